This design comes from an exercise in tuning for small area on the open sky130 flow, not from production work. Where RTL was checked, it was by simulation tests only, not by an equivalence proof against the original. Order is by start time. A run may have started before the one above it ended, and the first run may already hold edits. Not every run is shown, and edits may drop behaviour that the tests do not exercise. For runs 7 to 9, 11 and 12, only the layout was checked, not whether the RTL still works. No activity file was given, so power comes from the tool's default toggle rates.

### run.sh
#!/bin/bash
# synth_recipe.tcl (not shown) runs the flow's synth.tcl, then flattens the netlist and writes it again
# the make line also repeats each setting of config.mk as NAME=value (left out here)
make -C /OpenROAD-flow-scripts/flow DESIGN_CONFIG=/design/flow/config.mk WORK_HOME=/design/flow/orfs CLKGATE_MAP_FILE= SYNTH_SCRIPT=/design/flow/synth_recipe.tcl finish
### config.mk
export PLATFORM = sky130hd
export DESIGN_NAME = Edge_Detection_Top
export DESIGN_NICKNAME = Edge_Detection_Top
export VERILOG_FILES = /design/flow/design.v
export SDC_FILE = /design/flow/constraint.sdc
export NUM_CORES = 4
export LEC_CHECK = 0
export CAP_MARGIN = 40
export CORE_MARGIN = 2
export CORE_UTILIZATION = 35
export PLACE_DENSITY = 0.5
export SLEW_MARGIN = 40
### constraint.sdc
create_clock -name core_clock -period 10.0 [get_ports {clk}]
set_input_delay 2.0000 -clock core_clock [delete_from_list [all_inputs] [get_ports {clk}]]
set_output_delay 2.0000 -clock core_clock [all_outputs]
set_load 0.01 [all_outputs]
### design.v
`timescale 1ns / 1ps
module Edge_Detection_Top #(
    parameter WIDTH   = 8,
    parameter H_RES   = 80,
    parameter V_RES   = 120,
    parameter TH_HIGH = 40,
    parameter TH_LOW  = 20
) (
    input  logic             clk,
    input  logic             rstn,
    input  logic             i_vsync,
    input  logic             i_hsync,
    input  logic             i_de,
    input  logic [WIDTH-1:0] i_r_data,
    input  logic [WIDTH-1:0] i_g_data,
    input  logic [WIDTH-1:0] i_b_data,
    output logic             o_vsync,
    output logic             o_hsync,
    output logic             o_de,
    output logic [WIDTH-1:0] o_data
);
    localparam int SD = 173;             
    localparam int L2 = 2 * H_RES + 2;   
    logic [SD-1:0] vd, hd, sd;
    always_ff @(posedge clk) begin
        vd <= {vd[SD-2:0], i_vsync};
        hd <= {hd[SD-2:0], i_hsync};
        sd <= {sd[SD-2:0], i_de};
    end
    assign o_vsync = vd[SD-1];
    assign o_hsync = hd[SD-1];
    assign o_de    = sd[SD-1];
    wire en_g = sd[0];   
    wire en_s = sd[3];   
    wire en_n = sd[4];   
    logic [7:0] gray;
    logic [15:0] gsum;
    assign gsum = 16'(i_r_data * 7'd77) + 16'(i_g_data * 8'd150) + 16'(i_b_data * 5'd29);
    always_ff @(posedge clk) gray <= gsum[15:8];
    logic [8*L2-1:0] gc;   
    logic [7:0] g1, g2, g3;   
    logic [11:0] gconv;
    always_comb begin
        gconv = 12'(gc[8*((L2)-1)+:8]) + 12'({gc[8*((L2-1)-1)+:8], 1'b0}) + 12'(gc[8*((L2-2)-1)+:8])
              + 12'({gc[8*((H_RES+2)-1)+:8], 1'b0}) + 12'({gc[8*((H_RES+1)-1)+:8], 2'b0}) + 12'({gc[8*((H_RES)-1)+:8], 1'b0})
              + 12'(gc[8*((2)-1)+:8]) + 12'({gc[8*((1)-1)+:8], 1'b0}) + 12'(gray);
    end
    always_ff @(posedge clk) begin
        if (en_g) begin
            gc <= {gc[8*L2-9:0], gray};
            g1 <= gconv[11:4];
            g2 <= g1;
            g3 <= g2;
        end
    end
    logic [8*L2-1:0] sc;
    always_ff @(posedge clk) if (en_s) sc <= {sc[8*L2-9:0], g3};
    logic signed [10:0] gx, gy;
    always_ff @(posedge clk) begin
        gx <= $signed({3'b0, sc[8*((L2-2)-1)+:8]}) + $signed({2'b0, sc[8*((H_RES)-1)+:8], 1'b0}) + $signed({3'b0, g3})
            - $signed({3'b0, sc[8*((L2)-1)+:8]}) - $signed({2'b0, sc[8*((H_RES+2)-1)+:8], 1'b0}) - $signed({3'b0, sc[8*((2)-1)+:8]});
        gy <= $signed({3'b0, sc[8*((2)-1)+:8]}) + $signed({2'b0, sc[8*((1)-1)+:8], 1'b0}) + $signed({3'b0, g3})
            - $signed({3'b0, sc[8*((L2)-1)+:8]}) - $signed({2'b0, sc[8*((L2-1)-1)+:8], 1'b0}) - $signed({3'b0, sc[8*((L2-2)-1)+:8]});
    end
    logic [10:0] ax, ay;
    logic [11:0] msum;
    logic [7:0] mag;
    logic [1:0] dir;
    always_comb begin
        ax   = gx[10] ? 11'(-gx) : 11'(gx);
        ay   = gy[10] ? 11'(-gy) : 11'(gy);
        msum = ax + ay;
        mag  = (msum[11:9] != 3'b0) ? 8'hFF : msum[8:1];
        if (ax > {ay[9:0], 1'b0}) dir = 2'd0;
        else if (ay > {ax[9:0], 1'b0}) dir = 2'd2;
        else if (gx[10] == gy[10]) dir = 2'd3;
        else dir = 2'd1;
    end
    localparam int LM = H_RES + 1;
    logic [8*LM-1:0] mc;        
    logic [3:0] older_ok;       
    logic [H_RES-1:0] fl;       
    logic [2*H_RES-1:0] dl;     
    logic res;
    logic [7:0] ctr, nb;
    logic f_new, res_new;
    logic [1:0] dold;
    always_comb begin
        f_new = older_ok[dir] & ((dir != 2'd0) | (mc[8*((1)-1)+:8] >= mag));
        dold = dl[2*H_RES-1 -: 2];
        ctr  = mc[8*((LM)-1)+:8];
        case (dold)
            2'd1:    nb = mc[8*((2)-1)+:8];
            2'd2:    nb = mc[8*((1)-1)+:8];
            2'd3:    nb = mag;
            default: nb = 8'd0;
        endcase
        res_new = fl[H_RES-1] & (ctr >= nb);
    end
    always_ff @(posedge clk) begin
        if (en_n) begin
            mc <= {mc[8*LM-9:0], mag};
            older_ok[0] <= (mag >= TH_HIGH) & (mag >= mc[8*((1)-1)+:8]);
            older_ok[1] <= (mag >= TH_HIGH) & (mag >= mc[8*((H_RES-1)-1)+:8]);
            older_ok[2] <= (mag >= TH_HIGH) & (mag >= mc[8*((H_RES)-1)+:8]);
            older_ok[3] <= (mag >= TH_HIGH) & (mag >= mc[8*((H_RES+1)-1)+:8]);
            fl <= {fl[H_RES-2:0], f_new};
            dl <= {dl[2*H_RES-3:0], dir};
            res <= res_new;
        end
    end
    logic [5:0] od;
    always_ff @(posedge clk) od <= {od[4:0], en_n & res};
    assign o_data = {WIDTH{od[5]}};
endmodule
==> impl_metrics.env, run 1 <==
export IMPL_outcome="no timing/DRC/antenna violations"
export IMPL_path_class="in2reg"
export IMPL_synth_avg_cell_area_um2=24.96
export IMPL_die_h_um=603.2
export IMPL_synth_area_leader_cell="edfxtp_1"
export IMPL_comb_power_share=0.140
export IMPL_firstDrtPassIters=4
export IMPL_grt_pass1_vias=44980
export IMPL_post_route_util=0.4074
export IMPL_ys_ff_latch=4064
export IMPL_grt_max_degree=182
export IMPL_startpoint_type="input port"
export IMPL_critical_path_startpoint="i_g_data[6]"
export IMPL_clk_pin_slew_ns=0.06
export IMPL_wl_mm=156.1
export IMPL_numPortBuffers=38
export IMPL_max_vdd_ir_drop_uv=174.4
export IMPL_cts_resized=0
export IMPL_r2r_start="gy[0]$_DFF_P_"
export IMPL_layout_common_cells="edfxtp_1, dfxtp_1, clkbuf_16"
export IMPL_synth_main_ff_cell="edfxtp_1"
export IMPL_htree_levels=5
export IMPL_antenna_found_initial=7
export IMPL_cp_endpoint="gray[7]$_DFF_P_"
export IMPL_layout_drive_gt1_share=0.1147
export IMPL_synth_distinct_cells=65
export IMPL_power_density_mw_per_mm2=278.2
export IMPL_cp_slowest_stage_delay_ns=0.58
export IMPL_clock_fmax_mhz=127.8
export IMPL_async_reset_ff_frac=0
export IMPL_swShare=0.2415
export IMPL_dp_cells=9869
export IMPL_ys_warnings_count=1
export IMPL_cts_sinks=4064
export IMPL_vias=43900
export IMPL_drv_cap=0
export IMPL_finalHoldViolCount=0
export IMPL_whs_ns=0.3157
export IMPL_crit_top_cell="fa_1"
export IMPL_crit_fanout=4
export IMPL_syn_inst=5034
export IMPL_fin_skew_ns=0.05622
export IMPL_pwr_share_clk=0.363
export IMPL_syn_num_nets=5412
export IMPL_clock_path_buffers=4
export IMPL_synth_edf_count=3509
export IMPL_setup_tns_ns=0
export IMPL_yosysSeqAreaShare=0.9271
export IMPL_track_usage=0.08416
export IMPL_area_growth_pct=16.12
export IMPL_grt_first_pass_wirelength_mm=252.7
export IMPL_setup_viol=0
export IMPL_path_cells="clkdlybuf4s50_1 -> ha_1 -> ha_1 -> inv_1 -> fa_1 -> fa_1 -> inv_1 -> ha_1 -> xnor2_1 -> fa_1 -> inv_1 -> fa_1 -> fa_1 -> inv_1 -> fa_1 -> ha_1 -> a31oi_1 -> o21ai_0 -> or4_1 -> a31oi_1 -> xnor2_1"
export IMPL_r2r_slack_ns=4.24
export IMPL_io_pins=40
export IMPL_die_x_um=603.2
export IMPL_p_int_w=0.03079
export IMPL_dp_hpwl_mm=71.74
export IMPL_drt_wirelength_per_cell_um=14.69
export IMPL_r2r_cells=23
export IMPL_slew_headroom=0.4462
export IMPL_row_count=220
export IMPL_seqPwrFrac=0.496
export IMPL_synth_top_area_share=0.8386
export IMPL_critPathRequiredTime_ns=10.85
export IMPL_dieArea_mm2=0.3638
export IMPL_coreArea_mm2=0.3581
export IMPL_cts_tree="built"
export IMPL_synth_cell_area_mm2=0.1256
export IMPL_cts_made_buffers=403
export IMPL_route_detailed_drc=0
export IMPL_place_gp_congestion=0.7094
export IMPL_final_instance_count_excl_fill=10630
export IMPL_post_cts_buffers=0
export IMPL_p_switching_w=0.009803
export IMPL_leakage_nw=50.58
export IMPL_post_route_min_period_ns=7.823
export IMPL_initial_core_util=0.3508
export IMPL_ctsHoldBuffers=0
export IMPL_cts_root_buf="clkbuf_16"
export IMPL_period_share=0.7823
export IMPL_report_final_slew_viol_count=0
export IMPL_tightest_slew_ns=0.8307
export IMPL_ys_top_cells_by_area="edfxtp_1, dfxtp_1, fa_1"
export IMPL_clk_latency_ns=0.93
export IMPL_end_kind="flip-flop"
export IMPL_r2r_end="res$_DFFE_PP_"
export IMPL_drtIter0Drc=3614
export IMPL_grt_remaining_overflow=0
export IMPL_rsz0062_at_grt="false"
export IMPL_fin_nets=5883
export IMPL_ant_nets=0
export IMPL_viasPerCell=4.131
export IMPL_min_path_type="reg2reg"
export IMPL_crit_slowest_cell="clkdlybuf4s50_1"
export IMPL_layout_commonest_cell="edfxtp_1"
export IMPL_arrival_ns=8.67
[how the worst min path moves through the flow]
stage                                from               to  slack [ns]  cells after the start
final                     hd[148]$_DFF_P_  hd[149]$_DFF_P_        0.32                      0
after global routing      hd[148]$_DFF_P_  hd[149]$_DFF_P_        0.32                      0
after CTS                 hd[148]$_DFF_P_  hd[149]$_DFF_P_        0.31                      0
after detailed placement  hd[117]$_DFF_P_  hd[118]$_DFF_P_        0.31                      0
after global placement     hd[67]$_DFF_P_   hd[68]$_DFF_P_        0.31                      0
after floorplan             sd[2]$_DFF_P_    sd[3]$_DFF_P_        0.31                      0
[power groups by stage]
stage	sequential, W	clock [W]	combinational (W)
2_1_floorplan	0.0207	0	0.00421
3_3_place_gp	0.0205	0	0.00582
3_5_place_dp	0.0205	0	0.00585
4_1_cts	0.0202	0.0154	0.00588
5_1_grt	0.0203	0.0161	0.00665
6_report	0.0201	0.0147	0.00570
[synthesized netlist by cell type (3+ instances only)]
| master | number |
|---|---|
| and2_1 | 4 |
| dfxtp_1 | 555 |
| nand2_1 | 24 |
| o31ai_1 | 11 |
| or3_1 | 4 |
| a31oi_1 | 3 |
| a21oi_1 | 46 |
| nand4_1 | 6 |
| or2_2 | 3 |
| buf_4 | 8 |
| nor2b_1 | 14 |
| maj3_1 | 6 |
| inv_1 | 212 |
| fa_1 | 170 |
| nand2b_1 | 16 |
| a21o_1 | 37 |
| mux2_2 | 3 |
| clkbuf_1 | 7 |
| xor2_1 | 16 |
| nor2_1 | 41 |
| ha_1 | 179 |
| o21a_1 | 5 |
| o21bai_1 | 6 |
| mux2i_1 | 3 |
| nor3_1 | 6 |
| nand3_1 | 13 |
| xnor2_1 | 52 |
| edfxtp_1 | 3509 |
| o22ai_1 | 4 |
| o21ai_0 | 24 |
| or4_1 | 3 |
[critical path, delay by kind of cell]
family	cells	cell delay, ns
AO/OA/AOI/OAI	3	0.84
AND/OR/NAND/NOR	1	0.50
XOR/XNOR	2	0.42
buffers and inverters	5	0.82
adder cells (fa/ha/maj)	10	4.08
[cell type report]
type	count	area, um2
antenna	2	5.005
clock buffer	549	11240
clock inverter	202	1927
fill	30960	212200
inverter	212	795.8
multi-input combinational	743	8295
sequential	4064	116500
tap	4773	5972
timing repair buffer	81	1172
[per-stage QoR]
step / setup slack (ns) / total power (W) / area (um2)
2_1_floorplan: -1.971 / 0.02495 / 125700
3_3_place_gp: 0.9931 / 0.02633 / 132300
3_5_place_dp: 1.070 / 0.02634 / 132600
4_1_cts: 2.096 / 0.04145 / 145800
5_1_grt: 1.744 / 0.04296 / 145900
6_report: 2.177 / 0.04059 / 145900
[layer usage]
metal	share of wire	vias up	global-route usage
met3	0.042	424	0.01858
met5	0.00019	-	0
met2	0.40	590	0.1120
met4	0.036	6	0.03574
li1	-	20320	-
met1	0.52	22560	0.1311
[sequential cells by signal (all words and copies together) (netlist names), 11 cells and up]
| signal | flops |
|---|---|
| dl | 160 |
| fl | 80 |
| gy | 11 |
| vd | 173 |
| sd | 173 |
| sc | 1296 |
| gc | 1296 |
| gx | 11 |
| mc | 648 |
| hd | 173 |
[logic make-up (layout without fill, tap and decap cells)]
| family | after synthesis | count (layout) | share of synthesized area |
|---|---|---|---|
| flops | 4064 | 4064 | 0.9271 |
| fa+ha+maj | 356 | 356 | 0.04548 |
| buf+inv | 227 | 1044 | 0.007021 |
| compound gates | 168 | 168 | 0.009132 |
| simple gates | 143 | 143 | 0.005786 |
| xor+xnor | 70 | 70 | 0.004999 |
| mux | 6 | 6 | 0.0005079 |
| other cells | 0 | 2 | 0 |
==> run 2: changes to the inputs <==
==> config.mk (replaced) <==
export PLATFORM = sky130hd
export DESIGN_NAME = Edge_Detection_Top
export DESIGN_NICKNAME = Edge_Detection_Top
export VERILOG_FILES = /design/flow/design.v
export SDC_FILE = /design/flow/constraint.sdc
export NUM_CORES = 4
export LEC_CHECK = 0
export CAP_MARGIN = 10
export CORE_MARGIN = 2
export CORE_UTILIZATION = 60
export PLACE_DENSITY = 0.7
export SLEW_MARGIN = 10
==> run 2 against run 1 <==
Net effect: still clean on timing, DRC and antenna; flip-flop and latch count did not move; hold slack worse by 0.016 ns; maximum frequency decreased by 0.88%; non-clock buffer count decreased by 11; via count shrank 0.56%; critical endpoint unchanged.
==> impl_metrics.env, run 2 <==
export IMPL_path_buf_inv=5
export IMPL_crit_slowest_cell="clkdlybuf4s50_1"
export IMPL_slew_headroom=0.2303
export IMPL_wl_mm=162.4
export IMPL_setup_viol=0
export IMPL_synth_avg_cell_area_um2=24.96
export IMPL_grt_remaining_overflow=0
export IMPL_dieArea_mm2=0.2131
export IMPL_r2r_end="res$_DFFE_PP_"
export IMPL_viasPerCell=5.099
export IMPL_report_final_slew_viol_count=0
export IMPL_grt_first_pass_wirelength_mm=251.9
export IMPL_coreArea_mm2=0.2077
export IMPL_post_route_util=0.6845
export IMPL_clk_latency_ns=0.93
export IMPL_htree_levels=5
export IMPL_numPortBuffers=38
export IMPL_min_from="hd[64]$_DFF_P_"
export IMPL_dp_hpwl_mm=70.07
export IMPL_ys_warnings_count=1
export IMPL_end_kind="flip-flop"
export IMPL_synth_distinct_cells=65
export IMPL_startpoint_type="input port"
export IMPL_async_reset_ff_frac=0
export IMPL_finalHoldViolCount=0
export IMPL_synth_top_area_share=0.8386
export IMPL_crit_top_cell="fa_1"
export IMPL_post_cts_buffers=0
export IMPL_drtIter0Drc=4045
export IMPL_power_density_mw_per_mm2=281.5
export IMPL_outcome="no timing/DRC/antenna violations"
export IMPL_synth_main_ff_cell="edfxtp_1"
export IMPL_crit_family="adder cells"
export IMPL_ant_nets=0
export IMPL_arrival_ns=8.70
export IMPL_row_count=167
export IMPL_cts_sinks=4064
export IMPL_fin_nets=5851
export IMPL_drt_wirelength_per_cell_um=18.96
export IMPL_clk_pin_slew_ns=0.06
export IMPL_leakage_nw=50.02
export IMPL_syn_inst=5034
export IMPL_min_path_type="reg2reg"
export IMPL_route_detailed_drc=0
export IMPL_vias=43650
export IMPL_layout_commonest_cell="edfxtp_1"
export IMPL_grt_max_degree=228
export IMPL_drv_cap=0
export IMPL_io_pins=40
export IMPL_max_vdd_ir_drop_uv=220.8
export IMPL_clock_fmax_mhz=126.7
export IMPL_holdPathEnd="hd[65]$_DFF_P_"
export IMPL_clock_path_buffers=4
export IMPL_ctsHoldBuffers=0
export IMPL_setup_tns_ns=0
export IMPL_power_total_w=0.04002
export IMPL_yosysSeqAreaShare=0.9271
export IMPL_critPathRequiredTime_ns=10.81
export IMPL_cp_slowest_stage_delay_ns=0.51
export IMPL_fin_skew_ns=0.06722
export IMPL_synth_edf_count=3509
export IMPL_layout_drive_gt1_share=0.1054
export IMPL_layout_common_cells="edfxtp_1, dfxtp_1, clkbuf_16"
export IMPL_top_regs="gc: 1296 flops, sc: 1296 flops, mc: 648 flops"
export IMPL_r2r_slack_ns=4.41
export IMPL_initial_core_util=0.6049
export IMPL_cts_made_buffers=382
export IMPL_cts_root_buf="clkbuf_16"
export IMPL_grt_pass1_vias=44350
export IMPL_crit_fanout=4
export IMPL_syn_num_nets=5412
export IMPL_r2r_start="gy[0]$_DFF_P_"
export IMPL_rsz0062_at_grt="false"
export IMPL_ys_ff_latch=4064
export IMPL_ys_top_cells_by_area="edfxtp_1, dfxtp_1, fa_1"
export IMPL_track_usage=0.1526
export IMPL_place_gp_congestion=0.7554
export IMPL_period_share=0.7892
export IMPL_synth_top_cells_by_count="edfxtp_1, dfxtp_1, inv_1"
export IMPL_area_growth_pct=13.15
export IMPL_path_cells="clkdlybuf4s50_1 -> ha_1 -> ha_1 -> inv_1 -> fa_1 -> fa_1 -> inv_1 -> ha_1 -> xnor2_1 -> fa_1 -> inv_1 -> fa_1 -> fa_1 -> inv_1 -> fa_1 -> ha_1 -> a31oi_1 -> o21ai_0 -> or4_1 -> a31oi_1 -> xnor2_1"
export IMPL_r2r_cells=23
export IMPL_path_class="in2reg"
export IMPL_yosys_cell_count_top_type="edfxtp_1"
export IMPL_die_h_um=461.6
export IMPL_post_route_min_period_ns=7.892
export IMPL_antenna_found_initial=3
export IMPL_firstDrtPassIters=5
export IMPL_cts_tree="built"
export IMPL_die_x_um=461.6
export IMPL_cts_resized=0
export IMPL_tightest_slew_ns=1.155
export IMPL_worstHoldPathCells=0
export IMPL_synth_area_leader_cell="edfxtp_1"
export IMPL_synth_cell_area_mm2=0.1256
run 2: cell counts after synthesis:
Identical to the previous run, type by type.
run 2: area by class of cell:
type	instances	area (um2)
inverter	212	795.8
timing repair buffer	70	745.7
fill	12280	65530
antenna	2	5.005
multi-input combinational	743	8280
clock inverter	200	1981
tap	2788	3488
clock buffer	482	10380
sequential	4064	116500
run 2: how the worst max path moves through the flow:
| stage | endpoint | depth (start not counted) | start |
|---|---|---|---|
| after floorplan | sd[5]$_DFF_P_ | 0 | sd[4]$_DFF_P_ |
| after global placement | gray[7]$_DFF_P_ | 21 | i_g_data[4] |
| after CTS | gray[7]$_DFF_P_ | 21 | i_g_data[6] |
| after detailed placement | gray[7]$_DFF_P_ | 21 | i_g_data[6] |
| after global routing | gray[7]$_DFF_P_ | 21 | i_g_data[4] |
| final | gray[7]$_DFF_P_ | 21 | i_g_data[4] |
run 2: kinds of logic after synthesis:
group,after synthesis,synth area share
DFF,4064,0.9271
AOI/OAI and AO/OA,168,0.009132
muxes,6,0.0005079
and+or+nand+nor,143,0.005786
xor gates and xnor gates,70,0.004999
adders and majority gates,356,0.04548
buffers and inverters,227,0.007021
run 2: layer usage:
layer,part of all wire,vias up,global-route usage
met3,0.037,348,0.02905
met5,0,-,0
met1,0.49,22340,0.2351
met4,0.027,0,0.05239
met2,0.45,773,0.2237
li1,-,20190,-
run 2: power by group:
part | total [W] | switching (W) | internal [W]
Combinational | 0.00564 | 0.00321 | 0.00243
Sequential | 0.0202 | 0.000445 | 0.0198
Clock | 0.0142 | 0.00589 | 0.00829
run 2: stage by stage:
step           hold WS (ns)  worst slack (ns)  cell area, um2  std cells
6_report             0.2996             2.108          142200       8561
5_1_grt              0.3146             1.709          142200       8560
3_5_place_dp         0.3121             1.061          129800       7877
3_3_place_gp         0.3106             1.031          129800       7877
2_1_floorplan        0.3089            -1.971          125700       5034
4_1_cts              0.3038             2.019          142200       8559
==> run 3: changes to the inputs <==
==> flow/run.sh (new file) <==
#!/bin/bash
# Standard ORFS layout, except that clock tree synthesis uses small clock
# buffers and inserts no dummy balancing loads.  Each tool's output goes to a
# log file of its own in this folder.
set -euo pipefail
cd "$(dirname "$0")/.."
source flow/opts.sh
bash standard.sh "CTS_ARGS=$CTS_ARGS" $EXTRA synth > synth.log 2>&1
bash standard.sh "CTS_ARGS=$CTS_ARGS" $EXTRA floorplan > floorplan.log 2>&1
bash standard.sh "CTS_ARGS=$CTS_ARGS" $EXTRA place > place.log 2>&1
bash standard.sh "CTS_ARGS=$CTS_ARGS" $EXTRA cts > cts.log 2>&1
bash standard.sh "CTS_ARGS=$CTS_ARGS" $EXTRA finish > finish.log 2>&1
==> flow/opts.sh (new file) <==
CTS_ARGS="-sink_clustering_enable -repair_clock_nets -dont_use_dummy_load -buf_list sky130_fd_sc_hd__clkbuf_4"
EXTRA=""
==> standard.sh (new file) <==
#!/bin/bash
# synth_recipe.tcl (not shown) runs the flow's synth.tcl, then flattens the netlist and writes it again
# the make line also repeats each setting of config.mk as NAME=value (left out here)
make -C /OpenROAD-flow-scripts/flow DESIGN_CONFIG=/design/flow/config.mk WORK_HOME=/design/flow/orfs CLKGATE_MAP_FILE= SYNTH_SCRIPT=/design/flow/synth_recipe.tcl "${@:-finish}"
removed: run.sh
==> run 3 against run 2 <==
Net effect: critical path depth unchanged; die area unchanged; hold slack worse by 0.048 ns; first-iteration DRC count down 5.3%; cell area down 3.8%; sequential share of layout area up 3.3 points; final cell count up 2.8%; synthesized area unchanged; routed wire length down 7.5%; setup slack better by 0.35 ns; largest cell class unchanged.
==> impl_metrics.env, run 3 <==
export IMPL_outcome="no timing/DRC/antenna violations"
export IMPL_vias=45120
export IMPL_synth_top_area_share=0.8386
export IMPL_drtIter0Drc=3830
export IMPL_cts_sinks=4064
export IMPL_grt_first_pass_wirelength_mm=239.6
export IMPL_power_density_mw_per_mm2=256.6
export IMPL_syn_inst=5034
export IMPL_synth_avg_cell_area_um2=24.96
export IMPL_layout_common_cells="edfxtp_1, clkbuf_4, dfxtp_1"
export IMPL_slew_headroom=0.2144
export IMPL_arrival_ns=8.73
export IMPL_cts_tree="built"
export IMPL_firstDrtPassIters=5
export IMPL_clock_path_buffers=4
export IMPL_cts_root_buf="clkbuf_4"
export IMPL_synth_edf_count=3509
export IMPL_setup_viol=0
export IMPL_cts_resized=0
export IMPL_numPortBuffers=38
export IMPL_grt_pass1_vias=46310
export IMPL_clock_fmax_mhz=132.6
export IMPL_wl_mm=150.1
export IMPL_layout_commonest_cell="edfxtp_1"
export IMPL_critPathRequiredTime_ns=11.19
export IMPL_grt_max_degree=228
export IMPL_wl_met2_mm=61.98
export IMPL_finalHoldViolCount=0
export IMPL_leakage_nw=48.16
export IMPL_clk_pin_slew_ns=0.07
export IMPL_synth_top_cells_by_count="edfxtp_1, dfxtp_1, inv_1"
export IMPL_initial_core_util=0.6049
export IMPL_worst_slack_ns=2.458
export IMPL_coreArea_mm2=0.2077
export IMPL_end_kind="flip-flop"
export IMPL_synth_main_ff_cell="edfxtp_1"
export IMPL_synth_cell_area_mm2=0.1256
export IMPL_dr_max_layer_used="met4"
export IMPL_yosysSeqAreaShare=0.9271
export IMPL_power_total_w=0.03508
export IMPL_syn_num_nets=5412
export IMPL_grt_remaining_overflow=0
export IMPL_wl_met1_mm=77.73
export IMPL_die_x_um=461.6
export IMPL_ctsHoldBuffers=0
export IMPL_wl_met3_mm=7.008
export IMPL_dp_hpwl_mm=70.07
export IMPL_max_vdd_ir_drop_uv=202.0
export IMPL_route_detailed_drc=0
export IMPL_place_gp_congestion=0.7554
export IMPL_async_reset_ff_frac=0
export IMPL_area_growth_pct=8.813
export IMPL_cts_made_buffers=918
export IMPL_post_cts_buffers=0
export IMPL_fin_skew_ns=0.1628
export IMPL_ant_nets=0
export IMPL_viasPerCell=5.124
export IMPL_synth_area_leader_cell="edfxtp_1"
export IMPL_drt_wirelength_per_cell_um=17.05
export IMPL_place_ws_ns=1.061
export IMPL_synth_distinct_cells=65
export IMPL_path_class="in2reg"
export IMPL_period_share=0.7542
export IMPL_clk_latency_ns=1.42
export IMPL_startpoint_type="input port"
export IMPL_drv_cap=0
export IMPL_antenna_found_initial=6
export IMPL_dp_cells=7877
export IMPL_dieArea_mm2=0.2131
export IMPL_htree_levels=6
export IMPL_report_final_slew_viol_count=0
export IMPL_io_pins=40
export IMPL_post_route_min_period_ns=7.542
export IMPL_ys_ff_latch=4064
export IMPL_track_usage=0.1420
export IMPL_tightest_slew_ns=1.178
export IMPL_top_regs="gc: 1296 flops, sc: 1296 flops, mc: 648 flops"
export IMPL_layout_drive_gt1_share=0.1615
export IMPL_row_count=167
export IMPL_yosys_cell_count_top_type="edfxtp_1"
export IMPL_min_path_type="reg2reg"
export IMPL_ys_top_cells_by_area="edfxtp_1, dfxtp_1, fa_1"
export IMPL_fin_nets=6387
export IMPL_rsz0062_at_grt="false"
export IMPL_die_h_um=461.6
export IMPL_post_route_util=0.6583
export IMPL_crit_fanout=4
export IMPL_ys_warnings_count=1
export IMPL_final_instance_count_excl_fill=8804
[run 3: cell types whose count changed in the layout (fill, tap and decap cells not counted), moves of 10 or more]
cell and delta:
clkbuf_16 -392, clkinv_2 -71, clkbuf_8 -21, clkbuf_4 +913
inv_6 -10, clkbuf_1 -63, clkinvlp_4 -10, clkinv_1 -60
bufinv_16 -37
[run 3: logic make-up after synthesis]
logic type | after synthesis | share of synthesized area
adders and majority gates | 356 | 0.04548
DFF | 4064 | 0.9271
muxes | 6 | 0.0005079
xor gates and xnor gates | 70 | 0.004999
and+or+nand+nor | 143 | 0.005786
AOI/OAI and AO/OA | 168 | 0.009132
buffers and inverters | 227 | 0.007021
[run 3: critical path, stage by stage]
cell	delay, ns
clkdlybuf4s50_1	0.51
ha_1	0.34
ha_1	0.27
inv_1	0.05
fa_1	0.49
fa_1	0.51
inv_1	0.04
ha_1	0.34
xnor2_1	0.27
fa_1	0.46
inv_1	0.09
fa_1	0.43
fa_1	0.49
inv_1	0.05
fa_1	0.50
ha_1	0.34
a31oi_1	0.36
o21ai_0	0.33
or4_1	0.50
a31oi_1	0.22
xnor2_1	0.13
[run 3: final cells by class]
| type | count | area [um2] |
|---|---|---|
| Multi-Input combinational cell | 743 | 8280 |
| Tap cell | 2788 | 3488 |
| Inverter | 212 | 795.8 |
| Fill cell | 13120 | 70980 |
| Antenna cell | 9 | 22.52 |
| Timing Repair Buffer | 70 | 745.7 |
| Clock buffer | 918 | 6892 |
| Sequential cell | 4064 | 116500 |
[run 3: worst paths after layout]
path                                startpoint         endpoint  slack (ns)  cells past startpoint
worst min register to register  hd[83]$_DFF_P_   hd[84]$_DFF_P_        0.25                      0
worst max-delay path               i_g_data[4]  gray[7]$_DFF_P_        2.46                     21
worst min-delay path            hd[83]$_DFF_P_   hd[84]$_DFF_P_        0.25                      0
worst max register to register   gy[0]$_DFF_P_    res$_DFFE_PP_        4.47                     23
[run 3: through the flow]
stage | cell area (um2) | hold WS (ns) | setup TNS (ns)
2_1_floorplan | 125700 | 0.3089 | -1393.91
3_3_place_gp | 129800 | 0.3106 | 0
3_5_place_dp | 129800 | 0.3121 | 0
4_1_cts | 136700 | 0.2329 | 0
5_1_grt | 136700 | 0.2402 | 0
6_report | 136700 | 0.2518 | 0
[run 3: report_power, final]
| group | total, W | switching [W] | leakage, nW | internal, W |
|---|---|---|---|---|
| registers | 0.0202 | 0.000411 | 38.9 | 0.0198 |
| clock network | 0.00930 | 0.00514 | 4.22 | 0.00416 |
| logic | 0.00561 | 0.00318 | 5.07 | 0.00243 |
| total | 0.0351 | 0.00874 | 48.2 | 0.0263 |
[run 3: routing by layer]
metal | GRT usage | up-vias
li1 | - | 21200
met1 | 0.2294 | 22650
met2 | 0.1783 | 981
met3 | 0.04172 | 285
met4 | 0.06616 | 0
met5 | 0 | -
==> run 4: changes to the inputs <==
==> flow/opts.sh (replaced) <==
CTS_ARGS="-sink_clustering_enable -repair_clock_nets -dont_use_dummy_load -buf_list sky130_fd_sc_hd__clkbuf_8"
EXTRA=""
==> run 4 against run 3 <==
Net effect: first-iteration DRC count decreased by 2.8%; clock skew shrank 0.060 ns; flip-flop and latch count is the same; sequential power about the same; maximum frequency fell by 4.2%; synthesized area is the same; routed wire length decreased by 0.85%; critical path depth unchanged; clock-buffer cell count is 312 lower; final cell count is 3.6% lower; hold slack better by 0.028 ns; largest power group unchanged.
==> impl_metrics.env, run 4 <==
export IMPL_clock_path_buffers=4
export IMPL_die_h_um=461.6
export IMPL_clk_latency_ns=1.05
export IMPL_track_usage=0.1398
export IMPL_ant_nets=0
export IMPL_synth_edf_count=3509
export IMPL_grt_remaining_overflow=0
export IMPL_vias=43630
export IMPL_grt_first_pass_wirelength_mm=234.9
export IMPL_ys_ff_latch=4064
export IMPL_comb_power_share=0.154
export IMPL_end_kind="flip-flop"
export IMPL_grt_max_degree=228
export IMPL_pwr_share_clk=0.290
export IMPL_multi_input_area_mm2=0.008280
export IMPL_synth_top_cells_by_count="edfxtp_1, dfxtp_1, inv_1"
export IMPL_synth_main_ff_cell="edfxtp_1"
export IMPL_htree_levels=6
export IMPL_cts_tree="built"
export IMPL_coreArea_mm2=0.2077
export IMPL_layout_commonest_cell="edfxtp_1"
export IMPL_use_met3=0.03726
export IMPL_swShare=0.2415
export IMPL_worst_slack_ns=2.129
export IMPL_finalHoldViolCount=0
export IMPL_ys_warnings_count=1
export IMPL_route_detailed_drc=0
export IMPL_rsz0062_at_grt="false"
export IMPL_fin_skew_ns=0.1030
export IMPL_cts_sinks=4064
export IMPL_power_total_w=0.03632
export IMPL_yosys_cell_count_top_type="edfxtp_1"
export IMPL_syn_num_nets=5412
export IMPL_yosysSeqAreaShare=0.9271
export IMPL_seqPwrFrac=0.556
export IMPL_cts_resized=0
export IMPL_setup_viol=0
export IMPL_grt_pass1_vias=44060
export IMPL_place_ws_ns=1.061
export IMPL_n_fill_cell=12500
export IMPL_cts_root_buf="clkbuf_8"
export IMPL_p_switching_w=0.008771
export IMPL_row_count=167
export IMPL_dieArea_mm2=0.2131
export IMPL_die_x_um=461.6
export IMPL_outcome="no timing/DRC/antenna violations"
export IMPL_top_regs="gc: 1296 flops, sc: 1296 flops, mc: 648 flops"
export IMPL_path_class="in2reg"
export IMPL_drtIter0Drc=3724
export IMPL_arrival_ns=8.75
export IMPL_wl_mm=148.8
export IMPL_max_vdd_ir_drop_uv=205.9
export IMPL_tightest_slew_ns=1.209
export IMPL_post_cts_buffers=0
export IMPL_area_growth_pct=9.962
export IMPL_dp_hpwl_mm=70.07
export IMPL_leakage_nw=48.29
export IMPL_layout_drive_gt1_share=0.1155
export IMPL_crit_fanout=4
export IMPL_synth_distinct_cells=65
export IMPL_min_path_type="reg2reg"
export IMPL_ctsHoldBuffers=0
export IMPL_syn_inst=5034
export IMPL_cts_made_buffers=606
export IMPL_viasPerCell=5.139
export IMPL_met1_usage=0.2277
export IMPL_critPathRequiredTime_ns=10.88
export IMPL_drv_cap=0
export IMPL_antenna_found_initial=4
export IMPL_numPortBuffers=38
export IMPL_clock_fmax_mhz=127.0
export IMPL_ys_top_cells_by_area="edfxtp_1, dfxtp_1, fa_1"
export IMPL_p_int_w=0.02755
export IMPL_top_usage_layer="met1"
export IMPL_slew_headroom=0.1937
export IMPL_synth_cell_area_mm2=0.1256
export IMPL_post_route_min_period_ns=7.871
export IMPL_grtUsageMet2=0.1791
export IMPL_place_gp_congestion=0.7554
export IMPL_synth_area_leader_cell="edfxtp_1"
export IMPL_period_share=0.7871
export IMPL_initial_core_util=0.6049
export IMPL_power_density_mw_per_mm2=262.9
export IMPL_register_area_mm2=0.1165
export IMPL_layout_common_cells="edfxtp_1, clkbuf_8, dfxtp_1"
export IMPL_io_pins=40
export IMPL_drt_wirelength_per_cell_um=17.53
export IMPL_clk_pin_slew_ns=0.06
export IMPL_synth_top_area_share=0.8386
export IMPL_report_final_slew_viol_count=0
export IMPL_synth_avg_cell_area_um2=24.96
export IMPL_fin_nets=6075
export IMPL_startpoint_type="input port"
export IMPL_async_reset_ff_frac=0
export IMPL_firstDrtPassIters=7
==> run 4: cell counts after synthesis <==
No cell type changed its count.
==> run 4: layout make-up <==
class                      instances  area share
tap                             2788     0.02525
inverter                         212    0.005760
sequential                      4064      0.8432
antenna                            7   0.0001268
timing repair buffer              70    0.005397
multi-input combinational        743     0.05993
clock buffer                     606     0.06037
==> run 4: metal layers <==
metal  vias up  share of wire
met1     22130           0.51
met2       864           0.41
li1      20270              -
met5         -              0
met4         0          0.029
met3       374          0.049
==> run 4: power by group through the flow <==
stage	logic, W	registers, W	clock network, W
floorplan	0.00421	0.0207	0
global placement	0.00559	0.0205	0
detailed placement	0.00569	0.0205	0
CTS	0.00573	0.0202	0.0110
global route	0.00647	0.0203	0.0117
finish	0.00561	0.0202	0.0105
==> run 4: logic make-up (layout without fill, tap and decap cells) <==
family | Yosys count | after routing | synth area share
DFF | 4064 | 4064 | 0.9271
adders and majority gates | 356 | 356 | 0.04548
buffers and inverters | 227 | 888 | 0.007021
AOI/OAI and AO/OA | 168 | 168 | 0.009132
and+or+nand+nor | 143 | 143 | 0.005786
xor gates and xnor gates | 70 | 70 | 0.004999
muxes | 6 | 6 | 0.0005079
other | 0 | 7 | 0
==> run 4: per-stage QoR <==
step	hold slack (ns)	cell area [um2]	instances	utilization	setup TNS, ns
finish	0.2799	138200	8490	0.6652	0
global route	0.2801	138200	8489	0.6652	0
CTS	0.2762	138100	8483	0.6651	0
detailed placement	0.3121	129800	7877	0.6250	0
global placement	0.3106	129800	7877	0.6250	0
floorplan	0.3089	125700	5034	-	-1393.91
==> run 4: critical path, stage by stage <==
cell,delay (ns)
clkdlybuf4s50_1,0.51
ha_1,0.34
ha_1,0.27
inv_1,0.05
fa_1,0.49
fa_1,0.51
inv_1,0.04
ha_1,0.34
xnor2_1,0.27
fa_1,0.46
inv_1,0.09
fa_1,0.43
fa_1,0.49
inv_1,0.05
fa_1,0.50
ha_1,0.34
a31oi_1,0.36
o21ai_0,0.33
or4_1,0.51
a31oi_1,0.22
xnor2_1,0.13
==> run 4: final timing paths <==
check | from | end | slack [ns] | cells past startpoint
worst max-delay path | i_g_data[4] | gray[7]$_DFF_P_ | 2.13 | 21
worst min register to register | sd[107]$_DFF_P_ | sd[108]$_DFF_P_ | 0.28 | 0
worst min-delay path | sd[107]$_DFF_P_ | sd[108]$_DFF_P_ | 0.28 | 0
worst max register to register | gy[0]$_DFF_P_ | res$_DFFE_PP_ | 4.44 | 23
==> run 5: changes to the inputs <==
--- a/design.v
+++ b/design.v
@@ -34,8 +34,13 @@
     wire en_s = sd[3];   
     wire en_n = sd[4];   
     logic [7:0] gray;
-    logic [15:0] gsum;
-    assign gsum = 16'(i_r_data * 7'd77) + 16'(i_g_data * 8'd150) + 16'(i_b_data * 5'd29);
+    logic [15:0] gsum, rr, gg, bb, rb;
+    assign rr = 16'(i_r_data);
+    assign gg = 16'(i_g_data);
+    assign bb = 16'(i_b_data);
+    assign rb = rr + bb;
+    assign gsum = (rr << 6) + (bb << 4) + (rb << 3) + (rb << 2) + rb
+                + (gg << 7) + (gg << 4) + (gg << 2) + (gg << 1);
     always_ff @(posedge clk) gray <= gsum[15:8];
     logic [8*L2-1:0] gc;   
     logic [7:0] g1, g2, g3;   
@@ -55,26 +60,30 @@
     end
     logic [8*L2-1:0] sc;
     always_ff @(posedge clk) if (en_s) sc <= {sc[8*L2-9:0], g3};
-    logic signed [10:0] gx, gy;
+    logic signed [10:0] ss, tt;
     always_ff @(posedge clk) begin
-        gx <= $signed({3'b0, sc[8*((L2-2)-1)+:8]}) + $signed({2'b0, sc[8*((H_RES)-1)+:8], 1'b0}) + $signed({3'b0, g3})
-            - $signed({3'b0, sc[8*((L2)-1)+:8]}) - $signed({2'b0, sc[8*((H_RES+2)-1)+:8], 1'b0}) - $signed({3'b0, sc[8*((2)-1)+:8]});
-        gy <= $signed({3'b0, sc[8*((2)-1)+:8]}) + $signed({2'b0, sc[8*((1)-1)+:8], 1'b0}) + $signed({3'b0, g3})
-            - $signed({3'b0, sc[8*((L2)-1)+:8]}) - $signed({2'b0, sc[8*((L2-1)-1)+:8], 1'b0}) - $signed({3'b0, sc[8*((L2-2)-1)+:8]});
+        ss <= $signed({3'b0, g3}) - $signed({3'b0, sc[8*((L2)-1)+:8]})
+            + $signed({3'b0, sc[8*((H_RES)-1)+:8]}) - $signed({3'b0, sc[8*((H_RES+2)-1)+:8]})
+            + $signed({3'b0, sc[8*((1)-1)+:8]}) - $signed({3'b0, sc[8*((L2-1)-1)+:8]});
+        tt <= $signed({3'b0, sc[8*((L2-2)-1)+:8]}) - $signed({3'b0, sc[8*((2)-1)+:8]})
+            + $signed({3'b0, sc[8*((H_RES)-1)+:8]}) - $signed({3'b0, sc[8*((H_RES+2)-1)+:8]})
+            - $signed({3'b0, sc[8*((1)-1)+:8]}) + $signed({3'b0, sc[8*((L2-1)-1)+:8]});
     end
-    logic [10:0] ax, ay;
-    logic [11:0] msum;
+    logic [9:0] as, at, ma, mb;
+    logic s_ge_t;
+    logic [11:0] mb3;
     logic [7:0] mag;
     logic [1:0] dir;
     always_comb begin
-        ax   = gx[10] ? 11'(-gx) : 11'(gx);
-        ay   = gy[10] ? 11'(-gy) : 11'(gy);
-        msum = ax + ay;
-        mag  = (msum[11:9] != 3'b0) ? 8'hFF : msum[8:1];
-        if (ax > {ay[9:0], 1'b0}) dir = 2'd0;
-        else if (ay > {ax[9:0], 1'b0}) dir = 2'd2;
-        else if (gx[10] == gy[10]) dir = 2'd3;
-        else dir = 2'd1;
+        as   = ss[10] ? 10'(-ss) : 10'(ss);
+        at   = tt[10] ? 10'(-tt) : 10'(tt);
+        s_ge_t = as >= at;
+        ma   = s_ge_t ? as : at;
+        mb   = s_ge_t ? at : as;
+        mb3  = 12'(mb) + 12'({mb, 1'b0});
+        mag  = (ma[9:8] != 2'b0) ? 8'hFF : ma[7:0];
+        if (mb3 > 12'(ma)) dir = (ss[10] == tt[10]) ? 2'd0 : 2'd2;
+        else dir = s_ge_t ? 2'd3 : 2'd1;
     end
     localparam int LM = H_RES + 1;
     logic [8*LM-1:0] mc;        
==> flow/opts.sh (replaced) <==
CTS_ARGS="-sink_clustering_enable -repair_clock_nets -dont_use_dummy_load -buf_list sky130_fd_sc_hd__clkbuf_8 -sink_clustering_size 20 -sink_clustering_max_diameter 50"
EXTRA=""
==> run 5 against run 4 <==
Net effect: clock skew fell by 0.0071 ns; combinational power up 33%; first-iteration DRC count shrank 2.0%; setup slack better by 0.64 ns; final cell count fell by 3.5%; flip-flop and latch count stayed put; critical path type is now reg2reg; largest power group unchanged; highest routed layer unchanged.
==> impl_metrics.env, run 5 <==
export IMPL_wl_mm=140.0
export IMPL_yosys_cell_count_top_type="edfxtp_1"
export IMPL_grt_remaining_overflow=0
export IMPL_power_total_w=0.03464
export IMPL_grt_max_degree=234
export IMPL_r2r_start="tt[2]$_DFF_P_"
export IMPL_grtUsageMet2=0.1721
export IMPL_track_usage=0.1309
export IMPL_r2r_slack_ns=2.77
export IMPL_cts_resized=0
export IMPL_period_share=0.7234
export IMPL_cts_sinks=4064
export IMPL_dp_hpwl_mm=68.25
export IMPL_ys_top_cells_by_area="edfxtp_1, dfxtp_1, fa_1"
export IMPL_coreArea_mm2=0.2073
export IMPL_r2r_end="fl[0]$_DFFE_PP_"
export IMPL_drt_wirelength_per_cell_um=17.09
export IMPL_path_class="reg2reg"
export IMPL_die_h_um=461.0
export IMPL_cts_tree="built"
export IMPL_initial_core_util=0.6045
export IMPL_final_cell_area_mm2=0.1334
export IMPL_leakage_nw=45.88
export IMPL_path_buf_inv=0
export IMPL_area_growth_pct=6.436
export IMPL_layout_commonest_cell="edfxtp_1"
export IMPL_max_vdd_ir_drop_uv=462.5
export IMPL_layout_drive_gt1_share=0.06209
export IMPL_fin_nets=5733
export IMPL_syn_inst=5062
export IMPL_top_regs="gc: 1296 flops, sc: 1296 flops, mc: 648 flops"
export IMPL_cts_root_buf="clkbuf_8"
export IMPL_slew_headroom=0.1872
export IMPL_die_x_um=461.0
export IMPL_setup_viol=0
export IMPL_ys_ff_latch=4064
export IMPL_n_fill_cell=13110
export IMPL_route_detailed_drc=0
export IMPL_place_ws_ns=1.764
export IMPL_critPathRequiredTime_ns=10.83
export IMPL_htree_levels=5
export IMPL_vias=42030
export IMPL_numPortBuffers=38
export IMPL_post_route_min_period_ns=7.234
export IMPL_startpoint_type="flip-flop"
export IMPL_use_met3=0.02600
export IMPL_post_cts_buffers=0
export IMPL_synth_top_cells_by_count="edfxtp_1, dfxtp_1, inv_1"
export IMPL_grt_first_pass_wirelength_mm=221.1
export IMPL_synth_top_area_share=0.8409
export IMPL_clk_pin_slew_ns=0.11
export IMPL_min_path_type="reg2reg"
export IMPL_outcome="no timing/DRC/antenna violations"
export IMPL_clk_latency_ns=1.03
export IMPL_ant_nets=0
export IMPL_holdPathEnd="sd[116]$_DFF_P_"
export IMPL_viasPerCell=5.132
export IMPL_synth_area_leader_cell="edfxtp_1"
export IMPL_worstHoldPathCells=0
export IMPL_top_usage_layer="met1"
export IMPL_worst_slack_ns=2.766
export IMPL_met1_usage=0.2198
export IMPL_report_final_slew_viol_count=0
export IMPL_r2r_cells=28
export IMPL_async_reset_ff_frac=0
export IMPL_place_gp_congestion=0.7648
export IMPL_syn_num_nets=5398
export IMPL_setup_tns_ns=0
export IMPL_ctsHoldBuffers=0
export IMPL_worstSetupPathDepth=28
export IMPL_cp_slowest_stage_delay_ns=0.57
export IMPL_layout_common_cells="edfxtp_1, dfxtp_1, clkbuf_8"
export IMPL_power_density_mw_per_mm2=259.8
export IMPL_min_from="sd[115]$_DFF_P_"
export IMPL_synth_edf_count=3509
export IMPL_ys_warnings_count=1
export IMPL_io_pins=40
export IMPL_synth_main_ff_cell="edfxtp_1"
export IMPL_rsz0062_at_grt="false"
export IMPL_dieArea_mm2=0.2125
export IMPL_grt_pass1_vias=40820
export IMPL_yosysSeqAreaShare=0.9296
export IMPL_synth_distinct_cells=62
export IMPL_synth_cell_area_mm2=0.1253
export IMPL_arrival_ns=8.06
export IMPL_fin_skew_ns=0.09587
export IMPL_firstDrtPassIters=5
export IMPL_antenna_found_initial=2
export IMPL_cts_made_buffers=287
export IMPL_drv_cap=0
export IMPL_tightest_slew_ns=1.219
export IMPL_clock_fmax_mhz=138.2
export IMPL_drtIter0Drc=3650
export IMPL_crit_family="compound AO/OA/AOI/OAI gates"
export IMPL_crit_fanout=25
export IMPL_place_area_mm2=0.1294
export IMPL_row_count=167
export IMPL_crit_slowest_cell="nand2_1"
export IMPL_end_kind="flip-flop"
export IMPL_clock_path_buffers=4
export IMPL_synth_avg_cell_area_um2=24.75
export IMPL_finalHoldViolCount=0
export IMPL_whs_ns=0.2551
run 5: routing by layer:
layer / up-vias / wire length [um]
met1: 21450 / 73630
met5: - / 0
met2: 614 / 57080
met3: 308 / 5361
li1: 19660 / -
met4: 0 / 3876
run 5: how the worst max path moves through the flow:
stage	from	end	slack, ns
2_1_floorplan	sd[4]$_DFF_P_	sd[5]$_DFF_P_	-1.97
3_3_place_gp	i_b_data[0]	gray[7]$_DFF_P_	1.72
3_5_place_dp	i_r_data[0]	gray[7]$_DFF_P_	1.76
4_1_cts	tt[2]$_DFF_P_	fl[0]$_DFFE_PP_	2.69
5_1_grt	tt[2]$_DFF_P_	fl[0]$_DFFE_PP_	2.00
6_report	tt[2]$_DFF_P_	fl[0]$_DFFE_PP_	2.77
run 5: where the power goes:
| group | switching [W] | internal, W | leakage, nW |
|---|---|---|---|
| Clock | 0.00445 | 0.00259 | 2.06 |
| Sequential | 0.000410 | 0.0197 | 38.9 |
| Combinational | 0.00425 | 0.00320 | 4.95 |
run 5: layout make-up:
class / instances / area [um2] / share of cell area
Tap cell: 2788 / 3488 / 0.02616
Clock buffer: 287 / 3950 / 0.02962
Timing Repair Buffer: 65 / 708.2 / 0.005310
Antenna cell: 6 / 15.01 / 0.0001126
Sequential cell: 4064 / 116500 / 0.8735
Inverter: 223 / 837.1 / 0.006276
Multi-Input combinational cell: 756 / 7873 / 0.05903
run 5: metrics by stage:
stage / util / cells
after floorplan: - / 5062
after global placement: 0.6243 / 7896
after detailed placement: 0.6243 / 7896
after CTS: 0.6433 / 8183
after global routing: 0.6434 / 8187
final: 0.6434 / 8189
run 5: logic make-up (layout without fill, tap and decap cells):
kind of cell               count (synthesis)  in the layout  synth area share
adders and majority gates                307            307           0.03964
buffers and inverters                    242            575          0.007549
DFF                                     4064           4064            0.9296
AOI/OAI and AO/OA                        210            210           0.01101
muxes                                      9              9         0.0007589
other                                      0              6                 0
and+or+nand+nor                          157            157          0.006311
xor gates and xnor gates                  73             73          0.005103
run 5: worst reg2reg max path: cells and delay by family, from the launching register on:
kind,cells,cell delay [ns]
flops,1,0.35
xor+xnor,2,0.41
fa+ha+maj,3,0.86
simple gates,9,2.31
compound gates,12,2.76
mux,2,0.40
==> run 6: changes to the inputs <==
==> flow/opts.sh (replaced) <==
CTS_ARGS="-sink_clustering_enable -repair_clock_nets -dont_use_dummy_load -buf_list sky130_fd_sc_hd__clkbuf_4 -sink_clustering_size 10 -sink_clustering_max_diameter 40"
EXTRA=""
==> run 6 against run 5 <==
Net effect: largest power group unchanged; still clean; combinational power is essentially flat; routed wire length is 2.3% higher; critical path depth did not move; hold slack better by 0.0056 ns; setup slack got worse by 0.056 ns; synthesized area stayed put.
==> impl_metrics.env, run 6 <==
export IMPL_route_detailed_drc=0
export IMPL_setup_tns_ns=0
export IMPL_comb_power_share=0.217
export IMPL_synth_main_ff_cell="edfxtp_1"
export IMPL_r2r_cells=28
export IMPL_cp_slowest_stage_delay_ns=0.57
export IMPL_worst_slack_ns=2.711
export IMPL_syn_num_nets=5398
export IMPL_die_h_um=461.0
export IMPL_crit_slowest_cell="nand2_1"
export IMPL_critical_path_startpoint="tt[2]$_DFF_P_"
export IMPL_n_fill_cell=13390
export IMPL_cts_tree="built"
export IMPL_die_x_um=461.0
export IMPL_report_final_slew_viol_count=0
export IMPL_r2r_end="fl[0]$_DFFE_PP_"
export IMPL_layout_drive_gt1_share=0.09514
export IMPL_finalHoldViolCount=0
export IMPL_clk_latency_ns=1.40
export IMPL_synth_top_area_share=0.8409
export IMPL_grt_remaining_overflow=0
export IMPL_viasPerCell=5.156
export IMPL_yosysSeqAreaShare=0.9296
export IMPL_ys_ff_latch=4064
export IMPL_synth_edf_count=3509
export IMPL_period_share=0.7289
export IMPL_muxShareOfSynthArea=0.0007589
export IMPL_seqPwrFrac=0.586
export IMPL_yosys_area_share_adder=0.03964
export IMPL_swShare=0.2688
export IMPL_area_growth_pct=6.187
export IMPL_firstDrtPassIters=5
export IMPL_r2r_start="tt[2]$_DFF_P_"
export IMPL_synth_top_family_by_area="adder cells"
export IMPL_place_ws_ns=1.764
export IMPL_track_usage=0.1349
export IMPL_cts_made_buffers=484
export IMPL_final_instance_count_excl_fill=8388
export IMPL_synth_distinct_cells=62
export IMPL_post_route_min_period_ns=7.289
export IMPL_ctsHoldBuffers=0
export IMPL_cts_sinks=4064
export IMPL_ant_nets=0
export IMPL_crit_fanout=25
export IMPL_antenna_found_initial=3
export IMPL_path_class="reg2reg"
export IMPL_synthXorXnorAreaFrac=0.005103
export IMPL_p_int_w=0.02516
export IMPL_yosys_cell_count_top_type="edfxtp_1"
export IMPL_slew_headroom=0.2004
export IMPL_drtIter0Drc=3973
export IMPL_synth_avg_cell_area_um2=24.75
export IMPL_synth_compound_area_frac=0.01101
export IMPL_cp_endpoint="fl[0]$_DFFE_PP_"
export IMPL_min_path_type="reg2reg"
export IMPL_cts_resized=0
export IMPL_top_regs="gc: 1296 flops, sc: 1296 flops, mc: 648 flops"
export IMPL_synth_top_cells_by_count="edfxtp_1, dfxtp_1, inv_1"
export IMPL_setup_viol=0
export IMPL_layout_common_cells="edfxtp_1, dfxtp_1, clkbuf_4"
export IMPL_initial_core_util=0.6045
export IMPL_pwr_share_clk=0.197
export IMPL_numPortBuffers=38
export IMPL_layout_commonest_cell="edfxtp_1"
export IMPL_place_gp_congestion=0.7648
export IMPL_p_switching_w=0.009247
export IMPL_ys_top_cells_by_area="edfxtp_1, dfxtp_1, fa_1"
export IMPL_rsz0062_at_grt="false"
export IMPL_coreArea_mm2=0.2073
export IMPL_arrival_ns=8.45
export IMPL_dp_hpwl_mm=68.25
export IMPL_grt_first_pass_wirelength_mm=228.0
export IMPL_io_pins=40
export IMPL_power_total_w=0.03440
export IMPL_drt_wirelength_per_cell_um=17.07
export IMPL_r2r_slack_ns=2.71
export IMPL_critPathRequiredTime_ns=11.16
export IMPL_fin_nets=5930
export IMPL_clk_pin_slew_ns=0.10
export IMPL_synth_simple_area_share=0.006311
export IMPL_fin_skew_ns=0.1150
export IMPL_dp_cells=7896
export IMPL_htree_levels=5
export IMPL_outcome="no timing/DRC/antenna violations"
export IMPL_wl_mm=143.2
export IMPL_ys_warnings_count=1
export IMPL_clock_path_buffers=4
export IMPL_post_cts_buffers=0
export IMPL_max_vdd_ir_drop_uv=465.8
export IMPL_power_density_mw_per_mm2=258.6
export IMPL_end_kind="flip-flop"
export IMPL_leakage_nw=46.04
export IMPL_drv_cap=0
export IMPL_grt_pass1_vias=42770
export IMPL_dieArea_mm2=0.2125
export IMPL_synth_cell_area_mm2=0.1253
export IMPL_row_count=167
export IMPL_synth_area_leader_cell="edfxtp_1"
export IMPL_startpoint_type="flip-flop"
export IMPL_clock_fmax_mhz=137.2
export IMPL_async_reset_ff_frac=0
export IMPL_tightest_slew_ns=1.199
export IMPL_whs_ns=0.2607
export IMPL_syn_inst=5062
export IMPL_vias=43250
export IMPL_grt_max_degree=234
export IMPL_cts_root_buf="clkbuf_4"
run 6: cell families after synthesis:
logic type / count (synthesis)
fa+ha+maj: 307
xor+xnor: 73
mux: 9
flops: 4064
compound gates: 210
simple gates: 157
buf+inv: 242
run 6: per-layer routing:
metal  part of all wire  GRT usage  vias up
li1                   -          -    20250
met1               0.53     0.2254    21870
met2               0.40     0.1725      780
met3              0.042    0.02998      342
met4              0.027    0.05448        0
met5                  0          0        -
run 6: final cells by class:
cell class,instances,area [um2],share of cell area
multi-input cells,756,7873,0.05917
well taps,2788,3488,0.02622
diodes,8,20.02,0.0001505
repair buffers,65,708.2,0.005323
clock buffers,484,3633,0.02731
inverters,223,837.1,0.006291
flip-flops and latches,4064,116500,0.8755
run 6: stage by stage:
step	instance area, um2	utilization
5_1_grt	133100	0.6419
2_1_floorplan	125300	-
3_3_place_gp	129400	0.6243
6_report	133100	0.6419
3_5_place_dp	129400	0.6243
4_1_cts	133000	0.6418
run 6: power by group through the flow:
stage               clock network (W)  registers (W)  logic (W)
global route                  0.00785         0.0203    0.00854
finish                        0.00679         0.0201    0.00746
detailed placement                  0         0.0205    0.00755
floorplan                           0         0.0207    0.00577
global placement                    0         0.0205    0.00739
CTS                           0.00724         0.0202    0.00760
run 6: worst min-delay path by stage:
stage	from	end	slack [ns]	cells after the start
6_report	hd[27]$_DFF_P_	hd[28]$_DFF_P_	0.26	0
5_1_grt	hd[27]$_DFF_P_	hd[28]$_DFF_P_	0.26	0
4_1_cts	sd[20]$_DFF_P_	sd[21]$_DFF_P_	0.26	0
3_5_place_dp	sd[106]$_DFF_P_	sd[107]$_DFF_P_	0.31	0
3_3_place_gp	sd[2]$_DFF_P_	sd[3]$_DFF_P_	0.31	0
2_1_floorplan	sd[2]$_DFF_P_	sd[3]$_DFF_P_	0.31	0
run 6: critical path: cells and delay by family, from the launching register on:
family,cells,cell delay (ns)
AND/OR/NAND/NOR,9,2.30
flip-flops,1,0.36
XOR/XNOR,2,0.41
multiplexers,2,0.40
adder cells (fa/ha/maj),3,0.86
AO/OA/AOI/OAI,12,2.76
==> run 7: changes to the inputs <==
--- a/design.v
+++ b/design.v
@@ -61,19 +61,19 @@
     logic [8*L2-1:0] sc;
     always_ff @(posedge clk) if (en_s) sc <= {sc[8*L2-9:0], g3};
     logic signed [10:0] ss, tt;
-    always_ff @(posedge clk) begin
-        ss <= $signed({3'b0, g3}) - $signed({3'b0, sc[8*((L2)-1)+:8]})
+    always_comb begin
+        ss = $signed({3'b0, g3}) - $signed({3'b0, sc[8*((L2)-1)+:8]})
             + $signed({3'b0, sc[8*((H_RES)-1)+:8]}) - $signed({3'b0, sc[8*((H_RES+2)-1)+:8]})
             + $signed({3'b0, sc[8*((1)-1)+:8]}) - $signed({3'b0, sc[8*((L2-1)-1)+:8]});
-        tt <= $signed({3'b0, sc[8*((L2-2)-1)+:8]}) - $signed({3'b0, sc[8*((2)-1)+:8]})
+        tt = $signed({3'b0, sc[8*((L2-2)-1)+:8]}) - $signed({3'b0, sc[8*((2)-1)+:8]})
             + $signed({3'b0, sc[8*((H_RES)-1)+:8]}) - $signed({3'b0, sc[8*((H_RES+2)-1)+:8]})
             - $signed({3'b0, sc[8*((1)-1)+:8]}) + $signed({3'b0, sc[8*((L2-1)-1)+:8]});
     end
     logic [9:0] as, at, ma, mb;
     logic s_ge_t;
     logic [11:0] mb3;
-    logic [7:0] mag;
-    logic [1:0] dir;
+    logic [7:0] mag_c, mag;
+    logic [1:0] dir_c, dir;
     always_comb begin
         as   = ss[10] ? 10'(-ss) : 10'(ss);
         at   = tt[10] ? 10'(-tt) : 10'(tt);
@@ -81,9 +81,13 @@
         ma   = s_ge_t ? as : at;
         mb   = s_ge_t ? at : as;
         mb3  = 12'(mb) + 12'({mb, 1'b0});
-        mag  = (ma[9:8] != 2'b0) ? 8'hFF : ma[7:0];
-        if (mb3 > 12'(ma)) dir = (ss[10] == tt[10]) ? 2'd0 : 2'd2;
-        else dir = s_ge_t ? 2'd3 : 2'd1;
+        mag_c = (ma[9:8] != 2'b0) ? 8'hFF : ma[7:0];
+        if (mb3 > 12'(ma)) dir_c = (ss[10] == tt[10]) ? 2'd0 : 2'd2;
+        else dir_c = s_ge_t ? 2'd3 : 2'd1;
+    end
+    always_ff @(posedge clk) begin
+        mag <= mag_c;
+        dir <= dir_c;
     end
     localparam int LM = H_RES + 1;
     logic [8*LM-1:0] mc;        
==> flow/run.sh (replaced) <==
#!/bin/bash
# Standard ORFS layout (standard.sh, standard synthesis), except for
# the make variables in flow/opts.sh: clock tree synthesis with small clock
# buffers and no dummy balancing loads, and small port buffers.
# Each step's output goes to a log file of its own in this folder.
set -euo pipefail
cd "$(dirname "$0")/.."
source flow/opts.sh
for step in synth floorplan place cts finish; do
  bash standard.sh "${ARGS[@]}" $step > $step.log 2>&1
done
==> flow/opts.sh (replaced) <==
ARGS=(
  "CTS_ARGS=-sink_clustering_enable -repair_clock_nets -dont_use_dummy_load -buf_list sky130_fd_sc_hd__clkbuf_4 -sink_clustering_size 11 -sink_clustering_max_diameter 40"
  "BUFFER_PORTS_ARGS=-buffer_cell sky130_fd_sc_hd__buf_1"
)
==> run 7 against run 6 <==
Net effect: first-iteration DRC count fell by 1.6%; routed wire length is 2.3% higher; cell area hardly changed; setup slack worse by 2.0 ns; global-route usage rose by 0.32 points; critical path depth rose by 18; core utilization barely moved; clock skew grew 0.040 ns; highest routed layer unchanged.
==> impl_metrics.env, run 7 <==
export IMPL_io_pins=40
export IMPL_slew_headroom=0.2557
export IMPL_viasPerCell=5.159
export IMPL_route_detailed_drc=0
export IMPL_grt_first_pass_wirelength_mm=231.1
export IMPL_ant_nets=0
export IMPL_cp_slowest_stage_delay_ns=0.48
export IMPL_synth_area_leader_cell="edfxtp_1"
export IMPL_syn_num_nets=5442
export IMPL_clock_path_buffers=4
export IMPL_worstSetupPathDepth=46
export IMPL_drtIter0Drc=3911
export IMPL_drt_wirelength_per_cell_um=17.35
export IMPL_report_final_slew_viol_count=0
export IMPL_critPathRequiredTime_ns=11.22
export IMPL_layout_common_cells="edfxtp_1, dfxtp_1, clkbuf_4"
export IMPL_fin_skew_ns=0.1550
export IMPL_tightest_slew_ns=1.116
export IMPL_initial_core_util=0.6047
export IMPL_finalHoldViolCount=0
export IMPL_yosys_cell_count_top_type="edfxtp_1"
export IMPL_area_growth_pct=6.176
export IMPL_dieArea_mm2=0.2126
export IMPL_fin_nets=5984
export IMPL_min_path_type="reg2reg"
export IMPL_dp_hpwl_mm=72.87
export IMPL_muxShareOfSynthArea=0.001298
export IMPL_setup_viol=0
export IMPL_place_gp_congestion=0.7770
export IMPL_track_usage=0.1381
export IMPL_setup_tns_ns=0
export IMPL_clk_pin_slew_ns=0.11
export IMPL_ys_top_cells_by_area="edfxtp_1, dfxtp_1, fa_1"
export IMPL_crit_family="compound AO/OA/AOI/OAI gates"
export IMPL_synth_avg_cell_area_um2=24.55
export IMPL_worstHoldPathCells=0
export IMPL_layout_drive_gt1_share=0.1012
export IMPL_yosysSeqAreaShare=0.9275
export IMPL_drv_cap=0
export IMPL_whs_ns=0.2618
export IMPL_layout_commonest_cell="edfxtp_1"
export IMPL_cts_sinks=4052
export IMPL_vias=43540
export IMPL_arrival_ns=10.52
export IMPL_synth_edf_count=3509
export IMPL_synth_main_ff_cell="edfxtp_1"
export IMPL_post_route_min_period_ns=9.293
export IMPL_worst_slack_ns=0.7070
export IMPL_startpoint_type="flip-flop"
export IMPL_cts_made_buffers=456
export IMPL_grt_max_degree=216
export IMPL_ys_warnings_count=1
export IMPL_r2r_cells=46
export IMPL_die_x_um=461.0
export IMPL_place_ws_ns=0.2285
export IMPL_cts_tree="built"
export IMPL_clk_latency_ns=1.37
export IMPL_synth_simple_area_share=0.007996
export IMPL_synth_compound_area_frac=0.01033
export IMPL_synth_top_cells_by_count="edfxtp_1, dfxtp_1, inv_1"
export IMPL_end_kind="flip-flop"
export IMPL_synthXorXnorAreaFrac=0.005241
export IMPL_antenna_found_initial=3
export IMPL_cts_root_buf="clkbuf_4"
export IMPL_period_share=0.9293
export IMPL_coreArea_mm2=0.2073
export IMPL_synth_top_area_share=0.8407
export IMPL_syn_inst=5105
export IMPL_crit_slowest_cell="fa_1"
export IMPL_synth_top_family_by_area="adder cells"
export IMPL_grt_pass1_vias=43200
export IMPL_wl_mm=146.4
export IMPL_synth_distinct_cells=66
export IMPL_r2r_slack_ns=0.71
export IMPL_crit_fanout=8
export IMPL_yosys_area_share_adder=0.03973
export IMPL_path_class="reg2reg"
export IMPL_outcome="no timing/DRC/antenna violations"
export IMPL_top_regs="gc: 1296 flops, sc: 1296 flops, mc: 648 flops"
export IMPL_firstDrtPassIters=5
export IMPL_numPortBuffers=38
export IMPL_path_buf_inv=4
export IMPL_synth_cell_area_mm2=0.1253
export IMPL_htree_levels=5
export IMPL_async_reset_ff_frac=0
export IMPL_grt_remaining_overflow=0
export IMPL_die_h_um=461.0
export IMPL_ys_ff_latch=4052
export IMPL_row_count=167
export IMPL_crit_top_cell="ha_1"
export IMPL_clock_fmax_mhz=107.6
[run 7: cell types whose count changed in the layout (fill, tap and decap cells not counted), sizes merged, moves of 10 or more]
| cell | previous run | this run |
|---|---|---|
| buf | 27 | 103 |
| clkdlybuf4s50 | 38 | 0 |
| clkbuf | 484 | 456 |
| a21o | 32 | 18 |
| inv | 223 | 237 |
| dfxtp | 555 | 543 |
| nand2 | 38 | 49 |
| o21bai | 21 | 10 |
| nor2 | 43 | 53 |
| xnor2 | 45 | 55 |
[run 7: cell type report]
class	instances	area [um2]
timing repair buffer	103	788.3
clock buffer	456	3423
antenna	7	17.52
inverter	237	889.6
fill	13470	74200
multi-input combinational	797	8214
sequential	4052	116300
tap	2788	3488
[run 7: metrics by stage]
| stage | util | cell area, um2 | std cells |
|---|---|---|---|
| detailed placement | 0.6246 | 129500 | 7970 |
| global route | 0.6420 | 133100 | 8440 |
| finish | 0.6420 | 133100 | 8440 |
| CTS | 0.6411 | 132900 | 8426 |
| global placement | 0.6246 | 129500 | 7970 |
| floorplan | - | 125300 | 5105 |
[run 7: metal layers]
metal	GRT usage	vias to the layer above	wire length [um]
li1	-	20410	-
met1	0.2301	21960	76140
met2	0.1791	826	59880
met3	0.02986	341	6439
met4	0.05296	0	3933
met5	0	-	0
[run 7: worst reg2reg max path: cells and delay by family, from the launching register on]
kind / cells / cell delay [ns]
xor gates and xnor gates: 3 / 0.43
AOI/OAI and AO/OA: 21 / 3.70
and+or+nand+nor: 11 / 2.00
muxes: 1 / 0.21
DFF: 1 / 0.41
adders and majority gates: 6 / 1.91
buffers and inverters: 4 / 0.48
[run 7: path summary, 6_finish.rpt]
| check | start | to |
|---|---|---|
| hold reg to reg | mc[583]$_DFFE_PP_ | mc[591]$_DFFE_PP_ |
| setup reg to reg | sc[9]$_DFFE_PP_ | dir[1]$_DFF_P_ |
| setup / recovery | sc[9]$_DFFE_PP_ | dir[1]$_DFF_P_ |
| hold / removal | mc[583]$_DFFE_PP_ | mc[591]$_DFFE_PP_ |
[run 7: timing repair]
action	in CTS	in global routing
buffers inserted	0	6
endpoints found under the setup margin	0	2
gates resized for setup	0	31
hold buffers	0	0
[run 7: cell families after synthesis]
logic type	after synthesis
AOI/OAI and AO/OA	200
DFF	4052
and+or+nand+nor	199
adders and majority gates	308
buffers and inverters	257
muxes	14
xor gates and xnor gates	75
Power of run 7 is left out: the tool's default activity adds up to more than one toggle a clock period on the data nets, which glitch-free logic cannot reach.
==> run 8: changes to the inputs <==
==> flow/opts.sh (replaced) <==
ARGS=(
  "CTS_ARGS=-sink_clustering_enable -repair_clock_nets -dont_use_dummy_load -buf_list sky130_fd_sc_hd__clkbuf_4 -sink_clustering_size 12 -sink_clustering_max_diameter 35"
  "BUFFER_PORTS_ARGS=-buffer_cell sky130_fd_sc_hd__buf_1"
)
--- a/config.mk
+++ b/config.mk
@@ -7,6 +7,6 @@
 export LEC_CHECK = 0
 export CAP_MARGIN = 10
 export CORE_MARGIN = 2
-export CORE_UTILIZATION = 60
-export PLACE_DENSITY = 0.7
+export CORE_UTILIZATION = 70
+export PLACE_DENSITY = 0.8
 export SLEW_MARGIN = 10
==> run 8 against run 7 <==
Net effect: still clean on timing, DRC and antenna; global-route usage grew 3.7 points; clock-buffer cell count grew 13; synthesized cell count is the same; clock skew grew 0.0056 ns; synthesized area is the same; first-iteration DRC count grew 2.1%; sequential share of layout area grew 0.30 points; cell area shrank 0.34%; setup slack lost 0.0094 ns; via count grew 0.89%; flip-flop and latch count is the same; critical path depth shrank 4; critical path type unchanged; largest cell class unchanged; highest routed layer is now met5.
==> impl_metrics.env, run 8 <==
export IMPL_outcome="no timing/DRC/antenna violations"
export IMPL_cp_slowest_stage_delay_ns=0.56
export IMPL_final_instance_count_excl_fill=8017
export IMPL_synth_area_leader_cell="edfxtp_1"
export IMPL_dp_hpwl_mm=84.97
export IMPL_post_route_min_period_ns=9.302
export IMPL_fin_nets=5993
export IMPL_track_usage=0.1753
export IMPL_synth_top_area_share=0.8407
export IMPL_ant_nets=0
export IMPL_top_regs="gc: 1296 flops, sc: 1296 flops, mc: 648 flops"
export IMPL_arrival_ns=10.60
export IMPL_ctsHoldBuffers=0
export IMPL_ys_warnings_count=1
export IMPL_whs_ns=0.2701
export IMPL_critPathRequiredTime_ns=11.30
export IMPL_startpoint_type="flip-flop"
export IMPL_row_count=155
export IMPL_synth_distinct_cells=66
export IMPL_synth_cell_area_mm2=0.1253
export IMPL_place_area_mm2=0.1289
export IMPL_slew_headroom=0.1980
export IMPL_synth_main_ff_cell="edfxtp_1"
export IMPL_area_growth_pct=5.814
export IMPL_clk_pin_slew_ns=0.11
export IMPL_cts_sinks=4052
export IMPL_final_cell_area_mm2=0.1326
export IMPL_place_gp_congestion=0.8104
export IMPL_drtIter0Drc=3993
export IMPL_syn_inst=5105
export IMPL_grt_max_degree=227
export IMPL_post_route_util=0.7441
export IMPL_crit_slowest_cell="fa_1"
export IMPL_clock_fmax_mhz=107.5
export IMPL_synth_edf_count=3509
export IMPL_die_x_um=427.1
export IMPL_layout_commonest_cell="edfxtp_1"
export IMPL_path_class="reg2reg"
export IMPL_tightest_slew_ns=1.203
export IMPL_firstDrtPassIters=7
export IMPL_cts_made_buffers=469
export IMPL_vias=43930
export IMPL_async_reset_ff_frac=0
export IMPL_grt_remaining_overflow=0
export IMPL_grt_pass1_vias=44680
export IMPL_yosysSeqAreaShare=0.9275
export IMPL_end_kind="flip-flop"
export IMPL_coreArea_mm2=0.1782
export IMPL_cts_tree="built"
export IMPL_synth_top_cells_by_count="edfxtp_1, dfxtp_1, inv_1"
export IMPL_antenna_found_initial=9
export IMPL_drt_wirelength_per_cell_um=19.56
export IMPL_synth_avg_cell_area_um2=24.55
export IMPL_setup_viol=0
export IMPL_initial_core_util=0.7032
export IMPL_crit_fanout=13
export IMPL_layout_common_cells="edfxtp_1, dfxtp_1, clkbuf_4"
export IMPL_wl_mm=156.8
export IMPL_drv_cap=0
export IMPL_clock_path_buffers=4
export IMPL_die_h_um=427.1
export IMPL_layout_drive_gt1_share=0.1029
export IMPL_syn_num_nets=5442
export IMPL_period_share=0.9302
export IMPL_ys_ff_latch=4052
export IMPL_route_detailed_drc=0
export IMPL_dieArea_mm2=0.1824
export IMPL_finalHoldViolCount=0
export IMPL_numPortBuffers=38
export IMPL_yosys_cell_count_top_type="edfxtp_1"
export IMPL_dp_cells=7535
export IMPL_ys_top_cells_by_area="edfxtp_1, dfxtp_1, fa_1"
export IMPL_htree_levels=5
export IMPL_viasPerCell=5.479
export IMPL_min_path_type="reg2reg"
export IMPL_fin_skew_ns=0.1606
export IMPL_report_final_slew_viol_count=0
export IMPL_grt_first_pass_wirelength_mm=243.6
export IMPL_io_pins=40
export IMPL_cts_root_buf="clkbuf_4"
export IMPL_clk_latency_ns=1.43
-- run 8: logic make-up (layout without fill, tap and decap cells) --
group	after synthesis	after routing	synth area share
flops	4052	4052	0.9275
xor+xnor	75	75	0.005241
fa+ha+maj	308	308	0.03973
other cells	0	8	0
buf+inv	257	806	0.007946
compound gates	200	200	0.01033
mux	14	14	0.001298
simple gates	199	199	0.007996
-- run 8: final timing paths --
path,startpoint,end,slack [ns],cells after the start
setup / recovery,sc[634]$_DFFE_PP_,dir[1]$_DFF_P_,0.70,42
hold / removal,hd[47]$_DFF_P_,hd[48]$_DFF_P_,0.27,0
setup reg to reg,sc[634]$_DFFE_PP_,dir[1]$_DFF_P_,0.70,42
hold reg to reg,hd[47]$_DFF_P_,hd[48]$_DFF_P_,0.27,0
-- run 8: per-stage QoR --
step	setup WS, ns	TNS (ns)
3_3_place_gp	0.3742	0
5_1_grt	-0.06481	-0.06481
6_report	0.6976	0
3_5_place_dp	0.2111	0
4_1_cts	0.1999	0
2_1_floorplan	-1.971	-1393.91
-- run 8: cell type report --
type                            instances  area (um2)
Inverter                              237       889.6
Antenna cell                            8       20.02
Fill cell                            9221       45610
Sequential cell                      4052      116300
Clock buffer                          469        3521
Tap cell                             2355        2947
Timing Repair Buffer                  100       758.2
Multi-Input combinational cell        796        8233
-- run 8: critical path: cells and delay by family, from the launching register on --
kind	cells	cell delay, ns
flops	1	0.43
mux	1	0.21
xor+xnor	2	0.23
compound gates	14	2.51
fa+ha+maj	7	2.84
buf+inv	6	0.67
simple gates	12	2.39
-- run 8: timing repair --
action,4_1_cts,5_1_grt
endpoints found under the setup margin,0,2
buffers inserted,0,5
hold endpoints to repair,0,0
gates resized for setup,0,30
-- run 8: per-layer routing --
layer	track usage	vias up	routed length, um
met2	0.2522	940	71510
met5	0	-	9
met4	0.06385	2	3816
li1	-	20420	-
met3	0.03557	325	7366
met1	0.2749	22240	74110
Power of run 8 is not shown: the default activity estimate is doubtful for this run.
==> run 9: changes to the inputs <==
--- a/design.v
+++ b/design.v
@@ -60,20 +60,23 @@
     end
     logic [8*L2-1:0] sc;
     always_ff @(posedge clk) if (en_s) sc <= {sc[8*L2-9:0], g3};
+    logic signed [9:0] dfd, dhb, dia, dcg;
     logic signed [10:0] ss, tt;
     always_comb begin
-        ss = $signed({3'b0, g3}) - $signed({3'b0, sc[8*((L2)-1)+:8]})
-            + $signed({3'b0, sc[8*((H_RES)-1)+:8]}) - $signed({3'b0, sc[8*((H_RES+2)-1)+:8]})
-            + $signed({3'b0, sc[8*((1)-1)+:8]}) - $signed({3'b0, sc[8*((L2-1)-1)+:8]});
-        tt = $signed({3'b0, sc[8*((L2-2)-1)+:8]}) - $signed({3'b0, sc[8*((2)-1)+:8]})
-            + $signed({3'b0, sc[8*((H_RES)-1)+:8]}) - $signed({3'b0, sc[8*((H_RES+2)-1)+:8]})
-            - $signed({3'b0, sc[8*((1)-1)+:8]}) + $signed({3'b0, sc[8*((L2-1)-1)+:8]});
+        dfd = $signed({2'b0, sc[8*((H_RES)-1)+:8]}) - $signed({2'b0, sc[8*((H_RES+2)-1)+:8]});   
+        dhb = $signed({2'b0, sc[8*((1)-1)+:8]}) - $signed({2'b0, sc[8*((L2-1)-1)+:8]});          
+        dia = $signed({2'b0, g3}) - $signed({2'b0, sc[8*((L2)-1)+:8]});                          
+        dcg = $signed({2'b0, sc[8*((L2-2)-1)+:8]}) - $signed({2'b0, sc[8*((2)-1)+:8]});          
+    end
+    always_ff @(posedge clk) begin
+        ss <= 11'(dia) + 11'(dfd) + 11'(dhb);
+        tt <= 11'(dcg) + 11'(dfd) - 11'(dhb);
     end
     logic [9:0] as, at, ma, mb;
     logic s_ge_t;
     logic [11:0] mb3;
-    logic [7:0] mag_c, mag;
-    logic [1:0] dir_c, dir;
+    logic [7:0] mag;
+    logic [1:0] dir;
     always_comb begin
         as   = ss[10] ? 10'(-ss) : 10'(ss);
         at   = tt[10] ? 10'(-tt) : 10'(tt);
@@ -81,13 +84,9 @@
         ma   = s_ge_t ? as : at;
         mb   = s_ge_t ? at : as;
         mb3  = 12'(mb) + 12'({mb, 1'b0});
-        mag_c = (ma[9:8] != 2'b0) ? 8'hFF : ma[7:0];
-        if (mb3 > 12'(ma)) dir_c = (ss[10] == tt[10]) ? 2'd0 : 2'd2;
-        else dir_c = s_ge_t ? 2'd3 : 2'd1;
-    end
-    always_ff @(posedge clk) begin
-        mag <= mag_c;
-        dir <= dir_c;
+        mag  = (ma[9:8] != 2'b0) ? 8'hFF : ma[7:0];
+        if (mb3 > 12'(ma)) dir = (ss[10] == tt[10]) ? 2'd0 : 2'd2;
+        else dir = s_ge_t ? 2'd3 : 2'd1;
     end
     localparam int LM = H_RES + 1;
     logic [8*LM-1:0] mc;        
==> flow/opts.sh (replaced) <==
ARGS=(
  "CTS_ARGS=-sink_clustering_enable -repair_clock_nets -dont_use_dummy_load -buf_list sky130_fd_sc_hd__clkbuf_4 -sink_clustering_size 10 -sink_clustering_max_diameter 40"
  "BUFFER_PORTS_ARGS=-buffer_cell sky130_fd_sc_hd__buf_1"
)
--- a/config.mk
+++ b/config.mk
@@ -7,6 +7,6 @@
 export LEC_CHECK = 0
 export CAP_MARGIN = 10
 export CORE_MARGIN = 2
-export CORE_UTILIZATION = 70
-export PLACE_DENSITY = 0.8
+export CORE_UTILIZATION = 60
+export PLACE_DENSITY = 0.7
 export SLEW_MARGIN = 10
==> run 9 against run 8 <==
Net effect: still clean; non-clock buffer count fell by 30; critical path depth fell by 14; clock skew fell by 0.024 ns; sequential share of layout area rose by 0.083 points.
==> impl_metrics.env, run 9 <==
export IMPL_async_reset_ff_frac=0
export IMPL_setup_viol=0
export IMPL_grt_remaining_overflow=0
export IMPL_startpoint_type="flip-flop"
export IMPL_synth_distinct_cells=74
export IMPL_yosys_cell_count_top_type="edfxtp_1"
export IMPL_layout_commonest_cell="edfxtp_1"
export IMPL_dp_cells=7926
export IMPL_ys_top_cells_by_area="edfxtp_1, dfxtp_1, fa_1"
export IMPL_fin_skew_ns=0.1366
export IMPL_worst_slack_ns=2.856
export IMPL_initial_core_util=0.6045
export IMPL_die_x_um=461.0
export IMPL_post_route_min_period_ns=7.144
export IMPL_layout_common_cells="edfxtp_1, dfxtp_1, clkbuf_4"
export IMPL_min_path_type="reg2reg"
export IMPL_r2r_cells=28
export IMPL_coreArea_mm2=0.2073
export IMPL_synth_main_ff_cell="edfxtp_1"
export IMPL_post_cts_buffers=0
export IMPL_final_cell_area_mm2=0.1328
export IMPL_place_ws_ns=2.107
export IMPL_path_class="reg2reg"
export IMPL_multi_input_area_mm2=0.007841
export IMPL_critPathRequiredTime_ns=11.11
export IMPL_synth_top_cells_by_count="edfxtp_1, dfxtp_1, inv_1"
export IMPL_crit_fanout=28
export IMPL_area_growth_pct=5.966
export IMPL_cts_tree="built"
export IMPL_track_usage=0.1383
export IMPL_cts_root_buf="clkbuf_4"
export IMPL_numPortBuffers=38
export IMPL_top_regs="gc: 1296 flops, sc: 1296 flops, mc: 648 flops"
export IMPL_syn_inst=5089
export IMPL_synth_edf_count=3509
export IMPL_ys_ff_latch=4064
export IMPL_power_density_mw_per_mm2=259.8
export IMPL_drv_cap=0
export IMPL_clk_latency_ns=1.42
export IMPL_tightest_slew_ns=1.162
export IMPL_io_pins=40
export IMPL_grt_max_degree=216
export IMPL_vias=43340
export IMPL_place_gp_congestion=0.7588
export IMPL_drtIter0Drc=3438
export IMPL_period_share=0.7144
export IMPL_place_area_mm2=0.1291
export IMPL_cts_resized=0
export IMPL_viasPerCell=5.149
export IMPL_route_detailed_drc=0
export IMPL_ys_warnings_count=1
export IMPL_synth_avg_cell_area_um2=24.62
export IMPL_register_area_mm2=0.1165
export IMPL_firstDrtPassIters=5
export IMPL_cts_made_buffers=480
export IMPL_drt_wirelength_per_cell_um=17.34
export IMPL_wl_mm=145.9
export IMPL_htree_levels=5
export IMPL_die_h_um=461.0
export IMPL_finalHoldViolCount=0
export IMPL_report_final_slew_viol_count=0
export IMPL_synth_cell_area_mm2=0.1253
export IMPL_fin_nets=5940
export IMPL_cp_slowest_stage_delay_ns=0.64
export IMPL_outcome="no timing/DRC/antenna violations"
export IMPL_leakage_nw=45.91
export IMPL_clock_fmax_mhz=140.0
export IMPL_dieArea_mm2=0.2125
export IMPL_dp_hpwl_mm=71.20
export IMPL_syn_num_nets=5409
export IMPL_clk_pin_slew_ns=0.10
export IMPL_cts_sinks=4064
export IMPL_max_vdd_ir_drop_uv=381.1
export IMPL_end_kind="flip-flop"
export IMPL_synth_top_area_share=0.8410
export IMPL_arrival_ns=8.25
export IMPL_final_instance_count_excl_fill=8417
export IMPL_grt_pass1_vias=43230
export IMPL_grt_first_pass_wirelength_mm=232.0
export IMPL_n_fill_cell=13520
export IMPL_crit_slowest_cell="nand2_1"
export IMPL_layout_drive_gt1_share=0.09719
export IMPL_yosysSeqAreaShare=0.9297
export IMPL_synth_area_leader_cell="edfxtp_1"
export IMPL_slew_headroom=0.2256
export IMPL_worstHoldPathCells=0
export IMPL_power_total_w=0.03450
export IMPL_ctsHoldBuffers=0
export IMPL_ant_nets=0
export IMPL_clock_path_buffers=4
export IMPL_antenna_found_initial=3
export IMPL_row_count=167
export IMPL_rsz0062_at_grt="false"
## run 9: cell types whose count changed after synthesis, sizes merged, moves of 6 or more
cell    delta
a21o      +22
a21oi      +9
a31oi      +6
dfxtp     +12
fa        -27
ha        +10
inv       -22
nand2      -6
nand3      -7
nor2      -11
o21bai    +16
xor2       +8
## run 9: critical path: cells and delay by family, from the launching register on
family / cells / cell delay (ns)
compound gates: 16 / 3.26
simple gates: 4 / 1.57
fa+ha+maj: 4 / 1.16
xor+xnor: 2 / 0.38
flops: 1 / 0.36
mux: 1 / 0.10
buf+inv: 1 / 0.08
## run 9: kinds of logic (layout without fill, tap and decap cells)
| kind of cell | Yosys count | in the layout | synth area share |
|---|---|---|---|
| AOI/OAI and AO/OA | 241 | 241 | 0.01267 |
| adders and majority gates | 291 | 291 | 0.03643 |
| and+or+nand+nor | 167 | 167 | 0.007070 |
| other | 0 | 11 | 0 |
| DFF | 4064 | 4064 | 0.9297 |
| xor gates and xnor gates | 81 | 81 | 0.005662 |
| muxes | 9 | 9 | 0.0007490 |
| buffers and inverters | 236 | 765 | 0.007749 |
## run 9: layout make-up
| class | instances | area share |
|---|---|---|
| repair buffers | 70 | 0.003826 |
| inverters | 215 | 0.006078 |
| clock buffers | 480 | 0.02714 |
| diodes | 11 | 0.0002073 |
| well taps | 2788 | 0.02627 |
| multi-input cells | 789 | 0.05906 |
| flip-flops and latches | 4064 | 0.8774 |
## run 9: metal layers
metal / part of all wire / wire length, um / track usage
met5: 0 / 0 / 0
met4: 0.029 / 4294 / 0.05725
met3: 0.042 / 6170 / 0.03053
met2: 0.41 / 60110 / 0.1804
met1: 0.52 / 75380 / 0.2269
## run 9: final timing paths
kind	startpoint	end	slack (ns)
setup / recovery	ss[3]$_DFF_P_	dl[1]$_DFFE_PP_	2.86
hold / removal	sd[15]$_DFF_P_	sd[16]$_DFF_P_	0.27
setup reg to reg	ss[3]$_DFF_P_	dl[1]$_DFFE_PP_	2.86
hold reg to reg	sd[15]$_DFF_P_	sd[16]$_DFF_P_	0.27
## run 9: power by group
part / internal [W] / leakage [nW] / switching [W]
sequential: 0.0197 / 38.9 / 0.000411
combinational: 0.00318 / 4.84 / 0.00440
clock: 0.00220 / 2.21 / 0.00456
## run 9: through the flow
step | TNS [ns] | hold slack [ns] | utilization
2_1_floorplan | -1393.91 | 0.3089 | -
3_3_place_gp | 0 | 0.3094 | 0.6230
3_5_place_dp | 0 | 0.3121 | 0.6230
4_1_cts | 0 | 0.2563 | 0.6404
5_1_grt | 0 | 0.2589 | 0.6405
6_report | 0 | 0.2652 | 0.6405
==> run 10: changes to the inputs <==
--- a/design.v
+++ b/design.v
@@ -42,17 +42,20 @@
     assign gsum = (rr << 6) + (bb << 4) + (rb << 3) + (rb << 2) + rb
                 + (gg << 7) + (gg << 4) + (gg << 2) + (gg << 1);
     always_ff @(posedge clk) gray <= gsum[15:8];
-    logic [8*L2-1:0] gc;   
+    localparam int GL = 2 * H_RES;
+    logic [8*GL-1:0] gc;      
+    logic [9:0] vnew, va, vb;
+    logic [11:0] gconv;
     logic [7:0] g1, g2, g3;   
-    logic [11:0] gconv;
     always_comb begin
-        gconv = 12'(gc[8*((L2)-1)+:8]) + 12'({gc[8*((L2-1)-1)+:8], 1'b0}) + 12'(gc[8*((L2-2)-1)+:8])
-              + 12'({gc[8*((H_RES+2)-1)+:8], 1'b0}) + 12'({gc[8*((H_RES+1)-1)+:8], 2'b0}) + 12'({gc[8*((H_RES)-1)+:8], 1'b0})
-              + 12'(gc[8*((2)-1)+:8]) + 12'({gc[8*((1)-1)+:8], 1'b0}) + 12'(gray);
+        vnew  = 10'(gc[8*((GL)-1)+:8]) + 10'({gc[8*((H_RES)-1)+:8], 1'b0}) + 10'(gray);
+        gconv = 12'(vb) + 12'({va, 1'b0}) + 12'(vnew);
     end
     always_ff @(posedge clk) begin
         if (en_g) begin
-            gc <= {gc[8*L2-9:0], gray};
+            gc <= {gc[8*GL-9:0], gray};
+            va <= vnew;
+            vb <= va;
             g1 <= gconv[11:4];
             g2 <= g1;
             g3 <= g2;
==> run 10 against run 9 <==
Net effect: core utilization shrank 0.10 points; sequential power is essentially flat; register-to-register slack lost 0.06 ns; critical path depth grew 2; first-iteration DRC count grew 14%; final cell count grew 0.19%; clock power grew 0.6%; via count grew 0.33%; routed wire length shrank 0.55%; largest cell class unchanged; highest routed layer unchanged.
==> impl_metrics.env, run 10 <==
export IMPL_ys_ff_latch=4068
export IMPL_crit_slowest_cell="a2111o_1"
export IMPL_power_density_mw_per_mm2=258.7
export IMPL_viasPerCell=5.156
export IMPL_fin_skew_ns=0.1492
export IMPL_critPathRequiredTime_ns=11.19
export IMPL_yosys_cell_count_top_type="edfxtp_1"
export IMPL_worstHoldPathCells=0
export IMPL_synth_top_area_share=0.8447
export IMPL_place_gp_congestion=0.7765
export IMPL_post_cts_buffers=0
export IMPL_cts_root_buf="clkbuf_4"
export IMPL_area_growth_pct=6.042
export IMPL_clock_fmax_mhz=138.8
export IMPL_synth_main_ff_cell="edfxtp_1"
export IMPL_ant_nets=0
export IMPL_layout_common_cells="edfxtp_1, dfxtp_1, clkbuf_4"
export IMPL_period_share=0.7202
export IMPL_cts_tree="built"
export IMPL_post_route_min_period_ns=7.202
export IMPL_power_total_w=0.03426
export IMPL_largest_register_ffs=1296
export IMPL_drtIter0Drc=3907
export IMPL_max_vdd_ir_drop_uv=596.5
export IMPL_dieArea_mm2=0.2118
export IMPL_grt_remaining_overflow=0
export IMPL_initial_core_util=0.6031
export IMPL_n_fill_cell=13420
export IMPL_tightest_slew_ns=1.146
export IMPL_setup_tns_ns=0
export IMPL_leakage_nw=45.94
export IMPL_async_reset_ff_frac=0
export IMPL_finalHoldViolCount=0
export IMPL_drv_cap=0
export IMPL_cts_made_buffers=484
export IMPL_clock_path_buffers=4
export IMPL_layout_commonest_cell="edfxtp_1"
export IMPL_syn_num_nets=5391
export IMPL_layout_drive_gt1_share=0.09586
export IMPL_firstDrtPassIters=5
export IMPL_setup_viol=0
export IMPL_end_kind="flip-flop"
export IMPL_min_path_type="reg2reg"
export IMPL_synth_edf_count=3513
export IMPL_wl_mm=145.2
export IMPL_clk_latency_ns=1.39
export IMPL_coreArea_mm2=0.2071
export IMPL_r2r_cells=30
export IMPL_numPortBuffers=38
export IMPL_synth_area_leader_cell="edfxtp_1"
export IMPL_synth_cell_area_mm2=0.1249
export IMPL_synth_top_cells_by_count="edfxtp_1, dfxtp_1, inv_1"
export IMPL_row_count=167
export IMPL_top_regs="sc: 1296 flops, gc: 1280 flops, mc: 648 flops"
export IMPL_track_usage=0.1360
export IMPL_dp_hpwl_mm=70.60
export IMPL_register_area_mm2=0.1166
export IMPL_die_x_um=460.2
export IMPL_top_register="sc"
export IMPL_synth_avg_cell_area_um2=24.48
export IMPL_grt_first_pass_wirelength_mm=226.9
export IMPL_final_instance_count_excl_fill=8433
export IMPL_ys_top_cells_by_area="edfxtp_1, dfxtp_1, ha_1"
export IMPL_cts_sinks=4068
export IMPL_clk_pin_slew_ns=0.10
export IMPL_final_cell_area_mm2=0.1324
export IMPL_vias=43480
export IMPL_route_detailed_drc=0
export IMPL_ys_warnings_count=1
export IMPL_synth_distinct_cells=68
export IMPL_yosysSeqAreaShare=0.9337
export IMPL_startpoint_type="flip-flop"
export IMPL_place_area_mm2=0.1288
export IMPL_slew_headroom=0.2359
export IMPL_drt_wirelength_per_cell_um=17.21
export IMPL_report_final_slew_viol_count=0
export IMPL_grt_pass1_vias=42390
export IMPL_rsz0062_at_grt="false"
export IMPL_dp_cells=7937
export IMPL_htree_levels=5
export IMPL_syn_inst=5102
export IMPL_crit_fanout=41
export IMPL_ctsHoldBuffers=0
export IMPL_fin_nets=5924
export IMPL_cp_slowest_stage_delay_ns=0.50
export IMPL_multi_input_area_mm2=0.007229
export IMPL_arrival_ns=8.39
export IMPL_path_class="reg2reg"
export IMPL_die_h_um=460.2
export IMPL_io_pins=40
export IMPL_grt_max_degree=222
export IMPL_outcome="no timing/DRC/antenna violations"
export IMPL_antenna_found_initial=5
export IMPL_cts_resized=0
[run 10: area by class of cell]
type / count / area share
Multi-Input combinational cell: 767 / 0.05459
Antenna cell: 12 / 0.0002268
Timing Repair Buffer: 66 / 0.003798
Clock buffer: 484 / 0.02744
Sequential cell: 4068 / 0.8806
Inverter: 248 / 0.007029
Tap cell: 2788 / 0.02634
[run 10: kinds of logic (layout without fill, tap and decap cells)]
logic type / Yosys count / after routing / share of synthesized area
AO/OA/AOI/OAI: 229 / 229 / 0.01225
XOR/XNOR: 86 / 86 / 0.006092
adder cells (fa/ha/maj): 260 / 260 / 0.03134
buffers and inverters: 267 / 798 / 0.008416
flip-flops: 4068 / 4068 / 0.9337
multiplexers: 12 / 12 / 0.001032
other: 0 / 12 / 0
AND/OR/NAND/NOR: 180 / 180 / 0.007174
[run 10: critical path: cells and delay by family (launching register included)]
kind | cells | cell delay [ns]
compound gates | 10 | 2.28
simple gates | 11 | 2.13
fa+ha+maj | 4 | 1.07
mux | 3 | 0.61
xor+xnor | 2 | 0.54
flops | 1 | 0.38
[run 10: per-layer routing]
| metal | wire, um | global-route usage | vias up |
|---|---|---|---|
| met2 | 58520 | 0.1739 | 771 |
| met5 | 0 | 0 | - |
| met1 | 76230 | 0.2266 | 21920 |
| met4 | 4217 | 0.05622 | 0 |
| met3 | 6183 | 0.03053 | 357 |
| li1 | - | - | 20430 |
[run 10: worst paths after layout]
| kind | to | startpoint | slack [ns] |
|---|---|---|---|
| worst max-delay path | fl[0]$_DFFE_PP_ | tt[2]$_DFF_P_ | 2.80 |
| worst min-delay path | hd[104]$_DFF_P_ | hd[103]$_DFF_P_ | 0.24 |
| worst max register to register | fl[0]$_DFFE_PP_ | tt[2]$_DFF_P_ | 2.80 |
| worst min register to register | hd[104]$_DFF_P_ | hd[103]$_DFF_P_ | 0.24 |
[run 10: per-stage QoR]
stage	util	hold WS [ns]	setup slack [ns]
2_1_floorplan	-	0.3089	-1.971
3_3_place_gp	0.6218	0.3104	2.194
3_5_place_dp	0.6218	0.3121	2.260
4_1_cts	0.6394	0.2170	2.716
5_1_grt	0.6395	0.2192	2.199
6_report	0.6395	0.2389	2.798
[run 10: power by group]
part	internal [W]	total, W	switching (W)
Combinational	0.00304	0.00728	0.00424
Sequential	0.0198	0.0202	0.000409
Clock	0.00222	0.00680	0.00459
Total	0.0250	0.0343	0.00924
==> run 11: changes to the inputs <==
--- a/design.v
+++ b/design.v
@@ -19,7 +19,7 @@
     output logic             o_de,
     output logic [WIDTH-1:0] o_data
 );
-    localparam int SD = 173;             
+    localparam int SD = 2 * H_RES + 13;  
     localparam int L2 = 2 * H_RES + 2;   
     logic [SD-1:0] vd, hd, sd;
     always_ff @(posedge clk) begin
--- a/config.mk
+++ b/config.mk
@@ -8,5 +8,6 @@
 export CAP_MARGIN = 10
 export CORE_MARGIN = 2
 export CORE_UTILIZATION = 60
+export GPL_TIMING_DRIVEN = 0
 export PLACE_DENSITY = 0.7
 export SLEW_MARGIN = 10
==> run 11 against run 10 <==
Net effect: still clean on timing, DRC and antenna; sequential power about the same; flip-flop and latch count unchanged; total power increased by 0.63%; sequential share of layout area decreased by 0.84 points; combinational power increased by 4.0%; clock power about the same; maximum frequency decreased by 6.5%; final cell count increased by 0.50%; global-route usage about the same; core utilization increased by 0.62 points; synthesized area unchanged; critical path type unchanged.
==> impl_metrics.env, run 11 <==
export IMPL_cts_made_buffers=482
export IMPL_track_usage=0.1361
export IMPL_ys_top_cells_by_area="edfxtp_1, dfxtp_1, ha_1"
export IMPL_worst_slack_ns=2.300
export IMPL_dieArea_mm2=0.2118
export IMPL_cts_sinks=4068
export IMPL_path_class="reg2reg"
export IMPL_post_cts_buffers=0
export IMPL_p_int_w=0.02512
export IMPL_cts_tree="built"
export IMPL_synth_edf_count=3513
export IMPL_crit_slowest_cell="a2111o_1"
export IMPL_drt_wirelength_per_cell_um=16.95
export IMPL_ant_nets=0
export IMPL_layout_drive_gt1_share=0.1023
export IMPL_clk_latency_ns=1.34
export IMPL_setup_viol=0
export IMPL_min_from="sd[149]$_DFF_P_"
export IMPL_clock_fmax_mhz=129.9
export IMPL_coreArea_mm2=0.2071
export IMPL_io_pins=40
export IMPL_top_regs="sc: 1296 flops, gc: 1280 flops, mc: 648 flops"
export IMPL_min_path_type="reg2reg"
export IMPL_seqPwrFrac=0.584
export IMPL_post_route_util=0.6457
export IMPL_cts_resized=0
export IMPL_synth_top_cells_by_count="edfxtp_1, dfxtp_1, inv_1"
export IMPL_syn_num_nets=5391
export IMPL_dp_cells=7985
export IMPL_r2r_end="fl[0]$_DFFE_PP_"
export IMPL_finalHoldViolCount=0
export IMPL_cts_root_buf="clkbuf_4"
export IMPL_largest_register_ffs=1296
export IMPL_crit_fanout=10
export IMPL_antenna_found_initial=7
export IMPL_r2r_slack_ns=2.30
export IMPL_final_cell_area_mm2=0.1337
export IMPL_path_buf_inv=3
export IMPL_area_growth_pct=7.062
export IMPL_clock_path_buffers=4
export IMPL_synth_main_ff_cell="edfxtp_1"
export IMPL_leakage_nw=46.53
export IMPL_layout_common_cells="edfxtp_1, dfxtp_1, clkbuf_4"
export IMPL_holdPathEnd="sd[150]$_DFF_P_"
export IMPL_place_ws_ns=2.213
export IMPL_r2r_cells=33
export IMPL_grt_max_degree=74
export IMPL_post_route_min_period_ns=7.700
export IMPL_critPathRequiredTime_ns=11.09
export IMPL_wl_mm=143.6
export IMPL_final_instance_count_excl_fill=8475
export IMPL_swShare=0.2715
export IMPL_pwr_share_clk=0.196
export IMPL_dp_hpwl_mm=74.34
export IMPL_drv_cap=0
export IMPL_firstDrtPassIters=5
export IMPL_tightest_slew_ns=0.8403
export IMPL_fin_skew_ns=0.1158
export IMPL_slew_headroom=0.4339
export IMPL_die_h_um=460.2
export IMPL_grt_remaining_overflow=0
export IMPL_grt_first_pass_wirelength_mm=227.7
export IMPL_report_final_slew_viol_count=0
export IMPL_vias=43540
export IMPL_ys_warnings_count=1
export IMPL_numPortBuffers=38
export IMPL_die_x_um=460.2
export IMPL_initial_core_util=0.6031
export IMPL_place_gp_congestion=0.7597
export IMPL_clk_pin_slew_ns=0.10
export IMPL_r2r_start="tt[2]$_DFF_P_"
export IMPL_ctsHoldBuffers=0
export IMPL_period_share=0.7700
export IMPL_yosysSeqAreaShare=0.9337
export IMPL_top_register="sc"
export IMPL_place_area_mm2=0.1301
export IMPL_synth_cell_area_mm2=0.1249
export IMPL_arrival_ns=8.79
export IMPL_async_reset_ff_frac=0
export IMPL_synth_top_area_share=0.8447
export IMPL_drtIter0Drc=3300
export IMPL_end_kind="flip-flop"
export IMPL_crit_family="compound AO/OA/AOI/OAI gates"
export IMPL_p_switching_w=0.009360
export IMPL_rsz0062_at_grt="false"
export IMPL_htree_levels=5
export IMPL_synth_distinct_cells=68
export IMPL_fin_nets=5970
export IMPL_viasPerCell=5.137
export IMPL_outcome="no timing/DRC/antenna violations"
export IMPL_comb_power_share=0.219
export IMPL_synth_avg_cell_area_um2=24.48
export IMPL_layout_commonest_cell="edfxtp_1"
export IMPL_route_detailed_drc=0
export IMPL_ys_ff_latch=4068
export IMPL_syn_inst=5102
export IMPL_grt_pass1_vias=43250
export IMPL_yosys_cell_count_top_type="edfxtp_1"
export IMPL_synth_area_leader_cell="edfxtp_1"
export IMPL_worstHoldPathCells=0
export IMPL_power_density_mw_per_mm2=257.9
export IMPL_max_vdd_ir_drop_uv=458.4
export IMPL_row_count=167
export IMPL_cp_slowest_stage_delay_ns=0.49
export IMPL_startpoint_type="flip-flop"
==> run 11: cell counts after synthesis <==
No cell type changed its count.
==> run 11: how the worst max path moves through the flow <==
| stage | startpoint | depth (start not counted) | endpoint |
|---|---|---|---|
| after floorplan | sd[4]$_DFF_P_ | 0 | sd[5]$_DFF_P_ |
| after CTS | tt[2]$_DFF_P_ | 33 | fl[0]$_DFFE_PP_ |
| final | tt[2]$_DFF_P_ | 33 | fl[0]$_DFFE_PP_ |
| after global placement | sd[4]$_DFF_P_ | 0 | sd[5]$_DFF_P_ |
| after global routing | tt[4]$_DFF_P_ | 33 | fl[0]$_DFFE_PP_ |
| after detailed placement | tt[2]$_DFF_P_ | 33 | fl[0]$_DFFE_PP_ |
==> run 11: area by class of cell <==
cell class / count / area [um2]
diodes: 8 / 20.02
plain buffers: 19 / 120.1
clock buffers: 482 / 3618
fillers: 13220 / 73370
inverters: 248 / 930.9
multi-input cells: 767 / 7229
flip-flops and latches: 4068 / 116600
well taps: 2788 / 3488
repair buffers: 95 / 1682
==> run 11: layer usage <==
metal,wire length (um),up-vias,part of all wire,GRT usage
li1,-,20520,-,-
met1,75050,21850,0.52,0.2253
met2,58470,794,0.41,0.1765
met3,6274,370,0.044,0.03068
met4,3846,0,0.027,0.05344
met5,0,-,0,0
==> run 11: power groups by stage <==
stage | logic (W) | clock network [W] | registers [W]
CTS | 0.00777 | 0.00722 | 0.0202
floorplan | 0.00559 | 0 | 0.0208
finish | 0.00757 | 0.00677 | 0.0201
global route | 0.00875 | 0.00781 | 0.0203
detailed placement | 0.00772 | 0 | 0.0205
global placement | 0.00734 | 0 | 0.0211
==> run 11: cell families (layout without fill, tap and decap cells) <==
logic type      after synthesis  in the layout  share of synthesized area
mux                          12             12                   0.001032
flops                      4068           4068                     0.9337
compound gates              229            229                    0.01225
buf+inv                     267            844                   0.008416
other cells                   0              8                          0
simple gates                180            180                   0.007174
xor+xnor                     86             86                   0.006092
fa+ha+maj                   260            260                    0.03134
==> run 11: worst register-to-register path: cells and delay by family (launching register included) <==
family | cells | cell delay, ns
AOI/OAI and AO/OA | 10 | 2.35
xor gates and xnor gates | 2 | 0.51
adders and majority gates | 4 | 1.13
buffers and inverters | 3 | 0.59
DFF | 1 | 0.37
muxes | 3 | 0.68
and+or+nand+nor | 11 | 1.93
==> run 11: through the flow <==
stage / hold WS [ns] / TNS, ns / total power, W
after global routing: 0.2056 / 0 / 0.03682
after floorplan: 0.3089 / -1393.94 / 0.02636
after global placement: 0.3090 / - / 0.02845
after detailed placement: 0.3118 / 0 / 0.02824
final: 0.2494 / 0 / 0.03448
after CTS: 0.2148 / 0 / 0.03516
==> run 12: changes to the inputs <==
==> flow/opts.sh (replaced) <==
ARGS=(
  "CTS_ARGS=-sink_clustering_enable -repair_clock_nets -dont_use_dummy_load -buf_list sky130_fd_sc_hd__clkbuf_4 -sink_clustering_size 10 -sink_clustering_max_diameter 50"
  "BUFFER_PORTS_ARGS=-buffer_cell sky130_fd_sc_hd__buf_1"
)
--- a/config.mk
+++ b/config.mk
@@ -8,6 +8,5 @@
 export CAP_MARGIN = 10
 export CORE_MARGIN = 2
 export CORE_UTILIZATION = 60
-export GPL_TIMING_DRIVEN = 0
 export PLACE_DENSITY = 0.7
 export SLEW_MARGIN = 10
==> run 12 against run 11 <==
Net effect: clock-buffer cell count is 20 lower; synthesized cell count did not move; clock power down 1%; core utilization is 0.70 points lower; die area stayed put; hold slack worse by 0.011 ns; critical path depth shrank 3; register-to-register slack improved by 0.46 ns; routed wire length grew 0.83%; final cell count down 0.80%; combinational power fell by 3.8%.
==> impl_metrics.env, run 12 <==
export IMPL_period_share=0.7239
export IMPL_end_kind="flip-flop"
export IMPL_cts_tree="built"
export IMPL_grt_max_degree=222
export IMPL_min_path_type="reg2reg"
export IMPL_tightest_slew_ns=1.180
export IMPL_antenna_found_initial=6
export IMPL_setup_viol=0
export IMPL_report_final_slew_viol_count=0
export IMPL_synth_main_ff_cell="edfxtp_1"
export IMPL_synth_top_area_share=0.8447
export IMPL_path_class="reg2reg"
export IMPL_fin_nets=5902
export IMPL_viasPerCell=5.166
export IMPL_numPortBuffers=38
export IMPL_max_vdd_ir_drop_uv=595.3
export IMPL_synth_area_leader_cell="edfxtp_1"
export IMPL_drt_wirelength_per_cell_um=17.23
export IMPL_cts_made_buffers=462
export IMPL_ctsHoldBuffers=0
export IMPL_coreArea_mm2=0.2071
export IMPL_path_buf_inv=0
export IMPL_power_total_w=0.03413
export IMPL_synth_distinct_cells=68
export IMPL_slew_headroom=0.2133
export IMPL_route_detailed_drc=0
export IMPL_power_density_mw_per_mm2=258.1
export IMPL_crit_fanout=41
export IMPL_clock_fmax_mhz=138.1
export IMPL_row_count=167
export IMPL_yosysSeqAreaShare=0.9337
export IMPL_rsz0062_at_grt="false"
export IMPL_post_route_min_period_ns=7.239
export IMPL_initial_core_util=0.6031
export IMPL_grt_first_pass_wirelength_mm=227.1
export IMPL_crit_slowest_cell="a2111o_1"
export IMPL_ys_ff_latch=4068
export IMPL_ys_warnings_count=1
export IMPL_async_reset_ff_frac=0
export IMPL_crit_family="compound AO/OA/AOI/OAI gates"
export IMPL_clk_latency_ns=1.31
export IMPL_drv_cap=0
export IMPL_htree_levels=5
export IMPL_synth_edf_count=3513
export IMPL_place_gp_congestion=0.7765
export IMPL_startpoint_type="flip-flop"
export IMPL_vias=43430
export IMPL_clk_pin_slew_ns=0.11
export IMPL_ant_nets=0
export IMPL_synth_cell_area_mm2=0.1249
export IMPL_cp_slowest_stage_delay_ns=0.50
export IMPL_synth_top_cells_by_count="edfxtp_1, dfxtp_1, inv_1"
export IMPL_dp_hpwl_mm=70.60
export IMPL_wl_mm=144.8
export IMPL_clock_path_buffers=4
export IMPL_layout_drive_gt1_share=0.09232
export IMPL_arrival_ns=8.36
export IMPL_drtIter0Drc=3915
export IMPL_leakage_nw=45.84
export IMPL_io_pins=40
export IMPL_cts_sinks=4068
export IMPL_ys_top_cells_by_area="edfxtp_1, dfxtp_1, ha_1"
export IMPL_synth_avg_cell_area_um2=24.48
export IMPL_grt_pass1_vias=42400
export IMPL_die_h_um=460.2
export IMPL_largest_register_ffs=1296
export IMPL_grt_remaining_overflow=0
export IMPL_dieArea_mm2=0.2118
export IMPL_track_usage=0.1361
export IMPL_cts_resized=0
export IMPL_top_register="sc"
export IMPL_post_route_util=0.6387
export IMPL_die_x_um=460.2
export IMPL_yosys_cell_count_top_type="edfxtp_1"
export IMPL_layout_common_cells="edfxtp_1, dfxtp_1, clkbuf_4"
export IMPL_top_regs="sc: 1296 flops, gc: 1280 flops, mc: 648 flops"
export IMPL_syn_num_nets=5391
export IMPL_fin_skew_ns=0.1030
export IMPL_finalHoldViolCount=0
export IMPL_critPathRequiredTime_ns=11.12
export IMPL_firstDrtPassIters=5
export IMPL_whs_ns=0.2385
export IMPL_area_growth_pct=5.902
export IMPL_post_cts_buffers=0
export IMPL_layout_commonest_cell="edfxtp_1"
export IMPL_outcome="no timing/DRC/antenna violations"
export IMPL_cts_root_buf="clkbuf_4"
export IMPL_syn_inst=5102
==> run 12: cell count changes in the layout (fill, tap and decap cells not counted), sizes merged <==
cell and change:
clkbuf -22, buf -46
==> run 12: metrics by stage <==
stage	TNS (ns)	setup WS, ns	std cells	cell area [um2]
final	0	2.761	8407	132300
after global routing	0	2.094	8406	132300
after CTS	0	2.634	8399	132200
after detailed placement	0	2.260	7937	128800
after global placement	0	2.194	7937	128800
after floorplan	-1393.94	-1.971	5102	124900
==> run 12: final timing paths <==
path / startpoint / to / slack, ns / cells after the start
worst max-delay path: tt[2]$_DFF_P_ / fl[0]$_DFFE_PP_ / 2.76 / 30
worst max register to register: tt[2]$_DFF_P_ / fl[0]$_DFFE_PP_ / 2.76 / 30
worst min-delay path: vd[43]$_DFF_P_ / vd[44]$_DFF_P_ / 0.24 / 0
worst min register to register: vd[43]$_DFF_P_ / vd[44]$_DFF_P_ / 0.24 / 0
==> run 12: final cells by class <==
cell class | instances | area [um2]
sequential | 4068 | 116600
fill | 13450 | 74820
multi-input combinational | 767 | 7229
tap | 2788 | 3488
clock buffer | 462 | 3468
inverter | 248 | 930.9
timing repair buffer | 66 | 503.0
antenna | 8 | 20.02
==> run 12: report_power, final <==
group / switching, W / internal [W] / total (W)
Clock: 0.00456 / 0.00212 / 0.00668
Sequential: 0.000410 / 0.0198 / 0.0202
Combinational: 0.00424 / 0.00304 / 0.00728
Total: 0.00921 / 0.0249 / 0.0341
==> run 12: logic make-up after synthesis <==
family                     Yosys count  share of synthesized area
AOI/OAI and AO/OA                  229                    0.01225
xor gates and xnor gates            86                   0.006092
adders and majority gates          260                    0.03134
buffers and inverters              267                   0.008416
DFF                               4068                     0.9337
muxes                               12                   0.001032
and+or+nand+nor                    180                   0.007174
==> run 12: routing by layer <==
layer	GRT usage	vias up	routed length, um
li1	-	20350	-
met1	0.2267	21970	75440
met2	0.1745	776	59210
met3	0.03053	334	6380
met4	0.05481	0	3810
met5	0	-	0
==> run 13: changes to the inputs <==
--- a/design.v
+++ b/design.v
@@ -63,17 +63,17 @@
     end
     logic [8*L2-1:0] sc;
     always_ff @(posedge clk) if (en_s) sc <= {sc[8*L2-9:0], g3};
-    logic signed [9:0] dfd, dhb, dia, dcg;
+    logic [9:0] sp, sn, tp, tn;
     logic signed [10:0] ss, tt;
     always_comb begin
-        dfd = $signed({2'b0, sc[8*((H_RES)-1)+:8]}) - $signed({2'b0, sc[8*((H_RES+2)-1)+:8]});   
-        dhb = $signed({2'b0, sc[8*((1)-1)+:8]}) - $signed({2'b0, sc[8*((L2-1)-1)+:8]});          
-        dia = $signed({2'b0, g3}) - $signed({2'b0, sc[8*((L2)-1)+:8]});                          
-        dcg = $signed({2'b0, sc[8*((L2-2)-1)+:8]}) - $signed({2'b0, sc[8*((2)-1)+:8]});          
+        sp = 10'(g3) + 10'(sc[8*((H_RES)-1)+:8]) + 10'(sc[8*((1)-1)+:8]);                   
+        sn = 10'(sc[8*((L2)-1)+:8]) + 10'(sc[8*((H_RES+2)-1)+:8]) + 10'(sc[8*((L2-1)-1)+:8]);  
+        tp = 10'(sc[8*((L2-2)-1)+:8]) + 10'(sc[8*((H_RES)-1)+:8]) + 10'(sc[8*((L2-1)-1)+:8]);  
+        tn = 10'(sc[8*((2)-1)+:8]) + 10'(sc[8*((H_RES+2)-1)+:8]) + 10'(sc[8*((1)-1)+:8]);     
     end
     always_ff @(posedge clk) begin
-        ss <= 11'(dia) + 11'(dfd) + 11'(dhb);
-        tt <= 11'(dcg) + 11'(dfd) - 11'(dhb);
+        ss <= $signed({1'b0, sp}) - $signed({1'b0, sn});
+        tt <= $signed({1'b0, tp}) - $signed({1'b0, tn});
     end
     logic [9:0] as, at, ma, mb;
     logic s_ge_t;
==> flow/opts.sh (replaced) <==
ARGS=(
  "CTS_ARGS=-sink_clustering_enable -repair_clock_nets -dont_use_dummy_load -buf_list sky130_fd_sc_hd__clkbuf_4 -sink_clustering_size 10 -sink_clustering_max_diameter 40"
  "BUFFER_PORTS_ARGS=-buffer_cell sky130_fd_sc_hd__buf_1"
)
==> run 13 against run 12 <==
Net effect: maximum frequency fell by 0.96%; highest routed layer unchanged; largest cell class unchanged; still clean on timing, DRC and antenna; register-to-register slack got worse by 0.07 ns; combinational power up 3.3%.
==> impl_metrics.env, run 13 <==
export IMPL_outcome="no timing/DRC/antenna violations"
export IMPL_fin_skew_ns=0.1161
export IMPL_critical_path_startpoint="ss[0]$_DFF_P_"
export IMPL_die_x_um=459.8
export IMPL_layout_common_cells="edfxtp_1, dfxtp_1, clkbuf_4"
export IMPL_die_h_um=459.8
export IMPL_ant_nets=0
export IMPL_leakage_nw=45.66
export IMPL_layout_drive_gt1_share=0.09484
export IMPL_post_route_min_period_ns=7.309
export IMPL_grt_max_degree=241
export IMPL_critPathRequiredTime_ns=11.05
export IMPL_r2r_cells=24
export IMPL_synth_cell_area_mm2=0.1247
export IMPL_clk_pin_slew_ns=0.10
export IMPL_cp_endpoint="dl[1]$_DFFE_PP_"
export IMPL_max_vdd_ir_drop_uv=735.4
export IMPL_finalHoldViolCount=0
export IMPL_grt_first_pass_wirelength_mm=224.4
export IMPL_syn_num_nets=5319
export IMPL_async_reset_ff_frac=0
export IMPL_syn_inst=5019
export IMPL_synth_top_cells_by_count="edfxtp_1, dfxtp_1, inv_1"
export IMPL_cts_root_buf="clkbuf_4"
export IMPL_p_int_w=0.02514
export IMPL_dp_cells=7769
export IMPL_cts_sinks=4068
export IMPL_slew_headroom=0.1739
export IMPL_ys_top_cells_by_area="edfxtp_1, dfxtp_1, fa_1"
export IMPL_crit_fanout=25
export IMPL_cts_made_buffers=481
export IMPL_coreArea_mm2=0.2069
export IMPL_wl_mm=140.7
export IMPL_power_density_mw_per_mm2=261.0
export IMPL_largest_register_ffs=1296
export IMPL_route_detailed_drc=0
export IMPL_yosysSeqAreaShare=0.9352
export IMPL_top_regs="sc: 1296 flops, gc: 1280 flops, mc: 648 flops"
export IMPL_n_fill_cell=13420
export IMPL_grt_remaining_overflow=0
export IMPL_rsz0062_at_grt="false"
export IMPL_clock_fmax_mhz=136.8
export IMPL_firstDrtPassIters=5
export IMPL_ctsHoldBuffers=0
export IMPL_top_register="sc"
export IMPL_path_class="reg2reg"
export IMPL_clock_path_buffers=4
export IMPL_clk_latency_ns=1.41
export IMPL_drv_cap=0
export IMPL_setup_viol=0
export IMPL_row_count=167
export IMPL_synth_top_area_share=0.8461
export IMPL_whs_ns=0.2608
export IMPL_startpoint_type="flip-flop"
export IMPL_place_gp_congestion=0.7421
export IMPL_end_kind="flip-flop"
export IMPL_drt_wirelength_per_cell_um=17.04
export IMPL_use_met3=0.03099
export IMPL_comb_power_share=0.218
export IMPL_antenna_found_initial=6
export IMPL_area_growth_pct=5.944
export IMPL_tightest_slew_ns=1.239
export IMPL_pwr_share_clk=0.196
export IMPL_drtIter0Drc=3688
export IMPL_report_final_slew_viol_count=0
export IMPL_htree_levels=5
export IMPL_numPortBuffers=38
export IMPL_initial_core_util=0.6027
export IMPL_dp_hpwl_mm=67.38
export IMPL_grtUsageMet2=0.1678
export IMPL_layout_commonest_cell="edfxtp_1"
export IMPL_synth_avg_cell_area_um2=24.84
export IMPL_vias=42710
export IMPL_register_area_mm2=0.1166
export IMPL_synth_area_leader_cell="edfxtp_1"
export IMPL_cts_resized=0
export IMPL_min_path_type="reg2reg"
export IMPL_met1_usage=0.2247
export IMPL_period_share=0.7309
export IMPL_seqPwrFrac=0.585
export IMPL_track_usage=0.1335
export IMPL_p_switching_w=0.009328
export IMPL_arrival_ns=8.36
export IMPL_ys_ff_latch=4068
export IMPL_r2r_end="dl[1]$_DFFE_PP_"
export IMPL_ys_warnings_count=1
export IMPL_final_instance_count_excl_fill=8258
export IMPL_synth_main_ff_cell="edfxtp_1"
export IMPL_multi_input_area_mm2=0.007078
export IMPL_r2r_slack_ns=2.69
export IMPL_top_usage_layer="met1"
export IMPL_io_pins=40
export IMPL_cts_tree="built"
export IMPL_viasPerCell=5.172
export IMPL_dieArea_mm2=0.2115
export IMPL_r2r_start="ss[0]$_DFF_P_"
export IMPL_swShare=0.2706
export IMPL_synth_distinct_cells=61
export IMPL_grt_pass1_vias=42150
export IMPL_yosys_cell_count_top_type="edfxtp_1"
export IMPL_post_cts_buffers=0
export IMPL_synth_edf_count=3513
export IMPL_fin_nets=5848
==> run 13: cell count changes in the layout (fill, tap and decap cells not counted), moves of 7 or more <==
cell,previous run,this run
xnor2_1,52,45
o21ai_0,30,38
a21oi_1,75,57
nand2b_1,23,16
nand2_1,35,42
inv_1,246,234
a21o_1,39,27
ha_1,172,142
fa_1,88,129
xor2_1,33,16
clkbuf_4,462,481
nor2_1,57,45
==> run 13: power by group through the flow <==
stage	clock [W]	sequential [W]	combinational [W]
global route	0.00786	0.0203	0.00867
global placement	0	0.0205	0.00737
finish	0.00677	0.0202	0.00752
detailed placement	0	0.0206	0.00757
floorplan	0	0.0208	0.00575
CTS	0.00723	0.0202	0.00764
==> run 13: worst min-delay path by stage <==
stage | from | endpoint | slack, ns | depth (start not counted)
global placement | sd[2]$_DFF_P_ | sd[3]$_DFF_P_ | 0.31 | 0
global route | hd[88]$_DFF_P_ | hd[89]$_DFF_P_ | 0.27 | 0
CTS | hd[69]$_DFF_P_ | hd[70]$_DFF_P_ | 0.27 | 0
floorplan | sd[2]$_DFF_P_ | sd[3]$_DFF_P_ | 0.31 | 0
detailed placement | hd[108]$_DFF_P_ | hd[109]$_DFF_P_ | 0.31 | 0
finish | hd[69]$_DFF_P_ | hd[70]$_DFF_P_ | 0.26 | 0
==> run 13: critical path, cell delays in order, from the launching register on <==
cell and delay [ns]:
dfxtp_1 0.44, inv_1 0.13, ha_1 0.23, nand2b_1 0.16, xor2_1 0.35, inv_1 0.22
ha_1 0.27, a211oi_1 0.32, o21ai_0 0.25, a31oi_4 0.33, or2_1 0.73, a21oi_1 0.25
ha_1 0.31, a311o_1 0.33, o32a_1 0.30, a221oi_2 0.36, o21ai_1 0.19, a21o_1 0.20
a21oi_1 0.17, xnor2_1 0.14, ha_1 0.28, a2111oi_0 0.40, a21oi_1 0.19, nor4_4 0.37
mux2i_1 0.13
==> run 13: cell type report <==
class / instances / share of cell area
Sequential cell: 4068 / 0.8828
Multi-Input combinational cell: 697 / 0.05359
Clock buffer: 481 / 0.02734
Tap cell: 2704 / 0.02561
Inverter: 234 / 0.006650
Timing Repair Buffer: 66 / 0.003808
Antenna cell: 8 / 0.0001516
==> run 13: metal layers <==
metal | vias to the layer above | routed length, um
met4 | 0 | 4017
li1 | 20090 | -
met1 | 21440 | 73850
met5 | - | 0
met3 | 371 | 6616
met2 | 818 | 56230
==> run 13: kinds of logic (layout without fill, tap and decap cells) <==
family	count (synthesis)	in the layout	synth area share
simple gates	162	162	0.006453
compound gates	194	194	0.01035
mux	9	9	0.0007226
other cells	0	8	0
flops	4068	4068	0.9352
fa+ha+maj	271	271	0.03496
xor+xnor	61	61	0.004285
buf+inv	254	781	0.007988
==> run 13: metrics by stage <==
stage | total power (W) | instance area (um2) | setup slack, ns | utilization | setup TNS (ns)
floorplan | 0.02652 | 124700 | -1.971 | - | -1393.94
global placement | 0.02791 | 128500 | 1.783 | 0.6210 | 0
detailed placement | 0.02813 | 128500 | 1.903 | 0.6210 | 0
CTS | 0.03507 | 132100 | 2.704 | 0.6384 | 0
global route | 0.03683 | 132100 | 2.072 | 0.6385 | 0
finish | 0.03447 | 132100 | 2.691 | 0.6385 | 0
==> run 14: changes to the inputs <==
==> flow/opts.sh (replaced) <==
ARGS=(
  "CTS_ARGS=-sink_clustering_enable -repair_clock_nets -dont_use_dummy_load -buf_list sky130_fd_sc_hd__clkbuf_4 -sink_clustering_size 10 -sink_clustering_max_diameter 50"
  "BUFFER_PORTS_ARGS=-buffer_cell sky130_fd_sc_hd__buf_1"
)
==> run 14 against run 13 <==
Net effect: routed wire length is 0.18% lower; synthesized area is the same; global-route usage about the same; non-clock buffer count unchanged; clock-buffer cell count fell by 20; sequential share of layout area up 0.094 points; setup slack got worse by 0.020 ns; largest power group unchanged.
==> impl_metrics.env, run 14 <==
export IMPL_synth_area_leader_cell="edfxtp_1"
export IMPL_arrival_ns=8.40
export IMPL_setup_viol=0
export IMPL_p_switching_w=0.009321
export IMPL_numPortBuffers=38
export IMPL_dp_hpwl_mm=67.38
export IMPL_tightest_slew_ns=1.321
export IMPL_end_kind="flip-flop"
export IMPL_clk_latency_ns=1.38
export IMPL_ant_nets=0
export IMPL_leakage_nw=45.57
export IMPL_cts_tree="built"
export IMPL_synth_cell_area_mm2=0.1247
export IMPL_pwr_share_clk=0.194
export IMPL_grt_max_degree=241
export IMPL_grt_first_pass_wirelength_mm=224.1
export IMPL_startpoint_type="flip-flop"
export IMPL_yosysSeqAreaShare=0.9352
export IMPL_ys_top_cells_by_area="edfxtp_1, dfxtp_1, fa_1"
export IMPL_top_regs="sc: 1296 flops, gc: 1280 flops, mc: 648 flops"
export IMPL_dr_max_layer_used="met5"
export IMPL_synth_top_area_share=0.8461
export IMPL_fin_nets=5828
export IMPL_post_route_util=0.6379
export IMPL_place_gp_congestion=0.7421
export IMPL_fin_skew_ns=0.1313
export IMPL_whs_ns=0.2657
export IMPL_layout_common_cells="edfxtp_1, dfxtp_1, clkbuf_4"
export IMPL_clock_path_buffers=4
export IMPL_n_fill_cell=13410
export IMPL_cts_resized=0
export IMPL_async_reset_ff_frac=0
export IMPL_firstDrtPassIters=5
export IMPL_drv_cap=0
export IMPL_period_share=0.7329
export IMPL_post_route_min_period_ns=7.329
export IMPL_die_x_um=459.8
export IMPL_grt_pass1_vias=42120
export IMPL_path_class="reg2reg"
export IMPL_syn_num_nets=5319
export IMPL_layout_commonest_cell="edfxtp_1"
export IMPL_post_cts_buffers=0
export IMPL_syn_inst=5019
export IMPL_cts_made_buffers=461
export IMPL_swShare=0.2711
export IMPL_synth_top_cells_by_count="edfxtp_1, dfxtp_1, inv_1"
export IMPL_finalHoldViolCount=0
export IMPL_coreArea_mm2=0.2069
export IMPL_area_growth_pct=5.832
export IMPL_route_detailed_drc=0
export IMPL_clk_pin_slew_ns=0.11
export IMPL_track_usage=0.1334
export IMPL_antenna_found_initial=7
export IMPL_wl_met3_mm=6.417
export IMPL_synth_avg_cell_area_um2=24.84
export IMPL_row_count=167
export IMPL_htree_levels=5
export IMPL_critPathRequiredTime_ns=11.07
export IMPL_dieArea_mm2=0.2115
export IMPL_wl_mm=140.5
export IMPL_cts_sinks=4068
export IMPL_report_final_slew_viol_count=0
export IMPL_wl_met2_mm=56.57
export IMPL_seqPwrFrac=0.587
export IMPL_crit_fanout=25
export IMPL_grt_remaining_overflow=0
export IMPL_die_h_um=459.8
export IMPL_outcome="no timing/DRC/antenna violations"
export IMPL_rsz0062_at_grt="false"
export IMPL_ctsHoldBuffers=0
export IMPL_p_int_w=0.02506
export IMPL_comb_power_share=0.219
export IMPL_ys_ff_latch=4068
export IMPL_clock_fmax_mhz=136.4
export IMPL_wl_met1_mm=73.55
export IMPL_ys_warnings_count=1
export IMPL_min_path_type="reg2reg"
export IMPL_synth_edf_count=3513
export IMPL_cts_root_buf="clkbuf_4"
export IMPL_synth_distinct_cells=61
export IMPL_initial_core_util=0.6027
export IMPL_power_density_mw_per_mm2=260.5
export IMPL_yosys_cell_count_top_type="edfxtp_1"
export IMPL_top_register="sc"
export IMPL_io_pins=40
export IMPL_vias=42610
export IMPL_layout_drive_gt1_share=0.09157
export IMPL_drtIter0Drc=3735
export IMPL_largest_register_ffs=1296
export IMPL_drt_wirelength_per_cell_um=17.04
export IMPL_slew_headroom=0.1194
export IMPL_setup_tns_ns=0
export IMPL_max_vdd_ir_drop_uv=739.5
export IMPL_synth_main_ff_cell="edfxtp_1"
export IMPL_viasPerCell=5.170
[run 14: cell counts after synthesis]
No cell type changed its count.
[run 14: power by group through the flow]
stage | combinational [W] | clock [W] | sequential (W)
after floorplan | 0.00575 | 0 | 0.0208
after global placement | 0.00737 | 0 | 0.0205
after detailed placement | 0.00757 | 0 | 0.0206
after CTS | 0.00764 | 0.00713 | 0.0202
after global routing | 0.00867 | 0.00774 | 0.0203
final | 0.00753 | 0.00667 | 0.0202
[run 14: kinds of logic (layout without fill, tap and decap cells)]
logic type | after synthesis | in the layout | synth area share
xor+xnor | 61 | 61 | 0.004285
fa+ha+maj | 271 | 271 | 0.03496
other cells | 0 | 12 | 0
compound gates | 194 | 194 | 0.01035
mux | 9 | 9 | 0.0007226
buf+inv | 254 | 761 | 0.007988
simple gates | 162 | 162 | 0.006453
flops | 4068 | 4068 | 0.9352
[run 14: final timing paths]
check                  startpoint              end  slack (ns)  cells past startpoint
hold / removal    sd[110]$_DFF_P_  sd[111]$_DFF_P_        0.27                      0
setup / recovery    ss[0]$_DFF_P_  dl[1]$_DFFE_PP_        2.67                     24
setup reg to reg    ss[0]$_DFF_P_  dl[1]$_DFFE_PP_        2.67                     24
hold reg to reg   sd[110]$_DFF_P_  sd[111]$_DFF_P_        0.27                      0
[run 14: final cells by class]
class	instances	area, um2	area share
sequential	4068	116600	0.8838
clock buffer	461	3461	0.02623
tap	2704	3383	0.02564
inverter	234	878.3	0.006657
timing repair buffer	66	503.0	0.003812
antenna	12	30.03	0.0002276
multi-input combinational	697	7078	0.05364
[run 14: critical path, stage by stage (launching register included)]
cell	delay, ns
dfxtp_1	0.44
inv_1	0.13
ha_1	0.23
nand2b_1	0.16
xor2_1	0.35
inv_1	0.22
ha_1	0.27
a211oi_1	0.32
o21ai_0	0.25
a31oi_4	0.33
or2_1	0.73
a21oi_1	0.25
ha_1	0.31
a311o_1	0.33
o32a_1	0.30
a221oi_2	0.36
o21ai_1	0.19
a21o_1	0.20
a21oi_1	0.17
xnor2_1	0.14
ha_1	0.28
a2111oi_0	0.41
a21oi_1	0.19
nor4_4	0.38
mux2i_1	0.13
[run 14: routing by layer]
layer	GRT usage	vias up
met4	0.05440	2
met1	0.2230	21460
met3	0.03111	359
li1	-	20050
met2	0.1693	744
met5	0	-
[run 14: stage by stage]
stage                     instances  area (um2)  setup slack [ns]  total power, W
final                          8242      131900             2.671         0.03438
after global routing           8242      131900             2.064         0.03670
after CTS                      8230      131900             2.700         0.03497
after detailed placement       7769      128500             1.903         0.02813
after global placement         7769      128500             1.783         0.02791
after floorplan                5019      124700            -1.971         0.02652
==> run 15: changes to the inputs <==
==> flow/opts.sh (replaced) <==
ARGS=(
  "CTS_ARGS=-sink_clustering_enable -repair_clock_nets -dont_use_dummy_load -buf_list sky130_fd_sc_hd__clkbuf_4 -sink_clustering_size 12 -sink_clustering_max_diameter 35"
  "BUFFER_PORTS_ARGS=-buffer_cell sky130_fd_sc_hd__buf_1"
)
==> run 15 against run 14 <==
Net effect: clock power is 1% higher; cell area is 0.12% higher; flip-flop and latch count stayed put; setup slack better by 0.070 ns; sequential power hardly changed; largest cell class unchanged.
==> impl_metrics.env, run 15 <==
export IMPL_area_growth_pct=5.958
export IMPL_clock_path_buffers=4
export IMPL_end_kind="flip-flop"
export IMPL_crit_slowest_cell="or2_1"
export IMPL_numPortBuffers=38
export IMPL_synth_compound_area_frac=0.01035
export IMPL_path_class="reg2reg"
export IMPL_yosys_cell_count_top_type="edfxtp_1"
export IMPL_critPathRequiredTime_ns=11.07
export IMPL_largest_register_ffs=1296
export IMPL_dp_hpwl_mm=67.38
export IMPL_viasPerCell=5.178
export IMPL_synth_edf_count=3513
export IMPL_finalHoldViolCount=0
export IMPL_dp_cells=7769
export IMPL_cp_slowest_stage_delay_ns=0.73
export IMPL_report_final_slew_viol_count=0
export IMPL_r2r_slack_ns=2.74
export IMPL_post_route_min_period_ns=7.259
export IMPL_clock_fmax_mhz=137.8
export IMPL_holdPathEnd="hd[70]$_DFF_P_"
export IMPL_multi_input_area_mm2=0.007078
export IMPL_r2r_start="ss[0]$_DFF_P_"
export IMPL_outcome="no timing/DRC/antenna violations"
export IMPL_register_area_mm2=0.1166
export IMPL_power_total_w=0.03446
export IMPL_ys_ff_latch=4068
export IMPL_rsz0062_at_grt="false"
export IMPL_startpoint_type="flip-flop"
export IMPL_clk_latency_ns=1.37
export IMPL_synth_avg_cell_area_um2=24.84
export IMPL_ys_warnings_count=1
export IMPL_r2r_end="dl[1]$_DFFE_PP_"
export IMPL_synth_main_ff_cell="edfxtp_1"
export IMPL_leakage_nw=45.67
export IMPL_die_x_um=459.8
export IMPL_vias=42770
export IMPL_cts_sinks=4068
export IMPL_fin_skew_ns=0.1165
export IMPL_path_cells="inv_1 -> ha_1 -> nand2b_1 -> xor2_1 -> inv_1 -> ha_1 -> a211oi_1 -> o21ai_0 -> a31oi_4 -> or2_1 -> a21oi_1 -> ha_1 -> a311o_1 -> o32a_1 -> a221oi_2 -> o21ai_1 -> a21o_1 -> a21oi_1 -> xnor2_1 -> ha_1 -> a2111oi_0 -> a21oi_1 -> nor4_4 -> mux2i_1"
export IMPL_cts_tree="built"
export IMPL_layout_common_cells="edfxtp_1, dfxtp_1, clkbuf_4"
export IMPL_place_gp_congestion=0.7421
export IMPL_layout_drive_gt1_share=0.09533
export IMPL_synth_top_family_by_area="adder cells"
export IMPL_max_vdd_ir_drop_uv=731.0
export IMPL_grt_pass1_vias=42240
export IMPL_cts_made_buffers=484
export IMPL_syn_num_nets=5319
export IMPL_layout_commonest_cell="edfxtp_1"
export IMPL_top_regs="sc: 1296 flops, gc: 1280 flops, mc: 648 flops"
export IMPL_final_instance_count_excl_fill=8259
export IMPL_coreArea_mm2=0.2069
export IMPL_drv_cap=0
export IMPL_synth_top_cells_by_count="edfxtp_1, dfxtp_1, inv_1"
export IMPL_synthXorXnorAreaFrac=0.004285
export IMPL_top_register="sc"
export IMPL_worstHoldPathCells=0
export IMPL_post_route_util=0.6386
export IMPL_syn_inst=5019
export IMPL_synth_area_leader_cell="edfxtp_1"
export IMPL_final_cell_area_mm2=0.1321
export IMPL_io_pins=40
export IMPL_crit_top_cell="ha_1"
export IMPL_tightest_slew_ns=1.240
export IMPL_async_reset_ff_frac=0
export IMPL_drt_wirelength_per_cell_um=17.00
export IMPL_r2r_cells=24
export IMPL_place_area_mm2=0.1285
export IMPL_ys_top_cells_by_area="edfxtp_1, dfxtp_1, fa_1"
export IMPL_slew_headroom=0.1735
export IMPL_period_share=0.7259
export IMPL_post_cts_buffers=0
export IMPL_row_count=167
export IMPL_synth_top_area_share=0.8461
export IMPL_cts_resized=0
export IMPL_route_detailed_drc=0
export IMPL_setup_viol=0
export IMPL_synth_simple_area_share=0.006453
export IMPL_yosys_area_share_adder=0.03496
export IMPL_initial_core_util=0.6027
export IMPL_fin_nets=5851
export IMPL_crit_fanout=25
export IMPL_drtIter0Drc=3696
export IMPL_yosysSeqAreaShare=0.9352
export IMPL_clk_pin_slew_ns=0.11
export IMPL_wl_mm=140.4
export IMPL_min_path_type="reg2reg"
export IMPL_synth_distinct_cells=61
export IMPL_ant_nets=0
export IMPL_htree_levels=5
export IMPL_die_h_um=459.8
export IMPL_arrival_ns=8.33
export IMPL_ctsHoldBuffers=0
export IMPL_muxShareOfSynthArea=0.0007226
export IMPL_dieArea_mm2=0.2115
export IMPL_cts_root_buf="clkbuf_4"
export IMPL_n_fill_cell=13370
export IMPL_grt_remaining_overflow=0
export IMPL_grt_max_degree=241
export IMPL_setup_tns_ns=0
export IMPL_track_usage=0.1331
export IMPL_power_density_mw_per_mm2=260.9
export IMPL_firstDrtPassIters=5
export IMPL_synth_cell_area_mm2=0.1247
export IMPL_min_from="hd[69]$_DFF_P_"
export IMPL_grt_first_pass_wirelength_mm=223.7
export IMPL_antenna_found_initial=6
## run 15: cell counts after synthesis
No cell type changed its count.
## run 15: critical path: cells and delay by family, from the launching register on
kind | cells | cell delay [ns]
fa+ha+maj | 4 | 1.09
flops | 1 | 0.44
buf+inv | 2 | 0.35
mux | 1 | 0.13
compound gates | 12 | 3.25
xor+xnor | 2 | 0.49
simple gates | 3 | 1.27
## run 15: per-layer routing
layer / global-route usage / wire, um
met1: 0.2215 / 73410
met2: 0.1681 / 56340
met3: 0.03178 / 6558
met4: 0.05683 / 4123
met5: 0 / 0
## run 15: cells by family (layout without fill, tap and decap cells)
kind of cell / count (synthesis) / in the layout
other: 0 / 6
and+or+nand+nor: 162 / 162
AOI/OAI and AO/OA: 194 / 194
muxes: 9 / 9
xor gates and xnor gates: 61 / 61
buffers and inverters: 254 / 784
adders and majority gates: 271 / 271
DFF: 4068 / 4068
## run 15: final cells by class
| type | instances | share of cell area |
|---|---|---|
| Antenna cell | 6 | 0.0001137 |
| Clock buffer | 484 | 0.02750 |
| Inverter | 234 | 0.006649 |
| Multi-Input combinational cell | 697 | 0.05358 |
| Sequential cell | 4068 | 0.8827 |
| Tap cell | 2704 | 0.02561 |
| Timing Repair Buffer | 66 | 0.003807 |
## run 15: worst max path at each step
| stage | slack (ns) | start | endpoint |
|---|---|---|---|
| after detailed placement | 1.90 | i_r_data[0] | gray[7]$_DFF_P_ |
| after CTS | 2.70 | ss[0]$_DFF_P_ | dl[1]$_DFFE_PP_ |
| after global routing | 2.10 | ss[0]$_DFF_P_ | dl[1]$_DFFE_PP_ |
| final | 2.74 | ss[0]$_DFF_P_ | dl[1]$_DFFE_PP_ |
| after global placement | 1.78 | i_r_data[0] | gray[7]$_DFF_P_ |
| after floorplan | -1.97 | sd[4]$_DFF_P_ | sd[5]$_DFF_P_ |
## run 15: stage by stage
stage,hold slack (ns),setup slack (ns)
final,0.2159,2.741
after global routing,0.2361,2.099
after CTS,0.2442,2.697
after detailed placement,0.3121,1.903
after global placement,0.3093,1.783
after floorplan,0.3089,-1.971
## run 15: power breakdown
group | leakage, nW | internal, W | switching (W)
combinational | 4.54 | 0.00317 | 0.00435
clock | 2.23 | 0.00222 | 0.00455
sequential | 38.9 | 0.0198 | 0.000409
==> run 16: changes to the inputs <==
==> flow/opts.sh (replaced) <==
ARGS=(
  "CTS_ARGS=-sink_clustering_enable -repair_clock_nets -dont_use_dummy_load -buf_list sky130_fd_sc_hd__clkbuf_4 -sink_clustering_size 11 -sink_clustering_max_diameter 45"
  "BUFFER_PORTS_ARGS=-buffer_cell sky130_fd_sc_hd__buf_1"
)
==> run 16 against run 15 <==
Net effect: die area unchanged; combinational power about the same; clock power decreased by 4.0%; critical endpoint unchanged; largest cell class unchanged; largest power group unchanged.
==> impl_metrics.env, run 16 <==
export IMPL_yosysSeqAreaShare=0.9352
export IMPL_setup_tns_ns=0
export IMPL_clock_fmax_mhz=135.7
export IMPL_drtIter0Drc=3818
export IMPL_antenna_found_initial=6
export IMPL_leakage_nw=45.44
export IMPL_synth_top_area_share=0.8461
export IMPL_ys_top_cells_by_area="edfxtp_1, dfxtp_1, fa_1"
export IMPL_die_x_um=459.8
export IMPL_synth_area_leader_cell="edfxtp_1"
export IMPL_die_h_um=459.8
export IMPL_row_count=167
export IMPL_viasPerCell=5.169
export IMPL_r2r_cells=24
export IMPL_numPortBuffers=38
export IMPL_finalHoldViolCount=0
export IMPL_ctsHoldBuffers=0
export IMPL_fin_skew_ns=0.1159
export IMPL_report_final_slew_viol_count=0
export IMPL_post_route_util=0.6369
export IMPL_muxShareOfSynthArea=0.0007226
export IMPL_slew_headroom=0.1837
export IMPL_htree_levels=5
export IMPL_top_register="sc"
export IMPL_cts_resized=0
export IMPL_route_detailed_drc=0
export IMPL_synth_edf_count=3513
export IMPL_rsz0062_at_grt="false"
export IMPL_crit_top_cell="ha_1"
export IMPL_place_gp_congestion=0.7421
export IMPL_synth_cell_area_mm2=0.1247
export IMPL_grt_pass1_vias=41880
export IMPL_period_share=0.7368
export IMPL_firstDrtPassIters=5
export IMPL_grt_remaining_overflow=0
export IMPL_wl_mm=140.1
export IMPL_critPathRequiredTime_ns=11.01
export IMPL_synth_avg_cell_area_um2=24.84
export IMPL_setup_viol=0
export IMPL_async_reset_ff_frac=0
export IMPL_end_kind="flip-flop"
export IMPL_coreArea_mm2=0.2069
export IMPL_tightest_slew_ns=1.224
export IMPL_crit_fanout=25
export IMPL_synth_compound_area_frac=0.01035
export IMPL_top_regs="sc: 1296 flops, gc: 1280 flops, mc: 648 flops"
export IMPL_synthXorXnorAreaFrac=0.004285
export IMPL_layout_commonest_cell="edfxtp_1"
export IMPL_synth_top_family_by_area="adder cells"
export IMPL_syn_inst=5019
export IMPL_yosys_area_share_adder=0.03496
export IMPL_grt_first_pass_wirelength_mm=222.4
export IMPL_path_class="reg2reg"
export IMPL_io_pins=40
export IMPL_crit_slowest_cell="or2_1"
export IMPL_clock_path_buffers=4
export IMPL_grt_max_degree=241
export IMPL_outcome="no timing/DRC/antenna violations"
export IMPL_worstHoldPathCells=0
export IMPL_final_cell_area_mm2=0.1317
export IMPL_dp_hpwl_mm=67.38
export IMPL_cts_made_buffers=434
export IMPL_area_growth_pct=5.667
export IMPL_path_cells="inv_1 -> ha_1 -> nand2b_1 -> xor2_1 -> inv_1 -> ha_1 -> a211oi_1 -> o21ai_0 -> a31oi_4 -> or2_1 -> a21oi_1 -> ha_1 -> a311o_1 -> o32a_1 -> a221oi_2 -> o21ai_1 -> a21o_1 -> a21oi_1 -> xnor2_1 -> ha_1 -> a2111oi_0 -> a21oi_1 -> nor4_4 -> mux2i_1"
export IMPL_power_density_mw_per_mm2=259.6
export IMPL_synth_simple_area_share=0.006453
export IMPL_cts_sinks=4068
export IMPL_layout_common_cells="edfxtp_1, dfxtp_1, clkbuf_4"
export IMPL_ys_ff_latch=4068
export IMPL_syn_num_nets=5319
export IMPL_startpoint_type="flip-flop"
export IMPL_n_fill_cell=13430
export IMPL_place_area_mm2=0.1285
export IMPL_synth_main_ff_cell="edfxtp_1"
export IMPL_layout_drive_gt1_share=0.08711
export IMPL_track_usage=0.1322
export IMPL_dieArea_mm2=0.2115
export IMPL_cts_root_buf="clkbuf_4"
export IMPL_vias=42460
export IMPL_arrival_ns=8.37
export IMPL_drt_wirelength_per_cell_um=17.06
export IMPL_synth_distinct_cells=61
export IMPL_synth_top_cells_by_count="edfxtp_1, dfxtp_1, inv_1"
export IMPL_ys_warnings_count=1
export IMPL_initial_core_util=0.6027
export IMPL_drv_cap=0
export IMPL_cts_tree="built"
export IMPL_largest_register_ffs=1296
export IMPL_min_path_type="reg2reg"
export IMPL_ant_nets=0
export IMPL_yosys_cell_count_top_type="edfxtp_1"
export IMPL_post_cts_buffers=0
export IMPL_post_route_min_period_ns=7.368
export IMPL_clk_latency_ns=1.37
export IMPL_cp_slowest_stage_delay_ns=0.73
export IMPL_fin_nets=5801
export IMPL_max_vdd_ir_drop_uv=736.2
export IMPL_clk_pin_slew_ns=0.11
==> run 16: final cells by class <==
| class | count | area, um2 | area share |
|---|---|---|---|
| Antenna cell | 11 | 27.53 | 0.0002089 |
| Clock buffer | 434 | 3258 | 0.02473 |
| Inverter | 234 | 878.3 | 0.006667 |
| Multi-Input combinational cell | 697 | 7078 | 0.05373 |
| Sequential cell | 4068 | 116600 | 0.8852 |
| Tap cell | 2704 | 3383 | 0.02568 |
| Timing Repair Buffer | 66 | 503.0 | 0.003818 |
==> run 16: final timing paths <==
| kind | startpoint | end | slack, ns |
|---|---|---|---|
| setup / recovery | ss[0]$_DFF_P_ | dl[1]$_DFFE_PP_ | 2.63 |
| hold / removal | hd[88]$_DFF_P_ | hd[89]$_DFF_P_ | 0.25 |
| setup reg to reg | ss[0]$_DFF_P_ | dl[1]$_DFFE_PP_ | 2.63 |
| hold reg to reg | hd[88]$_DFF_P_ | hd[89]$_DFF_P_ | 0.25 |
==> run 16: cells by family after synthesis <==
logic type	after synthesis
AO/OA/AOI/OAI	194
XOR/XNOR	61
adder cells (fa/ha/maj)	271
buffers and inverters	254
flip-flops	4068
multiplexers	9
AND/OR/NAND/NOR	162
==> run 16: per-stage QoR <==
| stage | instances | setup WS, ns | total power (W) | hold slack, ns |
|---|---|---|---|---|
| 6_report | 8214 | 2.632 | 0.03420 | 0.2485 |
| 3_3_place_gp | 7769 | 1.783 | 0.02791 | 0.3093 |
| 3_5_place_dp | 7769 | 1.903 | 0.02813 | 0.3121 |
| 5_1_grt | 8212 | 1.973 | 0.03649 | 0.2473 |
| 4_1_cts | 8203 | 2.586 | 0.03478 | 0.2346 |
| 2_1_floorplan | 5019 | -1.971 | 0.02652 | 0.3089 |
==> run 16: metal layers <==
metal,vias to the layer above,share of wire,track usage
met2,754,0.40,0.1685
met4,0,0.030,0.05304
met3,367,0.045,0.02937
met5,-,0,0
met1,21370,0.53,0.2219
li1,19970,-,-
==> run 16: report_power, final <==
part	total, W	internal (W)	switching (W)
Sequential	0.0202	0.0198	0.000410
Clock	0.00650	0.00200	0.00450
Combinational	0.00752	0.00317	0.00435
Total	0.0342	0.0249	0.00926
==> run 16: critical path: cells and delay by family (launching register included) <==
| family | cells | cell delay, ns |
|---|---|---|
| muxes | 1 | 0.13 |
| xor gates and xnor gates | 2 | 0.49 |
| DFF | 1 | 0.44 |
| buffers and inverters | 2 | 0.35 |
| AOI/OAI and AO/OA | 12 | 3.26 |
| adders and majority gates | 4 | 1.09 |
| and+or+nand+nor | 3 | 1.26 |

-- what the ideal ports hide --
The results above use ideal ports. As a check the final layouts listed here were re-extracted and re-timed, cells and wires unchanged.
Step 1 assumes that a clkbuf_16 drives the clock port and a buf_2 every other input.
Step 2, shift: input delay + t, output delay - t, t = (earliest + latest rising clock arrival at the registers) / 2. This alone moves slack from input paths to output paths.
Three values: no drivers, after step 1, after step 2; two values: the first two.
run	t, ns	setup slack, ns	pins driven straight from the clock port
run 1	0.993	2.177 / 2.242 / 1.249	1
run 2	0.987	2.108 / 2.165 / 1.177	1
run 3	1.421	2.458 / 2.511 / 1.090	1
run 4	1.085	2.129 / 2.185 / 1.100	1
run 5	1.063	2.766 / 2.766 / 1.793	1
run 6	1.401	2.711 / 2.711 / 1.866	1
run 7	1.379	0.707 / 0.707 / 0.707	1
run 8	1.433	0.698 / 0.698 / 0.698	1
run 9	1.425	2.856 / 2.856 / 2.188	1
run 10	1.397	2.798 / 2.798 / 2.328	1
run 11	1.371	2.300 / 2.300 / 2.300	1
run 12	1.368	2.761 / 2.761 / 2.315	1
run 13	1.417	2.691 / 2.691 / 2.073	1
run 14	1.409	2.671 / 2.671 / 2.094	1
run 15	1.424	2.741 / 2.741 / 2.099	1
run 16	1.395	2.632 / 2.632 / 2.109	1
After both steps every run listed still meets setup and hold. For run 3, which loses most, drivers alone change the setup slack by +0.053 ns; drivers and shift together by -1.368 ns.
